Background: an optimization exercise with open tools, aiming at small area. Do not read the settings as production practice. Where RTL was checked, it was by simulation tests only, not by an equivalence proof against the original. The runs stand in the order in which they began. Some may have run side by side, so a run need not build on the results above it, and the first need not be the original design. Not every run is shown, and edits may drop behaviour that the tests do not exercise. No functional check of the RTL was part of runs 8, 10 and 21. The clock port is modelled as an ideal driver, which makes a skipped or thinned clock tree look cheaper than it is; a real chip needs a root buffer or a tree. Power is estimated from default activity; no workload was simulated.

### flow/design.v
module binary_to_segment(
    input [4:0] binary_in,
    output reg [6:0] seven_out
    );
always @(binary_in)
begin
	case(binary_in)								 
		5'b00000: seven_out =7'b0000001;			 
		5'b00001: seven_out =7'b1001111;			 
		5'b00010: seven_out =7'b0010010;			 
		5'b00011: seven_out =7'b0000110;			 
		5'b00100: seven_out =7'b1001100;			 
		5'b00101: seven_out =7'b0100100;			 
		5'b00110: seven_out =7'b0100000;			 
		5'b00111: seven_out =7'b0001111;			 
		5'b01000: seven_out =7'b0000000;			 
		5'b01001: seven_out =7'b0000100;			 
		5'b01010: seven_out =7'b0001000;			 
		5'b01011: seven_out =7'b1100000;			 
		5'b01100: seven_out =7'b0110001;			 
		5'b01101: seven_out =7'b1000010;			 
		5'b01110: seven_out =7'b0110000;			 
		5'b01111: seven_out =7'b0111000;			 
		5'b10000: seven_out =7'b1110000; 		 
		5'b10001: seven_out =7'b1111110;			 
		5'b10010: seven_out =7'b0011000;			 
		5'b10011: seven_out =7'b0100100;			 
		5'b10100: seven_out =7'b1000010;        
		5'b10101: seven_out =7'b0110001;			 
		5'b10110: seven_out =7'b1111111;			 
		5'b10111: seven_out =7'b1000001;			 
		5'b11000: seven_out =7'b1101010;			 
		5'b11001: seven_out =7'b1110001;			 
		default: seven_out = 7'h1;
	endcase
end
endmodule
module seven_segment(
    input clk,
    input en,
    input rst,
	 input [19:0] big_bin,
	 output reg [3:0]AN,
	 output [6:0]seven_out
    );
	reg [4:0] seven_in;
	reg [1:0] count;
	always @(posedge clk or posedge rst)
	begin
		if (rst) begin
			AN <= 4'b1110;
			seven_in <= 0;
			count <= 0;
		end
		else if (en) begin
		count <= count + 1;
		case (count)
	 	0: begin
			AN <= 4'b1110;
			seven_in <= big_bin[4:0];
	 	end
	 	1: begin
			AN <= 4'b1101;
			seven_in <= big_bin[9:5];
		end
		2: begin
			AN <= 4'b1011;
			seven_in <= big_bin[14:10];
		end
		3: begin
			AN <= 4'b0111;
			seven_in <= big_bin[19:15];
		end
		endcase
		end
	end
	binary_to_segment disp0(seven_in,seven_out);
endmodule
module debouncer(
	input 		clk,
	input 		en,
	input 		rst,
	input 		noisy_in,  
	output reg 	clean_out  
    );
reg noisy_in_reg;
reg clean_out_tmp1;  
reg clean_out_tmp2;  
always@(posedge clk or posedge rst)
begin
	if (rst==1'b1) begin
		noisy_in_reg <= 0;
		clean_out_tmp1 <= 0;
		clean_out_tmp2 <= 0;
		clean_out <= 0;
	end
	else if (en) begin
		noisy_in_reg <= noisy_in;  
				clean_out_tmp1 <= noisy_in_reg;
			clean_out_tmp2 <= clean_out_tmp1;
			clean_out <= ~clean_out_tmp2 & clean_out_tmp1;  
	end
end
endmodule
module clk_divider1k #(
	parameter toggle_value = 2,
	parameter W = 2
)(
	input clk_in,
	input rst,
	output reg divided_clk,
	output tick
    );
reg[W-1:0] cnt;
assign tick = (cnt==toggle_value) & ~divided_clk;
always@(posedge clk_in or posedge rst)
begin
	if (rst==1) begin
		cnt <= 0;
		divided_clk <= 0;
	end
	else begin
		if (cnt==toggle_value) begin
			cnt <= 0;
			divided_clk <= ~divided_clk;
		end
		else begin
			cnt <= cnt +1;
			divided_clk <= divided_clk;
		end
	end
end
endmodule
module clk_divider10M #(
	parameter toggle_value = 9,
	parameter W = 4
)(
	input clk_in,
	input rst,
	output reg divided_clk,
	output tick
    );
reg[W-1:0] cnt;
assign tick = (cnt==toggle_value) & ~divided_clk;
always@(posedge clk_in or posedge rst)
begin
	if (rst==1) begin
		cnt <= 0;
		divided_clk <= 0;
	end
	else begin
		if (cnt==toggle_value) begin
			cnt <= 0;
			divided_clk <= ~divided_clk;
		end
		else begin
			cnt <= cnt +1;
			divided_clk <= divided_clk;
		end
	end
end
endmodule
module ASM (input clk,
	 input en,
	 input ssd_en,
    input rst,
    input clr,
    input ent,
    input change,
	 output reg [4:0] led,
    input [3:0] sw,
	 output [3:0]AN,
	 output [6:0]seven_out
	 ); 
 reg [19:0] ssd;
 reg [15:0] password; 
 reg [15:0] inpassword;
 reg [5:0] current_state;
 reg islocked;
 reg [5:0] next_state;	
parameter IDLE = 5'b00000;  
parameter GETFIRSTDIGIT = 5'b00001;  
parameter GETSECONDDIGIT = 5'b00010;  
parameter GETTHIRDDIGIT = 5'b00011;  
parameter GETFOURTHDIGIT = 5'b00100;  
parameter NEWFIRSTDIGIT= 5'b00101;
parameter NEWSECONDDIGIT= 5'b00110;
parameter NEWTHIRDDIGIT= 5'b00111;
parameter NEWFOURTHDIGIT= 5'b01000;
parameter UNLOCKEDSTATE = 5'b01001;
parameter CHECKPASSWORD = 5'b01010;
parameter LOCKEDSTATE = 5'b01011;
parameter CLEAR = 5'b01100;
parameter C=5'b01111;  
parameter L=5'b01101;  
parameter S=5'b10011;
parameter d=5'b10100;
parameter O=5'b00000;
parameter P=5'b10010;
parameter E=5'b01110;
parameter n=5'b01100;
parameter dash=5'b10001;
parameter blank=5'b01010;
parameter zero = 1'b0;
	always @ (posedge clk or posedge rst)
	begin
		if(rst==1)
			current_state<= IDLE;
		else if(en)
		current_state<= next_state;
	end
	always @ (*)
	begin
			if(current_state == IDLE)
			begin
				if(ent == 1)
					next_state = GETFIRSTDIGIT;
				else if(clr == 1)
					next_state = GETFIRSTDIGIT;
				else 
					next_state = current_state;			
			end
			else if (current_state == UNLOCKEDSTATE)
			begin
				if (ent == 1)
					next_state = GETFIRSTDIGIT;
				else if (change == 1)
					next_state = NEWFIRSTDIGIT;
				else
					next_state = current_state;
			end
			else if (current_state == LOCKEDSTATE)
			begin
				if (ent == 1)
					next_state = GETFIRSTDIGIT;
				else
					next_state = current_state;
			end
			else if (current_state == GETFIRSTDIGIT)
			begin
				if (ent == 1)
					next_state = GETSECONDDIGIT;
				else if(clr == 1)
					next_state = GETFIRSTDIGIT;
				else
					next_state = current_state;
			end
			else if (current_state == GETSECONDDIGIT)
			begin
				if (ent == 1)
					next_state = GETTHIRDDIGIT;
				else if(clr == 1)
					next_state = GETFIRSTDIGIT;
				else
					next_state = current_state;
			end
			else if (current_state == GETTHIRDDIGIT)
			begin
				if (ent == 1)
					next_state = GETFOURTHDIGIT;
				else if(clr == 1)
					next_state = GETFIRSTDIGIT;
				else
					next_state = current_state;
			end
			else if (current_state == GETFOURTHDIGIT)
			begin
				if (ent == 1)
					next_state = CHECKPASSWORD;
				else if(clr == 1)
					next_state = GETFIRSTDIGIT;
				else
					next_state = current_state;
			end
			else if (current_state == NEWFIRSTDIGIT)
			begin
				if (ent == 1)
					next_state = NEWSECONDDIGIT;
				else if(clr == 1)
					next_state = NEWFIRSTDIGIT;
				else
					next_state = current_state;
			end
			else if (current_state == NEWSECONDDIGIT)
			begin
				if (ent == 1)
					next_state = NEWTHIRDDIGIT;
				else if(clr == 1)
					next_state = NEWFIRSTDIGIT;
				else
				next_state = current_state;
			end
			else if (current_state == NEWTHIRDDIGIT)
			begin
				if (ent == 1)
					next_state = NEWFOURTHDIGIT;
				else if(clr == 1)
					next_state = NEWFIRSTDIGIT;
				else
					next_state = current_state;
			end
			else if (current_state == NEWFOURTHDIGIT)
			begin
				if (ent == 1)
					next_state = LOCKEDSTATE;
				else if(clr == 1)
					next_state = NEWFIRSTDIGIT;
				else
					next_state = current_state;
			end
			else if (current_state == CHECKPASSWORD)
			begin
				if (inpassword == password)
				begin
					if (islocked == 1)
						next_state = UNLOCKEDSTATE;
					else
						next_state = LOCKEDSTATE;					
				end	
				else
				begin
					if (islocked == 1)
						next_state = LOCKEDSTATE;
					else
						next_state = UNLOCKEDSTATE;
				end
			end
			else
				next_state = current_state;
	end
	always @ (posedge clk or posedge rst)
	begin
		if(rst)
		begin
			password[15:0]<=16'b0000000000000000;
			islocked <= 1;
		end
		else if(en)
			if(current_state == IDLE)
			begin
			 	password[15:0] <= 16'b0000000000000000; 
			end
			else if(current_state == GETFIRSTDIGIT)
			begin
				if(ent==1)
					inpassword[15:12]<=sw[3:0];  
			end
			else if (current_state == GETSECONDDIGIT)
			begin
				if(ent==1)
					inpassword[11:8]<=sw[3:0];  
			end
			else if (current_state == GETTHIRDDIGIT)
			begin
				if(ent==1)
					inpassword[7:4]<=sw[3:0];  
			end
			else if (current_state == GETFOURTHDIGIT)
			begin
				if(ent==1)
					inpassword[3:0]<=sw[3:0];  
			end
			else if (current_state == LOCKEDSTATE || current_state == IDLE)
			begin
				islocked <= 1;
			end
			else if (current_state == UNLOCKEDSTATE)
			begin
				islocked <= 0;
			end
			else if(current_state == NEWFIRSTDIGIT)
			begin
				if(ent==1)
					password[15:12]<=sw[3:0];
			end
			else if (current_state == NEWSECONDDIGIT)
			begin
				if(ent==1)
					password[11:8]<=sw[3:0];
			end
			else if (current_state == NEWTHIRDDIGIT)
			begin
				if(ent==1)
					password[7:4]<=sw[3:0];
			end
			else if (current_state == NEWFOURTHDIGIT)
			begin
				if(ent==1)
					password[3:0]<=sw[3:0];
			end
	end
	always @(posedge clk or posedge rst)
	begin
		if(rst)
		begin
		ssd <= {C, L, S, d};
		led <= IDLE;
		end
		else if(!en)
		begin
		end
		else if(current_state == IDLE)
		begin
		ssd <= {C, L, S, d};	 
		led <= IDLE;
		end
		else if(current_state == GETFIRSTDIGIT)
		begin
		ssd <= { zero,sw[3:0], blank, blank, blank};	
		led <= GETFIRSTDIGIT;
		end
		else if(current_state == GETSECONDDIGIT)
		begin
		ssd <= { dash,zero,sw[3:0], blank, blank};
		led <= GETSECONDDIGIT;
		end
		else if(current_state == GETTHIRDDIGIT)
		begin
		ssd <= { dash , dash,zero,sw[3:0], blank};
		led <= GETTHIRDDIGIT;
		end
		else if(current_state == GETFOURTHDIGIT)
		begin
		ssd <= { dash , dash, dash,zero,sw[3:0]};
		led <= GETFOURTHDIGIT;
		end
		else if(current_state == NEWFIRSTDIGIT)
		begin
		ssd <= { zero, sw[3:0], blank, blank, blank};	 
		led <= NEWFIRSTDIGIT;
		end
		else if(current_state == NEWSECONDDIGIT)
		begin
		ssd <= {zero,password[15:12], zero,sw[3:0], blank, blank};	 
		led <= NEWSECONDDIGIT;
		end
		else if(current_state == NEWTHIRDDIGIT)
		begin
		ssd <= { zero,password[15:12] , zero, password[11:8], zero,sw[3:0], blank};	
		led <= NEWTHIRDDIGIT;
		end
		else if(current_state == NEWFOURTHDIGIT)
		begin
		ssd <= { zero,password[15:12] , zero, password[11:8], zero, password[7:4], zero,sw[3:0]};
		led <= NEWFOURTHDIGIT;
		end
		else if(current_state == UNLOCKEDSTATE)
		begin
		ssd <= {O, P, E, n};
		led <= UNLOCKEDSTATE;		
		end
		else if(current_state == LOCKEDSTATE)
		begin
		ssd <= {C, L, S, d};	
		led <= LOCKEDSTATE;			
		end
	end
    seven_segment SSD(clk, ssd_en, rst, ssd, AN, seven_out);
endmodule
module topmodule(input clk_in,
    input rst,
    input clr,
    input ent,
    input chg,
	 output [4:0]led,
	 output [3:0]AN,
    input [3:0]sw,
	 output [6:0]seven_out
    );
	wire clk_out1, clk_out2, tick1, tick2, clear, enter, change;
    clk_divider1k clock1k(clk_in, rst, clk_out1, tick1);
    clk_divider10M  clock10M(clk_in, rst, clk_out2, tick2);
    debouncer clear1(clk_in, tick2, rst, clr, clear);
    debouncer enter1(clk_in, tick2, rst, ent, enter);
    debouncer change1(clk_in, tick2, rst, chg, change);
    ASM ASMmodule(clk_in, tick2, tick1, rst, clear, enter, change, led, sw, AN, seven_out);
endmodule
### flow/run.sh
#!/bin/bash
# synth_recipe.tcl (not shown) runs the flow's synth.tcl, then flattens the netlist and writes it again
# the make line also repeats each setting of config.mk as NAME=value (left out here)
make -C /OpenROAD-flow-scripts/flow DESIGN_CONFIG=/design/flow/config.mk WORK_HOME=/design/flow/orfs CLKGATE_MAP_FILE= SYNTH_SCRIPT=/design/flow/synth_recipe.tcl finish
### flow/config.mk
export PLATFORM = sky130hd
export DESIGN_NAME = topmodule
export DESIGN_NICKNAME = topmodule
export VERILOG_FILES = /design/flow/design.v
export SDC_FILE = /design/flow/constraint.sdc
export NUM_CORES = 4
export LEC_CHECK = 0
export CAP_MARGIN = 20
export CORE_MARGIN = 2
export CORE_UTILIZATION = 40
export SLEW_MARGIN = 20
### flow/constraint.sdc
create_clock -name core_clock -period 10.0 [get_ports {clk_in}]
set_input_delay 2.0000 -clock core_clock [delete_from_list [all_inputs] [get_ports {clk_in}]]
set_output_delay 2.0000 -clock core_clock [all_outputs]
set_load 0.01 [all_outputs]
==> flow_summary_export.csv, run 1 <==
group,metric,value,unit
synth,ys_top_cells_by_area,"dfrtp_1 30%, edfxtp_1 9.2%, dfstp_2 8.1%, nand2_1 6.4%, o21ai_0 4.5%",
cells_and_area,syn2layout_area_growth,12.2,%
synth,synth_largest_area_cell,"dfrtp_1",
global_routing,grt_pass1_wl,20.3,mm
clock_tree,cts.repair.resized,0,
die,die-area,13900,µm²
global_routing,antenna_found_initial,0,
clock_tree,hold_buffers,0,
status,status,"timing/DRC/antenna clean",
critical_path,crit_required,8.00,ns
pwr,leakage,2.40,nW
cells_and_area,reg_top3,"ASMmodule.ssd x20, ASMmodule.inpassword x16, ASMmodule.password x16",
clock_tree,insertion_delay,0.34,ns
detailed_routing,dr.pass1.iters,7,
detailed_routing,num_vias,3999,
clock_tree,cts_setup_buffers,0,
place,hpwl,8.58,mm
die,ios,25,
critical_path,endpoint_kind,"primary output",
sta,min_period_over_period,0.445,
detailed_routing,totalWireLength,12.3,mm
clock_tree,numCtsBuffers,9,
detailed_routing,viasPerCell,5.55,
global_routing,grt_pass1_vias,3854,
critical_path,cp-start-kind,"register",
sta,setup_tns,0,ns
sta,fin_ws,5.55,ns
synth,syn-cell-area,5200,µm²
clock_tree,root_buffer,"clkbuf_16",
pwr,p_per_area,134,nW/µm²
die,die_x,118,µm
sta,fmax,225,MHz
place,place_inst,704,
job,drv_cap,0,
clock_tree,ctsLongestPathBuffers,2,
synth,synth_edf_count,16,
synth,netlist_instances,545,
detailed_routing,ant_nets,0,
global_routing,grtUsageTotal,0.182,
cells_and_area,regMostFlops,"ASMmodule.ssd",
synth,async_reset_ff_frac,0.830,
sta,tightest_slew,0.949,ns
clock_tree,cts.sinks,94,
die,core_region_area,12700,µm²
synth,syn_nets,564,
pwr,peakVddDrop,0.122,mV
cells_and_area,largest_reg_flops,20,
clock_tree,cts_htree_levels,3,
die,rows,41,
cells_and_area,drive_above_1_share,0.131,
synth,ys_seq_area_frac,0.472,
clock_tree,path_clk_slew,0.06,ns
place,preCtsSetupSlack,5.77,ns
global_routing,grt_overflow_total,0,
sta,fin_worst_skew,0.00574,ns
die,initial_core_util,0.410,
place,io_buffer_count,23,
detailed_routing,drc_errors,0,
place,gp_congestion,0.904,
detailed_routing,wl_per_cell,17.1,µm
sta,hold_violations,0,
synth,yosysWarnings,6,
die,dieHeight,118,µm
sta,slew_violations,0,
synth,ys_types,72,
sta,layout_min_cycle_time,4.45,ns
global_routing,grt_max_degree,44,
clock_tree,tritoncts,"yes",
hold_path,min_path_type,"reg2reg",
synth,ys.flop_type,"dfrtp_1",
sta,rsz0062_at_grt,"false",
cells_and_area,num-nets-final,562,
critical_path,crit_fanout,7,
synth,synth.most_common_cell,"nand2_1",
critical_path,cp.arrival,2.45,ns
synth,avgSynthCellArea,9.54,µm²
cells_and_area,stdcell_count,720,
sta,relSlewSlack,0.367,
critical_path,crit_type,"reg2out",
synth,ys_seq_elements,94,
cells_and_area,antenna_cells,0,
cells_and_area,fin_area,5830,µm²
detailed_routing,dr.first_iter.drc_count,438,
place,dpl_cell_area,5500,µm²
synth,synth.top_cell.area_share,0.298,
cells_and_area,fillers,1234,
synth,synth_commonest_cells,"89 x nand2_1, 62 x dfrtp_1, 47 x o21ai_0",
sta,setup_viol,0,
-- cells by family (layout without fill, tap and decap cells) --
group	Yosys count	count (layout)	synth area share
AOI/OAI and AO/OA	148	148	0.192
xor gates and xnor gates	19	19	0.0320
adders and majority gates	10	10	0.0241
buffers and inverters	54	57	0.0445
DFF	94	94	0.472
muxes	25	25	0.0553
other	1	1	0.000721
and+or+nand+nor	194	194	0.180
-- power by group --
part,switching (W),total (W),internal (W)
Sequential,0.000000771,0.000392,0.000391
Combinational,0.0000106,0.0000144,0.00000376
Clock,0.000140,0.000374,0.000234
-- placed cells by master (no fill, tap or decap), types with 3 or more instances in the layout --
cell type,count
a21oi_1,29
a21o_1,6
o211ai_1,3
dfstp_2,16
o221ai_1,3
inv_1,13
xnor2_1,19
o22ai_1,4
o31ai_1,6
and2_1,6
a31oi_1,6
buf_4,4
nor2b_1,5
nand4_1,5
edfxtp_1,16
nor4_1,6
nand3b_1,4
ha_1,10
a222oi_1,5
o2111ai_1,4
nand2b_1,11
nand2_1,89
a211oi_1,4
clkbuf_16,10
or2_2,3
nor2_1,37
mux2i_1,4
a2bb2oi_1,5
nor3_1,5
o21ai_0,47
clkdlybuf4s50_1,23
mux2_2,20
nand3_1,6
dfrtp_1,62
-- area by class of cell --
class,count,area [µm²],share of cell area
Sequential cell,94,2450,0.420
Timing Repair Buffer,27,260,0.0446
Clock buffer,11,254,0.0435
Inverter,14,53.8,0.00922
Tap cell,172,215,0.0369
Multi-Input combinational cell,397,2520,0.431
Clock inverter,5,81.3,0.0139
-- final timing paths --
kind / to / start / cells after the start / slack (ns)
min in group asynchronous: clock10M.cnt[3] / rst / 2 / 2.04
worst min register to register: clock1k.cnt[0] / clock1k.cnt[1] / 1 / 0.45
worst max register to register: ASMmodule.inpassword[3] / clock10M.cnt[2] / 4 / 7.20
worst min-delay path: clock1k.cnt[0] / clock1k.cnt[1] / 1 / 0.45
worst max-delay path: seven_out[1] / ASMmodule.SSD.seven_in[0] / 5 / 5.55
max in group asynchronous: ASMmodule.ssd[5] / rst / 3 / 6.97
-- critical path: stages, from the launching register on --
cell	delay, ns
dfrtp_1	0.47
inv_1	0.13
ha_1	0.29
mux2_2	0.28
mux4_2	0.45
clkdlybuf4s50_1	0.49
-- layer usage --
metal / up-vias / share of wire / track usage
met5: - / 0 / 0
met4: 0 / 0.021 / 0.0685
met3: 19 / 0.047 / 0.0373
met2: 117 / 0.48 / 0.289
met1: 1915 / 0.45 / 0.247
li1: 1948 / - / -
-- metrics by stage --
| step | hold slack [ns] | power [W] | utilization |
|---|---|---|---|
| 6_report | 0.454 | 0.000780 | 0.460 |
| 4_1_cts | 0.450 | 0.000792 | 0.460 |
| 3_3_place_gp | 0.429 | 0.000413 | 0.434 |
| 5_1_grt | 0.469 | 0.000806 | 0.460 |
| 2_1_floorplan | 0.418 | 0.000405 | - |
| 3_5_place_dp | 0.441 | 0.000414 | 0.434 |
==> run 2: changes to the inputs <==
==> flow/design.v (replaced) <==
module topmodule(input clk_in,
    input rst,
    input clr,
    input ent,
    input chg,
    output [4:0] led,
    output [3:0] AN,
    input [3:0] sw,
    output [6:0] seven_out
    );
    reg [1:0] m3;    
    reg [1:0] m4;    
    reg [2:0] m5;    
    always @(posedge clk_in or posedge rst)
        if (rst) begin
            m3 <= 2'b00;
            m4 <= 2'b00;
            m5 <= 3'b000;
        end else begin
            m3 <= {m3[0], ~(m3[1] | m3[0])};
            m4 <= {m4[1] ^ m4[0], ~m4[0]};
            m5 <= {m5[1:0], ~(m5[2] | m5[1])};
        end
    wire dtick = m3[1] & ~m4[0];
    wire btick = ~m4[1] & m4[0] & m5[2] & ~m5[1];
    reg [2:0] e_s, c_s, g_s;
    reg e_p, c_p, g_p;
    always @(posedge clk_in or posedge rst)
        if (rst) begin
            e_s <= 3'b000; c_s <= 3'b000; g_s <= 3'b000;
            e_p <= 1'b0; c_p <= 1'b0; g_p <= 1'b0;
        end else if (btick) begin
            e_s <= {e_s[1:0], ent};
            c_s <= {c_s[1:0], clr};
            g_s <= {g_s[1:0], chg};
            e_p <= e_s[1] & ~e_s[2];
            c_p <= c_s[1] & ~c_s[2];
            g_p <= g_s[1] & ~g_s[2];
        end
    localparam IDLE = 4'd0, G1 = 4'd1, G2 = 4'd2, G3 = 4'd3, G4 = 4'd4,
               N1 = 4'd5, N2 = 4'd6, N3 = 4'd7, N4 = 4'd8,
               UNL = 4'd9, CHK = 4'd10, LCK = 4'd11;
    reg [3:0] st;         
    reg [3:0] ls;         
    reg [3:0] sws;        
    reg [15:0] pw;        
    reg match;            
    reg locked;
    reg [3:0] nst;
    always @(*) begin
        nst = st;
        case (st)
            IDLE: if (e_p | c_p) nst = G1;
            G1:   if (e_p) nst = G2; else if (c_p) nst = G1;
            G2:   if (e_p) nst = G3; else if (c_p) nst = G1;
            G3:   if (e_p) nst = G4; else if (c_p) nst = G1;
            G4:   if (e_p) nst = CHK; else if (c_p) nst = G1;
            N1:   if (e_p) nst = N2; else if (c_p) nst = N1;
            N2:   if (e_p) nst = N3; else if (c_p) nst = N1;
            N3:   if (e_p) nst = N4; else if (c_p) nst = N1;
            N4:   if (e_p) nst = LCK; else if (c_p) nst = N1;
            UNL:  if (e_p) nst = G1; else if (g_p) nst = N1;
            LCK:  if (e_p) nst = G1;
            CHK:  nst = (match == locked) ? UNL : LCK;
            default: nst = st;
        endcase
    end
    always @(posedge clk_in or posedge rst)
        if (rst) begin
            st <= IDLE;
            ls <= IDLE;
        end else if (btick) begin
            st <= nst;
            if (st != CHK) ls <= st;
        end
    reg [3:0] pdig;
    always @(*)
        case (st)
            G1: pdig = pw[15:12];
            G2: pdig = pw[11:8];
            G3: pdig = pw[7:4];
            default: pdig = pw[3:0];
        endcase
    always @(posedge clk_in)
        if (btick) begin
            if (st != CHK) sws <= sw;
            if (st == IDLE) pw <= 16'h0000;
            if (e_p) begin
                if (st == N1) pw[15:12] <= sw;
                if (st == N2) pw[11:8] <= sw;
                if (st == N3) pw[7:4] <= sw;
                if (st == N4) pw[3:0] <= sw;
                if (st == G1) match <= (sw == pdig);
                if (st == G2 || st == G3 || st == G4) match <= match & (sw == pdig);
            end
            if (st == IDLE || st == LCK) locked <= 1'b1;
            if (st == UNL) locked <= 1'b0;
        end
    assign led = {1'b0, ls};
    localparam [4:0] CH_DASH = 5'b10000, CH_P = 5'b10001, CH_BL = 5'h0A;
    wire [4:0] csw = {1'b0, sws};
    reg [4:0] dg0, dg1, dg2, dg3;    
    always @(*) begin
        dg3 = CH_BL; dg2 = CH_BL; dg1 = CH_BL; dg0 = CH_BL;
        case (ls)
            G1, N1: dg3 = csw;
            G2: begin dg3 = CH_DASH; dg2 = csw; end
            G3: begin dg3 = CH_DASH; dg2 = CH_DASH; dg1 = csw; end
            G4: begin dg3 = CH_DASH; dg2 = CH_DASH; dg1 = CH_DASH; dg0 = csw; end
            N2: begin dg3 = {1'b0, pw[15:12]}; dg2 = csw; end
            N3: begin dg3 = {1'b0, pw[15:12]}; dg2 = {1'b0, pw[11:8]}; dg1 = csw; end
            N4: begin dg3 = {1'b0, pw[15:12]}; dg2 = {1'b0, pw[11:8]}; dg1 = {1'b0, pw[7:4]}; dg0 = csw; end
            UNL: begin dg3 = 5'h00; dg2 = CH_P; dg1 = 5'h0E; dg0 = 5'h0C; end
            default: begin dg3 = 5'h0F; dg2 = 5'h0D; dg1 = 5'h05; dg0 = 5'h0D; end
        endcase
    end
    reg [1:0] nd;       
    reg first;          
    reg [4:0] ch;       
    always @(posedge clk_in or posedge rst)
        if (rst) begin
            nd <= 2'd0;
            first <= 1'b1;
            ch <= 5'h00;
        end else if (dtick) begin
            nd <= nd + 2'd1;
            first <= 1'b0;
            case (nd)
                2'd0: ch <= dg0;
                2'd1: ch <= dg1;
                2'd2: ch <= dg2;
                default: ch <= dg3;
            endcase
        end
    assign AN[0] = ~(first | nd == 2'd1);
    assign AN[1] = ~(nd == 2'd2);
    assign AN[2] = ~(nd == 2'd3);
    assign AN[3] = ~(~first & nd == 2'd0);
    reg [6:0] seg;
    always @(*)
        if (ch[4])
            seg = ch[0] ? 7'b0011000 : 7'b1111110;
        else
            case (ch[3:0])
                4'h0: seg = 7'b0000001;
                4'h1: seg = 7'b1001111;
                4'h2: seg = 7'b0010010;
                4'h3: seg = 7'b0000110;
                4'h4: seg = 7'b1001100;
                4'h5: seg = 7'b0100100;
                4'h6: seg = 7'b0100000;
                4'h7: seg = 7'b0001111;
                4'h8: seg = 7'b0000000;
                4'h9: seg = 7'b0000100;
                4'hA: seg = 7'b0001000;
                4'hB: seg = 7'b1100000;
                4'hC: seg = 7'b0110001;
                4'hD: seg = 7'b1000010;
                4'hE: seg = 7'b0110000;
                default: seg = 7'b0111000;
            endcase
    assign seven_out = seg;
endmodule
==> flow_summary_export.csv, run 2 <==
group,metric,value,unit
die,rows,35,
synth,avgSynthCellArea,8.97,µm²
place,gp_congestion,0.916,
critical_path,crit_top_cell,"inv_1",
cells_and_area,regMostFlops,"pw",
synth,synth.most_common_cell,"nand2_1",
detailed_routing,totalWireLength,8.69,mm
detailed_routing,wl_per_cell,16.1,µm
die,die-area,10200,µm²
synth,syn-cell-area,3750,µm²
detailed_routing,drc_errors,0,
pwr,p_per_area,122,nW/µm²
synth,ys.flop_type,"dfrtp_1",
synth,syn_nets,439,
synth,synth_largest_area_cell,"dfrtp_1",
synth,ys_types,69,
synth,synth_edf_count,22,
global_routing,antenna_found_initial,0,
cells_and_area,num-nets-final,445,
critical_path,cp_top_family,"buffers and inverters",
synth,ys_seq_area_frac,0.410,
sta,setup_tns,0,ns
clock_tree,cts_htree_levels,3,
clock_tree,cts_setup_buffers,0,
synth,ys_top_cells_by_area,"dfrtp_1 23%, edfxtp_1 18%, nand2_1 6.1%, ha_1 4.0%, o21ai_0 3.9%",
critical_path,crit_fanout,9,
detailed_routing,ant_nets,0,
critical_path,worstPathCellList,"inv_1 -> ha_1 -> inv_1 -> mux4_2 -> or2_2 -> clkdlybuf4s50_1",
cells_and_area,syn2layout_area_growth,12.7,%
sta,fmax,219,MHz
global_routing,grt_max_degree,36,
global_routing,grt_pass1_vias,2954,
global_routing,grtUsageTotal,0.184,
sta,rsz0062_at_grt,"false",
detailed_routing,dr.pass1.iters,4,
cells_and_area,antenna_cells,0,
synth,netlist_instances,418,
clock_tree,root_buffer,"clkbuf_8",
cells_and_area,drive_above_1_share,0.0816,
synth,synth.top_cell.area_share,0.227,
sta,tightest_slew,1.04,ns
place,hpwl,5.91,mm
critical_path,slowest_stage,"dfrtp_1",
detailed_routing,num_vias,3098,
clock_tree,numCtsBuffers,9,
critical_path,crit_path_max_incr_delay,0.49,ns
synth,synth_commonest_cells,"61 x nand2_1, 34 x dfrtp_1, 31 x nor2_1",
sta,fin_worst_skew,0.0128,ns
pwr,peakVddDrop,0.0723,mV
critical_path,endpoint_kind,"primary output",
place,io_buffer_count,23,
hold_path,min_path_type,"reg2reg",
sta,layout_min_cycle_time,4.56,ns
sta,min_period_over_period,0.456,
clock_tree,hold_buffers,0,
clock_tree,cts.repair.resized,0,
clock_tree,tritoncts,"yes",
die,core_region_area,9150,µm²
clock_tree,cts.sinks,57,
sta,hold_violations,0,
die,dieHeight,101,µm
cells_and_area,largest_reg_flops,16,
global_routing,grt_overflow_total,0,
sta,relSlewSlack,0.310,
synth,ys_seq_elements,57,
critical_path,cp_num_buf_inv,3,
sta,slew_violations,0,
die,ios,25,
critical_path,cp-start-kind,"register",
cells_and_area,post-route-util,0.462,
synth,async_reset_ff_frac,0.614,
cells_and_area,final_common_cell,"nand2_1",
detailed_routing,viasPerCell,5.74,
critical_path,crit_required,8.00,ns
status,status,"timing/DRC/antenna clean",
clock_tree,path_clk_slew,0.07,ns
global_routing,grt_pass1_wl,14.8,mm
die,die_x,101,µm
clock_tree,insertion_delay,0.33,ns
critical_path,cp.arrival,2.56,ns
pwr,leakage,1.74,nW
die,initial_core_util,0.410,
sta,setup_viol,0,
clock_tree,ctsLongestPathBuffers,2,
cells_and_area,layout_common_cells,"61 x nand2_1, 34 x dfrtp_1, 31 x nor2_1",
cells_and_area,reg_top3,"pw x16, ch x5",
detailed_routing,dr.first_iter.drc_count,187,
critical_path,crit_type,"reg2out",
job,drv_cap,0,
synth,yosysWarnings,1,
## run 2: changes by cell type after synthesis, moves of 6 or more
cell      previous run  this run
dfrtp_1             62        34
nand2_1             89        61
mux2_2              20         1
o21ai_0             47        29
clkbuf_1            25         9
dfstp_2             16         1
a22o_1               1        15
xnor2_1             19         6
inv_1               14        24
nor2b_1              5        14
a21oi_1             29        23
edfxtp_1            16        22
nor2_1              37        31
## run 2: worst paths after layout
| check | slack [ns] | start | to | cells past startpoint |
|---|---|---|---|---|
| worst max register to register | 7.68 | st[1] | st[0] | 5 |
| worst max-delay path | 5.44 | ch[0] | seven_out[3] | 6 |
| min in group asynchronous | 2.07 | rst | g_s[2] | 3 |
| worst min-delay path | 0.35 | m5[0] | m5[1] | 0 |
| worst min register to register | 0.35 | m5[0] | m5[1] | 0 |
| max in group asynchronous | 7.59 | rst | first | 3 |
## run 2: cells by family after synthesis
group           synth area share
other cells              0.00100
fa+ha+maj                 0.0400
flops                      0.410
compound gates             0.245
mux                       0.0224
simple gates               0.201
buf+inv                   0.0651
xor+xnor                  0.0164
## run 2: layer usage
metal / vias to the layer above / track usage / part of all wire / wire (µm)
met5: - / 0 / 0 / 0
met4: 0 / 0.0685 / 0.010 / 89
met3: 6 / 0.0326 / 0.049 / 430
met2: 81 / 0.291 / 0.48 / 4140
met1: 1494 / 0.254 / 0.46 / 4030
li1: 1517 / - / - / -
## run 2: final cells by class
type                    instances  area [µm²]
clock inverters                 2        36.3
multi-input cells             307        1970
inverters                      25        93.8
repair buffers                 24         238
clock buffers                  14         215
well taps                     111         139
flip-flops and latches         57        1540
fillers                       861        4920
## run 2: where the power goes
| group | total, W | switching (W) | internal, W | leakage (nW) |
|---|---|---|---|---|
| clock network | 0.000261 | 0.0000952 | 0.000166 | 0.130 |
| registers | 0.000244 | 0.000000756 | 0.000243 | 0.585 |
| logic | 0.0000111 | 0.00000648 | 0.00000463 | 1.02 |
| total | 0.000516 | 0.000102 | 0.000414 | 1.74 |
## run 2: metrics by stage
| step | power, W | worst slack (ns) | area [µm²] | instances | hold WS [ns] |
|---|---|---|---|---|---|
| floorplan | 0.000254 | 6.39 | 3750 | 418 | 0.331 |
| global placement | 0.000259 | 5.87 | 3980 | 524 | 0.334 |
| CTS | 0.000523 | 5.41 | 4230 | 540 | 0.354 |
| global route | 0.000533 | 5.29 | 4230 | 540 | 0.359 |
| finish | 0.000516 | 5.44 | 4230 | 540 | 0.350 |
| detailed placement | 0.000260 | 5.79 | 3980 | 524 | 0.343 |
==> run 3: changes to the inputs <==
--- a/flow/config.mk
+++ b/flow/config.mk
@@ -5,7 +5,9 @@
 export SDC_FILE = /design/flow/constraint.sdc
 export NUM_CORES = 4
 export LEC_CHECK = 0
+export ABC_AREA = 1
 export CAP_MARGIN = 20
 export CORE_MARGIN = 2
 export CORE_UTILIZATION = 40
+export CTS_BUF_LIST = sky130_fd_sc_hd__clkbuf_4
 export SLEW_MARGIN = 20
==> flow_summary_export.csv, run 3 <==
group,metric,value,unit
pwr,peakVddDrop,0.0569,mV
sta,setup_tns,0,ns
synth,synth_largest_area_cell,"dfrtp_1",
sta,fmax,233,MHz
global_routing,grt_max_degree,36,
detailed_routing,dr.pass1.iters,4,
global_routing,grt_pass1_wl,14.1,mm
pwr,seqPwrFrac,0.550,
clock_tree,root_buffer,"clkbuf_4",
synth,ys_seq_elements,57,
cells_and_area,layout_common_cells,"142 x nand2_1, 48 x inv_1, 47 x nor2_1",
synth,async_reset_ff_frac,0.614,
pwr,comb_power_share,0.025,
job,drv_cap,0,
place,gp_congestion,0.937,
sta,slew_violations,0,
clock_tree,numCtsBuffers,9,
critical_path,crit_fanout,7,
cells_and_area,num-nets-final,517,
synth,ys.flop_type,"dfrtp_1",
die,initial_core_util,0.416,
place,place_inst,589,
die,ios,25,
place,preCtsSetupSlack,6.18,ns
critical_path,ff2ff_path_depth,9,
clock_tree,cts.sinks,57,
synth,ys_seq_area_frac,0.445,
critical_path,endpoint_kind,"primary output",
die,die-area,9390,µm²
sta,setup_viol,0,
sta,hold_violations,0,
cells_and_area,antenna_cells,0,
sta,fin_ws,5.72,ns
critical_path,crit_required,8.00,ns
sta,tightest_slew,0.633,ns
die,die_x,96.9,µm
pwr,p_per_area,112,nW/µm²
clock_tree,hold_buffers,0,
cells_and_area,syn2layout_area_growth,14.0,%
global_routing,grt_overflow_total,0,
global_routing,grt_pass1_vias,2903,
sta,fin_worst_skew,0.0128,ns
hold_path,min_path_type,"reg2reg",
clock_tree,tritoncts,"yes",
detailed_routing,wl_per_cell,13.9,µm
synth,synth_edf_count,22,
global_routing,grtUsageTotal,0.184,
synth,netlist_instances,469,
clock_tree,insertion_delay,0.41,ns
critical_path,cp-start-kind,"register",
detailed_routing,ant_nets,0,
cells_and_area,stdcell_count,605,
sta,layout_min_cycle_time,4.28,ns
critical_path,crit_type,"reg2out",
critical_path,cp.arrival,2.28,ns
synth,syn_nets,490,
clock_tree,path_clk_slew,0.10,ns
pwr,swShare,0.214,
detailed_routing,viasPerCell,5.13,
synth,synth_commonest_cells,"142 x nand2_1, 48 x inv_1, 47 x nor2_1",
place,io_buffer_count,23,
global_routing,antenna_found_initial,0,
cells_and_area,final_common_cell,"nand2_1",
place,hpwl,5.96,mm
synth,synth.most_common_cell,"nand2_1",
clock_tree,ctsLongestPathBuffers,2,
clock_tree,cts.repair.resized,0,
sta,rsz0062_at_grt,"false",
pwr,leakage,1.79,nW
synth,ys_top_cells_by_area,"dfrtp_1 25%, edfxtp_1 19%, nand2_1 15%, nand3_1 6.5%, o21ai_0 6.2%",
die,dieHeight,96.9,µm
cells_and_area,fin_area,3930,µm²
cells_and_area,drive_above_1_share,0.0660,
cells_and_area,regMostFlops,"pw",
synth,avgSynthCellArea,7.36,µm²
pwr,p_int,0.000348,W
synth,ys_types,37,
detailed_routing,dr.first_iter.drc_count,172,
pwr,p_sw,0.0000944,W
detailed_routing,drc_errors,0,
clock_tree,cts_setup_buffers,0,
synth,syn-cell-area,3450,µm²
synth,yosysWarnings,1,
detailed_routing,totalWireLength,8.39,mm
sta,relSlewSlack,0.576,
cells_and_area,reg_top3,"pw x16, ch x5",
die,core_region_area,8300,µm²
sta,min_period_over_period,0.428,
clock_tree,cts_htree_levels,3,
pwr,power.share.clock,0.425,
status,status,"timing/DRC/antenna clean",
synth,synth.top_cell.area_share,0.246,
detailed_routing,num_vias,3103,
die,rows,33,
place,dpl_cell_area,3770,µm²
hold_path,hold_path_depth,0,
cells_and_area,largest_reg_flops,16,
==> run 3: cell count changes in the layout (fill, tap and decap cells not counted), sizes merged, moves of 5 or more <==
cell    before  now
nand2       61  148
nand3        7   45
inv         26   55
nor2        32   50
a22o        15    0
o21ai       30   45
nor2b       14    0
a21o         7    0
nand2b       7    0
a221o        5    0
mux2i        5    0
nor3         7    2
or2          6    1
xnor2        6    1
==> run 3: power groups by stage <==
| stage | registers (W) | clock network [W] | logic, W |
|---|---|---|---|
| 5_1_grt | 0.000243 | 0.000202 | 0.0000126 |
| 2_1_floorplan | 0.000248 | 0 | 0.00000563 |
| 3_3_place_gp | 0.000248 | 0 | 0.0000109 |
| 4_1_cts | 0.000243 | 0.000194 | 0.0000112 |
| 6_report | 0.000243 | 0.000188 | 0.0000108 |
| 3_5_place_dp | 0.000248 | 0 | 0.0000111 |
==> run 3: cell families (layout without fill, tap and decap cells) <==
| family | after synthesis | count (layout) | share of synthesized area |
|---|---|---|---|
| AND/OR/NAND/NOR | 252 | 252 | 0.306 |
| AO/OA/AOI/OAI | 80 | 80 | 0.124 |
| buffers and inverters | 65 | 96 | 0.0750 |
| flip-flops | 57 | 57 | 0.445 |
| adder cells (fa/ha/maj) | 12 | 12 | 0.0435 |
| XOR/XNOR | 2 | 2 | 0.00508 |
| other | 1 | 1 | 0.00109 |
==> run 3: path summary, 6_finish.rpt <==
kind	from	end	slack, ns
min reg2reg	m5[0]	m5[1]	0.36
max in group asynchronous	rst	first	7.68
max	ch[1]	seven_out[6]	5.72
min	m5[0]	m5[1]	0.36
max reg2reg	m4[1]	locked	7.90
min in group asynchronous	rst	ls[3]	1.98
==> run 3: layout make-up <==
type	count	area, µm²
clock inverter	5	71.3
clock buffer	10	75.1
fill	823	4370
multi-input combinational	347	1660
inverter	56	210
tap	105	131
sequential	57	1540
timing repair buffer	25	253
==> run 3: routing by layer <==
layer	GRT usage	share of wire	vias up
met2	0.288	0.46	89
met4	0.0802	0.020	0
li1	-	-	1587
met5	0	0	-
met1	0.244	0.47	1414
met3	0.0419	0.051	13
==> run 3: worst max-delay path: stages, from the launching register on <==
cell	delay [ns]
dfrtp_1	0.47
inv_1	0.14
ha_1	0.20
inv_1	0.06
nor2_1	0.13
a21oi_1	0.05
o21ai_0	0.18
nand2_1	0.07
nand2_1	0.05
clkdlybuf4s50_1	0.52
==> run 3: metrics by stage <==
| stage | utilization | total power [W] | hold slack (ns) |
|---|---|---|---|
| 2_1_floorplan | - | 0.000254 | 0.331 |
| 3_3_place_gp | 0.455 | 0.000259 | 0.336 |
| 3_5_place_dp | 0.455 | 0.000259 | 0.346 |
| 4_1_cts | 0.472 | 0.000449 | 0.367 |
| 5_1_grt | 0.474 | 0.000458 | 0.392 |
| 6_report | 0.474 | 0.000442 | 0.365 |
==> run 4: changes to the inputs <==
--- a/flow/config.mk
+++ b/flow/config.mk
@@ -9,5 +9,7 @@
 export CAP_MARGIN = 20
 export CORE_MARGIN = 2
 export CORE_UTILIZATION = 40
-export CTS_BUF_LIST = sky130_fd_sc_hd__clkbuf_4
+export CTS_BUF_LIST = sky130_fd_sc_hd__clkbuf_8
+export CTS_CLUSTER_DIAMETER = 200
+export CTS_CLUSTER_SIZE = 60
 export SLEW_MARGIN = 20
==> flow_summary_export.csv, run 4 <==
group,metric,value,unit
clock_tree,ctsLongestPathBuffers,2,
synth,synth_commonest_cells,"142 x nand2_1, 48 x inv_1, 47 x nor2_1",
synth,ys_types,37,
global_routing,grt.busiest_layer,"met2",
sta,slew_violations,0,
synth,syn-cell-area,3450,µm²
clock_tree,tritoncts,"yes",
critical_path,endpoint_kind,"primary output",
synth,avgSynthCellArea,7.36,µm²
synth,synth_edf_count,22,
die,rows,33,
detailed_routing,num_vias,3113,
global_routing,grt_pass1_wl,13.9,mm
sta,setup_viol,0,
critical_path,crit_fanout,7,
sta,hold_violations,0,
pwr,p_total,0.000505,W
sta,setup_tns,0,ns
cells_and_area,final_common_cell,"nand2_1",
die,core_region_area,8300,µm²
job,drv_cap,0,
clock_tree,root_buffer,"clkbuf_8",
die,ios,25,
clock_tree,cts.sinks,57,
global_routing,globalRouteMet3Util,0.0405,
cells_and_area,layout_common_cells,"142 x nand2_1, 49 x inv_1, 47 x nor2_1",
cells_and_area,antenna_cells,0,
global_routing,met1_usage,0.242,
status,status,"timing/DRC/antenna clean",
synth,ys_seq_elements,57,
pwr,p_per_area,126,nW/µm²
sta,min_period_over_period,0.418,
detailed_routing,dr.pass1.iters,5,
detailed_routing,drc_errors,0,
die,die_x,96.9,µm
detailed_routing,totalWireLength,8.27,mm
cells_and_area,regMostFlops,"pw",
clock_tree,path_clk_slew,0.06,ns
clock_tree,cts_setup_buffers,0,
critical_path,cp-start-kind,"register",
synth,synth.top_cell.area_share,0.246,
synth,netlist_instances,469,
cells_and_area,num-nets-final,517,
synth,syn_nets,490,
clock_tree,insertion_delay,0.34,ns
die,die-area,9390,µm²
global_routing,grt_pass1_vias,2890,
synth,ys_seq_area_frac,0.445,
detailed_routing,wl_per_cell,13.7,µm
detailed_routing,ant_nets,0,
sta,tightest_slew,0.644,ns
synth,ys_top_cells_by_area,"dfrtp_1 25%, edfxtp_1 19%, nand2_1 15%, nand3_1 6.5%, o21ai_0 6.2%",
clock_tree,cts_htree_levels,3,
sta,relSlewSlack,0.569,
place,hpwl,5.96,mm
global_routing,grtUsageTotal,0.181,
sta,layout_min_cycle_time,4.18,ns
synth,synth.most_common_cell,"nand2_1",
place,io_buffer_count,23,
global_routing,grt_overflow_total,0,
synth,synth_largest_area_cell,"dfrtp_1",
sta,fmax,239,MHz
sta,fin_worst_skew,0.00675,ns
synth,ys.flop_type,"dfrtp_1",
sta,rsz0062_at_grt,"false",
die,initial_core_util,0.416,
critical_path,crit_type,"reg2out",
global_routing,grt_max_degree,36,
synth,async_reset_ff_frac,0.614,
cells_and_area,syn2layout_area_growth,16.3,%
cells_and_area,largest_reg_flops,16,
pwr,leakage,1.83,nW
critical_path,crit_required,8.00,ns
global_routing,antenna_found_initial,0,
die,dieHeight,96.9,µm
clock_tree,cts.repair.resized,0,
global_routing,grtUsageMet2,0.284,
critical_path,cp.arrival,2.18,ns
clock_tree,hold_buffers,0,
detailed_routing,dr.first_iter.drc_count,206,
detailed_routing,viasPerCell,5.15,
pwr,peakVddDrop,0.0649,mV
place,gp_congestion,0.937,
cells_and_area,drive_above_1_share,0.0700,
synth,yosysWarnings,1,
cells_and_area,reg_top3,"pw x16, ch x5",
hold_path,min_path_type,"reg2reg",
clock_tree,numCtsBuffers,9,
run 4: cell counts after synthesis:
No cell type changed its count.
run 4: report_power, final:
group / switching [W] / internal, W / total, W
Clock: 0.0000923 / 0.000159 / 0.000251
Combinational: 0.00000668 / 0.00000429 / 0.0000110
Sequential: 0.000000433 / 0.000243 / 0.000243
Total: 0.0000994 / 0.000406 / 0.000505
run 4: worst max-delay path, stage by stage, from the launching register on:
cell	delay (ns)
dfrtp_1	0.45
inv_1	0.14
ha_1	0.20
inv_1	0.06
a21oi_1	0.14
o21ai_0	0.10
o21ai_0	0.10
nand2_1	0.07
nand2_1	0.05
clkdlybuf4s50_1	0.52
run 4: cell type report:
cell class	instances	area, µm²
multi-input combinational	347	1660
sequential	57	1540
clock inverter	3	63.8
timing repair buffer	25	253
tap	105	131
fill	815	4280
clock buffer	12	165
inverter	56	210
run 4: cell families (layout without fill, tap and decap cells):
| family | count (synthesis) | count (layout) | share of synthesized area |
|---|---|---|---|
| compound gates | 80 | 80 | 0.124 |
| buf+inv | 65 | 96 | 0.0750 |
| fa+ha+maj | 12 | 12 | 0.0435 |
| other cells | 1 | 1 | 0.00109 |
| xor+xnor | 2 | 2 | 0.00508 |
| flops | 57 | 57 | 0.445 |
| simple gates | 252 | 252 | 0.306 |
run 4: path summary, 6_finish.rpt:
| kind | start | end | slack (ns) | cells after the start |
|---|---|---|---|---|
| worst max-delay path | ch[1] | seven_out[6] | 5.82 | 9 |
| worst min-delay path | m5[0] | m5[1] | 0.36 | 0 |
| worst max register to register | m4[1] | locked | 7.90 | 9 |
| worst min register to register | m5[0] | m5[1] | 0.36 | 0 |
| max in group asynchronous | rst | first | 7.59 | 3 |
| min in group asynchronous | rst | m5[1] | 2.07 | 3 |
run 4: metal layers:
layer / wire (µm) / part of all wire
met5: 0 / 0
met4: 185 / 0.022
met3: 400 / 0.048
met2: 3770 / 0.46
met1: 3920 / 0.47
run 4: through the flow:
stage	utilization	area, µm²	hold WS [ns]	worst slack (ns)	cells
3_3_place_gp	0.455	3770	0.336	6.25	589
5_1_grt	0.484	4020	0.390	5.61	605
2_1_floorplan	-	3450	0.331	6.78	469
3_5_place_dp	0.455	3770	0.346	6.18	589
6_report	0.484	4020	0.362	5.82	605
4_1_cts	0.482	4000	0.364	5.80	604
==> run 5: changes to the inputs <==
==> flow/design.v (replaced) <==
module topmodule(input clk_in,
    input rst,
    input clr,
    input ent,
    input chg,
    output [4:0] led,
    output [3:0] AN,
    input [3:0] sw,
    output [6:0] seven_out
    );
    reg [1:0] m3;    
    reg [1:0] m4;    
    reg [2:0] m5;    
    always @(posedge clk_in or posedge rst)
        if (rst) begin
            m3 <= 2'b00;
            m4 <= 2'b00;
            m5 <= 3'b000;
        end else begin
            m3 <= {m3[0], ~(m3[1] | m3[0])};
            m4 <= {m4[1] ^ m4[0], ~m4[0]};
            m5 <= {m5[1:0], ~(m5[2] | m5[1])};
        end
    wire dtick = m3[1] & ~m4[0];                           
    wire btick = ~m4[1] & m4[0] & m5[2] & ~m5[1];          
    reg [2:0] e_s, c_s, g_s;
    reg e_p, c_p, g_p;
    always @(posedge clk_in or posedge rst)
        if (rst) begin
            e_s <= 3'b000; c_s <= 3'b000; g_s <= 3'b000;
            e_p <= 1'b0; c_p <= 1'b0; g_p <= 1'b0;
        end else if (btick) begin
            e_s <= {e_s[1:0], ent};
            c_s <= {c_s[1:0], clr};
            g_s <= {g_s[1:0], chg};
            e_p <= e_s[1] & ~e_s[2];
            c_p <= c_s[1] & ~c_s[2];
            g_p <= g_s[1] & ~g_s[2];
        end
    localparam [3:0] S_IDLE = 4'b1000, S_UNL = 4'b1001, S_LCK = 4'b1011,
                     S_CHK = 4'b1010, S_G1 = 4'b0000, S_N1 = 4'b0100;
    reg [3:0] st;         
    reg [3:0] ls;         
    reg [3:0] sws;        
    reg [15:0] pw;        
    reg match;            
    reg locked;
    wire s_ent  = ~st[3];
    wire s_idle = st[3] & ~st[1] & ~st[0];
    wire s_unl  = st[3] & ~st[1] & st[0];
    wire s_chk  = st[3] & st[1] & ~st[0];
    wire s_lck  = st[3] & st[1] & st[0];
    reg [3:0] nst;
    always @(*) begin
        nst = st;
        if (s_ent) begin
            if (e_p) nst = (st[1:0] == 2'b11) ? {2'b10, 1'b1, st[2]} : {st[3:2], st[1:0] + 2'd1};
            else if (c_p) nst = {st[3:2], 2'b00};
        end else if (s_chk)
            nst = (match == locked) ? S_UNL : S_LCK;
        else if (e_p)
            nst = S_G1;
        else if (s_idle & c_p)
            nst = S_G1;
        else if (s_unl & g_p)
            nst = S_N1;
    end
    always @(posedge clk_in or posedge rst)
        if (rst) begin
            st <= S_IDLE;
            ls <= S_IDLE;
        end else if (btick) begin
            st <= nst;
            if (!s_chk) ls <= st;
        end
    reg [3:0] pdig;
    always @(*)
        case (st[1:0])
            2'd0: pdig = pw[15:12];
            2'd1: pdig = pw[11:8];
            2'd2: pdig = pw[7:4];
            default: pdig = pw[3:0];
        endcase
    wire [3:0] pwd = sw & {4{~s_idle}};
    wire s_new = ~st[3] & st[2];
    always @(posedge clk_in)
        if (btick) begin
            if (!s_chk) sws <= sw;
            if (s_idle | (s_new & st[1:0] == 2'd0)) pw[15:12] <= pwd;
            if (s_idle | (s_new & st[1:0] == 2'd1)) pw[11:8] <= pwd;
            if (s_idle | (s_new & st[1:0] == 2'd2)) pw[7:4] <= pwd;
            if (s_idle | (s_new & st[1:0] == 2'd3)) pw[3:0] <= pwd;
            if (s_ent & ~st[2] & e_p) match <= (match | st[1:0] == 2'd0) & (sw == pdig);
            if (s_idle | s_lck) locked <= 1'b1;
            if (s_unl) locked <= 1'b0;
        end
    assign led[4] = 1'b0;
    assign led[3:0] = ls[3] ? {ls[0], 1'b0, ls[1], ls[0]}
                            : ({2'b00, ls[1:0]} + {1'b0, ls[2], 1'b0, 1'b1});
    reg [1:0] nd;       
    reg first;          
    reg [4:0] ch;       
    wire [1:0] pos = ~ls[1:0];           
    wire above = nd > pos;
    wire at    = nd == pos;
    reg [3:0] pwj;
    always @(*)
        case (nd)
            2'd0: pwj = pw[3:0];
            2'd1: pwj = pw[7:4];
            2'd2: pwj = pw[11:8];
            default: pwj = pw[15:12];
        endcase
    reg [4:0] cc;
    always @(*) begin
        if (!ls[3]) begin
            if (ls[2] & (above | at)) cc = {1'b0, pwj};
            else if (at) cc = {1'b0, sws};
            else if (above) cc = 5'b10000;       
            else cc = 5'h0A;                      
        end else if (ls[1:0] == 2'b01) begin      
            case (nd)
                2'd3: cc = 5'h00;
                2'd2: cc = 5'b10001;
                2'd1: cc = 5'h0E;
                default: cc = 5'h0C;
            endcase
        end else begin                            
            case (nd)
                2'd3: cc = 5'h0F;
                2'd2: cc = 5'h0D;
                2'd1: cc = 5'h05;
                default: cc = 5'h0D;
            endcase
        end
    end
    always @(posedge clk_in or posedge rst)
        if (rst) begin
            nd <= 2'd0;
            first <= 1'b1;
            ch <= 5'h00;
        end else if (dtick) begin
            nd <= nd + 2'd1;
            first <= 1'b0;
            ch <= cc;
        end
    assign AN[0] = ~(first | nd == 2'd1);
    assign AN[1] = ~(nd == 2'd2);
    assign AN[2] = ~(nd == 2'd3);
    assign AN[3] = ~(~first & nd == 2'd0);
    reg [6:0] seg;
    always @(*)
        if (ch[4])
            seg = ch[0] ? 7'b0011000 : 7'b1111110;
        else
            case (ch[3:0])
                4'h0: seg = 7'b0000001;
                4'h1: seg = 7'b1001111;
                4'h2: seg = 7'b0010010;
                4'h3: seg = 7'b0000110;
                4'h4: seg = 7'b1001100;
                4'h5: seg = 7'b0100100;
                4'h6: seg = 7'b0100000;
                4'h7: seg = 7'b0001111;
                4'h8: seg = 7'b0000000;
                4'h9: seg = 7'b0000100;
                4'hA: seg = 7'b0001000;
                4'hB: seg = 7'b1100000;
                4'hC: seg = 7'b0110001;
                4'hD: seg = 7'b1000010;
                4'hE: seg = 7'b0110000;
                default: seg = 7'b0111000;
            endcase
    assign seven_out = seg;
endmodule
--- a/flow/config.mk
+++ b/flow/config.mk
@@ -9,7 +9,5 @@
 export CAP_MARGIN = 20
 export CORE_MARGIN = 2
 export CORE_UTILIZATION = 40
-export CTS_BUF_LIST = sky130_fd_sc_hd__clkbuf_8
-export CTS_CLUSTER_DIAMETER = 200
-export CTS_CLUSTER_SIZE = 60
+export CTS_BUF_LIST = sky130_fd_sc_hd__clkbuf_4
 export SLEW_MARGIN = 20
==> flow_summary_export.csv, run 5 <==
group,metric,value,unit
status,status,"timing/DRC/antenna clean",
die,dieHeight,93.1,µm
pwr,p_per_area,116,nW/µm²
die,initial_core_util,0.411,
detailed_routing,totalWireLength,6.58,mm
hold_path,hold_start,"m5[0]",
synth,synth_commonest_cells,"98 x nand2_1, 45 x inv_1, 36 x nor2_1",
critical_path,crit_type,"reg2out",
synth,synth_fa_ha_area_frac,0.0709,
cells_and_area,syn2layout_area_growth,13.7,%
synth,async_reset_ff_frac,0.614,
critical_path,cp.arrival,2.25,ns
clock_tree,insertion_delay,0.41,ns
synth,synthSimpleGateAreaFrac,0.239,
cells_and_area,num-nets-final,434,
hold_path,min_path_type,"reg2reg",
sta,fin_worst_skew,0.0130,ns
die,die_x,93.1,µm
pwr,leakage,1.68,nW
critical_path,cp-start-kind,"register",
critical_path,endpoint_kind,"primary output",
place,hpwl,4.91,mm
synth,synth_xor_xnor_area_share,0.0110,
critical_path,r2r_setup_slack,7.65,ns
place,place_inst,498,
sta,fin_ws,5.75,ns
global_routing,antenna_found_initial,0,
synth,ys_seq_elements,57,
global_routing,grt_max_degree,36,
die,ios,25,
cells_and_area,layout_common_cells,"98 x nand2_1, 45 x inv_1, 36 x nor2_1",
synth,ys_top_cells_by_area,"dfrtp_1 25%, edfxtp_1 21%, nand2_1 12%, ha_1 7.1%, inv_1 5.3%",
synth,avgSynthCellArea,8.33,µm²
critical_path,slowest_stage,"clkdlybuf4s50_1",
die,die-area,8660,µm²
cells_and_area,register_area,1540,µm²
detailed_routing,drc_errors,0,
synth,ys_seq_area_frac,0.485,
critical_path,cp_num_buf_inv,3,
clock_tree,cts_setup_buffers,0,
cells_and_area,multi_input_area,1380,µm²
synth,muxShareOfSynthArea,0,
pwr,peakVddDrop,0.0592,mV
sta,rsz0062_at_grt,"false",
critical_path,ff2ff_path_depth,6,
detailed_routing,ant_nets,0,
synth,netlist_instances,381,
cells_and_area,reg_top3,"pw x16, ch x5",
sta,fmax,235,MHz
critical_path,crit_path_max_incr_delay,0.53,ns
synth,syn_nets,408,
cells_and_area,stdcell_count,514,
synth,synth_compound_area_frac,0.114,
critical_path,r2r_end,"pw[14]",
hold_path,hold_path_end,"m5[1]",
synth,synth.most_common_cell,"nand2_1",
pwr,p_total,0.000417,W
sta,relSlewSlack,0.516,
critical_path,crit_required,8.00,ns
die,rows,32,
cells_and_area,regMostFlops,"pw",
place,gp_congestion,0.902,
detailed_routing,dr.pass1.iters,4,
synth,synth_largest_area_cell,"dfrtp_1",
cells_and_area,drive_above_1_share,0.0874,
clock_tree,ctsLongestPathBuffers,2,
sta,hold_violations,0,
clock_tree,numCtsBuffers,9,
synth,synth_top_family_by_area,"simple AND/OR/NAND/NOR gates",
detailed_routing,wl_per_cell,12.8,µm
clock_tree,cts.repair.resized,0,
synth,ys_types,39,
critical_path,timing.rr.start,"m4[1]",
job,drv_cap,0,
cells_and_area,fillers,749,
die,core_region_area,7730,µm²
clock_tree,tritoncts,"yes",
hold_path,hold_path_depth,0,
global_routing,grt_pass1_vias,2416,
place,io_buffer_count,23,
sta,layout_min_cycle_time,4.25,ns
sta,min_period_over_period,0.425,
clock_tree,path_clk_slew,0.10,ns
synth,syn-cell-area,3170,µm²
cells_and_area,largest_reg_flops,16,
critical_path,cp_top_family,"buffers and inverters",
critical_path,crit_fanout,7,
global_routing,grt_pass1_wl,11.2,mm
sta,tightest_slew,0.721,ns
global_routing,grt_overflow_total,0,
clock_tree,root_buffer,"clkbuf_4",
detailed_routing,dr.first_iter.drc_count,99,
sta,setup_viol,0,
clock_tree,hold_buffers,0,
detailed_routing,num_vias,2510,
critical_path,crit_cells,9,
clock_tree,cts.sinks,57,
global_routing,grtUsageTotal,0.166,
critical_path,worstPathCellList,"inv_1 -> ha_1 -> inv_1 -> a21oi_1 -> o21ai_0 -> o21ai_0 -> nand2_1 -> nand2_1 -> clkdlybuf4s50_1",
place,preCtsSetupSlack,6.18,ns
cells_and_area,final_common_cell,"nand2_1",
sta,setup_tns,0,ns
synth,synth.top_cell.area_share,0.252,
detailed_routing,viasPerCell,4.88,
clock_tree,cts_htree_levels,3,
sta,slew_violations,0,
synth,ys.flop_type,"dfrtp_1",
synth,synth_edf_count,22,
synth,yosysWarnings,1,
cells_and_area,antenna_cells,0,
## run 5: changes by cell type after synthesis, moves of 4 or more
cell	before	now
o21ai_0	43	30
nand2_1	142	98
nand2_2	6	2
nand3_1	45	22
inv_2	7	3
nor2_1	47	36
ha_1	12	18
## run 5: how the worst max path moves through the flow
stage | start | to | slack [ns]
global route | ch[1] | seven_out[6] | 5.54
CTS | ch[1] | seven_out[6] | 5.72
detailed placement | ch[1] | seven_out[6] | 6.18
global placement | ch[1] | seven_out[6] | 6.25
finish | ch[1] | seven_out[6] | 5.75
floorplan | ch[1] | seven_out[2] | 6.79
## run 5: logic make-up (layout without fill, tap and decap cells)
family                     count (synthesis)  in the layout
DFF                                       57             57
buffers and inverters                     59             90
xor gates and xnor gates                   4              4
and+or+nand+nor                          174            174
AOI/OAI and AO/OA                         68             68
other                                      1              1
adders and majority gates                 18             18
## run 5: cell type report
class,count,area share
Clock buffer,11,0.0229
Clock inverter,5,0.0132
Inverter,50,0.0527
Multi-Input combinational cell,265,0.383
Sequential cell,57,0.427
Tap cell,102,0.0354
Timing Repair Buffer,24,0.0659
## run 5: worst reg2reg max path: stages, from the launching register on
cell	delay, ns
dfrtp_1	0.37
inv_1	0.05
ha_1	0.13
nand2_1	0.08
nor2_4	0.33
inv_1	0.35
a211oi_1	0.67
## run 5: through the flow
step | hold slack (ns) | cell area (µm²) | util
floorplan | 0.331 | 3170 | -
global placement | 0.334 | 3480 | 0.450
detailed placement | 0.340 | 3480 | 0.450
CTS | 0.370 | 3610 | 0.467
global route | 0.394 | 3610 | 0.467
finish | 0.365 | 3610 | 0.467
## run 5: per-layer routing
metal  vias up  share of wire  global-route usage
met5         -              0                   0
met4         0          0.019              0.0809
met3        11          0.033              0.0314
met2        48           0.49               0.284
met1      1164           0.45               0.201
li1       1287              -                   -
## run 5: power by group
| part | leakage [nW] | internal [W] | switching [W] |
|---|---|---|---|
| Clock | 0.0757 | 0.0000795 | 0.0000824 |
| Sequential | 0.624 | 0.000244 | 0.000000462 |
| Combinational | 0.978 | 0.00000464 | 0.00000664 |
==> run 6: changes to the inputs <==
==> flow/flow/run.sh (new file) <==
#!/bin/bash
# Layout flow: the standard synthesis, then the combinational logic is
# mapped again for area (flip-flops kept as synthesized), then the standard flow's
# standard layout with small port buffers.
set -euo pipefail
W=$(pwd)
F=$W/flow
LIB=$FLOW_HOME/platforms/sky130hd/lib/sky130_fd_sc_hd__tt_025C_1v80.lib
R=$W/orfs/results/sky130hd/topmodule/base

bash standard.sh synth > $W/synth.log 2>&1
cp $R/1_2_yosys.v $W/std_synth.v

DU=$(grep -oE 'cell \("?sky130_fd_sc_hd__(lpflow|probe)[A-Za-z0-9_]*' $LIB | sed -E 's/cell \("?//' | tr '\n' ' ')
RS_IN=$W/std_synth.v RS_OUT=$W/resynth.v RS_LIB=$LIB RS_SCRIPT=$F/area.abc RS_DONTUSE="$DU" \
    yosys -c $F/resynth.tcl > $W/resynth.log 2>&1
cp $W/resynth.v $R/1_2_yosys.v
touch $R/1_2_yosys.v

export BUFFER_PORTS_ARGS="-buffer_cell sky130_fd_sc_hd__buf_1"
bash standard.sh finish > $W/layout.log 2>&1
==> flow/flow/area.abc (new file) <==
strash
&get -n
&deepsyn -T 20
&put
dch -f
amap
topo
==> flow/flow/resynth.tcl (new file) <==
# Re-map the combinational logic of a synthesized netlist; flip-flop instances are kept as they are.
# env: RS_IN RS_OUT RS_LIB RS_SCRIPT RS_DONTUSE
yosys read_liberty -ignore_miss_func $::env(RS_LIB)
yosys read_verilog $::env(RS_IN)
yosys hierarchy -top topmodule
yosys setattr -mod -set keep_hierarchy 1 sky130_fd_sc_hd__df* sky130_fd_sc_hd__edf* sky130_fd_sc_hd__sdf* sky130_fd_sc_hd__dl* sky130_fd_sc_hd__conb_1
yosys flatten
yosys opt_clean -purge
yosys stat
set du ""
foreach c $::env(RS_DONTUSE) { append du " -dont_use $c" }
yosys "abc -script $::env(RS_SCRIPT) -liberty $::env(RS_LIB) $du"
yosys opt_clean -purge
yosys hierarchy -top topmodule
yosys "stat -liberty $::env(RS_LIB)"
yosys write_verilog -noattr -noexpr -nohex -nodec $::env(RS_OUT)
==> flow/standard.sh (new file) <==
#!/bin/bash
# synth_recipe.tcl (not shown) runs the flow's synth.tcl, then flattens the netlist and writes it again
# the make line also repeats each setting of config.mk as NAME=value (left out here)
make -C /OpenROAD-flow-scripts/flow DESIGN_CONFIG=/design/flow/config.mk WORK_HOME=/design/flow/orfs CLKGATE_MAP_FILE= SYNTH_SCRIPT=/design/flow/synth_recipe.tcl "${@:-finish}"
removed: flow/run.sh
==> flow_summary_export.csv, run 6 <==
group,metric,value,unit
status,stop_error,"[ERROR ORD-2013] instance c_p$_DFFE_PP0P_/Q_reg LEF master $_DFF_PN0_ not found.",
status,lastStage,"netlist read-in after synthesis",
synth,yosysWarnings,1,
status,status,"did not finish",
==> run 7: changes to the inputs <==
--- a/flow/flow/resynth.tcl
+++ b/flow/flow/resynth.tcl
@@ -12,5 +12,10 @@
 yosys "abc -script $::env(RS_SCRIPT) -liberty $::env(RS_LIB) $du"
 yosys opt_clean -purge
 yosys hierarchy -top topmodule
+yosys splitnets
+yosys opt_clean -purge
+yosys insbuf -buf sky130_fd_sc_hd__buf_1 A X
+yosys "rename -hide w:*.*"
 yosys "stat -liberty $::env(RS_LIB)"
+yosys "blackbox sky130_fd_sc_hd__*"
 yosys write_verilog -noattr -noexpr -nohex -nodec $::env(RS_OUT)
==> flow_summary_export.csv, run 7 <==
group,metric,value,unit
status,status,"timing/DRC/antenna clean",
sta,hold_violations,0,
cells_and_area,final_common_cell,"nor2_1",
hold_path,min_path_type,"reg2reg",
critical_path,crit_top_cell,"clkinv_1",
sta,relSlewSlack,0.478,
place,io_buffer_count,23,
cells_and_area,layout_common_cells,"47 x nor2_1, 45 x clkinv_1, 32 x dfrtp_1",
clock_tree,cts_setup_buffers,0,
global_routing,grt_overflow_total,0,
pwr,power.share.clock,0.354,
sta,setup_viol,0,
sta,whs,0.360,ns
sta,setup_tns,0,ns
detailed_routing,ant_nets,0,
global_routing,antenna_found_initial,0,
detailed_routing,dr.first_iter.drc_count,153,
cells_and_area,drive_above_1_share,0.0673,
synth,avgSynthCellArea,9.65,µm²
clock_tree,numCtsBuffers,9,
sta,rsz0062_at_grt,"false",
die,initial_core_util,0.413,
cells_and_area,antenna_cells,0,
pwr,swShare,0.238,
clock_tree,path_clk_slew,0.11,ns
synth,syn_nets,281,
global_routing,grt_pass1_vias,1995,
place,dpl_cell_area,2820,µm²
detailed_routing,dr.pass1.iters,4,
detailed_routing,viasPerCell,5.51,
critical_path,cp_num_buf_inv,3,
critical_path,cp.arrival,1.96,ns
clock_tree,insertion_delay,0.40,ns
global_routing,grt_max_degree,36,
pwr,p_int,0.000299,W
pwr,p_sw,0.0000935,W
critical_path,crit_path_max_incr_delay,0.40,ns
cells_and_area,fin_area,2930,µm²
sta,fin_worst_skew,0.0149,ns
die,die-area,7230,µm²
critical_path,cp-start-kind,"register",
detailed_routing,wl_per_cell,14.5,µm
die,dieHeight,85.0,µm
pwr,seqPwrFrac,0.622,
clock_tree,hold_buffers,0,
detailed_routing,totalWireLength,5.63,mm
critical_path,worstPathCellList,"clkinv_1 -> or3_1 -> o211ai_1 -> clkinv_1 -> o21ai_0 -> buf_1",
cells_and_area,reg_top3,"pw x16, ch x5",
pwr,p_per_area,134,nW/µm²
clock_tree,cts.repair.resized,0,
critical_path,crit_required,8.00,ns
synth,netlist_instances,272,
global_routing,grt_pass1_wl,9.62,mm
synth,yosysWarnings,1,
sta,min_period_over_period,0.396,
clock_tree,root_buffer,"clkbuf_4",
die,rows,29,
die,ios,25,
clock_tree,ctsLongestPathBuffers,2,
pwr,comb_power_share,0.023,
clock_tree,cts_htree_levels,3,
detailed_routing,num_vias,2143,
pwr,leakage,1.09,nW
job,drv_cap,0,
clock_tree,tritoncts,"yes",
sta,tightest_slew,0.776,ns
global_routing,grtUsageTotal,0.171,
sta,slew_violations,0,
cells_and_area,num-nets-final,316,
critical_path,crit_type,"reg2out",
synth,syn-cell-area,2630,µm²
detailed_routing,drc_errors,0,
critical_path,endpoint_kind,"primary output",
clock_tree,cts.sinks,57,
cells_and_area,regMostFlops,"pw",
die,core_region_area,6350,µm²
cells_and_area,largest_reg_flops,16,
sta,fmax,253,MHz
critical_path,slowest_stage,"or3_1",
critical_path,crit_fanout,7,
die,die_x,85.0,µm
place,hpwl,4.13,mm
critical_path,cp_top_family,"buffers and inverters",
cells_and_area,syn2layout_area_growth,11.5,%
sta,layout_min_cycle_time,3.96,ns
place,gp_congestion,0.902,
pwr,peakVddDrop,0.0646,mV
run 7: metrics by stage:
step	total power, W	cells	utilization	setup WS, ns
floorplan	0.000255	272	-	6.45
global route	0.000410	389	0.461	5.88
finish	0.000393	389	0.461	6.04
detailed placement	0.000259	373	0.444	6.48
CTS	0.000396	389	0.461	6.03
global placement	0.000259	373	0.444	6.53
run 7: final cells by class:
cell class	count	area (µm²)
fillers	597	3420
flip-flops and latches	57	1540
multi-input cells	169	912
inverters	45	169
repair buffers	25	101
well taps	77	96.3
clock buffers	10	75.1
clock inverters	6	32.5
run 7: per-layer routing:
layer  global-route usage  vias up  wire length, µm
met5                    0        -                0
met4               0.0837        0               93
met3               0.0370       10              249
met2                0.268       63             2550
met1                0.227     1015             2740
li1                     -     1055                -
run 7: path summary, 6_finish.rpt:
check / start / depth (start not counted) / slack, ns / end
worst max-delay path: ch[1] / 6 / 6.04 / seven_out[6]
worst min-delay path: m5[0] / 0 / 0.36 / m5[1]
worst max register to register: m4[1] / 8 / 7.21 / locked
worst min register to register: m5[0] / 0 / 0.36 / m5[1]
max in group asynchronous: rst / 3 / 8.01 / st[3]
min in group asynchronous: rst / 3 / 1.63 / m5[1]
run 7: power by group through the flow:
stage,registers [W],clock network (W),logic (W)
finish,0.000245,0.000139,0.00000918
global route,0.000245,0.000154,0.0000107
CTS,0.000245,0.000142,0.00000947
detailed placement,0.000249,0,0.00000947
global placement,0.000249,0,0.00000922
floorplan,0.000249,0,0.00000595
==> run 8: changes to the inputs <==
--- a/flow/design.v
+++ b/flow/design.v
@@ -8,21 +8,22 @@
     input [3:0] sw,
     output [6:0] seven_out
     );
+    reg [1:0] nd;    
     reg [1:0] m3;    
-    reg [1:0] m4;    
+    reg       odd;   
     reg [2:0] m5;    
     always @(posedge clk_in or posedge rst)
         if (rst) begin
             m3 <= 2'b00;
-            m4 <= 2'b00;
+            odd <= 1'b0;
             m5 <= 3'b000;
         end else begin
             m3 <= {m3[0], ~(m3[1] | m3[0])};
-            m4 <= {m4[1] ^ m4[0], ~m4[0]};
+            odd <= ~odd;
             m5 <= {m5[1:0], ~(m5[2] | m5[1])};
         end
-    wire dtick = m3[1] & ~m4[0];                           
-    wire btick = ~m4[1] & m4[0] & m5[2] & ~m5[1];          
+    wire dtick = m3[1] & ~odd;                             
+    wire btick = odd & (nd[0] ~^ m3[1]) & m5[2] & ~m5[1];  
     reg [2:0] e_s, c_s, g_s;
     reg e_p, c_p, g_p;
     always @(posedge clk_in or posedge rst)
@@ -97,7 +98,6 @@
     assign led[4] = 1'b0;
     assign led[3:0] = ls[3] ? {ls[0], 1'b0, ls[1], ls[0]}
                             : ({2'b00, ls[1:0]} + {1'b0, ls[2], 1'b0, 1'b1});
-    reg [1:0] nd;       
     reg first;          
     reg [4:0] ch;       
     wire [1:0] pos = ~ls[1:0];           
==> flow/flow/run.sh (replaced) <==
#!/bin/bash
# Layout flow: the standard synthesis; then the combinational logic is
# mapped again for area with a few ABC scripts (flip-flops kept exactly as
# synthesized) and the smallest result is kept; then the standard layout
# with the smallest buffer on the ports and a clock tree without dummy loads.
set -euo pipefail
W=$(pwd)
F=$W/flow
LIB=$FLOW_HOME/platforms/sky130hd/lib/sky130_fd_sc_hd__tt_025C_1v80.lib
R=$W/orfs/results/sky130hd/topmodule/base

bash standard.sh synth > $W/synth.log 2>&1
cp $R/1_2_yosys.v $W/std_synth.v

DU=$(grep -oE 'cell \("?sky130_fd_sc_hd__(lpflow|probe)[A-Za-z0-9_]*' $LIB | sed -E 's/cell \("?//' | tr '\n' ' ')
for s in $F/s*.abc; do
    n=$(basename $s .abc)
    RS_IN=$W/std_synth.v RS_OUT=$W/resynth_$n.v RS_LIB=$LIB RS_SCRIPT=$s RS_DONTUSE="$DU" \
        yosys -c $F/resynth.tcl > $W/resynth_$n.log 2>&1 &
done
wait
best=""; barea=""
for s in $F/s*.abc; do
    n=$(basename $s .abc)
    a=$(grep "Chip area for top module" $W/resynth_$n.log | awk '{print $NF}')
    echo "$n $a" >> $W/resynth_areas.txt
    if [[ -z "$barea" ]] || awk "BEGIN{exit !($a < $barea)}"; then best=$n; barea=$a; fi
done
echo "best $best $barea" >> $W/resynth_areas.txt
cp $W/resynth_$best.v $R/1_2_yosys.v
touch $R/1_2_yosys.v

export BUFFER_PORTS_ARGS="-buffer_cell sky130_fd_sc_hd__buf_1"
export CTS_ARGS="$(cat $F/cts_args)"
bash standard.sh finish > $W/layout.log 2>&1
==> flow/flow/cts_args (new file) <==
-sink_clustering_enable -repair_clock_nets -dont_use_dummy_load -sink_clustering_size 30 -sink_clustering_max_diameter 200 -buf_list sky130_fd_sc_hd__clkbuf_8
==> flow/flow/s1.abc (new file) <==
strash
&get -n
&deepsyn -T 20
&put
dch -f
amap
topo
==> flow/flow/s2.abc (new file) <==
strash
&get -n
&deepsyn -T 20 -S 7
&put
dch -f
map -a
topo
==> flow/flow/s3.abc (new file) <==
strash
dch -f
amap
topo
==> flow/flow/s4.abc (new file) <==
strash
&get -n
&deepsyn -T 20 -S 3
&put
dch -f
amap
topo
--- a/flow/config.mk
+++ b/flow/config.mk
@@ -6,8 +6,7 @@
 export NUM_CORES = 4
 export LEC_CHECK = 0
 export ABC_AREA = 1
-export CAP_MARGIN = 20
+export CAP_MARGIN = 0
 export CORE_MARGIN = 2
 export CORE_UTILIZATION = 40
-export CTS_BUF_LIST = sky130_fd_sc_hd__clkbuf_4
-export SLEW_MARGIN = 20
+export SLEW_MARGIN = 0
removed: flow/flow/area.abc
==> flow_summary_export.csv, run 8 <==
group,metric,value,unit
status,status,"timing/DRC/antenna clean",
detailed_routing,dr.pass1.iters,4,
clock_tree,hold_buffers,0,
sta,setup_tns,0,ns
critical_path,cp_num_buf_inv,3,
sta,rsz0062_at_grt,"false",
global_routing,grtUsageTotal,0.165,
global_routing,grt_overflow_total,0,
sta,slew_violations,0,
critical_path,slowest_stage,"dfrtp_1",
cells_and_area,stdcell_count,376,
global_routing,grt_pass1_vias,1902,
detailed_routing,viasPerCell,5.56,
critical_path,cp-start-kind,"register",
clock_tree,tritoncts,"yes",
sta,relSlewSlack,0.424,
sta,hold_violations,0,
place,gp_congestion,0.914,
critical_path,timing.rr.start,"nd[0]",
clock_tree,cts.repair.resized,0,
critical_path,worstPathCellList,"clkinv_1 -> nor2_1 -> clkinv_1 -> nor2_1 -> nor3_1 -> o221ai_1 -> buf_1",
critical_path,endpoint_kind,"primary output",
place,hpwl,4.11,mm
detailed_routing,ant_nets,0,
cells_and_area,reg_top3,"pw x16, ch x5",
cells_and_area,multi_input_area,906,µm²
sta,tightest_slew,0.856,ns
cells_and_area,layout_common_cells,"57 x nor2_1, 41 x clkinv_1, 31 x dfrtp_1",
synth,syn-cell-area,2570,µm²
detailed_routing,drc_errors,0,
critical_path,crit_path_max_incr_delay,0.38,ns
critical_path,cp_top_family,"simple AND/OR/NAND/NOR gates",
job,drv_cap,0,
global_routing,grt_max_degree,21,
critical_path,crit_fanout,5,
pwr,p_per_area,127,nW/µm²
cells_and_area,drive_above_1_share,0.0368,
sta,fin_worst_skew,0.0220,ns
hold_path,hold_start,"m5[0]",
clock_tree,cts_htree_levels,2,
clock_tree,path_clk_slew,0.09,ns
clock_tree,insertion_delay,0.31,ns
detailed_routing,wl_per_cell,15.0,µm
die,ios,25,
critical_path,crit_type,"reg2out",
clock_tree,cts.sinks,56,
critical_path,cp.arrival,1.76,ns
die,initial_core_util,0.410,
synth,yosysWarnings,1,
place,io_buffer_count,23,
die,core_region_area,6280,µm²
cells_and_area,final_common_cell,"nor2_1",
critical_path,critPathLaunch,"ch[2]",
pwr,peakVddDrop,0.0800,mV
synth,netlist_instances,270,
clock_tree,numCtsBuffers,5,
place,place_inst,371,
sta,layout_min_cycle_time,3.76,ns
detailed_routing,dr.first_iter.drc_count,177,
hold_path,min_path_type,"reg2reg",
critical_path,crit_required,8.00,ns
detailed_routing,num_vias,2091,
detailed_routing,totalWireLength,5.65,mm
clock_tree,root_buffer,"clkbuf_8",
global_routing,antenna_found_initial,0,
die,die_x,84.2,µm
cells_and_area,antenna_cells,0,
cells_and_area,regMostFlops,"pw",
die,dieHeight,84.2,µm
sta,min_period_over_period,0.376,
die,die-area,7090,µm²
sta,setup_viol,0,
clock_tree,cts_setup_buffers,0,
pwr,leakage,1.04,nW
sta,fmax,266,MHz
global_routing,grt_pass1_wl,9.29,mm
die,rows,29,
cells_and_area,num-nets-final,310,
cells_and_area,largest_reg_flops,16,
cells_and_area,syn2layout_area_growth,10.5,%
cells_and_area,fillers,629,
clock_tree,ctsLongestPathBuffers,2,
cells_and_area,register_area,1520,µm²
synth,syn_nets,279,
synth,avgSynthCellArea,9.53,µm²
==> run 8: per-stage QoR <==
step / hold WS [ns] / power, W / utilization / cell area, µm² / worst slack, ns
after floorplan: 0.331 / 0.000251 / - / 2570 / 5.99
after global placement: 0.333 / 0.000254 / 0.442 / 2770 / 6.64
after detailed placement: 0.337 / 0.000254 / 0.442 / 2770 / 6.60
after CTS: 0.359 / 0.000365 / 0.453 / 2840 / 6.26
after global routing: 0.367 / 0.000375 / 0.453 / 2840 / 6.06
final: 0.355 / 0.000360 / 0.453 / 2840 / 6.24
==> run 8: layout make-up <==
class,count,share of cell area
sequential,56,0.533
timing repair buffer,25,0.0357
inverter,41,0.0542
multi-input combinational,172,0.319
tap,77,0.0339
clock buffer,5,0.0242
==> run 8: power breakdown <==
| part | internal [W] | switching, W | total, W |
|---|---|---|---|
| clock | 0.0000454 | 0.0000657 | 0.000111 |
| sequential | 0.000240 | 0.000000583 | 0.000240 |
| combinational | 0.00000262 | 0.00000605 | 0.00000867 |
| total | 0.000288 | 0.0000723 | 0.000360 |
==> run 8: routing by layer <==
layer | up-vias | global-route usage | routed length [µm]
li1 | 1035 | - | -
met1 | 991 | 0.244 | 2860
met2 | 58 | 0.244 | 2420
met3 | 7 | 0.0344 | 317
met4 | 0 | 0.0513 | 57
met5 | - | 0 | 0
==> run 8: worst paths after layout <==
kind / slack, ns / end / depth (start not counted)
max: 6.24 / seven_out[6] / 7
min: 0.36 / m5[1] / 0
min reg2reg: 0.36 / m5[1] / 0
min in group asynchronous: 1.65 / c_s[0] / 2
max reg2reg: 7.15 / locked / 8
max in group asynchronous: 7.69 / ls[3] / 3
==> run 9: changes to the inputs <==
--- a/flow/design.v
+++ b/flow/design.v
@@ -38,62 +38,51 @@
             c_p <= c_s[1] & ~c_s[2];
             g_p <= g_s[1] & ~g_s[2];
         end
-    localparam [3:0] S_IDLE = 4'b1000, S_UNL = 4'b1001, S_LCK = 4'b1011,
-                     S_CHK = 4'b1010, S_G1 = 4'b0000, S_N1 = 4'b0100;
-    reg [3:0] st;         
-    reg [3:0] ls;         
+    reg [3:0] ls;
+    reg [1:0] ev;
     reg [3:0] sws;        
     reg [15:0] pw;        
     reg match;            
     reg locked;
-    wire s_ent  = ~st[3];
-    wire s_idle = st[3] & ~st[1] & ~st[0];
-    wire s_unl  = st[3] & ~st[1] & st[0];
-    wire s_chk  = st[3] & st[1] & ~st[0];
-    wire s_lck  = st[3] & st[1] & st[0];
-    reg [3:0] nst;
-    always @(*) begin
-        nst = st;
-        if (s_ent) begin
-            if (e_p) nst = (st[1:0] == 2'b11) ? {2'b10, 1'b1, st[2]} : {st[3:2], st[1:0] + 2'd1};
-            else if (c_p) nst = {st[3:2], 2'b00};
-        end else if (s_chk)
-            nst = (match == locked) ? S_UNL : S_LCK;
-        else if (e_p)
-            nst = S_G1;
-        else if (s_idle & c_p)
-            nst = S_G1;
-        else if (s_unl & g_p)
-            nst = S_N1;
-    end
+    wire l_dig = ~ls[3];
+    wire l_idle = ls[3] & ~ls[0];
+    wire l_unl = ls[3] & ~ls[1] & ls[0];
+    wire s_chk  = l_dig & ~ls[2] & (ls[1:0] == 2'b11) & (ev == 2'b01);
+    wire s_rest = (l_dig & ~ls[2] & (ls[1:0] == 2'b11) & (ev == 2'b11))
+                | (l_dig & ls[2] & (ls[1:0] == 2'b11) & (ev == 2'b01))
+                | (ls[3] & ls[0] & (ev == 2'b00));
+    wire s_idle = l_idle & (ev == 2'b00);
+    wire s_dig  = ~s_chk & ~s_rest & ~s_idle;
+    wire s_new  = l_dig ? ls[2] : (ev == 2'b11);
+    wire [1:0] s_idx = (ev == 2'b01) ? ls[1:0] + 2'd1 : (ev[1] | ~l_dig) ? 2'd00 : ls[1:0];
     always @(posedge clk_in or posedge rst)
         if (rst) begin
-            st <= S_IDLE;
-            ls <= S_IDLE;
+            ls <= 4'b1000;
+            ev <= 2'b00;
         end else if (btick) begin
-            st <= nst;
-            if (!s_chk) ls <= st;
+            if (s_chk)
+                ev <= 2'b11;
+            else begin
+                ls <= s_dig ? {2'b00, s_new, s_idx} : s_rest ? {2'b10, locked, 1'b1} : 4'b1000;
+                if (s_dig)
+                    ev <= e_p ? 2'b01 : c_p ? 2'b10 : 2'b00;
+                else if (s_idle)
+                    ev <= (e_p | c_p) ? 2'b10 : 2'b00;
+                else
+                    ev <= e_p ? 2'b10 : (g_p & ~locked) ? 2'b11 : 2'b00;
+            end
         end
-    reg [3:0] pdig;
-    always @(*)
-        case (st[1:0])
-            2'd0: pdig = pw[15:12];
-            2'd1: pdig = pw[11:8];
-            2'd2: pdig = pw[7:4];
-            default: pdig = pw[3:0];
-        endcase
     wire [3:0] pwd = sw & {4{~s_idle}};
-    wire s_new = ~st[3] & st[2];
+    wire w_new = s_dig & s_new;
     always @(posedge clk_in)
         if (btick) begin
             if (!s_chk) sws <= sw;
-            if (s_idle | (s_new & st[1:0] == 2'd0)) pw[15:12] <= pwd;
-            if (s_idle | (s_new & st[1:0] == 2'd1)) pw[11:8] <= pwd;
-            if (s_idle | (s_new & st[1:0] == 2'd2)) pw[7:4] <= pwd;
-            if (s_idle | (s_new & st[1:0] == 2'd3)) pw[3:0] <= pwd;
-            if (s_ent & ~st[2] & e_p) match <= (match | st[1:0] == 2'd0) & (sw == pdig);
-            if (s_idle | s_lck) locked <= 1'b1;
-            if (s_unl) locked <= 1'b0;
+            if (s_idle | (w_new & s_idx == 2'd0)) pw[15:12] <= pwd;
+            if (s_idle | (w_new & s_idx == 2'd1)) pw[11:8] <= pwd;
+            if (s_idle | (w_new & s_idx == 2'd2)) pw[7:4] <= pwd;
+            if (s_idle | (w_new & s_idx == 2'd3)) pw[3:0] <= pwd;
+            if (s_idle | (w_new & s_idx == 2'd3 & e_p)) locked <= 1'b1;
+            if (s_chk) locked <= match ^ locked;
         end
     assign led[4] = 1'b0;
     assign led[3:0] = ls[3] ? {ls[0], 1'b0, ls[1], ls[0]}
@@ -134,6 +123,9 @@
             endcase
         end
     end
+    wire entered = ~ls[3] & ~ls[2] & (ev == 2'b01);
+    always @(posedge clk_in)
+        if (entered & at) match <= (match | ls[1:0] == 2'd0) & (sws == pwj);
     always @(posedge clk_in or posedge rst)
         if (rst) begin
             nd <= 2'd0;
--- a/flow/flow/run.sh
+++ b/flow/flow/run.sh
@@ -17,6 +17,7 @@
     n=$(basename $s .abc)
     RS_IN=$W/std_synth.v RS_OUT=$W/resynth_$n.v RS_LIB=$LIB RS_SCRIPT=$s RS_DONTUSE="$DU" \
         yosys -c $F/resynth.tcl > $W/resynth_$n.log 2>&1 &
+    [[ $(jobs -r | wc -l) -ge ${NUM_CORES:-4} ]] && wait -n
 done
 wait
 best=""; barea=""
==> flow/flow/s1.abc (replaced) <==
strash
&get -n
&deepsyn -T 20 -S 7
&put
dch -f
amap
topo
==> flow/flow/s2.abc (replaced) <==
strash
&get -n
&deepsyn -T 20 -S 14
&put
dch -f
amap
topo
==> flow/flow/s3.abc (replaced) <==
strash
&get -n
&deepsyn -T 20 -S 21
&put
dch -f
amap
topo
==> flow/flow/s4.abc (replaced) <==
strash
&get -n
&deepsyn -T 20 -S 28
&put
dch -f
amap
topo
==> flow/flow/s5.abc (new file) <==
strash
&get -n
&deepsyn -T 20 -S 35
&put
dch -f
amap
topo
==> flow/flow/s6.abc (new file) <==
strash
&get -n
&deepsyn -T 20 -S 42
&put
dch -f
amap
topo
==> flow/flow/s7.abc (new file) <==
strash
&get -n
&deepsyn -T 20 -S 49
&put
dch -f
amap
topo
==> flow/flow/s8.abc (new file) <==
strash
&get -n
&deepsyn -T 20 -S 56
&put
dch -f
amap
topo
==> flow/flow/s9.abc (new file) <==
strash
dch -f
amap
topo
==> flow_summary_export.csv, run 9 <==
group,metric,value,unit
clock_tree,insertion_delay,0.31,ns
pwr,p_per_area,127,nW/µm²
die,dieHeight,82.7,µm
detailed_routing,wl_per_cell,14.7,µm
sta,min_period_over_period,0.384,
clock_tree,root_buffer,"clkbuf_8",
sta,fmax,261,MHz
cells_and_area,num-nets-final,304,
clock_tree,cts_setup_buffers,0,
synth,avgSynthCellArea,9.38,µm²
job,drv_cap,0,
sta,tightest_slew,0.865,ns
sta,layout_min_cycle_time,3.84,ns
place,gp_congestion,0.847,
die,ios,25,
place,io_buffer_count,23,
pwr,p_sw,0.0000698,W
clock_tree,numCtsBuffers,5,
pwr,comb_power_share,0.022,
detailed_routing,ant_nets,0,
clock_tree,cts_htree_levels,2,
detailed_routing,dr.first_iter.drc_count,145,
critical_path,crit_required,8.00,ns
clock_tree,hold_buffers,0,
critical_path,crit_fanout,7,
pwr,seqPwrFrac,0.665,
global_routing,grt_max_degree,33,
cells_and_area,antenna_cells,0,
cells_and_area,reg_top3,"pw x16, ch x5",
die,die-area,6840,µm²
critical_path,cp.arrival,1.84,ns
clock_tree,tritoncts,"yes",
detailed_routing,viasPerCell,5.41,
sta,hold_violations,0,
pwr,power.share.clock,0.313,
clock_tree,cts.sinks,54,
sta,setup_tns,0,ns
global_routing,antenna_found_initial,0,
pwr,swShare,0.200,
die,die_x,82.7,µm
die,core_region_area,5960,µm²
cells_and_area,largest_reg_flops,16,
cells_and_area,drive_above_1_share,0.0341,
cells_and_area,layout_common_cells,"51 x nor2_1, 42 x clkinv_1, 30 x dfrtp_1",
detailed_routing,dr.pass1.iters,4,
global_routing,grt_pass1_vias,1900,
place,hpwl,4.05,mm
die,initial_core_util,0.416,
critical_path,endpoint_kind,"primary output",
cells_and_area,regMostFlops,"pw",
pwr,peakVddDrop,0.0535,mV
sta,relSlewSlack,0.419,
cells_and_area,final_common_cell,"nor2_1",
sta,setup_viol,0,
clock_tree,cts.repair.resized,0,
die,rows,28,
sta,rsz0062_at_grt,"false",
synth,netlist_instances,264,
cells_and_area,fillers,591,
clock_tree,path_clk_slew,0.09,ns
pwr,leakage,1.00,nW
synth,syn-cell-area,2480,µm²
detailed_routing,num_vias,1991,
detailed_routing,totalWireLength,5.40,mm
cells_and_area,syn2layout_area_growth,10.8,%
global_routing,grt_overflow_total,0,
sta,fin_worst_skew,0.0288,ns
cells_and_area,post-route-util,0.461,
synth,syn_nets,273,
status,status,"timing/DRC/antenna clean",
critical_path,cp-start-kind,"register",
sta,slew_violations,0,
detailed_routing,drc_errors,0,
global_routing,grtUsageTotal,0.174,
synth,yosysWarnings,1,
critical_path,crit_type,"reg2out",
hold_path,min_path_type,"reg2reg",
clock_tree,ctsLongestPathBuffers,2,
global_routing,grt_pass1_wl,8.89,mm
pwr,p_int,0.000279,W
-- run 9: layout make-up --
cell class	count	area, µm²	area share
clock buffers	5	68.8	0.0251
inverters	42	158	0.0575
multi-input cells	167	858	0.313
flip-flops and latches	54	1460	0.534
well taps	75	93.8	0.0342
repair buffers	25	101	0.0369
-- run 9: path summary, 6_finish.rpt --
check | startpoint | to | slack [ns] | depth (start not counted)
setup / recovery | ls[0] | led[3] | 6.16 | 5
hold / removal | m5[0] | m5[1] | 0.36 | 0
setup reg to reg | nd[0] | pw[12] | 6.43 | 10
hold reg to reg | m5[0] | m5[1] | 0.36 | 0
max in group asynchronous | rst | ls[3] | 7.93 | 3
min in group asynchronous | rst | ch[4] | 1.73 | 3
-- run 9: worst max-delay path, stage by stage (launching register included) --
cell	delay, ns
dfrtp_1	0.49
clkinv_1	0.23
nor2_1	0.32
nand3_1	0.18
and3_1	0.21
buf_1	0.12
-- run 9: power groups by stage --
| stage | clock network [W] | logic (W) | registers [W] |
|---|---|---|---|
| finish | 0.000109 | 0.00000761 | 0.000232 |
| global placement | 0 | 0.00000777 | 0.000237 |
| detailed placement | 0 | 0.00000792 | 0.000237 |
| CTS | 0.000112 | 0.00000795 | 0.000232 |
| global route | 0.000122 | 0.00000908 | 0.000232 |
| floorplan | 0 | 0.00000474 | 0.000237 |
-- run 9: layer usage --
layer  routed length (µm)  global-route usage  share of wire
met5                    0                   0              0
met4                   63              0.0459          0.012
met3                  270              0.0348          0.050
met2                 2710               0.305           0.50
met1                 2360               0.219           0.44
-- run 9: metrics by stage --
| stage | cell area, µm² | worst slack, ns | instances | total power [W] | hold WS [ns] |
|---|---|---|---|---|---|
| after floorplan | 2480 | 5.62 | 264 | 0.000241 | 0.331 |
| after global placement | 2680 | 6.48 | 363 | 0.000245 | 0.334 |
| after detailed placement | 2680 | 6.48 | 363 | 0.000245 | 0.348 |
| after CTS | 2740 | 6.15 | 368 | 0.000352 | 0.359 |
| after global routing | 2740 | 5.92 | 368 | 0.000363 | 0.368 |
| final | 2740 | 6.16 | 368 | 0.000349 | 0.357 |
==> run 10: changes to the inputs <==
--- a/flow/design.v
+++ b/flow/design.v
@@ -45,25 +45,25 @@
     reg match;            
     reg locked;
     wire l_dig = ~ls[3];
-    wire l_idle = ls[3] & ~ls[0];
-    wire l_unl = ls[3] & ~ls[1] & ls[0];
+    wire l_idle = ls[3] & ls[0];
+    wire l_unl = ls[3] & ~ls[1];
     wire s_chk  = l_dig & ~ls[2] & (ls[1:0] == 2'b11) & (ev == 2'b01);
     wire s_rest = (l_dig & ~ls[2] & (ls[1:0] == 2'b11) & (ev == 2'b11))
                 | (l_dig & ls[2] & (ls[1:0] == 2'b11) & (ev == 2'b01))
-                | (ls[3] & ls[0] & (ev == 2'b00));
+                | (ls[3] & ~ls[0] & (ev == 2'b00));
     wire s_idle = l_idle & (ev == 2'b00);
     wire s_dig  = ~s_chk & ~s_rest & ~s_idle;
     wire s_new  = l_dig ? ls[2] : (ev == 2'b11);
     wire [1:0] s_idx = (ev == 2'b01) ? ls[1:0] + 2'd1 : (ev[1] | ~l_dig) ? 2'd00 : ls[1:0];
     always @(posedge clk_in or posedge rst)
         if (rst) begin
-            ls <= 4'b1000;
+            ls <= 4'b1111;
             ev <= 2'b00;
         end else if (btick) begin
             if (s_chk)
                 ev <= 2'b11;
             else begin
-                ls <= s_dig ? {2'b00, s_new, s_idx} : s_rest ? {2'b10, locked, 1'b1} : 4'b1000;
+                ls <= s_dig ? {2'b00, s_new, s_idx} : s_rest ? {2'b10, locked, 1'b0} : 4'b1111;
                 if (s_dig)
                     ev <= e_p ? 2'b01 : c_p ? 2'b10 : 2'b00;
                 else if (s_idle)
@@ -85,8 +85,7 @@
             if (s_chk) locked <= match ^ locked;
         end
     assign led[4] = 1'b0;
-    assign led[3:0] = ls[3] ? {ls[0], 1'b0, ls[1], ls[0]}
-                            : ({2'b00, ls[1:0]} + {1'b0, ls[2], 1'b0, 1'b1});
+    assign led[3:0] = ls + 4'd1;
     reg first;          
     reg [4:0] ch;       
     wire [1:0] pos = ~ls[1:0];           
@@ -107,7 +106,7 @@
             else if (at) cc = {1'b0, sws};
             else if (above) cc = 5'b10000;       
             else cc = 5'h0A;                      
-        end else if (ls[1:0] == 2'b01) begin      
+        end else if (l_unl) begin                  
             case (nd)
                 2'd3: cc = 5'h00;
                 2'd2: cc = 5'b10001;
--- a/flow/config.mk
+++ b/flow/config.mk
@@ -9,4 +9,5 @@
 export CAP_MARGIN = 0
 export CORE_MARGIN = 2
 export CORE_UTILIZATION = 40
+export GPL_TIMING_DRIVEN = 0
 export SLEW_MARGIN = 0
==> flow_summary_export.csv, run 10 <==
group,metric,value,unit
global_routing,antenna_found_initial,0,
critical_path,r2r_setup_slack,5.90,ns
cells_and_area,drive_above_1_share,0.0430,
clock_tree,cts_setup_buffers,0,
place,gp_congestion,0.832,
critical_path,cp-start-kind,"register",
hold_path,hold_path_depth,0,
cells_and_area,multi_input_area,835,µm²
global_routing,grt_pass1_vias,1772,
place,hpwl,3.77,mm
critical_path,ff2ff_path_depth,9,
global_routing,grt_max_degree,33,
clock_tree,cts.repair.resized,0,
clock_tree,hold_buffers,0,
sta,hold_violations,0,
detailed_routing,totalWireLength,5.15,mm
detailed_routing,ant_nets,0,
clock_tree,cts_htree_levels,2,
critical_path,r2r_end,"pw[11]",
pwr,p_per_area,128,nW/µm²
critical_path,crit_type,"reg2reg",
sta,layout_min_cycle_time,4.10,ns
cells_and_area,antenna_cells,0,
sta,setup_tns,0,ns
sta,setup_viol,0,
status,status,"timing/DRC/antenna clean",
die,initial_core_util,0.413,
critical_path,cp-endpoint,"pw[11]",
clock_tree,ctsLongestPathBuffers,2,
pwr,seqPwrFrac,0.669,
sta,fmax,244,MHz
pwr,p_sw,0.0000678,W
cells_and_area,fillers,568,
sta,relSlewSlack,0.259,
cells_and_area,largest_reg_flops,16,
critical_path,crit_fanout,13,
sta,min_period_over_period,0.410,
cells_and_area,stdcell_count,354,
sta,slew_violations,0,
pwr,p_total,0.000347,W
clock_tree,numCtsBuffers,5,
pwr,peakVddDrop,0.0567,mV
global_routing,grtUsageTotal,0.165,
global_routing,grt_pass1_wl,8.36,mm
detailed_routing,wl_per_cell,14.5,µm
cells_and_area,regMostFlops,"pw",
hold_path,min_path_type,"reg2reg",
detailed_routing,viasPerCell,5.44,
die,ios,25,
cells_and_area,layout_common_cells,"39 x clkinv_1, 35 x nor2_1, 27 x dfrtp_1",
sta,rsz0062_at_grt,"false",
detailed_routing,num_vias,1926,
pwr,leakage,1.00,nW
critical_path,cp.arrival,4.04,ns
synth,avgSynthCellArea,9.78,µm²
pwr,comb_power_share,0.021,
cells_and_area,syn2layout_area_growth,10.7,%
sta,tightest_slew,1.10,ns
place,place_inst,349,
place,io_buffer_count,23,
die,die-area,6760,µm²
die,core_region_area,5920,µm²
clock_tree,tritoncts,"yes",
critical_path,crit_required,9.94,ns
cells_and_area,num-nets-final,290,
die,die_x,82.2,µm
detailed_routing,dr.pass1.iters,4,
pwr,swShare,0.195,
cells_and_area,post-route-util,0.458,
clock_tree,root_buffer,"clkbuf_8",
synth,syn_nets,259,
die,rows,28,
detailed_routing,dr.first_iter.drc_count,163,
synth,syn-cell-area,2450,µm²
cells_and_area,final_common_cell,"clkinv_1",
clock_tree,cts.sinks,54,
pwr,power.share.clock,0.310,
synth,netlist_instances,250,
critical_path,endpoint_kind,"register",
sta,fin_worst_skew,0.0156,ns
detailed_routing,drc_errors,0,
pwr,p_int,0.000279,W
clock_tree,insertion_delay,0.30,ns
critical_path,critPathLaunch,"nd[0]",
die,dieHeight,82.2,µm
place,dpl_cell_area,2640,µm²
job,drv_cap,0,
global_routing,grt_overflow_total,0,
cells_and_area,register_area,1470,µm²
cells_and_area,fin_area,2710,µm²
synth,yosysWarnings,1,
cells_and_area,reg_top3,"pw x16, ch x5",
clock_tree,path_clk_slew,0.09,ns
critical_path,timing.rr.start,"nd[0]",
## run 10: stage by stage
| step | hold slack, ns | setup WS [ns] |
|---|---|---|
| 2_1_floorplan | 0.331 | 5.77 |
| 3_3_place_gp | 0.336 | 3.96 |
| 3_5_place_dp | 0.342 | 5.92 |
| 4_1_cts | 0.376 | 5.89 |
| 5_1_grt | 0.396 | 5.63 |
| 6_report | 0.378 | 5.90 |
## run 10: final cells by class
| type | instances | area share |
|---|---|---|
| buffer | 1 | 0.00139 |
| clock buffer | 5 | 0.0254 |
| inverter | 39 | 0.0540 |
| multi-input combinational | 156 | 0.308 |
| sequential | 54 | 0.542 |
| tap | 75 | 0.0346 |
| timing repair buffer | 24 | 0.0346 |
## run 10: per-layer routing
layer  track usage  routed length (µm)  up-vias
li1              -                   -      954
met4        0.0550                  64        0
met5             0                   0        -
met3        0.0359                 176        7
met1         0.212                2490      923
met2         0.277                2420       42
## run 10: power by group through the flow
stage	Sequential, W	Clock (W)	Combinational [W]
6_report	0.000232	0.000108	0.00000726
5_1_grt	0.000233	0.000119	0.00000857
4_1_cts	0.000232	0.000111	0.00000755
3_5_place_dp	0.000237	0	0.00000753
3_3_place_gp	0.000237	0	0.00000733
2_1_floorplan	0.000237	0	0.00000489
## run 10: worst min path at each step
stage / startpoint / to / slack, ns
after floorplan: m5[0] / m5[1] / 0.33
after global placement: m5[0] / m5[1] / 0.34
after detailed placement: m5[0] / m5[1] / 0.34
after CTS: m5[0] / m5[1] / 0.38
after global routing: m5[0] / m5[1] / 0.40
final: m5[0] / m5[1] / 0.38
## run 10: critical path, stage by stage (launching register included)
cell and delay [ns]:
dfrtp_1 0.43, clkinv_1 0.15, o22ai_1 0.10, nor4b_2 0.66, buf_4 0.30, clkinv_1 0.34, nor2_1 0.64, clkinv_1 0.29
o32ai_1 0.37, nor2b_1 0.45
==> run 11: changes to the inputs <==
--- a/flow/design.v
+++ b/flow/design.v
@@ -72,16 +72,10 @@
                     ev <= e_p ? 2'b10 : (g_p & ~locked) ? 2'b11 : 2'b00;
             end
         end
-    wire [3:0] pwd = sw & {4{~s_idle}};
-    wire w_new = s_dig & s_new;
     always @(posedge clk_in)
         if (btick) begin
             if (!s_chk) sws <= sw;
-            if (s_idle | (w_new & s_idx == 2'd0)) pw[15:12] <= pwd;
-            if (s_idle | (w_new & s_idx == 2'd1)) pw[11:8] <= pwd;
-            if (s_idle | (w_new & s_idx == 2'd2)) pw[7:4] <= pwd;
-            if (s_idle | (w_new & s_idx == 2'd3)) pw[3:0] <= pwd;
-            if (s_idle | (w_new & s_idx == 2'd3 & e_p)) locked <= 1'b1;
+            if (s_idle | (s_dig & s_new & s_idx == 2'd3 & e_p)) locked <= 1'b1;
             if (s_chk) locked <= match ^ locked;
         end
     assign led[4] = 1'b0;
@@ -102,8 +96,8 @@
     reg [4:0] cc;
     always @(*) begin
         if (!ls[3]) begin
-            if (ls[2] & (above | at)) cc = {1'b0, pwj};
-            else if (at) cc = {1'b0, sws};
+            if (at) cc = {1'b0, sws};
+            else if (ls[2] & above) cc = {1'b0, pwj};
             else if (above) cc = 5'b10000;       
             else cc = 5'h0A;                      
         end else if (l_unl) begin                  
@@ -122,9 +116,19 @@
             endcase
         end
     end
-    wire entered = ~ls[3] & ~ls[2] & (ev == 2'b01);
+    wire entered = ~ls[3] & (ev == 2'b01);
     always @(posedge clk_in)
-        if (entered & at) match <= (match | ls[1:0] == 2'd0) & (sws == pwj);
+        if (entered & ~ls[2] & at) match <= (match | ls[1:0] == 2'd0) & (sws == pwj);
+    wire [3:0] pwd = sws & {4{~l_idle}};
+    wire pw_we = l_idle | (entered & ls[2] & at);
+    always @(posedge clk_in)
+        if (pw_we)
+            case (nd)
+                2'd0: pw[3:0] <= pwd;
+                2'd1: pw[7:4] <= pwd;
+                2'd2: pw[11:8] <= pwd;
+                default: pw[15:12] <= pwd;
+            endcase
     always @(posedge clk_in or posedge rst)
         if (rst) begin
             nd <= 2'd0;
==> flow_summary_export.csv, run 11 <==
group,metric,value,unit
status,status,"timing/DRC/antenna clean",
clock_tree,path_clk_slew,0.09,ns
pwr,peakVddDrop,0.0673,mV
pwr,p_per_area,127,nW/µm²
critical_path,cp-start-kind,"register",
sta,slew_violations,0,
clock_tree,insertion_delay,0.30,ns
clock_tree,numCtsBuffers,5,
sta,tightest_slew,1.09,ns
cells_and_area,drive_above_1_share,0.0430,
synth,syn-cell-area,2450,µm²
place,hpwl,3.72,mm
cells_and_area,num-nets-final,290,
critical_path,crit_type,"reg2out",
cells_and_area,reg_top3,"pw x16, ch x5",
clock_tree,cts_setup_buffers,0,
die,dieHeight,82.3,µm
clock_tree,cts_htree_levels,2,
critical_path,ff2ff_path_depth,10,
synth,netlist_instances,250,
die,die_x,82.3,µm
critical_path,cp.arrival,2.48,ns
global_routing,grt_pass1_vias,1738,
synth,yosysWarnings,1,
detailed_routing,wl_per_cell,13.9,µm
global_routing,antenna_found_initial,0,
detailed_routing,viasPerCell,5.45,
clock_tree,ctsLongestPathBuffers,2,
hold_path,hold_path_depth,0,
critical_path,crit_path_max_incr_delay,0.44,ns
sta,rsz0062_at_grt,"false",
cells_and_area,syn2layout_area_growth,10.7,%
critical_path,endpoint_kind,"primary output",
cells_and_area,antenna_cells,0,
cells_and_area,regMostFlops,"pw",
clock_tree,cts.sinks,54,
place,gp_congestion,0.849,
pwr,leakage,0.971,nW
sta,setup_tns,0,ns
critical_path,worstPathCellList,"clkinv_1 -> o21ai_0 -> clkinv_1 -> a31oi_1 -> o21ai_0 -> clkinv_1 -> nor2_1 -> o21ai_0 -> o221ai_1 -> buf_1",
global_routing,grt_overflow_total,0,
detailed_routing,dr.pass1.iters,4,
die,rows,28,
sta,relSlewSlack,0.271,
job,drv_cap,0,
detailed_routing,ant_nets,0,
synth,avgSynthCellArea,9.81,µm²
die,ios,25,
cells_and_area,largest_reg_flops,16,
sta,fmax,223,MHz
critical_path,crit_fanout,6,
detailed_routing,totalWireLength,4.93,mm
critical_path,slowest_stage,"dfrtp_1",
die,die-area,6770,µm²
detailed_routing,num_vias,1929,
clock_tree,root_buffer,"clkbuf_8",
sta,hold_violations,0,
die,core_region_area,5920,µm²
clock_tree,hold_buffers,0,
place,preCtsSetupSlack,5.94,ns
global_routing,grt_max_degree,33,
detailed_routing,drc_errors,0,
sta,layout_min_cycle_time,4.48,ns
clock_tree,tritoncts,"yes",
place,io_buffer_count,23,
clock_tree,cts.repair.resized,0,
hold_path,min_path_type,"reg2reg",
global_routing,grt_pass1_wl,8.25,mm
sta,setup_viol,0,
die,initial_core_util,0.414,
sta,fin_worst_skew,0.0144,ns
global_routing,grtUsageTotal,0.160,
cells_and_area,layout_common_cells,"45 x clkinv_1, 42 x nor2_1, 27 x dfrtp_1",
critical_path,crit_required,8.00,ns
synth,syn_nets,259,
detailed_routing,dr.first_iter.drc_count,158,
sta,min_period_over_period,0.448,
cells_and_area,final_common_cell,"clkinv_1",
sta,fin_ws,5.52,ns
run 11: final cells by class:
class | instances | area [µm²]
Buffer | 1 | 3.75
Clock buffer | 5 | 68.8
Fill cell | 566 | 3210
Inverter | 45 | 169
Multi-Input combinational cell | 150 | 818
Sequential cell | 54 | 1470
Tap cell | 75 | 93.8
Timing Repair Buffer | 24 | 93.8
run 11: path summary, 6_finish.rpt:
path | startpoint | to | slack [ns]
max | ch[3] | seven_out[3] | 5.52
min | m5[0] | m5[1] | 0.36
max reg2reg | nd[0] | ls[1] | 6.83
min reg2reg | m5[0] | m5[1] | 0.36
max in group asynchronous | rst | nd[1] | 7.70
min in group asynchronous | rst | m5[1] | 1.80
run 11: worst max-delay path, delay by kind of cell (launching register included):
kind / cells / cell delay [ns]
DFF: 1 / 0.44
buffers and inverters: 4 / 0.58
AOI/OAI and AO/OA: 5 / 1.12
and+or+nand+nor: 1 / 0.04
run 11: where the power goes:
group	total [W]	leakage, nW	internal (W)	switching, W
registers	0.000231	0.602	0.000231	0.000000591
logic	0.00000595	0.333	0.00000215	0.00000380
clock network	0.000107	0.0359	0.0000453	0.0000613
total	0.000344	0.971	0.000278	0.0000657
run 11: through the flow:
stage / hold slack (ns) / utilization / power, W / instance area (µm²) / cells
2_1_floorplan: 0.331 / - / 0.000240 / 2450 / 250
3_3_place_gp: 0.334 / 0.445 / 0.000242 / 2630 / 348
3_5_place_dp: 0.352 / 0.447 / 0.000242 / 2650 / 349
4_1_cts: 0.369 / 0.459 / 0.000349 / 2720 / 354
5_1_grt: 0.371 / 0.459 / 0.000360 / 2720 / 354
6_report: 0.364 / 0.459 / 0.000344 / 2720 / 354
run 11: layer usage:
layer,wire (µm),global-route usage,vias to the layer above
li1,-,-,957
met1,2440,0.242,907
met2,2170,0.229,57
met3,245,0.0337,8
met4,69,0.0550,0
met5,0,0,-
==> run 12: changes to the inputs <==
--- a/flow/design.v
+++ b/flow/design.v
@@ -80,7 +80,6 @@
         end
     assign led[4] = 1'b0;
     assign led[3:0] = ls + 4'd1;
-    reg first;          
     reg [4:0] ch;       
     wire [1:0] pos = ~ls[1:0];           
     wire above = nd > pos;
@@ -132,14 +131,13 @@
     always @(posedge clk_in or posedge rst)
         if (rst) begin
             nd <= 2'd0;
-            first <= 1'b1;
             ch <= 5'h00;
         end else if (dtick) begin
             nd <= nd + 2'd1;
-            first <= 1'b0;
             ch <= cc;
         end
-    assign AN[0] = ~(first | nd == 2'd1);
+    wire first = l_idle & ~ch[0];
+    assign AN[0] = ~(nd == 2'd1 | (nd == 2'd0 & first));
     assign AN[1] = ~(nd == 2'd2);
     assign AN[2] = ~(nd == 2'd3);
     assign AN[3] = ~(~first & nd == 2'd0);
==> flow/flow/s1.abc (replaced) <==
strash
&get -n
&deepsyn -J 300 -T 100 -S 1
&put
dch -f
amap
topo
==> flow/flow/s10.abc (new file) <==
strash
&get -n
&deepsyn -J 300 -T 100 -S 10
&put
dch -f
amap
topo
==> flow/flow/s11.abc (new file) <==
strash
&get -n
&deepsyn -J 300 -T 100 -S 11
&put
dch -f
amap
topo
==> flow/flow/s12.abc (new file) <==
strash
&get -n
&deepsyn -J 300 -T 100 -S 12
&put
dch -f
amap
topo
==> flow/flow/s13.abc (new file) <==
strash
dch -f
amap
topo
==> flow/flow/s2.abc (replaced) <==
strash
&get -n
&deepsyn -J 300 -T 100 -S 2
&put
dch -f
amap
topo
==> flow/flow/s3.abc (replaced) <==
strash
&get -n
&deepsyn -J 300 -T 100 -S 3
&put
dch -f
amap
topo
==> flow/flow/s4.abc (replaced) <==
strash
&get -n
&deepsyn -J 300 -T 100 -S 4
&put
dch -f
amap
topo
==> flow/flow/s5.abc (replaced) <==
strash
&get -n
&deepsyn -J 300 -T 100 -S 5
&put
dch -f
amap
topo
==> flow/flow/s6.abc (replaced) <==
strash
&get -n
&deepsyn -J 300 -T 100 -S 6
&put
dch -f
amap
topo
==> flow/flow/s7.abc (replaced) <==
strash
&get -n
&deepsyn -J 300 -T 100 -S 7
&put
dch -f
amap
topo
==> flow/flow/s8.abc (replaced) <==
strash
&get -n
&deepsyn -J 300 -T 100 -S 8
&put
dch -f
amap
topo
==> flow/flow/s9.abc (replaced) <==
strash
&get -n
&deepsyn -J 300 -T 100 -S 9
&put
dch -f
amap
topo
==> flow_summary_export.csv, run 12 <==
group,metric,value,unit
sta,fmax,252,MHz
synth,yosysWarnings,1,
place,hpwl,3.73,mm
cells_and_area,fillers,565,
global_routing,grt_pass1_vias,1771,
critical_path,endpoint_kind,"primary output",
pwr,leakage,0.963,nW
pwr,peakVddDrop,0.103,mV
cells_and_area,num-nets-final,284,
detailed_routing,dr.pass1.iters,4,
sta,fin_worst_skew,0.0202,ns
critical_path,r2r_setup_slack,6.55,ns
critical_path,crit_type,"reg2out",
sta,setup_viol,0,
status,status,"timing/DRC/antenna clean",
synth,syn_nets,253,
detailed_routing,ant_nets,0,
detailed_routing,dr.first_iter.drc_count,131,
clock_tree,root_buffer,"clkbuf_8",
die,dieHeight,81.5,µm
clock_tree,cts_htree_levels,2,
hold_path,hold_path_depth,0,
cells_and_area,final_common_cell,"nor2_1",
clock_tree,cts.repair.resized,0,
sta,layout_min_cycle_time,3.97,ns
cells_and_area,largest_reg_flops,16,
critical_path,cp.arrival,1.97,ns
die,die-area,6630,µm²
detailed_routing,totalWireLength,5.19,mm
critical_path,ff2ff_path_depth,8,
cells_and_area,layout_common_cells,"44 x nor2_1, 38 x clkinv_1, 27 x dfrtp_1",
sta,relSlewSlack,0.263,
clock_tree,cts_setup_buffers,0,
sta,rsz0062_at_grt,"false",
global_routing,grtUsageTotal,0.168,
cells_and_area,drive_above_1_share,0.0403,
sta,min_period_over_period,0.397,
global_routing,grt_max_degree,32,
synth,netlist_instances,244,
place,place_inst,343,
die,die_x,81.5,µm
pwr,p_per_area,128,nW/µm²
place,io_buffer_count,23,
critical_path,timing.rr.start,"nd[0]",
job,drv_cap,0,
clock_tree,cts.sinks,53,
clock_tree,insertion_delay,0.30,ns
cells_and_area,syn2layout_area_growth,10.9,%
synth,avgSynthCellArea,9.84,µm²
die,rows,28,
clock_tree,tritoncts,"yes",
sta,slew_violations,0,
die,core_region_area,5850,µm²
clock_tree,ctsLongestPathBuffers,2,
sta,setup_tns,0,ns
place,gp_congestion,0.869,
global_routing,antenna_found_initial,0,
detailed_routing,num_vias,1922,
critical_path,r2r_end,"locked",
detailed_routing,drc_errors,0,
sta,tightest_slew,1.10,ns
global_routing,grt_overflow_total,0,
cells_and_area,antenna_cells,0,
hold_path,min_path_type,"reg2reg",
synth,syn-cell-area,2400,µm²
cells_and_area,reg_top3,"pw x16, ch x5",
hold_path,hold_start,"m5[0]",
critical_path,crit_required,8.00,ns
clock_tree,hold_buffers,0,
critical_path,crit_fanout,10,
detailed_routing,wl_per_cell,14.9,µm
detailed_routing,viasPerCell,5.52,
clock_tree,path_clk_slew,0.09,ns
cells_and_area,stdcell_count,348,
die,initial_core_util,0.410,
global_routing,grt_pass1_wl,8.47,mm
hold_path,hold_path_end,"m5[1]",
cells_and_area,regMostFlops,"pw",
sta,hold_violations,0,
clock_tree,numCtsBuffers,5,
die,ios,25,
critical_path,critPathLaunch,"ls[0]",
critical_path,cp-start-kind,"register",
-- run 12: area by class of cell --
cell class | instances | area (µm²) | area share
Multi-Input combinational cell | 152 | 818 | 0.307
Inverter | 38 | 143 | 0.0536
Clock buffer | 5 | 68.8 | 0.0258
Timing Repair Buffer | 24 | 93.8 | 0.0352
Tap cell | 75 | 93.8 | 0.0352
Sequential cell | 53 | 1440 | 0.541
Buffer | 1 | 3.75 | 0.00141
-- run 12: critical path, cell delays in order, from the launching register on --
cell	delay [ns]
dfstp_2	0.57
clkinv_1	0.28
nor2_1	0.23
clkinv_1	0.18
nor2_1	0.18
o22ai_1	0.09
buf_1	0.13
-- run 12: worst max path at each step --
stage / cells past startpoint / endpoint
floorplan: 8 / locked
global placement: 8 / locked
detailed placement: 6 / led[3]
CTS: 6 / led[3]
global route: 6 / led[3]
finish: 6 / led[3]
-- run 12: stage by stage --
stage          power [W]  worst slack [ns]  cell area, µm²  utilization  hold WS [ns]
2_1_floorplan   0.000236              6.10            2400            -         0.331
3_3_place_gp    0.000238              4.62            2580        0.441         0.333
3_5_place_dp    0.000238              6.39            2590        0.443         0.335
4_1_cts         0.000345              6.05            2660        0.455         0.359
5_1_grt         0.000353              5.90            2660        0.455         0.366
6_report        0.000342              6.03            2660        0.455         0.356
-- run 12: where the power goes --
group          internal [W]    total, W  switching, W
Sequential         0.000227    0.000227   0.000000639
Combinational    0.00000218  0.00000594    0.00000376
Clock             0.0000453    0.000108     0.0000631
Total              0.000274    0.000342     0.0000675
-- run 12: metal layers --
layer  vias up  global-route usage  routed length, µm  part of all wire
met4         0              0.0559                 96             0.019
li1        945                   -                  -                 -
met1       913               0.227               2430              0.47
met3         9              0.0319                224             0.043
met5         -                   0                  0                 0
met2        55               0.272               2440              0.47
==> run 13: changes to the inputs <==
==> flow/flow/cts_args (replaced) <==
-sink_clustering_enable -repair_clock_nets -dont_use_dummy_load -buf_list {sky130_fd_sc_hd__clkbuf_4 sky130_fd_sc_hd__clkbuf_8}
==> flow_summary_export.csv, run 13 <==
group,metric,value,unit
status,status,"timing/DRC/antenna clean",
clock_tree,cts_htree_levels,2,
cells_and_area,num-nets-final,284,
clock_tree,insertion_delay,0.30,ns
die,rows,28,
clock_tree,ctsLongestPathBuffers,2,
critical_path,crit_type,"reg2out",
critical_path,endpoint_kind,"primary output",
place,io_buffer_count,23,
cells_and_area,regMostFlops,"pw",
detailed_routing,dr.pass1.iters,4,
synth,yosysWarnings,1,
clock_tree,cts_setup_buffers,0,
sta,fin_worst_skew,0.0202,ns
pwr,comb_power_share,0.017,
sta,tightest_slew,1.10,ns
critical_path,r2r_setup_slack,6.55,ns
detailed_routing,wl_per_cell,14.9,µm
cells_and_area,fin_area,2660,µm²
synth,netlist_instances,244,
die,initial_core_util,0.410,
die,die-area,6630,µm²
pwr,p_sw,0.0000675,W
critical_path,crit_required,8.00,ns
global_routing,antenna_found_initial,0,
hold_path,hold_path_end,"m5[1]",
sta,setup_tns,0,ns
critical_path,worstPathCellList,"clkinv_1 -> nor2_1 -> clkinv_1 -> nor2_1 -> o22ai_1 -> buf_1",
sta,hold_violations,0,
clock_tree,path_clk_slew,0.09,ns
pwr,peakVddDrop,0.103,mV
detailed_routing,dr.first_iter.drc_count,131,
critical_path,timing.rr.start,"nd[0]",
critical_path,cp.arrival,1.97,ns
pwr,seqPwrFrac,0.665,
synth,syn_nets,253,
global_routing,grt_pass1_vias,1771,
clock_tree,root_buffer,"clkbuf_8",
sta,slew_violations,0,
critical_path,cp-start-kind,"register",
clock_tree,hold_buffers,0,
die,ios,25,
cells_and_area,final_common_cell,"nor2_1",
clock_tree,numCtsBuffers,5,
die,core_region_area,5850,µm²
sta,whs,0.356,ns
place,dpl_cell_area,2590,µm²
pwr,p_per_area,128,nW/µm²
pwr,p_total,0.000342,W
pwr,p_int,0.000274,W
cells_and_area,reg_top3,"pw x16, ch x5",
pwr,power.share.clock,0.317,
synth,avgSynthCellArea,9.84,µm²
place,hpwl,3.73,mm
cells_and_area,fillers,565,
cells_and_area,largest_reg_flops,16,
global_routing,grt_max_degree,32,
critical_path,r2r_end,"locked",
sta,min_period_over_period,0.397,
global_routing,grt_pass1_wl,8.47,mm
clock_tree,cts.repair.resized,0,
hold_path,min_path_type,"reg2reg",
critical_path,ff2ff_path_depth,8,
sta,rsz0062_at_grt,"false",
global_routing,grt_overflow_total,0,
pwr,swShare,0.197,
sta,fmax,252,MHz
die,die_x,81.5,µm
pwr,leakage,0.963,nW
cells_and_area,layout_common_cells,"44 x nor2_1, 38 x clkinv_1, 27 x dfrtp_1",
sta,layout_min_cycle_time,3.97,ns
job,drv_cap,0,
detailed_routing,viasPerCell,5.52,
place,gp_congestion,0.869,
sta,setup_viol,0,
sta,relSlewSlack,0.263,
detailed_routing,totalWireLength,5.19,mm
detailed_routing,drc_errors,0,
cells_and_area,syn2layout_area_growth,10.9,%
critical_path,slowest_stage,"dfstp_2",
critical_path,crit_path_max_incr_delay,0.57,ns
clock_tree,cts.sinks,53,
die,dieHeight,81.5,µm
clock_tree,tritoncts,"yes",
critical_path,crit_fanout,10,
global_routing,grtUsageTotal,0.168,
cells_and_area,antenna_cells,0,
hold_path,hold_path_depth,0,
synth,syn-cell-area,2400,µm²
hold_path,hold_start,"m5[0]",
detailed_routing,ant_nets,0,
cells_and_area,drive_above_1_share,0.0403,
detailed_routing,num_vias,1922,
## run 13: stage by stage
| step | setup slack (ns) | std cells | utilization |
|---|---|---|---|
| global route | 5.90 | 348 | 0.455 |
| CTS | 6.05 | 348 | 0.455 |
| global placement | 4.62 | 342 | 0.441 |
| floorplan | 6.10 | 244 | - |
| detailed placement | 6.39 | 343 | 0.443 |
| finish | 6.03 | 348 | 0.455 |
## run 13: how the worst max path moves through the flow
stage / start / to / depth (start not counted)
after floorplan: nd[0] / locked / 8
after global placement: nd[0] / locked / 8
after detailed placement: ls[0] / led[3] / 6
after CTS: ls[0] / led[3] / 6
after global routing: ls[0] / led[3] / 6
final: ls[0] / led[3] / 6
## run 13: final cells by class
| cell class | instances | area [µm²] | area share |
|---|---|---|---|
| flip-flops and latches | 53 | 1440 | 0.541 |
| multi-input cells | 152 | 818 | 0.307 |
| inverters | 38 | 143 | 0.0536 |
| repair buffers | 24 | 93.8 | 0.0352 |
| well taps | 75 | 93.8 | 0.0352 |
| clock buffers | 5 | 68.8 | 0.0258 |
| plain buffers | 1 | 3.75 | 0.00141 |
## run 13: per-layer routing
metal,vias to the layer above,GRT usage,routed length [µm]
met1,913,0.227,2430
met3,9,0.0319,224
met5,-,0,0
met2,55,0.272,2440
met4,0,0.0559,96
li1,945,-,-
## run 13: power by group through the flow
stage | combinational [W] | sequential, W | clock, W
finish | 0.00000594 | 0.000227 | 0.000108
global route | 0.00000732 | 0.000228 | 0.000118
CTS | 0.00000619 | 0.000227 | 0.000111
detailed placement | 0.00000617 | 0.000232 | 0
global placement | 0.00000604 | 0.000232 | 0
floorplan | 0.00000413 | 0.000232 | 0
## run 13: critical path: cells and delay by family (launching register included)
kind                   cells  cell delay [ns]
DFF                        1             0.57
buffers and inverters      3             0.59
and+or+nand+nor            2             0.41
AOI/OAI and AO/OA          1             0.09
==> run 14: changes to the inputs <==
--- a/flow/flow/run.sh
+++ b/flow/flow/run.sh
@@ -2,7 +2,8 @@
 # Layout flow: the standard synthesis; then the combinational logic is
 # mapped again for area with a few ABC scripts (flip-flops kept exactly as
 # synthesized) and the smallest result is kept; then the standard layout
-# with the smallest buffer on the ports and a clock tree without dummy loads.
+# with the smallest buffer on the ports and a clock tree without dummy loads
+# and with a small root buffer.
 set -euo pipefail
 W=$(pwd)
 F=$W/flow
@@ -33,4 +34,5 @@
 
 export BUFFER_PORTS_ARGS="-buffer_cell sky130_fd_sc_hd__buf_1"
 export CTS_ARGS="$(cat $F/cts_args)"
+export POST_CTS_TCL=$F/post_cts.tcl
 bash standard.sh finish > $W/layout.log 2>&1
==> flow/flow/cts_args (replaced) <==
-sink_clustering_enable -repair_clock_nets -dont_use_dummy_load -sink_clustering_size 30 -sink_clustering_max_diameter 200 -buf_list sky130_fd_sc_hd__clkbuf_8
==> flow/flow/post_cts.tcl (new file) <==
# The clock root buffer only drives the few leaf buffers of the tree: use a
# small one.
set root [[ord::get_db_block] findInst clkbuf_0_clk_in]
if { $root != "NULL" } {
  replace_cell clkbuf_0_clk_in sky130_fd_sc_hd__clkbuf_2
  puts "post_cts: clock root buffer is now sky130_fd_sc_hd__clkbuf_2"
}
==> flow/flow/s13.abc (replaced) <==
strash
&get -n
&deepsyn -J 300 -T 100 -S 13
&put
dch -f
amap
topo
==> flow/flow/s14.abc (new file) <==
strash
&get -n
&deepsyn -J 300 -T 100 -S 14
&put
dch -f
amap
topo
==> flow/flow/s15.abc (new file) <==
strash
&get -n
&deepsyn -J 300 -T 100 -S 15
&put
dch -f
amap
topo
==> flow/flow/s16.abc (new file) <==
strash
&get -n
&deepsyn -J 300 -T 100 -S 16
&put
dch -f
amap
topo
==> flow/flow/s17.abc (new file) <==
strash
dch -f
amap
topo
==> flow_summary_export.csv, run 14 <==
group,metric,value,unit
critical_path,ff2ff_path_depth,8,
cells_and_area,regMostFlops,"pw",
detailed_routing,dr.pass1.iters,4,
sta,fmax,248,MHz
synth,syn_nets,253,
die,core_region_area,5850,µm²
sta,rsz0062_at_grt,"false",
critical_path,endpoint_kind,"primary output",
cells_and_area,syn2layout_area_growth,10.6,%
critical_path,cp.arrival,2.03,ns
place,io_buffer_count,23,
sta,setup_viol,0,
pwr,leakage,0.959,nW
detailed_routing,totalWireLength,5.19,mm
cells_and_area,antenna_cells,0,
critical_path,crit_type,"reg2out",
pwr,p_per_area,126,nW/µm²
job,drv_cap,0,
detailed_routing,viasPerCell,5.53,
global_routing,antenna_found_initial,0,
synth,avgSynthCellArea,9.84,µm²
detailed_routing,drc_errors,0,
clock_tree,cts.sinks,53,
sta,tightest_slew,1.10,ns
cells_and_area,num-nets-final,284,
global_routing,grt_max_degree,32,
cells_and_area,drive_above_1_share,0.0403,
sta,setup_tns,0,ns
die,rows,28,
synth,netlist_instances,244,
global_routing,grtUsageTotal,0.168,
cells_and_area,final_common_cell,"nor2_1",
hold_path,min_path_type,"reg2reg",
sta,min_period_over_period,0.403,
sta,layout_min_cycle_time,4.03,ns
sta,relSlewSlack,0.263,
sta,slew_violations,0,
cells_and_area,layout_common_cells,"44 x nor2_1, 38 x clkinv_1, 27 x dfrtp_1",
die,ios,25,
clock_tree,insertion_delay,0.38,ns
detailed_routing,dr.first_iter.drc_count,137,
sta,hold_violations,0,
place,hpwl,3.73,mm
global_routing,grt_pass1_vias,1768,
detailed_routing,ant_nets,0,
cells_and_area,largest_reg_flops,16,
critical_path,crit_required,8.00,ns
die,die_x,81.5,µm
global_routing,grt_overflow_total,0,
clock_tree,path_clk_slew,0.09,ns
place,preCtsSetupSlack,6.39,ns
critical_path,cp-start-kind,"register",
critical_path,crit_fanout,10,
pwr,peakVddDrop,0.102,mV
place,gp_congestion,0.869,
clock_tree,tritoncts,"yes",
synth,yosysWarnings,1,
cells_and_area,reg_top3,"pw x16, ch x5",
sta,fin_worst_skew,0.0201,ns
status,status,"timing/DRC/antenna clean",
detailed_routing,num_vias,1924,
die,die-area,6630,µm²
cells_and_area,fillers,566,
global_routing,grt_pass1_wl,8.47,mm
die,dieHeight,81.5,µm
sta,fin_ws,5.97,ns
detailed_routing,wl_per_cell,14.9,µm
hold_path,hold_path_depth,0,
die,initial_core_util,0.410,
synth,syn-cell-area,2400,µm²
==> run 14: layout make-up <==
class / count / area, µm² / share of cell area
buffer: 1 / 3.75 / 0.00141
clock buffer: 5 / 60.1 / 0.0226
inverter: 38 / 143 / 0.0537
multi-input combinational: 152 / 818 / 0.308
sequential: 53 / 1440 / 0.543
tap: 75 / 93.8 / 0.0354
timing repair buffer: 24 / 93.8 / 0.0354
==> run 14: worst max-delay path, cell delays in order, from the launching register on <==
cell      delay [ns]
dfstp_2         0.57
clkinv_1        0.28
nor2_1          0.23
clkinv_1        0.18
nor2_1          0.18
o22ai_1         0.09
buf_1           0.13
==> run 14: path summary, 6_finish.rpt <==
kind / startpoint / to / slack (ns)
setup / recovery: ls[0] / led[3] / 5.97
min in group asynchronous: rst / m5[0] / 1.72
hold / removal: m5[0] / m5[1] / 0.36
setup reg to reg: nd[0] / locked / 6.54
max in group asynchronous: rst / nd[0] / 7.76
hold reg to reg: m5[0] / m5[1] / 0.36
==> run 14: through the flow <==
stage	hold slack, ns	util	instance area (µm²)	instances	total power, W
6_report	0.356	0.454	2650	348	0.000334
5_1_grt	0.366	0.454	2650	348	0.000346
3_5_place_dp	0.335	0.443	2590	343	0.000238
3_3_place_gp	0.333	0.441	2580	342	0.000238
2_1_floorplan	0.331	-	2400	244	0.000236
==> run 14: where the power goes <==
part | internal (W) | switching [W]
clock | 0.0000384 | 0.0000627
combinational | 0.00000218 | 0.00000377
sequential | 0.000227 | 0.000000639
==> run 14: per-layer routing <==
metal	global-route usage	wire [µm]	vias to the layer above
met5	0	0	-
met4	0.0559	97	0
met3	0.0319	266	9
met2	0.272	2450	59
met1	0.227	2370	914
li1	-	-	942
==> run 15: changes to the inputs <==
--- a/flow/design.v
+++ b/flow/design.v
@@ -40,6 +40,7 @@
         end
     reg [3:0] ls;
     reg [1:0] ev;
+    localparam [1:0] EV_SAME = 2'b00, EV_NEXT = 2'b01, EV_FIRST = 2'b11, EV_SPEC = 2'b10;
     reg [3:0] sws;        
     reg [15:0] pw;        
     reg match;            
@@ -47,35 +48,35 @@
     wire l_dig = ~ls[3];
     wire l_idle = ls[3] & ls[0];
     wire l_unl = ls[3] & ~ls[1];
-    wire s_chk  = l_dig & ~ls[2] & (ls[1:0] == 2'b11) & (ev == 2'b01);
-    wire s_rest = (l_dig & ~ls[2] & (ls[1:0] == 2'b11) & (ev == 2'b11))
-                | (l_dig & ls[2] & (ls[1:0] == 2'b11) & (ev == 2'b01))
-                | (ls[3] & ~ls[0] & (ev == 2'b00));
-    wire s_idle = l_idle & (ev == 2'b00);
+    wire s_chk  = l_dig & ~ls[2] & (ls[1:0] == 2'b11) & (ev == EV_NEXT);
+    wire s_rest = (l_dig & ~ls[2] & (ls[1:0] == 2'b11) & (ev == EV_SPEC))
+                | (l_dig & ls[2] & (ls[1:0] == 2'b11) & (ev == EV_NEXT))
+                | (ls[3] & ~ls[0] & (ev == EV_SAME));
+    wire s_idle = l_idle & (ev == EV_SAME);
     wire s_dig  = ~s_chk & ~s_rest & ~s_idle;
-    wire s_new  = l_dig ? ls[2] : (ev == 2'b11);
-    wire [1:0] s_idx = (ev == 2'b01) ? ls[1:0] + 2'd1 : (ev[1] | ~l_dig) ? 2'd00 : ls[1:0];
+    wire s_new  = l_dig ? ls[2] : (ev == EV_SPEC);
+    wire [1:0] s_idx = (ev == EV_NEXT) ? ls[1:0] + 2'd1 : (ev == EV_FIRST | ev == EV_SPEC | ~l_dig) ? 2'd00 : ls[1:0];
     always @(posedge clk_in or posedge rst)
         if (rst) begin
             ls <= 4'b1111;
             ev <= 2'b00;
         end else if (btick) begin
             if (s_chk)
-                ev <= 2'b11;
+                ev <= EV_SPEC;
             else begin
-                ls <= s_dig ? {2'b00, s_new, s_idx} : s_rest ? {2'b10, locked, 1'b0} : 4'b1111;
+                ls <= s_dig ? {2'b00, s_new, s_idx} : s_rest ? {2'b10, locked | l_dig & ls[2], 1'b0} : 4'b1111;
                 if (s_dig)
-                    ev <= e_p ? 2'b01 : c_p ? 2'b10 : 2'b00;
+                    ev <= e_p ? EV_NEXT : c_p ? EV_FIRST : EV_SAME;
                 else if (s_idle)
-                    ev <= (e_p | c_p) ? 2'b10 : 2'b00;
+                    ev <= (e_p | c_p) ? EV_FIRST : EV_SAME;
                 else
-                    ev <= e_p ? 2'b10 : (g_p & ~locked) ? 2'b11 : 2'b00;
+                    ev <= e_p ? EV_FIRST : (g_p & ~locked) ? EV_SPEC : EV_SAME;
             end
         end
     always @(posedge clk_in)
         if (btick) begin
             if (!s_chk) sws <= sw;
-            if (s_idle | (s_dig & s_new & s_idx == 2'd3 & e_p)) locked <= 1'b1;
+            if (s_idle | (s_rest & l_dig & ls[2])) locked <= 1'b1;
             if (s_chk) locked <= match ^ locked;
         end
     assign led[4] = 1'b0;
@@ -115,7 +116,7 @@
             endcase
         end
     end
-    wire entered = ~ls[3] & (ev == 2'b01);
+    wire entered = ~ls[3] & (ev == EV_NEXT);
     always @(posedge clk_in)
         if (entered & ~ls[2] & at) match <= (match | ls[1:0] == 2'd0) & (sws == pwj);
     wire [3:0] pwd = sws & {4{~l_idle}};
==> flow_summary_export.csv, run 15 <==
group,metric,value,unit
job,drv_cap,0,
cells_and_area,syn2layout_area_growth,10.6,%
global_routing,grt_pass1_wl,8.09,mm
global_routing,antenna_found_initial,0,
critical_path,crit_fanout,11,
place,io_buffer_count,23,
place,preCtsSetupSlack,6.19,ns
critical_path,slowest_stage,"dfstp_2",
hold_path,hold_start,"m5[0]",
critical_path,cp-start-kind,"register",
sta,rsz0062_at_grt,"false",
synth,avgSynthCellArea,9.87,µm²
sta,fin_ws,5.77,ns
sta,min_period_over_period,0.423,
critical_path,crit_path_max_incr_delay,0.56,ns
cells_and_area,layout_common_cells,"52 x nor2_1, 38 x clkinv_1, 27 x dfrtp_1",
status,status,"timing/DRC/antenna clean",
die,ios,25,
sta,tightest_slew,1.11,ns
die,die-area,6630,µm²
synth,yosysWarnings,1,
clock_tree,insertion_delay,0.39,ns
synth,netlist_instances,243,
sta,slew_violations,0,
cells_and_area,reg_top3,"pw x16, ch x5",
sta,fmax,236,MHz
place,gp_congestion,0.841,
detailed_routing,viasPerCell,5.44,
synth,syn_nets,252,
sta,hold_violations,0,
detailed_routing,dr.first_iter.drc_count,110,
place,hpwl,3.62,mm
detailed_routing,totalWireLength,4.93,mm
detailed_routing,wl_per_cell,14.2,µm
critical_path,crit_top_cell,"nor2_1",
critical_path,worstPathCellList,"clkinv_1 -> nor2_1 -> clkinv_1 -> nor2_1 -> nor2_1 -> a21oi_1 -> buf_1",
detailed_routing,dr.pass1.iters,4,
die,rows,28,
cells_and_area,final_common_cell,"nor2_1",
sta,layout_min_cycle_time,4.23,ns
synth,syn-cell-area,2400,µm²
hold_path,min_path_type,"reg2reg",
cells_and_area,num-nets-final,283,
cells_and_area,drive_above_1_share,0.0404,
critical_path,crit_type,"reg2out",
detailed_routing,num_vias,1888,
pwr,peakVddDrop,0.0695,mV
critical_path,endpoint_kind,"primary output",
detailed_routing,drc_errors,0,
pwr,p_per_area,127,nW/µm²
global_routing,grtUsageTotal,0.162,
critical_path,cp_num_buf_inv,3,
cells_and_area,antenna_cells,0,
critical_path,timing.rr.start,"nd[0]",
global_routing,grt_overflow_total,0,
critical_path,critPathLaunch,"ls[0]",
pwr,leakage,0.951,nW
detailed_routing,ant_nets,0,
sta,setup_tns,0,ns
global_routing,grt_pass1_vias,1713,
critical_path,crit_required,8.00,ns
sta,setup_viol,0,
global_routing,grt_max_degree,32,
die,die_x,81.4,µm
sta,fin_worst_skew,0.0272,ns
critical_path,cp.arrival,2.23,ns
cells_and_area,largest_reg_flops,16,
critical_path,cp_top_family,"buffers and inverters",
die,initial_core_util,0.410,
die,core_region_area,5850,µm²
clock_tree,tritoncts,"yes",
cells_and_area,regMostFlops,"pw",
sta,relSlewSlack,0.256,
clock_tree,path_clk_slew,0.09,ns
die,dieHeight,81.4,µm
clock_tree,cts.sinks,53,
run 15: cell types whose count changed in the layout (fill, tap and decap cells not counted), moves of 3 or more:
cell,before,now
a22o_1,3,0
nand2_1,14,8
nor2_1,44,52
nor3_1,8,4
o32ai_1,3,7
or2_0,0,3
run 15: path summary, 6_finish.rpt:
path                       endpoint  slack, ns  cells past startpoint
min                           m5[1]       0.36                      0
min reg2reg                   m5[1]       0.36                      0
max in group asynchronous     ch[3]       7.76                      2
max                          led[3]       5.77                      7
min in group asynchronous     ev[0]       1.72                      2
max reg2reg                   ls[0]       7.01                      8
run 15: where the power goes:
part	leakage, nW	total, W	internal, W	switching [W]
clock	0.0329	0.000105	0.0000385	0.0000661
sequential	0.592	0.000227	0.000227	0.000000522
combinational	0.326	0.00000607	0.00000211	0.00000396
total	0.951	0.000338	0.000267	0.0000706
run 15: metal layers:
metal	vias to the layer above	global-route usage	wire [µm]
met5	-	0	0
met4	0	0.0559	71
met3	7	0.0319	222
met2	53	0.256	2270
met1	895	0.224	2360
li1	933	-	-
run 15: cell type report:
cell class              instances  area [µm²]
fillers                       554        3200
flip-flops and latches         53        1440
multi-input cells             151         816
inverters                      38         143
repair buffers                 24        93.8
well taps                      75        93.8
clock buffers                   5        60.1
plain buffers                   1        3.75
run 15: metrics by stage:
step / cells / util / hold WS, ns / area [µm²] / total power [W]
6_report: 347 / 0.453 / 0.357 / 2650 / 0.000338
5_1_grt: 347 / 0.453 / 0.376 / 2650 / 0.000347
3_5_place_dp: 342 / 0.443 / 0.342 / 2590 / 0.000238
3_3_place_gp: 341 / 0.441 / 0.336 / 2580 / 0.000238
2_1_floorplan: 243 / - / 0.331 / 2400 / 0.000236
==> run 16: changes to the inputs <==
--- a/flow/flow/run.sh
+++ b/flow/flow/run.sh
@@ -1,6 +1,6 @@
 #!/bin/bash
 # Layout flow: the standard synthesis; then the combinational logic is
-# mapped again for area with a few ABC scripts (flip-flops kept exactly as
+# mapped again for area with several ABC scripts (flip-flops kept exactly as
 # synthesized) and the smallest result is kept; then the standard layout
 # with the smallest buffer on the ports and a clock tree without dummy loads
 # and with a small root buffer.
@@ -14,7 +14,14 @@
 cp $R/1_2_yosys.v $W/std_synth.v
 
 DU=$(grep -oE 'cell \("?sky130_fd_sc_hd__(lpflow|probe)[A-Za-z0-9_]*' $LIB | sed -E 's/cell \("?//' | tr '\n' ' ')
-for s in $F/s*.abc; do
+# candidate ABC scripts: deepsyn with a fixed number of steps and several
+# seeds (deterministic), and a plain one
+mkdir -p $W/abc
+for i in $(seq 1 32); do
+    printf 'strash\n&get -n\n&deepsyn -J 300 -T 100 -S %d\n&put\ndch -f\namap\ntopo\n' $i > $W/abc/s$i.abc
+done
+printf 'strash\ndch -f\namap\ntopo\n' > $W/abc/s0.abc
+for s in $W/abc/s*.abc; do
     n=$(basename $s .abc)
     RS_IN=$W/std_synth.v RS_OUT=$W/resynth_$n.v RS_LIB=$LIB RS_SCRIPT=$s RS_DONTUSE="$DU" \
         yosys -c $F/resynth.tcl > $W/resynth_$n.log 2>&1 &
@@ -22,7 +29,7 @@
 done
 wait
 best=""; barea=""
-for s in $F/s*.abc; do
+for s in $W/abc/s*.abc; do
     n=$(basename $s .abc)
     a=$(grep "Chip area for top module" $W/resynth_$n.log | awk '{print $NF}')
     echo "$n $a" >> $W/resynth_areas.txt
@@ -30,6 +37,7 @@
 done
 echo "best $best $barea" >> $W/resynth_areas.txt
 cp $W/resynth_$best.v $R/1_2_yosys.v
+for f in $W/resynth_s*.v; do [[ $f == $W/resynth_$best.v ]] || rm -f $f; done
 touch $R/1_2_yosys.v
 
 export BUFFER_PORTS_ARGS="-buffer_cell sky130_fd_sc_hd__buf_1"
removed: flow/flow/s1.abc
removed: flow/flow/s10.abc
removed: flow/flow/s11.abc
removed: flow/flow/s12.abc
removed: flow/flow/s13.abc
removed: flow/flow/s14.abc
removed: flow/flow/s15.abc
removed: flow/flow/s16.abc
removed: flow/flow/s17.abc
removed: flow/flow/s2.abc
removed: flow/flow/s3.abc
removed: flow/flow/s4.abc
removed: flow/flow/s5.abc
removed: flow/flow/s6.abc
removed: flow/flow/s7.abc
removed: flow/flow/s8.abc
removed: flow/flow/s9.abc
==> flow_summary_export.csv, run 16 <==
group,metric,value,unit
synth,syn_nets,252,
place,hpwl,3.62,mm
critical_path,timing.rr.start,"nd[0]",
hold_path,min_path_type,"reg2reg",
sta,hold_violations,0,
detailed_routing,wl_per_cell,14.2,µm
detailed_routing,met2_length,2.27,mm
die,die-area,6630,µm²
cells_and_area,final_common_cell,"nor2_1",
sta,setup_viol,0,
sta,rsz0062_at_grt,"false",
clock_tree,path_clk_slew,0.09,ns
detailed_routing,dr.pass1.iters,4,
global_routing,antenna_found_initial,0,
detailed_routing,viasPerCell,5.44,
status,status,"timing/DRC/antenna clean",
sta,fmax,236,MHz
cells_and_area,stdcell_count,347,
global_routing,grt_pass1_vias,1713,
sta,fin_ws,5.77,ns
die,rows,28,
cells_and_area,drive_above_1_share,0.0404,
detailed_routing,route.met3.wl,222,µm
cells_and_area,fillers,554,
die,core_region_area,5850,µm²
place,io_buffer_count,23,
sta,relSlewSlack,0.256,
job,drv_cap,0,
place,place_inst,342,
cells_and_area,layout_common_cells,"52 x nor2_1, 38 x clkinv_1, 27 x dfrtp_1",
pwr,leakage,0.951,nW
synth,avgSynthCellArea,9.87,µm²
place,preCtsSetupSlack,6.19,ns
global_routing,grt_overflow_total,0,
critical_path,r2r_end,"ls[0]",
critical_path,crit_type,"reg2out",
detailed_routing,drc_errors,0,
cells_and_area,num-nets-final,283,
sta,tightest_slew,1.11,ns
sta,whs,0.357,ns
critical_path,ff2ff_path_depth,8,
sta,fin_worst_skew,0.0272,ns
cells_and_area,reg_top3,"pw x16, ch x5",
cells_and_area,largest_reg_flops,16,
die,ios,25,
critical_path,r2r_setup_slack,7.01,ns
synth,yosysWarnings,1,
sta,setup_tns,0,ns
pwr,peakVddDrop,0.0695,mV
cells_and_area,antenna_cells,0,
detailed_routing,ant_nets,0,
global_routing,grtUsageTotal,0.162,
detailed_routing,met1_length,2.36,mm
detailed_routing,num_vias,1888,
global_routing,grt_max_degree,32,
clock_tree,insertion_delay,0.39,ns
sta,slew_violations,0,
detailed_routing,totalWireLength,4.93,mm
pwr,p_per_area,127,nW/µm²
critical_path,crit_fanout,11,
detailed_routing,dr.max_layer_used,"met4",
clock_tree,cts.sinks,53,
clock_tree,tritoncts,"yes",
die,initial_core_util,0.410,
cells_and_area,syn2layout_area_growth,10.6,%
critical_path,cp-endpoint,"led[3]",
place,gp_congestion,0.841,
critical_path,endpoint_kind,"primary output",
die,die_x,81.4,µm
synth,syn-cell-area,2400,µm²
critical_path,cp-start-kind,"register",
sta,layout_min_cycle_time,4.23,ns
synth,netlist_instances,243,
critical_path,critPathLaunch,"ls[0]",
sta,min_period_over_period,0.423,
global_routing,grt_pass1_wl,8.09,mm
die,dieHeight,81.4,µm
detailed_routing,dr.first_iter.drc_count,110,
cells_and_area,regMostFlops,"pw",
critical_path,crit_required,8.00,ns
critical_path,cp.arrival,2.23,ns
-- run 16: stage by stage --
stage / cell area, µm² / utilization / total power, W
2_1_floorplan: 2400 / - / 0.000236
5_1_grt: 2650 / 0.453 / 0.000347
3_5_place_dp: 2590 / 0.443 / 0.000238
3_3_place_gp: 2580 / 0.441 / 0.000238
6_report: 2650 / 0.453 / 0.000338
-- run 16: area by class of cell --
class	instances	area (µm²)	share of cell area
buffer	1	3.75	0.00142
inverter	38	143	0.0538
multi-input combinational	151	816	0.308
timing repair buffer	24	93.8	0.0354
sequential	53	1440	0.544
clock buffer	5	60.1	0.0227
tap	75	93.8	0.0354
-- run 16: metal layers --
metal | up-vias | global-route usage
li1 | 933 | -
met1 | 895 | 0.224
met2 | 53 | 0.256
met3 | 7 | 0.0319
met4 | 0 | 0.0559
met5 | - | 0
-- run 16: power breakdown --
| part | total (W) | leakage, nW | switching (W) | internal, W |
|---|---|---|---|---|
| sequential | 0.000227 | 0.592 | 0.000000522 | 0.000227 |
| clock | 0.000105 | 0.0329 | 0.0000661 | 0.0000385 |
| combinational | 0.00000607 | 0.326 | 0.00000396 | 0.00000211 |
| total | 0.000338 | 0.951 | 0.0000706 | 0.000267 |
-- run 16: worst max-delay path, stage by stage (launching register included) --
cell and delay (ns):
dfstp_2 0.56, clkinv_1 0.29, nor2_1 0.28, clkinv_1 0.15, nor2_1 0.18, nor2_1 0.08
a21oi_1 0.13, buf_1 0.17
-- run 16: worst min path at each step --
| stage | startpoint | cells past startpoint | endpoint |
|---|---|---|---|
| 6_report | m5[0] | 0 | m5[1] |
| 3_3_place_gp | m5[0] | 0 | m5[1] |
| 2_1_floorplan | m5[0] | 0 | m5[1] |
| 5_1_grt | m5[0] | 0 | m5[1] |
| 3_5_place_dp | m5[0] | 0 | m5[1] |
==> run 17: changes to the inputs <==
--- a/flow/design.v
+++ b/flow/design.v
@@ -98,12 +98,12 @@
         if (!ls[3]) begin
             if (at) cc = {1'b0, sws};
             else if (ls[2] & above) cc = {1'b0, pwj};
-            else if (above) cc = 5'b10000;       
+            else if (above) cc = 5'b10001;       
             else cc = 5'h0A;                      
         end else if (l_unl) begin                  
             case (nd)
                 2'd3: cc = 5'h00;
-                2'd2: cc = 5'b10001;
+                2'd2: cc = 5'b10000;
                 2'd1: cc = 5'h0E;
                 default: cc = 5'h0C;
             endcase
@@ -145,7 +145,7 @@
     reg [6:0] seg;
     always @(*)
         if (ch[4])
-            seg = ch[0] ? 7'b0011000 : 7'b1111110;
+            seg = ~ch[0] ? 7'b0011000 : 7'b1111110;
         else
             case (ch[3:0])
                 4'h0: seg = 7'b0000001;
==> flow_summary_export.csv, run 17 <==
group,metric,value,unit
status,status,"timing/DRC/antenna clean",
sta,setup_tns,0,ns
synth,netlist_instances,248,
cells_and_area,drive_above_1_share,0.0397,
critical_path,slowest_stage,"dfrtp_1",
cells_and_area,num-nets-final,288,
critical_path,crit_top_cell,"clkinv_1",
clock_tree,cts.sinks,53,
sta,layout_min_cycle_time,3.91,ns
critical_path,cp_num_buf_inv,3,
pwr,swShare,0.202,
pwr,leakage,0.955,nW
pwr,comb_power_share,0.017,
pwr,p_sw,0.0000674,W
sta,whs,0.358,ns
global_routing,grt_pass1_wl,8.18,mm
die,initial_core_util,0.408,
pwr,p_per_area,127,nW/µm²
detailed_routing,dr.first_iter.drc_count,173,
critical_path,crit_path_max_incr_delay,0.41,ns
die,rows,28,
job,drv_cap,0,
detailed_routing,ant_nets,0,
sta,slew_violations,0,
critical_path,crit_required,8.00,ns
detailed_routing,drc_errors,0,
clock_tree,path_clk_slew,0.08,ns
detailed_routing,totalWireLength,4.90,mm
cells_and_area,layout_common_cells,"51 x nor2_1, 32 x clkinv_1, 27 x o21ai_0, 27 x dfrtp_1, 24 x buf_1",
die,ios,25,
critical_path,cp.arrival,1.91,ns
pwr,peakVddDrop,0.0855,mV
cells_and_area,final_common_cell,"nor2_1",
hold_path,min_path_type,"reg2reg",
pwr,p_int,0.000267,W
cells_and_area,register_area,1440,µm²
cells_and_area,post-route-util,0.452,
clock_tree,tritoncts,"yes",
die,core_region_area,5820,µm²
place,hpwl,3.68,mm
detailed_routing,dr.pass1.iters,4,
cells_and_area,stdcell_count,352,
sta,fin_worst_skew,0.0133,ns
place,io_buffer_count,23,
place,place_inst,347,
synth,syn_nets,257,
detailed_routing,wl_per_cell,13.9,µm
pwr,power.share.clock,0.303,
die,die_x,81.1,µm
cells_and_area,regMostFlops,"pw",
sta,rsz0062_at_grt,"false",
global_routing,grt_overflow_total,0,
critical_path,crit_type,"reg2out",
global_routing,grt_pass1_vias,1691,
die,dieHeight,81.1,µm
critical_path,cp_top_family,"compound AO/OA/AOI/OAI gates",
detailed_routing,num_vias,1842,
place,gp_congestion,0.860,
sta,relSlewSlack,0.270,
sta,hold_violations,0,
clock_tree,insertion_delay,0.39,ns
critical_path,cp-start-kind,"register",
cells_and_area,fillers,576,
synth,avgSynthCellArea,9.58,µm²
critical_path,worstPathCellList,"clkinv_1 -> nand2_1 -> o21ai_0 -> a21oi_1 -> clkinv_1 -> o22ai_1 -> buf_1",
global_routing,grt_max_degree,32,
cells_and_area,multi_input_area,816,µm²
sta,tightest_slew,1.09,ns
sta,fmax,256,MHz
global_routing,antenna_found_initial,0,
critical_path,crit_fanout,6,
cells_and_area,syn2layout_area_growth,10.7,%
sta,setup_viol,0,
synth,yosysWarnings,1,
detailed_routing,viasPerCell,5.23,
die,die-area,6570,µm²
cells_and_area,antenna_cells,0,
cells_and_area,largest_reg_flops,16,
global_routing,grtUsageTotal,0.164,
sta,min_period_over_period,0.391,
pwr,seqPwrFrac,0.680,
critical_path,endpoint_kind,"primary output",
cells_and_area,reg_top3,"pw x16, ch x5",
synth,syn-cell-area,2370,µm²
run 17: worst register-to-register path: stages, from the launching register on:
cell and delay, ns:
dfrtp_1 0.49, clkinv_1 0.19, o22ai_1 0.11, nor4b_2 0.62, buf_4 0.29, clkinv_1 0.34, nor2_1 0.51, o221ai_1 0.22
o21a_1 0.15
run 17: power groups by stage:
stage	Combinational [W]	Clock (W)	Sequential, W
final	0.00000565	0.000101	0.000227
after floorplan	0.00000377	0	0.000232
after global placement	0.00000580	0	0.000232
after global routing	0.00000709	0.000112	0.000227
after detailed placement	0.00000588	0	0.000232
run 17: final cells by class:
| type | instances | area share |
|---|---|---|
| multi-input combinational | 162 | 0.310 |
| sequential | 53 | 0.548 |
| clock buffer | 5 | 0.0228 |
| tap | 75 | 0.0357 |
| buffer | 1 | 0.00143 |
| timing repair buffer | 24 | 0.0357 |
| inverter | 32 | 0.0457 |
run 17: metrics by stage:
| step | total power [W] | area, µm² | setup slack, ns |
|---|---|---|---|
| 3_3_place_gp | 0.000237 | 2550 | 4.96 |
| 3_5_place_dp | 0.000238 | 2570 | 6.52 |
| 5_1_grt | 0.000346 | 2630 | 5.93 |
| 2_1_floorplan | 0.000235 | 2370 | 6.35 |
| 6_report | 0.000334 | 2630 | 6.09 |
run 17: worst paths after layout:
| path | start | depth (start not counted) | slack (ns) | endpoint |
|---|---|---|---|---|
| setup / recovery | ch[0] | 7 | 6.09 | seven_out[5] |
| hold / removal | m5[0] | 0 | 0.36 | m5[1] |
| hold reg to reg | m5[0] | 0 | 0.36 | m5[1] |
| setup reg to reg | nd[0] | 8 | 6.99 | ev[1] |
| min in group asynchronous | rst | 2 | 1.71 | m5[2] |
| max in group asynchronous | rst | 2 | 7.79 | nd[1] |
run 17: metal layers:
| layer | up-vias | routed length (µm) | share of wire | GRT usage |
|---|---|---|---|---|
| li1 | 930 | - | - | - |
| met1 | 859 | 2330 | 0.48 | 0.230 |
| met3 | 6 | 252 | 0.051 | 0.0356 |
| met2 | 47 | 2250 | 0.46 | 0.256 |
| met4 | 0 | 66 | 0.013 | 0.0508 |
| met5 | - | 0 | 0 | 0 |
==> run 18: changes to the inputs <==
--- a/flow/flow/run.sh
+++ b/flow/flow/run.sh
@@ -17,8 +17,9 @@
 # candidate ABC scripts: deepsyn with a fixed number of steps and several
 # seeds (deterministic), and a plain one
 mkdir -p $W/abc
-for i in $(seq 1 32); do
-    printf 'strash\n&get -n\n&deepsyn -J 300 -T 100 -S %d\n&put\ndch -f\namap\ntopo\n' $i > $W/abc/s$i.abc
+for i in $(seq 1 16); do
+    printf 'strash\n&get -n\n&deepsyn -J 1000 -T 300 -S %d\n&put\ndch -f\namap\ntopo\n' $i > $W/abc/s$i.abc
+    printf 'strash\n&get -n\n&deepsyn -J 300 -T 100 -S %d\n&put\ndch -f\namap\ntopo\n' $i > $W/abc/s$((i + 16)).abc
 done
 printf 'strash\ndch -f\namap\ntopo\n' > $W/abc/s0.abc
 for s in $W/abc/s*.abc; do
==> flow_summary_export.csv, run 18 <==
group,metric,value,unit
detailed_routing,dr.pass1.iters,4,
die,core_region_area,5820,µm²
sta,whs,0.358,ns
cells_and_area,num-nets-final,288,
synth,syn-cell-area,2370,µm²
critical_path,cp_num_buf_inv,3,
die,die-area,6570,µm²
global_routing,grt_overflow_total,0,
global_routing,grtUsageTotal,0.164,
global_routing,globalRouteMet3Util,0.0356,
pwr,peakVddDrop,0.0855,mV
synth,netlist_instances,248,
clock_tree,cts.sinks,53,
die,ios,25,
detailed_routing,wl_per_cell,13.9,µm
synth,syn_nets,257,
sta,fmax,256,MHz
sta,layout_min_cycle_time,3.91,ns
critical_path,crit_path_max_incr_delay,0.41,ns
job,drv_cap,0,
die,rows,28,
sta,fin_worst_skew,0.0133,ns
critical_path,crit_required,8.00,ns
sta,slew_violations,0,
sta,hold_violations,0,
critical_path,cp.arrival,1.91,ns
place,gp_congestion,0.860,
sta,tightest_slew,1.09,ns
cells_and_area,syn2layout_area_growth,10.7,%
detailed_routing,ant_nets,0,
clock_tree,path_clk_slew,0.08,ns
critical_path,slowest_stage,"dfrtp_1",
critical_path,crit_type,"reg2out",
cells_and_area,largest_reg_flops,16,
detailed_routing,drc_errors,0,
die,initial_core_util,0.408,
hold_path,min_path_type,"reg2reg",
synth,avgSynthCellArea,9.58,µm²
global_routing,met1_usage,0.230,
die,die_x,81.1,µm
global_routing,grt_max_degree,32,
global_routing,antenna_found_initial,0,
sta,rsz0062_at_grt,"false",
global_routing,grt_pass1_wl,8.18,mm
status,status,"timing/DRC/antenna clean",
clock_tree,tritoncts,"yes",
detailed_routing,totalWireLength,4.90,mm
clock_tree,insertion_delay,0.39,ns
global_routing,grtUsageMet2,0.256,
cells_and_area,layout_common_cells,"51 x nor2_1, 32 x clkinv_1, 27 x o21ai_0, 27 x dfrtp_1, 24 x buf_1",
critical_path,endpoint_kind,"primary output",
global_routing,grt_pass1_vias,1691,
critical_path,cp-start-kind,"register",
detailed_routing,dr.first_iter.drc_count,173,
die,dieHeight,81.1,µm
detailed_routing,num_vias,1842,
pwr,p_per_area,127,nW/µm²
critical_path,cp_top_family,"compound AO/OA/AOI/OAI gates",
cells_and_area,reg_top3,"pw x16, ch x5",
synth,yosysWarnings,1,
critical_path,crit_top_cell,"clkinv_1",
cells_and_area,final_common_cell,"nor2_1",
place,io_buffer_count,23,
sta,setup_viol,0,
sta,setup_tns,0,ns
place,hpwl,3.68,mm
pwr,leakage,0.955,nW
sta,min_period_over_period,0.391,
detailed_routing,viasPerCell,5.23,
critical_path,crit_fanout,6,
sta,relSlewSlack,0.270,
cells_and_area,regMostFlops,"pw",
global_routing,grt.busiest_layer,"met2",
critical_path,worstPathCellList,"clkinv_1 -> nand2_1 -> o21ai_0 -> a21oi_1 -> clkinv_1 -> o22ai_1 -> buf_1",
cells_and_area,antenna_cells,0,
cells_and_area,drive_above_1_share,0.0397,
==> run 18: cell counts in the layout (fill, tap and decap cells not counted) <==
No cell type changed its count.
==> run 18: power by group <==
group / internal [W] / switching [W] / leakage (nW)
registers: 0.000227 / 0.000000479 / 0.572
clock network: 0.0000383 / 0.0000630 / 0.0329
logic: 0.00000172 / 0.00000393 / 0.350
==> run 18: worst reg2reg max path, stage by stage, from the launching register on <==
cell,delay [ns]
dfrtp_1,0.49
clkinv_1,0.19
o22ai_1,0.11
nor4b_2,0.62
buf_4,0.29
clkinv_1,0.34
nor2_1,0.51
o221ai_1,0.22
o21a_1,0.15
==> run 18: per-layer routing <==
| metal | vias up | wire length, µm |
|---|---|---|
| li1 | 930 | - |
| met1 | 859 | 2330 |
| met2 | 47 | 2250 |
| met3 | 6 | 252 |
| met4 | 0 | 66 |
| met5 | - | 0 |
==> run 18: metrics by stage <==
step                       util  instance area, µm²  total power, W  cells  worst slack [ns]
final                     0.452                2630        0.000334    352              6.09
after global routing      0.452                2630        0.000346    352              5.93
after global placement    0.439                2550        0.000237    346              4.96
after detailed placement  0.442                2570        0.000238    347              6.52
after floorplan               -                2370        0.000235    248              6.35
==> run 18: area by class of cell <==
cell class              instances  area [µm²]
flip-flops and latches         53        1440
plain buffers                   1        3.75
multi-input cells             162         816
well taps                      75        93.8
repair buffers                 24        93.8
clock buffers                   5        60.1
inverters                      32         120
fillers                       576        3190
==> run 18: path summary, 6_finish.rpt <==
path / from / end / slack, ns / cells after the start
worst min register to register: m5[0] / m5[1] / 0.36 / 0
worst max register to register: nd[0] / ev[1] / 6.99 / 8
worst min-delay path: m5[0] / m5[1] / 0.36 / 0
max in group asynchronous: rst / nd[1] / 7.79 / 2
worst max-delay path: ch[0] / seven_out[5] / 6.09 / 7
min in group asynchronous: rst / m5[2] / 1.71 / 2
==> run 19: changes to the inputs <==
--- a/flow/flow/run.sh
+++ b/flow/flow/run.sh
@@ -3,7 +3,7 @@
 # mapped again for area with several ABC scripts (flip-flops kept exactly as
 # synthesized) and the smallest result is kept; then the standard layout
 # with the smallest buffer on the ports and a clock tree without dummy loads
-# and with a small root buffer.
+# and without its root buffer.
 set -euo pipefail
 W=$(pwd)
 F=$W/flow
@@ -17,9 +17,8 @@
 # candidate ABC scripts: deepsyn with a fixed number of steps and several
 # seeds (deterministic), and a plain one
 mkdir -p $W/abc
-for i in $(seq 1 16); do
-    printf 'strash\n&get -n\n&deepsyn -J 1000 -T 300 -S %d\n&put\ndch -f\namap\ntopo\n' $i > $W/abc/s$i.abc
-    printf 'strash\n&get -n\n&deepsyn -J 300 -T 100 -S %d\n&put\ndch -f\namap\ntopo\n' $i > $W/abc/s$((i + 16)).abc
+for i in $(seq 1 32); do
+    printf 'strash\n&get -n\n&deepsyn -J 300 -T 100 -S %d\n&put\ndch -f\namap\ntopo\n' $i > $W/abc/s$i.abc
 done
 printf 'strash\ndch -f\namap\ntopo\n' > $W/abc/s0.abc
 for s in $W/abc/s*.abc; do
==> flow/flow/post_cts.tcl (replaced) <==
set block [ord::get_db_block]
set root [$block findInst clkbuf_0_clk_in]
if { $root != "NULL" } {
  set in_net [[$root findITerm A] getNet]
  set out_net [[$root findITerm X] getNet]
  set loads {}
  foreach it [$out_net getITerms] {
    if { [$it getInst] != $root } { lappend loads $it }
  }
  if { [llength $loads] <= 4 && [llength [$out_net getBTerms]] == 0 } {
    foreach it $loads {
      $it disconnect
      $it connect $in_net
    }
    [$root findITerm A] disconnect
    [$root findITerm X] disconnect
    odb::dbInst_destroy $root
    odb::dbNet_destroy $out_net
    puts "post_cts: clock root buffer removed, clk_in drives [llength $loads] leaf buffers"
  } else {
    replace_cell clkbuf_0_clk_in sky130_fd_sc_hd__clkbuf_2
    puts "post_cts: clock root buffer is now sky130_fd_sc_hd__clkbuf_2"
  }
}
==> flow_summary_export.csv, run 19 <==
group,metric,value,unit
status,status,"timing/DRC/antenna clean",
critical_path,endpoint_kind,"primary output",
sta,relSlewSlack,0.271,
critical_path,crit_fanout,6,
critical_path,cp.arrival,1.67,ns
die,rows,28,
critical_path,cp-start-kind,"register",
sta,fin_worst_skew,0.0144,ns
clock_tree,cts.sinks,53,
hold_path,min_path_type,"reg2reg",
sta,tightest_slew,1.09,ns
cells_and_area,reg_top3,"pw x16, ch x5",
sta,layout_min_cycle_time,3.67,ns
detailed_routing,dr.first_iter.drc_count,146,
detailed_routing,met1_length,2.36,mm
global_routing,grtUsageTotal,0.161,
critical_path,slowest_stage,"dfrtp_1",
synth,avgSynthCellArea,9.58,µm²
global_routing,antenna_found_initial,0,
cells_and_area,final_common_cell,"nor2_1",
pwr,leakage,0.951,nW
place,gp_congestion,0.860,
cells_and_area,stdcell_count,351,
place,dpl_cell_area,2570,µm²
detailed_routing,route.met3.wl,232,µm
detailed_routing,num_vias,1829,
cells_and_area,layout_common_cells,"51 x nor2_1, 32 x clkinv_1, 27 x o21ai_0, 27 x dfrtp_1, 24 x buf_1",
global_routing,grt_pass1_vias,1685,
detailed_routing,dr.pass1.iters,4,
global_routing,grt_pass1_wl,8.13,mm
detailed_routing,viasPerCell,5.21,
synth,netlist_instances,248,
die,initial_core_util,0.408,
sta,setup_viol,0,
cells_and_area,largest_reg_flops,16,
pwr,peakVddDrop,0.0859,mV
detailed_routing,ant_nets,0,
sta,slew_violations,0,
job,drv_cap,0,
cells_and_area,regMostFlops,"pw",
place,io_buffer_count,23,
global_routing,grt_overflow_total,0,
detailed_routing,dr.max_layer_used,"met4",
sta,fmax,272,MHz
detailed_routing,totalWireLength,4.85,mm
place,hpwl,3.68,mm
critical_path,crit_type,"reg2out",
critical_path,crit_top_cell,"clkinv_1",
die,ios,25,
clock_tree,insertion_delay,0.15,ns
detailed_routing,drc_errors,0,
sta,setup_tns,0,ns
critical_path,crit_path_max_incr_delay,0.41,ns
synth,syn-cell-area,2370,µm²
synth,syn_nets,257,
critical_path,crit_required,8.00,ns
pwr,p_per_area,123,nW/µm²
cells_and_area,antenna_cells,0,
global_routing,grt_max_degree,32,
cells_and_area,syn2layout_area_growth,10.5,%
detailed_routing,met2_length,2.21,mm
synth,yosysWarnings,1,
die,die_x,81.1,µm
critical_path,worstPathCellList,"clkinv_1 -> nand2_1 -> o21ai_0 -> a21oi_1 -> clkinv_1 -> o22ai_1 -> buf_1",
die,dieHeight,81.1,µm
cells_and_area,fin_area,2620,µm²
sta,rsz0062_at_grt,"false",
clock_tree,path_clk_slew,0.08,ns
sta,min_period_over_period,0.367,
cells_and_area,drive_above_1_share,0.0362,
cells_and_area,num-nets-final,287,
die,core_region_area,5820,µm²
place,place_inst,347,
sta,hold_violations,0,
die,die-area,6570,µm²
detailed_routing,wl_per_cell,13.8,µm
[run 19: final timing paths]
path	start	endpoint	slack (ns)	cells past startpoint
setup / recovery	ch[0]	seven_out[5]	6.33	7
hold / removal	m5[0]	m5[1]	0.36	0
setup reg to reg	nd[0]	ev[1]	6.98	8
hold reg to reg	m5[0]	m5[1]	0.36	0
max in group asynchronous	rst	ch[3]	7.55	2
min in group asynchronous	rst	m5[2]	1.94	2
[run 19: report_power, final]
part           leakage (nW)  switching, W  internal, W
registers             0.572   0.000000479     0.000227
logic                 0.350    0.00000393   0.00000172
clock network        0.0288     0.0000523    0.0000368
[run 19: critical path, delay by kind of cell, from the launching register on]
kind                   cells  cell delay, ns
AOI/OAI and AO/OA          3            0.54
buffers and inverters      3            0.44
DFF                        1            0.41
and+or+nand+nor            1            0.15
[run 19: final cells by class]
class,instances,area [µm²]
plain buffers,1,3.75
repair buffers,24,93.8
fillers,577,3190
inverters,32,120
clock buffers,4,55.1
multi-input cells,162,816
well taps,75,93.8
flip-flops and latches,53,1440
[run 19: per-layer routing]
layer	global-route usage	up-vias
met2	0.256	43
li1	-	929
met4	0.0356	0
met3	0.0322	4
met5	0	-
met1	0.230	853
[run 19: through the flow]
stage,setup slack (ns),util,power [W],hold slack [ns]
after floorplan,6.35,-,0.000235,0.331
after global placement,4.96,0.439,0.000237,0.344
after detailed placement,6.52,0.442,0.000238,0.339
after global routing,6.18,0.451,0.000334,0.373
final,6.33,0.451,0.000322,0.358
==> run 20: changes to the inputs <==
--- a/flow/flow/run.sh
+++ b/flow/flow/run.sh
@@ -17,7 +17,7 @@
 # candidate ABC scripts: deepsyn with a fixed number of steps and several
 # seeds (deterministic), and a plain one
 mkdir -p $W/abc
-for i in $(seq 1 32); do
+for i in $(seq 1 64); do
     printf 'strash\n&get -n\n&deepsyn -J 300 -T 100 -S %d\n&put\ndch -f\namap\ntopo\n' $i > $W/abc/s$i.abc
 done
 printf 'strash\ndch -f\namap\ntopo\n' > $W/abc/s0.abc
==> flow_summary_export.csv, run 20 <==
group,metric,value,unit
cells_and_area,antenna_cells,0,
sta,fmax,244,MHz
sta,whs,0.355,ns
synth,netlist_instances,241,
critical_path,cp.arrival,2.11,ns
detailed_routing,drc_errors,0,
die,die_x,81.0,µm
detailed_routing,num_vias,1831,
critical_path,crit_type,"reg2out",
critical_path,timing.rr.start,"nd[0]",
cells_and_area,fillers,602,
cells_and_area,num-nets-final,280,
die,initial_core_util,0.407,
sta,fin_worst_skew,0.0148,ns
detailed_routing,totalWireLength,4.65,mm
global_routing,grt_pass1_vias,1607,
critical_path,r2r_setup_slack,6.86,ns
sta,layout_min_cycle_time,4.11,ns
critical_path,r2r_end,"ls[1]",
detailed_routing,dr.max_layer_used,"met4",
die,ios,25,
place,preCtsSetupSlack,6.04,ns
cells_and_area,final_common_cell,"nor2_1",
synth,avgSynthCellArea,9.83,µm²
critical_path,cp-endpoint,"AN[3]",
detailed_routing,met1_length,2.33,mm
critical_path,crit_required,8.00,ns
cells_and_area,largest_reg_flops,16,
cells_and_area,reg_top3,"pw x16, ch x5",
pwr,p_total,0.000321,W
critical_path,worstPathCellList,"clkinv_1 -> nor2_1 -> clkinv_1 -> nor2_1 -> or3_1 -> buf_1",
place,io_buffer_count,23,
critical_path,slowest_stage,"dfstp_2",
critical_path,ff2ff_path_depth,11,
job,drv_cap,0,
global_routing,grtUsageTotal,0.155,
detailed_routing,met2_length,2.05,mm
cells_and_area,layout_common_cells,"50 x nor2_1, 36 x clkinv_1, 27 x dfrtp_1",
die,dieHeight,81.0,µm
sta,tightest_slew,1.07,ns
critical_path,critPathLaunch,"ls[3]",
global_routing,grt_pass1_wl,7.85,mm
cells_and_area,regMostFlops,"pw",
pwr,peakVddDrop,0.0677,mV
sta,setup_viol,0,
detailed_routing,route.met3.wl,211,µm
global_routing,antenna_found_initial,0,
detailed_routing,wl_per_cell,13.5,µm
sta,setup_tns,0,ns
die,die-area,6560,µm²
cells_and_area,post-route-util,0.450,
pwr,leakage,0.946,nW
status,status,"timing/DRC/antenna clean",
place,hpwl,3.56,mm
place,gp_congestion,0.852,
global_routing,grt_max_degree,32,
critical_path,cp-start-kind,"register",
clock_tree,path_clk_slew,0.09,ns
sta,hold_violations,0,
cells_and_area,syn2layout_area_growth,10.5,%
die,core_region_area,5820,µm²
clock_tree,cts.sinks,53,
critical_path,crit_fanout,8,
detailed_routing,dr.pass1.iters,4,
cells_and_area,drive_above_1_share,0.0372,
sta,relSlewSlack,0.282,
die,rows,28,
hold_path,min_path_type,"reg2reg",
sta,slew_violations,0,
detailed_routing,ant_nets,0,
sta,min_period_over_period,0.411,
critical_path,cp_top_family,"simple AND/OR/NAND/NOR gates",
clock_tree,insertion_delay,0.15,ns
global_routing,grt_overflow_total,0,
critical_path,endpoint_kind,"primary output",
critical_path,crit_cells,6,
detailed_routing,dr.first_iter.drc_count,103,
sta,fin_ws,5.89,ns
synth,yosysWarnings,1,
critical_path,crit_path_max_incr_delay,0.62,ns
detailed_routing,viasPerCell,5.32,
critical_path,cp_num_buf_inv,3,
sta,rsz0062_at_grt,"false",
pwr,p_per_area,123,nW/µm²
synth,syn_nets,250,
synth,syn-cell-area,2370,µm²
## run 20: how the worst min path moves through the flow
stage / endpoint / startpoint / depth (start not counted) / slack [ns]
2_1_floorplan: m5[1] / m5[0] / 0 / 0.33
3_3_place_gp: m5[1] / m5[0] / 0 / 0.33
6_report: m5[1] / m5[0] / 0 / 0.36
5_1_grt: m5[1] / m5[0] / 0 / 0.37
3_5_place_dp: m5[1] / m5[0] / 0 / 0.35
## run 20: cell type report
class,instances,area (µm²),share of cell area
plain buffers,1,3.75,0.00143
inverters,36,135,0.0516
repair buffers,24,93.8,0.0358
flip-flops and latches,53,1440,0.550
clock buffers,4,55.1,0.0210
multi-input cells,151,796,0.304
well taps,75,93.8,0.0358
## run 20: report_power, final
| part | switching (W) | internal, W | leakage [nW] |
|---|---|---|---|
| sequential | 0.000000640 | 0.000227 | 0.592 |
| clock | 0.0000513 | 0.0000367 | 0.0288 |
| combinational | 0.00000364 | 0.00000197 | 0.325 |
| total | 0.0000556 | 0.000265 | 0.946 |
## run 20: per-layer routing
metal,GRT usage,up-vias
met3,0.0278,6
met4,0.0424,0
met2,0.237,40
li1,-,912
met1,0.227,873
met5,0,-
## run 20: metrics by stage
| step | instance area (µm²) | cells |
|---|---|---|
| floorplan | 2370 | 241 |
| finish | 2620 | 344 |
| global placement | 2550 | 339 |
| detailed placement | 2560 | 340 |
| global route | 2620 | 344 |
==> run 21: changes to the inputs <==
--- a/flow/design.v
+++ b/flow/design.v
@@ -38,7 +38,8 @@
             c_p <= c_s[1] & ~c_s[2];
             g_p <= g_s[1] & ~g_s[2];
         end
-    reg [3:0] ls;
+    reg [3:0] ls_n;               
+    wire [3:0] ls = ~ls_n;
     reg [1:0] ev;
     localparam [1:0] EV_SAME = 2'b00, EV_NEXT = 2'b01, EV_FIRST = 2'b11, EV_SPEC = 2'b10;
     reg [3:0] sws;        
@@ -58,13 +59,13 @@
     wire [1:0] s_idx = (ev == EV_NEXT) ? ls[1:0] + 2'd1 : (ev == EV_FIRST | ev == EV_SPEC | ~l_dig) ? 2'd00 : ls[1:0];
     always @(posedge clk_in or posedge rst)
         if (rst) begin
-            ls <= 4'b1111;
+            ls_n <= 4'b0000;
             ev <= 2'b00;
         end else if (btick) begin
             if (s_chk)
                 ev <= EV_SPEC;
             else begin
-                ls <= s_dig ? {2'b00, s_new, s_idx} : s_rest ? {2'b10, locked | l_dig & ls[2], 1'b0} : 4'b1111;
+                ls_n <= ~(s_dig ? {2'b00, s_new, s_idx} : s_rest ? {2'b10, locked | l_dig & ls[2], 1'b0} : 4'b1111);
                 if (s_dig)
                     ev <= e_p ? EV_NEXT : c_p ? EV_FIRST : EV_SAME;
                 else if (s_idle)
==> flow_summary_export.csv, run 21 <==
group,metric,value,unit
global_routing,grt_overflow_total,0,
detailed_routing,totalWireLength,4.92,mm
global_routing,grt_max_degree,32,
place,io_buffer_count,23,
critical_path,crit_required,8.00,ns
clock_tree,cts.sinks,53,
global_routing,grtUsageMet2,0.251,
critical_path,slowest_stage,"dfrtp_1",
critical_path,endpoint_kind,"primary output",
pwr,p_per_area,123,nW/µm²
job,drv_cap,0,
pwr,p_sw,0.0000572,W
synth,avgSynthCellArea,9.98,µm²
global_routing,grtUsageTotal,0.158,
cells_and_area,largest_reg_flops,16,
place,hpwl,3.60,mm
die,initial_core_util,0.408,
cells_and_area,layout_common_cells,"39 x nor2_1, 36 x clkinv_1, 31 x dfrtp_1",
pwr,leakage,0.951,nW
sta,min_period_over_period,0.377,
cells_and_area,antenna_cells,0,
critical_path,worstPathCellList,"clkinv_1 -> o22ai_1 -> nor3_1 -> a211o_1 -> a21oi_1 -> o21ai_0 -> buf_1",
pwr,peakVddDrop,0.0712,mV
global_routing,grt.busiest_layer,"met2",
sta,whs,0.370,ns
global_routing,grt_pass1_wl,8.02,mm
detailed_routing,ant_nets,0,
sta,rsz0062_at_grt,"false",
global_routing,antenna_found_initial,0,
critical_path,crit_type,"reg2out",
synth,netlist_instances,238,
sta,slew_violations,0,
clock_tree,path_clk_slew,0.09,ns
cells_and_area,reg_top3,"pw x16, ch x5, sws x4",
critical_path,crit_fanout,7,
synth,syn_nets,247,
global_routing,met1_usage,0.230,
sta,fin_worst_skew,0.00897,ns
detailed_routing,viasPerCell,5.40,
die,rows,28,
die,dieHeight,81.1,µm
critical_path,cp.arrival,1.77,ns
sta,relSlewSlack,0.271,
global_routing,grt_pass1_vias,1676,
cells_and_area,fillers,576,
critical_path,cp-start-kind,"register",
synth,yosysWarnings,1,
place,gp_congestion,0.840,
sta,setup_viol,0,
sta,fmax,265,MHz
clock_tree,insertion_delay,0.15,ns
synth,syn-cell-area,2370,µm²
cells_and_area,num-nets-final,277,
detailed_routing,dr.pass1.iters,5,
die,ios,25,
sta,hold_violations,0,
pwr,swShare,0.177,
pwr,comb_power_share,0.018,
global_routing,globalRouteMet3Util,0.0267,
detailed_routing,wl_per_cell,14.4,µm
detailed_routing,num_vias,1840,
detailed_routing,drc_errors,0,
pwr,seqPwrFrac,0.705,
die,core_region_area,5820,µm²
die,die-area,6570,µm²
critical_path,r2r_setup_slack,6.46,ns
critical_path,crit_path_max_incr_delay,0.46,ns
pwr,p_int,0.000265,W
cells_and_area,regMostFlops,"pw",
cells_and_area,drive_above_1_share,0.0226,
status,status,"timing/DRC/antenna clean",
cells_and_area,syn2layout_area_growth,10.5,%
pwr,power.share.clock,0.278,
sta,layout_min_cycle_time,3.77,ns
die,die_x,81.1,µm
hold_path,min_path_type,"reg2reg",
sta,tightest_slew,1.09,ns
sta,setup_tns,0,ns
detailed_routing,dr.first_iter.drc_count,102,
cells_and_area,final_common_cell,"nor2_1",
-- run 21: power groups by stage --
stage / sequential, W / clock (W) / combinational [W]
after floorplan: 0.000232 / 0 / 0.00000390
after global placement: 0.000232 / 0 / 0.00000585
after detailed placement: 0.000232 / 0 / 0.00000607
after global routing: 0.000228 / 0.000101 / 0.00000692
final: 0.000227 / 0.0000896 / 0.00000574
-- run 21: worst max-delay path: cells and delay by family, from the launching register on --
family,cells,cell delay (ns)
compound gates,4,0.71
flops,1,0.46
simple gates,1,0.12
buf+inv,2,0.32
-- run 21: routing by layer --
layer	routed length, µm	up-vias	part of all wire
li1	-	919	-
met1	2360	865	0.48
met2	2290	52	0.46
met3	232	4	0.047
met4	42	0	0.0085
met5	0	-	0
-- run 21: worst paths after layout --
| kind | start | endpoint | cells after the start |
|---|---|---|---|
| setup / recovery | ch[0] | seven_out[1] | 7 |
| hold / removal | m5[0] | m5[1] | 0 |
| setup reg to reg | nd[0] | ls_n[1] | 8 |
| hold reg to reg | m5[0] | m5[1] | 0 |
| max in group asynchronous | rst | g_p | 2 |
| min in group asynchronous | rst | c_s[1] | 2 |
-- run 21: final cells by class --
type | count | area, µm² | share of cell area
repair buffers | 24 | 93.8 | 0.0358
well taps | 75 | 93.8 | 0.0358
plain buffers | 2 | 7.51 | 0.00286
clock buffers | 4 | 55.1 | 0.0210
multi-input cells | 147 | 802 | 0.306
inverters | 36 | 135 | 0.0515
flip-flops and latches | 53 | 1440 | 0.547
-- run 21: metrics by stage --
step	util	area [µm²]	total power [W]	instances	setup WS [ns]
floorplan	-	2370	0.000236	238	6.00
global placement	0.439	2550	0.000238	336	4.42
detailed placement	0.442	2570	0.000238	337	6.43
global route	0.451	2620	0.000336	341	6.08
finish	0.451	2620	0.000323	341	6.23

==> static timing again, ports no longer ideal <==
In the flow no input, the clock included, has a driving cell. The finished layouts below were timed again as built, in two steps.
Step 1 sets driving cells, clkbuf_16 on the clock port and buf_2 on the other inputs (assumed; they add their load-dependent delay and slew).
Step 2 also shifts input and output timing later by t, the mid clock arrival at the registers, as if the neighbouring blocks saw the same clock.
Slacks: ideal ports / drivers / drivers and shift; pairs: ideal ports / drivers.
run | t (ns) | setup WS [ns] | worst slew at a driven data input, ns
run 1 | 0.381 | 5.551 / 5.512 / 5.842 | 0.03
run 2 | 0.354 | 5.440 / 5.412 / 5.766 | 0.03
run 3 | 0.433 | 5.716 / 5.686 / 6.119 | 0.03
run 4 | 0.364 | 5.819 / 5.788 / 6.153 | 0.03
run 5 | 0.427 | 5.752 / 5.724 / 6.152 | 0.03
run 7 | 0.422 | 6.044 / 6.018 / 6.440 | 0.03
run 8 | 0.324 | 6.239 / 6.210 / 6.534 | 0.03
run 9 | 0.324 | 6.163 / 6.136 / 6.430 | 0.03
run 10 | 0.324 | 5.900 / 5.900 / 5.900 | 0.03
run 11 | 0.320 | 5.516 / 5.490 / 5.809 | 0.03
run 12 | 0.320 | 6.034 / 6.009 / 6.329 | 0.03
run 13 | 0.320 | 6.034 / 6.009 / 6.329 | 0.03
run 14 | 0.390 | 5.966 / 5.943 / 6.333 | 0.03
run 15 | 0.404 | 5.769 / 5.741 / 6.145 | 0.03
run 16 | 0.404 | 5.769 / 5.741 / 6.145 | 0.03
run 17 | 0.409 | 6.092 / 6.067 / 6.477 | 0.04
run 18 | 0.409 | 6.092 / 6.067 / 6.477 | 0.04
run 19 | 0.201 | 6.326 / 6.271 / 6.471 | 0.04
run 20 | 0.193 | 5.895 / 5.841 / 6.033 | 0.03
run 21 | 0.196 | 6.232 / 6.181 / 6.376 | 0.03
After both steps every run listed still meets setup and hold.
